What follows belongs to an exercise in optimizing a design on an open flow for small area; a production flow would make more cautious choices.
RTL that was checked went through simulation tests only; none was proved equivalent to the original.
Order is by start time. A run may have started before the one above it ended, and the first run may already hold edits.
The series may have gaps, and a smaller design here may also do less where the tests do not look.
Only the layout flow was run in runs 1 and 3; the RTL was not checked for function there.
Power figures rest on the tool's default switching activity, not on a simulated workload.

==> design.v <==
module vga640x480(
    input wire i_clk,            
    input wire i_pix_stb,        
    input wire i_rst,            
    output wire o_hs,            
    output wire o_vs,            
    output wire o_blanking,      
    output wire o_active,        
    output wire o_screenend,     
    output wire o_animate,       
    output wire [9:0] o_x,       
    output wire [8:0] o_y        
    );
    localparam HS_STA = 16;               
    localparam HS_END = 16 + 96;          
    localparam HA_STA = 16 + 96 + 48;     
    localparam VS_STA = 480 + 10;         
    localparam VS_END = 480 + 10 + 2;     
    localparam VA_END = 480;              
    localparam LINE   = 800;              
    localparam SCREEN = 525;              
    reg [9:0] h_count;   
    reg [9:0] v_count;   
    assign o_hs = ~((h_count >= HS_STA) & (h_count < HS_END));
    assign o_vs = ~((v_count >= VS_STA) & (v_count < VS_END));
    assign o_x = (h_count < HA_STA) ? 0 : (h_count - HA_STA);
    assign o_y = (v_count >= VA_END) ? (VA_END - 1) : (v_count);
    assign o_blanking = ((h_count < HA_STA) | (v_count > VA_END - 1));
    assign o_active = ~((h_count < HA_STA) | (v_count > VA_END - 1)); 
    assign o_screenend = ((v_count == SCREEN - 1) & (h_count == LINE));
    assign o_animate = ((v_count == VA_END - 1) & (h_count == LINE));
    always @ (posedge i_clk)
    begin
        if (i_rst)   
        begin
            h_count <= 0;
            v_count <= 0;
        end
        if (i_pix_stb)   
        begin
            if (h_count == LINE)   
            begin
                h_count <= 0;
                v_count <= v_count + 1;
            end
            else 
                h_count <= h_count + 1;
            if (v_count == SCREEN)   
                v_count <= 0;
        end
    end
endmodule
module blockRunner(
    input wire CLK,              
    input wire RST_BTN,          
    output wire VGA_HS_O,        
    output wire VGA_VS_O,        
    output reg [3:0] VGA_R,      
    output reg [3:0] VGA_G,      
    output reg [3:0] VGA_B,      
    output wire a, ba, c, d, e, f, g,
    output wire a1, ba1, c1, d1, e1, f1, g1,
    output wire a2, ba2, c2, d2, e2, f2, g2,
    output wire a3, ba3, c3, d3, e3, f3, g3,
    input SW0,
    input KEY0,
    input KEY1,
    input KEY2,
    input KEY3
    );
    wire rst = ~RST_BTN;     
    reg [15:0] cnt;
    reg pix_stb;
    always @(posedge CLK)
        if (RST_BTN == 1'b0)
            {pix_stb, cnt} <= 17'd0;
        else
            {pix_stb, cnt} <= cnt + 16'h8000;   
    wire [9:0] x;   
    wire [8:0] y;   
    vga640x480 display (
        .i_clk(CLK),
        .i_pix_stb(pix_stb),
        .i_rst(rst),
        .o_hs(VGA_HS_O),
        .o_vs(VGA_VS_O),
        .o_x(x),
        .o_y(y)
    );
   	wire backDrop, sun, moon, cloud, cloud2, cloud3;
   	assign backDrop = ((x > 0) & (y > 300) & (x < 640) & (y < 477)) ? 1 : 0;
	assign sun = ((x > 475) & (y > 50) & (x < 550) & (y < 125)) ? 1 : 0;
	assign moon = ((x > 475) & (y > 50) & (x < 550) & (y < 125)) ? 1 : 0;
	assign cloud = ((x > cloud1X) & (x < cloud1Width + cloud1X) & (y > 75) & (y < 125)) ? 1 : 0;
	assign cloud2 = ((x > cloud2X) & (x < cloud2Width + cloud2X) & (y > 100) & (y < 150)) ? 1 : 0;
	assign cloud3 = ((x > cloud3X) & (x < cloud3Width + cloud3X) & (y > 85) & (y < 135)) ? 1 : 0;
	assign star = ((x > 20) & (x < 25) & (y > 50) & (y < 55)) ? 1 : 0;
	assign star1 = ((x > 70) & (x < 75) & (y > 125) & (y < 130)) ? 1 : 0;
	assign star2 = ((x > 100) & (x < 105) & (y > 30) & (y < 35)) ? 1 : 0;
	assign star3 = ((x > 150) & (x < 155) & (y > 65) & (y < 70)) ? 1 : 0;
	assign star4 = ((x > 200) & (x < 205) & (y > 20) & (y < 25)) ? 1 : 0;
	assign star5 = ((x > 240) & (x < 245) & (y > 80) & (y < 85)) ? 1 : 0;
	assign star6 = ((x > 300) & (x < 305) & (y > 90) & (y < 95)) ? 1 : 0;
	assign star7 = ((x > 340) & (x < 345) & (y > 40) & (y < 45)) ? 1 : 0;
	assign star8 = ((x > 410) & (x < 415) & (y > 75) & (y < 80)) ? 1 : 0;
	assign star9 = ((x > 450) & (x < 455) & (y > 90) & (y < 95)) ? 1 : 0;
	assign o1left = ((x > 90) & (y > 120) & (x < 120) & (y < 250)) ? 1 : 0;
	assign o1right = ((x > 190) & (y > 120) & (x < 220) & (y < 250)) ? 1 : 0;
	assign o1top = ((x > 90) & (y > 120) & (x < 220) & (y < 150)) ? 1 : 0;
	assign o1bottom = ((x > 90) & (y > 220) & (x < 220) & (y < 250)) ? 1 : 0;
	assign o2left = ((x > 285) & (y > 120) & (x < 315) & (y < 250)) ? 1 : 0;
	assign o2right = ((x > 385 ) & (y > 120) & (x < 415) & (y < 250 )) ? 1 : 0;
	assign o2top = ((x > 285) & (y > 120) & (x < 415) & (y < 150)) ? 1 : 0;
	assign o2bottom = ((x > 285) & (y > 220) & (x < 415) & (y < 250)) ? 1 : 0;
	assign fleft = ((x > 480) & (y > 120) & (x < 510) & (y <  250)) ? 1 : 0;
	assign ftop = ((x > 490) & (y > 120) & (x < 570) & (y < 150)) ? 1 : 0;
	assign fbottom = ((x > 490) & (y > 180) & (x < 550) & (y < 210)) ? 1 : 0;
	reg[9:0] cloud1X, cloud2X, cloud3X;
	reg[9:0] cloud1Width, cloud2Width, cloud3Width;
	reg nightToggle, dayToggle;
always@(posedge CLK)
	begin
		case(s)
			menu: begin
					cloud1X <= 10'd110;
					cloud2X <= 10'd300;
					cloud3X <= 10'd10;
					cloud1Width <= 10'd100;
					cloud2Width <= 10'd100;
					cloud3Width <= 10'd90;
					nightToggle <= 1'd0;
					dayToggle <= 1'd1;
					end
			playingDay: begin
						if(countTime >= 990)
							begin
								cloud1X <= cloud1X + 3'd2;
								cloud2X <= cloud2X + 1'd1;
								cloud3X <= cloud3X + 1'd1;
							end
						if(countDayNight >= 20)
							begin
								nightToggle <= !nightToggle;
								dayToggle <= !dayToggle;
							end
						end
			playingNight: begin
						if(countTime >= 990)
							begin
								cloud1X <= cloud1X + 3'd2;
								cloud2X <= cloud2X + 1'd1;
								cloud3X <= cloud3X + 1'd1;
							end
						if(countDayNight >= 20)
							begin
								nightToggle <= !nightToggle;
								dayToggle <= !dayToggle;
							end
						end		
		endcase
	end
	reg [1:0] s;
	reg [1:0] ns;
	parameter 
		menu = 2'd0,
		lose = 2'd1,
		playingDay = 2'd2,
		playingNight = 2'd3;
always@(posedge CLK or negedge RST_BTN)
begin
	if (RST_BTN == 1'b0)
		begin
			s <= menu;
		end
	else
		begin
			s <= ns;
		end
end
always@(*)
begin
	case(s)
		menu: 	begin
				if(KEY0 == 1'b0)
				begin
					ns = playingDay;
				end
				else
					ns = menu;
				end
		playingDay: begin
				if(hit == 1'b1)
					ns = lose;
				else if(nightToggle)
					ns = playingNight;
				else
					ns = playingDay;
				end
		playingNight: begin
				if(hit == 1'b1)
					ns = lose;
				else if(dayToggle)
					ns = playingDay;
				else
					ns = playingNight;
				end
		lose: begin
				if(KEY1 == 1'b0)
					ns = menu;
				else
					ns = lose;
				end
	endcase
end
sevenSeg ones(oneOut[3], oneOut[2], oneOut[1], oneOut[0], a, ba, c, d, e, f, g);
sevenSeg tens(tenOut[3], tenOut[2], tenOut[1], tenOut[0], a1, ba1, c1, d1, e1, f1, g1);
sevenSeg hunds(hunOut[3], hunOut[2], hunOut[1], hunOut[0], a2, ba2, c2, d2, e2, f2, g2);
sevenSeg thous(thoOut[3], thoOut[2], thoOut[1], thoOut[0], a3, ba3, c3, d3, e3, f3, g3);
reg[3:0] oneCount, oneHi, oneOut;
reg[3:0] tenCount, tenHi, tenOut;
reg[3:0] hunCount, hunHi, hunOut;
reg[3:0] thoCount, thoHi, thoOut;
always@(posedge CLK)
	begin
		if(RST_BTN == 1'b0)
			begin
				oneHi <= 4'd0;
				tenHi <= 4'd0;
				hunHi <= 4'd0;
				thoHi <= 4'd0;
			end
		if(SW0 == 1'b1)
			begin
				oneOut <= oneHi;
				tenOut <= tenHi;
				hunOut <= hunHi;
				thoOut <= thoHi;
			end
		else
			begin
				oneOut <= oneCount;
				tenOut <= tenCount;
				hunOut <= hunCount;
				thoOut <= thoCount;
			end
		case(s)
			menu: begin
					oneCount <= 4'd0;
					tenCount <= 4'd0;
					hunCount <= 4'd0;
					thoCount <= 4'd0;
					end
			playingDay: begin
						if(countTime >= 1_000)
							begin
								oneCount <= oneCount + 1'd1;
								if(oneCount >= 4'd9)
									begin
										tenCount <= tenCount + 1'd1;
										oneCount <= 1'd0;
									end
								if(tenCount > 4'd9)
									begin
										hunCount <= hunCount + 1'd1;
										tenCount <= 1'd0;
									end
								if(hunCount > 4'd9)
									begin
										thoCount <= thoCount + 1'd1;
										hunCount <= 1'd0;
									end
							end
						end
				playingNight: begin
						if(countTime >= 1_000)
							begin
								oneCount <= oneCount + 1'd1;
								if(oneCount >= 4'd9)
									begin
										tenCount <= tenCount + 1'd1;
										oneCount <= 1'd0;
									end
								if(tenCount >= 4'd9)
									begin
										hunCount <= hunCount + 1'd1;
										tenCount <= 1'd0;
									end
								if(hunCount >= 4'd9)
									begin
										thoCount <= thoCount + 1'd1;
										hunCount <= 1'd0;
									end
							end
						end
				lose: begin
						if(thoCount > thoHi)
							begin
								oneHi <= oneCount;
								tenHi <= tenCount;
								hunHi <= hunCount;
								thoHi <= thoCount;
							end
						else if(thoCount == thoHi)
							begin
								if(hunCount > hunHi)
									begin
										oneHi <= oneCount;
										tenHi <= tenCount;
										hunHi <= hunCount;
										thoHi <= thoCount;
									end
								else if(hunCount == hunHi)
									begin
										if(tenCount > tenHi)
											begin
												oneHi <= oneCount;
												tenHi <= tenCount;
												hunHi <= hunCount;
												thoHi <= thoCount;
											end
										else if(tenCount == tenHi)
											begin
												if(oneCount > oneHi)
													begin
														oneHi <= oneCount;
														tenHi <= tenCount;
														hunHi <= hunCount;
														thoHi <= thoCount;
													end
											end
									end
							end
						end				
			endcase
	end
wire bg = ~(backDrop || sun || blocks[0] || blocks[1] || blocks[2] || blocks[3] || dino || cloud || cloud2 || cloud3) && (x >= 1 && x <= 639 && y >= 1 && y <= 479);
always@(*)
	begin
		case(s)
			menu: begin
						VGA_R[3] = backDrop | sun;        
						VGA_G[3] = blocks[0] | blocks[1] | blocks[3] | blocks[2] | sun;  
						VGA_B[3] = dino | bg;         
						VGA_R[2] = backDrop | sun | cloud | cloud2 | cloud3 | bg;         
						VGA_G[2] = blocks[0] | blocks[1] | blocks[3] | blocks[2] | backDrop | sun | cloud | cloud2 | cloud3 | bg;  
						VGA_B[2] = cloud | cloud2 | cloud3 | dino;         
						VGA_R[1] = backDrop | sun | cloud | cloud2 | cloud3 | bg;         
						VGA_G[1] = backDrop | sun | cloud | cloud2 | cloud3 | bg;  
						VGA_B[1] = backDrop | cloud | cloud2 | cloud3 | dino;         
						VGA_R[0] = backDrop | cloud | cloud2 | cloud3;         
						VGA_G[0] = cloud | cloud2 | cloud3;  
						VGA_B[0] = cloud | cloud2 | cloud3 | dino | bg;         
					end
			playingDay: begin
						VGA_R[3] = backDrop | sun;         
						VGA_G[3] = blocks[0] | blocks[1] | blocks[3] | blocks[2] | sun;  
						VGA_B[3] = dino | bg;         
						VGA_R[2] = backDrop | sun | cloud | cloud2 | cloud3 | bg;         
						VGA_G[2] = backDrop | blocks[0] | blocks[1] | blocks[3] | blocks[2] | sun | cloud | cloud2 | cloud3 | bg;  
						VGA_B[2] = dino | cloud | cloud2 | cloud3;         
						VGA_R[1] = backDrop | sun | cloud | cloud2 | cloud3 | bg;         
						VGA_G[1] = backDrop | sun | cloud | cloud2 | cloud3 | bg; 
						VGA_B[1] = backDrop | dino | cloud | cloud2 | cloud3;         
						VGA_R[0] = backDrop | cloud | cloud2 | cloud3;         
						VGA_G[0] = cloud | cloud2 | cloud3;  
						VGA_B[0] = dino | cloud | cloud2 | cloud3 | bg;         
					end
			playingNight: begin
						VGA_R[3] = moon | star | star1 | star2 | star3 | star4 | star5 | star6 | star7 | star8 | star9;
						VGA_G[3] = moon | star | star1 | star2 | star3 | star4 | star5 | star6 | star7 | star8 | star9 | blocks[0] | blocks[1] | blocks[3] | blocks[2];  
						VGA_B[3] = dino | moon | star | star1 | star2 | star3 | star4 | star5 | star6 | star7 | star8 | star9;         
						VGA_R[2] = backDrop | moon | cloud | cloud2 | cloud3 |star | star1 | star2 | star3 | star4 | star5 | star6 | star7 | star8 | star9;         
						VGA_G[2] = backDrop | moon | cloud | cloud2 | cloud3 | star | star1 | star2 | star3 | star4 | star5 | star6 | star7 | star8 | star9 | blocks[0] | blocks[1] | blocks[3] | blocks[2];  
						VGA_B[2] = dino | cloud | cloud2 | cloud3 | moon | star | star1 | star2 | star3 | star4 | star5 | star6 | star7 | star8 | star9;         
						VGA_R[1] = backDrop | moon | cloud | cloud2 | cloud3 | star | star1 | star2 | star3 | star4 | star5 | star6 | star7 | star8 | star9;         
						VGA_G[1] = backDrop | moon | cloud | cloud2 | cloud3 | star | star1 | star2 | star3 | star4 | star5 | star6 | star7 | star8 | star9; 
						VGA_B[1] = backDrop | dino | cloud | cloud2 | cloud3 | moon | star | star1 | star2 | star3 | star4 | star5 | star6 | star7 | star8 | star9;         
						VGA_R[0] = backDrop | cloud | cloud2 | cloud3 | moon | star | star1 | star2 | star3 | star4 | star5 | star6 | star7 | star8 | star9;         
						VGA_G[0] = cloud | cloud2 | cloud3 | moon | star | star1 | star2 | star3 | star4 | star5 | star6 | star7 | star8 | star9;  
						VGA_B[0] = dino | cloud | cloud2 | cloud3 | moon | star | star1 | star2 | star3 | star4 | star5 | star6 | star7 | star8 | star9;         
						end
			lose: begin
						VGA_R[0] = backDrop;         
						VGA_G[0] = blocks[0] | blocks[1] | blocks[3] | blocks[2];  
						VGA_B[0] = 0;         
						VGA_R[1] = backDrop | o1left | o1right | o1bottom | o1top | o2left | o2right | o2top | o2bottom | fleft | ftop | fbottom;         
						VGA_G[1] = 0;  
						VGA_B[1] = 0;        
						VGA_R[2] = backDrop;         
						VGA_G[2] = 0; 
						VGA_B[2] = 0;         
						VGA_R[3] = backDrop | o1left | o1right | o1bottom | o1top | o2left | o2right | o2top | o2bottom | fleft | ftop | fbottom;         
						VGA_G[3] = 0;  
						VGA_B[3] = 0;         
					end
		endcase
end
wire dino;
reg[9:0] dinoX;
reg[8:0] dinoY;
reg[9:0] dinoWidth;
reg[8:0] dinoHeight;
reg[1:0] direction;
reg[7:0] speedD;
reg[19:0] count;
reg[7:0] count2;
reg st_count2;
always@(posedge CLK)
	begin
		case(s)
		menu: 		begin
					dinoX <= 75;
					dinoWidth <= 15;
					dinoHeight <= 40;			
				end
		playingDay: begin
			if(KEY2 == 1'b0)  
				begin
					dinoX <= 75;
					dinoWidth <= 15;
					dinoHeight <= 20;
					speedD <= 2;
				end
			else 
				begin
					dinoX <= 75;
					dinoWidth <= 15;
					dinoHeight <= 40;
					speedD <= 2;
				end
			end
		playingNight: begin
			if(KEY2 == 1'b0)  
				begin
					dinoX <= 75;
					dinoWidth <= 15;
					dinoHeight <= 20;
					speedD <= 2;
				end
			else 
				begin
					dinoX <= 75;
					dinoWidth <= 15;
					dinoHeight <= 40;
					speedD <= 2;
				end
			end
		endcase
	end
always@(posedge CLK)
	begin
		if(RST_BTN == 1'b0)
			begin
				count <= 20'd0;
				count2 <= 8'd0;
				st_count2 <= 1'b0;
			end
		else
		begin
		if(count == 20'd5000)
			begin
				count <= 20'd0;
			end
		else
			begin
				count <= count + 20'd1;
			end
		if (st_count2 == 1'b1)
			begin
				if (count2 <= 8'd90)
					begin
						if (count == 20'd5000)
							begin
								count2 <= count2 + 1'b1;
							end
					end
				else
					begin
						st_count2 <= 1'b0;
						count2 <= 8'd0;
					end
			end
		case(s)
			playingDay: begin
						if(KEY3 == 1'b0)
							begin
								st_count2 <= 1'b1;
							end
						else if(KEY2 == 1'b0 && st_count2 == 1'b1)
							begin
								count2 <= 8'd90;
							end
						end
			playingNight: begin
						if(KEY3 == 1'b0)
							begin
								st_count2 <= 1'b1;
							end
						else if(KEY2 == 1'b0 && st_count2 == 1'b1)
							begin
								count2 <= 8'd90;
							end
						end
		endcase
		end
end
assign dino = ((x > dinoX) & (x < dinoWidth + dinoX) & (y > dinoY) & (y < dinoHeight + dinoY)) ? 1 : 0;
always@(posedge CLK)
	begin
		case(s)
			menu: begin
					dinoY <= 260;
					direction <= 2'd3;
					end
			playingDay: begin
					if(count == 20'd5000)  
						begin
							if(direction == 2'b1)
								begin
									dinoY <= dinoY - speedD;
								end
							else if(direction == 2'd2)
								begin
									dinoY <= dinoY + speedD;
								end
							else if (direction == 2'd3)
								begin
									dinoY <= dinoY;
								end
							if(count2 > 8'd0 && count2 <= 8'd45)
								begin
									direction <= 2'b1;
								end
							else if(count2 >= 8'd45 && count2 <= 8'd90)
								begin
									direction <= 2'd2;
								end
							else if(count2 == 8'd0)
								begin
									direction <= 2'd3;
								end
							end
							else if(KEY2 == 1'b0  && (count2 >= 90 || count2 == 0))  
								begin
									dinoY <= 280;
								end
							else if(count2 >= 90 || count2 == 0)
								begin
									dinoY <= 260;
								end
						end
			playingNight: begin
					if(count == 20'd5000)  
						begin
							if(direction == 2'b1)
								begin
									dinoY <= dinoY - speedD;
								end
							else if(direction == 2'd2)
								begin
									dinoY <= dinoY + speedD;
								end
							else if (direction == 2'd3)
								begin
									dinoY <= dinoY;
								end
							if(count2 > 8'd0 && count2 <= 8'd45)
								begin
									direction <= 2'b1;
								end
							else if(count2 >= 8'd45 && count2 <= 8'd90)
								begin
									direction <= 2'd2;
								end
							else if(count2 == 8'd0)
								begin
									direction <= 2'd3;
								end
							end
							else if(KEY2 == 1'b0  && (count2 >= 90 || count2 == 0))
								begin
									dinoY <= 280;
								end
							else if(count2 >= 90 || count2 == 0)
								begin
									dinoY <= 260;
								end
					end
		endcase
end
	randomBlock randGen(CLK, rstRand, rstSeed, seed, ranHeight, ranWidth, ranY);
	reg rstRand;
	wire[3:0] blocks;
	reg[9:0] b1X, b2X, b3X, b4X;
	reg[8:0] b1Y, b2Y, b3Y, b4Y;
	wire[8:0] ranY;
	reg[9:0] b1Width, b2Width, b3Width, b4Width;
	wire[8:0] ranWidth;
	reg[8:0] b1Height, b2Height, b3Height, b4Height;
	wire[8:0] ranHeight;
	reg[7:0] speedB;
	reg[19:0] countB1, countB2;
	reg[25:0] countTime;
	reg[5:0] countTime2, countDayNight;
	assign blocks[0] = ((x > b1X) & (x < b1Width + b1X) & (y > b1Y) & (y < b1Height + b1Y)) ? 1 : 0;
	assign blocks[1] = ((x > b2X) & (x < b2Width + b2X) & (y > b2Y) & (y < b2Height + b2Y)) ? 1 : 0;
	assign blocks[2] = ((x > b3X) & (x < b3Width + b3X) & (y > b3Y) & (y < b3Height + b3Y)) ? 1 : 0;
	assign blocks[3] = ((x > b4X) & (x < b4Width + b4X) & (y > b4Y) & (y < b4Height + b4Y)) ? 1 : 0;
always@(posedge CLK) 
	begin
		if(RST_BTN == 1'b0)
			begin
				countTime <= 26'd0;
				countB1 <= 20'd0;
			end
		case(s)
			menu: begin
				b1Width <= 20;
				b2Width <= 20;
				b3Width <= 20;
				b4Width <= 25;
				b1Height <= 20;
				b2Height <= 40;
				b3Height <= 30;
				b4Height <= 10;
				b1Y <= 280;
				b2Y <= 260;
				b3Y <= 270;
				b4Y <= 260;
				b1X <= 10;
				b2X <= 690;
				b3X <= 460;
				b4X <= 230;
				speedB <= 1;
				countTime2 <= 1'd0;
				countDayNight <= 1'd0;
				rstRand <= 1'b0;
				end
			playingDay:	begin
					rstRand <= 1'b1;				
					if(blocks[0] == 1'b1 && (b1X < 1 || b1X > 679))
						begin
							b2Width <= ranWidth;
							b2Height <= ranHeight;
							b2Y <= ranY;
						end
					if(blocks[1] == 1'b1 && (b2X < 1 || b2X > 679))
						begin
							b3Width <= ranWidth;
							b3Height <= ranHeight;
							b3Y <= ranY;
						end
					if(blocks[2] == 1'b1 && (b3X < 1 || b3X > 679))
						begin
							b4Width <= ranWidth;
							b4Height <= ranHeight;
							b4Y <= ranY;
						end
					if(blocks[3] == 1'b1 && (b4X < 1 || b4X > 679))
						begin
							b1Width <= ranWidth;
							b1Height <= ranHeight;
							b1Y <= ranY;
						end
					countTime <= countTime + 1'd1;
					countB1 <= countB1 + 1'd1;
					if(countB1 == 20'd5000)
						begin
							b1X <= b1X - speedB;
							b2X <= b2X - speedB;
							b3X <= b3X - speedB;
							b4X <= b4X - speedB;
							countB1 <= 20'd0;
						end
					if(countTime >= 1_000)
						begin
							countTime <= 0;
							countTime2 <= countTime2 + 1'd1;
							countDayNight <= countDayNight + 1'd1;
						end
					if(countTime2 >= 5'd30 && speedB <= 5'd3)
						begin
							speedB <= speedB + 1'd1;
							countTime2 <= 1'd0;
						end
					if(countDayNight >= 5'd20)
						begin
							countDayNight <= 5'd0;
						end
				end
			playingNight:	begin
					rstRand <= 1'b1;
					if(blocks[0] == 1'b1 && (b1X < 1 || b1X > 679))
						begin
							b1Width <= ranWidth;
							b1Height <= ranHeight;
							b1Y <= ranY;
						end
					if(blocks[1] == 1'b1 && (b2X < 1 || b2X > 679))
						begin
							b2Width <= ranWidth;
							b2Height <= ranHeight;
							b2Y <= ranY;
						end
					if(blocks[2] == 1'b1 && (b3X < 1 || b3X > 679))
						begin
							b3Width <= ranWidth;
							b3Height <= ranHeight;
							b3Y <= ranY;
						end
					if(blocks[3] == 1'b1 && (b4X < 1 || b4X > 679))
						begin
							b4Width <= ranWidth;
							b4Height <= ranHeight;
							b4Y <= ranY;
						end
					countTime <= countTime + 1'd1;
					countB1 <= countB1 + 1'd1;
					if(countB1 == 20'd5000)
						begin
							b1X <= b1X - speedB;
							b2X <= b2X - speedB;
							b3X <= b3X - speedB;
							b4X <= b4X - speedB;
							countB1 <= 20'd0;
						end
					if(countTime >= 1_000)
						begin
							countTime <= 0;
							countTime2 <= countTime2 + 1'd1;
							countDayNight <= countDayNight + 1'd1;
						end
					if(countTime2 >= 5'd30 && speedB <= 5'd3)
						begin
							speedB <= speedB + 1'd1;
							countTime2 <= 1'd0;
						end
					if(countDayNight >= 5'd20)
						begin
							countDayNight <= 5'd0;
						end
				end
		endcase
	end
reg[2:0] seedCount, seed;
reg rstSeed;
always@(posedge CLK)
	begin
		case(s)
			menu: begin
					rstSeed <= 1'b1;
					seedCount <= 1'b0;
					end
			playingDay: begin
							rstSeed <= 1'b1;
							seedCount <= seedCount + 1'd1;
							if(seedCount >= 3'd8)
								begin
									seedCount <= 3'd0;
								end
							if(KEY3 == 1'b0 || KEY2 == 1'b0)
								begin
									rstSeed <= 1'b0;
									seed <= seedCount;
								end
							end
			playingNight: begin
							rstSeed <= 1'b1;
							seedCount <= seedCount + 1'd1;
							if(seedCount >= 3'd8)
								begin
									seedCount <= 3'd0;
								end
							if(KEY3 == 1'b0 || KEY2 == 1'b0)
								begin
									rstSeed <= 1'b0;
									seed <= seedCount;
								end
							end
		endcase
	end
wire hit;
assign hit = ((dino && blocks[0]) || (dino && blocks[1]) || (dino && blocks[3]) || (dino && blocks[2]));
endmodule
module sevenSeg(a, b, c, d, o1, o2, o3, o4, o5, o6, o7);
	input a, b, c, d; 
	output o1, o2, o3, o4, o5, o6, o7;
	assign o1 =~((~b&~d) | (~a&c) | (b&c) | (a&~d) | (~a&b&d) | (a&~b&~c));
	assign o2 =~((~a&~b) | (~b&~d) | (~a&~c&~d) | (~a&c&d) | (a&~c&d));
	assign o3 =~((~a&~c) | (~a&d) | (~c&d) | (~a&b) | (a&~b));
	assign o4 =~((~a&~b&~d) | (~b&c&d) | (b&~c&d) | (b&c&~d) | (a&~c&~d));
	assign o5 =~((~b&~d) | (c&~d) | (a&c) | (a&b));
	assign o6 =~((~c&~d) | (b&~d) | (a&~b) | (a&c) | (~a&b&~c));
	assign o7 =~((~b&c) | (c&~d) | (a&~b) | (a&d) | (~a&b&~c));
endmodule 
module linearFeedShiftReg(
input clk, rst, rstSeed,
input[2:0] seed,
output reg[2:0] out
);
always@(posedge clk)
	begin
		if(rst == 1'b0)
			out <= seed;
		else
			out <= {out[1]^out[2], out[2:0]};
	end
endmodule
module randomBlock(
input clk, rst, rstSeed,
input[2:0] seed,
output reg[5:0] height, width,
output reg[8:0] yVal
);
reg[2:0] S, NS;
wire[2:0] out;
linearFeedShiftReg regboi(clk, rstSeed, seed, out);
parameter
	blockT1 = 3'b000,
	blockT2 = 3'b001,
	blockT3 = 3'b010,
	blockT4 = 3'b011,
	blockT5 = 3'b100,
	blockT6 = 3'b101,
	blockT7 = 3'b110,
	blockT8 = 3'b111;
always@(posedge clk or negedge rst)
	begin
		if(rst == 1'b0)
			S <= blockT1;
		else
			S <= NS;
	end
always@(posedge clk)
	begin
		case(S)
			blockT1: begin
						height <= 6'd20;
						width <= 6'd20;
						yVal <= 9'd280;
						NS <= blockT2;
						end
			blockT2: begin
						height <= 6'd40;
						width <= 6'd15;
						yVal <= 9'd260;
						NS <= blockT3;
						end
			blockT3: begin
						height <= 6'd30;
						width <= 6'd10;
						yVal <= 9'd270;
						NS <= blockT4;
						end
			blockT4: begin
						height <= 6'd40;
						width <= 6'd20;
						yVal <= 9'd260;
						NS <= blockT5;
						end
			blockT5: begin
						height <= 6'd35;
						width <= 6'd20;
						yVal <= 9'd265;
						NS <= blockT6;
						end
			blockT6: begin
						height <= 6'd10;
						width <= 6'd25;
						yVal <= 9'd270;
						NS <= blockT7;
						end
			blockT7: begin
						height <= 6'd10;
						width <= 6'd25;
						yVal <= 9'd280;
						NS <= blockT8;
						end
			blockT8: begin
						height <= 6'd10;
						width <= 6'd25;
						yVal <= 9'd260;
						NS <= blockT1;
						end
			default: NS <= out;
		endcase
	end
endmodule
==> run.sh <==
#!/bin/bash
# synth_recipe.tcl (not shown) runs the flow's synth.tcl, then flattens the netlist and writes it again
# the make line also repeats each setting of config.mk as NAME=value (left out here)
make -C /OpenROAD-flow-scripts/flow DESIGN_CONFIG=/design/flow/config.mk WORK_HOME=/design/flow/orfs CLKGATE_MAP_FILE= SYNTH_SCRIPT=/design/flow/synth_recipe.tcl finish
==> config.mk <==
export PLATFORM = sky130hd
export DESIGN_NAME = blockRunner
export DESIGN_NICKNAME = blockRunner
export VERILOG_FILES = /design/flow/design.v
export SDC_FILE = /design/flow/constraint.sdc
export NUM_CORES = 4
export LEC_CHECK = 0
export CAP_MARGIN = 20
export CORE_MARGIN = 2
export CORE_UTILIZATION = 40
export SLEW_MARGIN = 20
==> constraint.sdc <==
create_clock -name core_clock -period 10.0 [get_ports {CLK}]
set_input_delay 2.0000 -clock core_clock [delete_from_list [all_inputs] [get_ports {CLK}]]
set_output_delay 2.0000 -clock core_clock [all_outputs]
set_load 0.01 [all_outputs]
==> qor.yml, run 1 <==
clock_tree:
  clock_path_buffers: 3
  htreeDepth: 2
  clock-sinks: 330
  numCtsBuffers: 39
  post_cts_buffers: 0
  cts_root_buffer: "clkbuf_16"
  cts_resized: 0
  clk_pin_slew_ps: 60
  clkLatencyLatePin_ps: 580
  hold_buffers: 0
  cts_tree: "yes"
sta:
  rsz0062_at_grt: "no"
  fin_crit_ps: 8950
  tns_ps: 0
  timing.hold.ws_ps: 58.09
  report.final.slew_viol_count: 0
  worstMarginPinSlew_ps: 1061
  finalCritPeriodShare_pct: 89.50
  slew_headroom_pct: 28.61
  finClkSkew_ps: 21.78
  fmax_mhz: 111.7
  final-hold-violation-count: 0
  setup_violations: 0
floorplan:
  die_area_um2: 65240
  coreArea_um2: 62740
  pin_count: 49
  start_util_pct: 40.31
  row_count: 92
  die_y_um: 255.4
  die_x_um: 255.4
critical_path:
  startpoint_type: "flop"
  arrival_ps: 6950
  cp_slowest_stage_delay_ps: 960
  slowest_stage: "edfxtp_1"
  cp_cell_sequence: "inv_1, ha_1, or2_2, o22ai_2, ha_1, and4_1, a221o_1, a311oi_1, nor3_1, o211ai_1, nand4_1, o31ai_1, or2_1, clkdlybuf4s50_1"
  crit_buf_inv: 2
  regToRegEndpoint: "b4Width[4]"
  reg2reg_slack_ps: 4490
  crit_top_cell: "ha_1"
  cp_top_family: "compound AO/OA/AOI/OAI gates"
  end_kind: "primary output"
  crit_fanout: 27
  rr_startpoint: "display.h_count[5]"
  crit_type: "reg -> out"
  reg2reg_depth: 14
  cp.required_ps: 8000
  cp-startpoint: "display.h_count[5]"
route:
  wirelength_mm: 71.23
  vias_per_cell: 5.626
  drcViolationCount: 0
  dr.first_iter.drc_count: 1672
  dr.pass1.iters: 5
  ant_nets: 0
  wl_per_cell_um: 19.19
  vias: 20880
yosys:
  synth_warnings: 30
  synthArstFlopShare_pct: 1.515
  synth_top_area_share_pct: 27.91
  ys_seq_area_share_pct: 35.53
  avgSynthCellArea_um2: 9.014
  yosys-top-cells-area: "edfxtp_1, ha_1, dfxtp_1"
  yosysTopAreaCell: "edfxtp_1"
  syn_inst: 2805
  synth_edf_count: 235
  synth_area_um2: 25290
  ys_ff_latch: 330
  synthFlopType: "edfxtp_1"
  ys_types: 85
pwr:
  ir_drop_mv: 0.1489
  p_per_area_nw_per_um2: 173.9
  leakagePower_nw: 11.69
layout:
  final_common_cell: "ha_1"
  final_core_util_pct: 44.67
  nets: 3167
  layout_common_cells: "ha_1, nor2_1, edfxtp_1"
  fin_cells: 3711
  areaGrowthSynthToFinish_pct: 10.84
  num-fill-cells: 6000
  layout-drive-gt1-share_pct: 4.330
place:
  portBuffers: 48
  place_congestion: 0.9303
  post-place-cells: 3636
  dp_hpwl_mm: 53.47
global_routing:
  grt_usage_pct: 21.53
  grt_pass1_wl_mm: 113.8
  grt_max_degree: 56
  antenna_found_initial: 0
  grt_overflow: 0
  first_global_vias: 20780
job:
  drv_cap: 0
min_path:
  worst_hold_path_type: "reg -> async"
run_status:
  status: "no timing/DRC/antenna violations"
## flip-flops by register name, summed over array words and instances (netlist names), 6 cells and up
register         flops
countTime           26
countB1             20
count               20
b1X                 10
b2X                 10
b3X                 10
b4X                 10
cloud2X             10
cloud3X             10
display.h_count     10
display.v_count     10
cloud1X              9
dinoY                9
count2               8
speedB               8
countDayNight        6
countTime2           6
## kinds of logic after synthesis
logic type,after synthesis,synth area share [%]
AO/OA/AOI/OAI,610,15.20
XOR/XNOR,196,6.789
adder cells (fa/ha/maj),337,16.99
buffers and inverters,342,5.156
flip-flops,330,35.53
multiplexers,31,1.252
other,1,0.01483
AND/OR/NAND/NOR,958,19.07
## cells in the mapped netlist, types with 9 or more instances
| cell | instances |
|---|---|
| nand2b_1 | 54 |
| nand4_1 | 47 |
| and2_1 | 36 |
| nand2_1 | 188 |
| or2_2 | 10 |
| a21oi_1 | 154 |
| and4_1 | 11 |
| a21o_1 | 53 |
| nand3_1 | 87 |
| mux2i_1 | 26 |
| xnor2_1 | 137 |
| or3_1 | 15 |
| clkbuf_1 | 82 |
| a211oi_1 | 29 |
| xor2_1 | 59 |
| ha_1 | 313 |
| o211ai_1 | 19 |
| nor2b_1 | 49 |
| dfxtp_1 | 90 |
| o22ai_1 | 9 |
| a31oi_1 | 20 |
| nor2_1 | 253 |
| and3_1 | 40 |
| a41oi_1 | 12 |
| inv_1 | 233 |
| nor3_1 | 75 |
| nor3b_1 | 18 |
| nor4_1 | 39 |
| o2111ai_1 | 10 |
| o31ai_1 | 10 |
| edfxtp_1 | 235 |
| o21ai_0 | 180 |
| o21bai_1 | 11 |
| o21a_1 | 12 |
| a22oi_1 | 9 |
| fa_1 | 14 |
| maj3_1 | 10 |
## report_power, final
group          internal (W)  switching [W]
clock              0.000855       0.000596
combinational      0.000675       0.000787
sequential          0.00170       0.000256
## layer usage
metal | track usage (%) | vias up | wire, um
li1 | - | 10150 | -
met1 | 28.72 | 10020 | 32280
met2 | 35.89 | 570 | 33130
met3 | 2.550 | 144 | 3350
met4 | 7.843 | 0 | 2470
met5 | 0 | - | 0
## cell type report
class | count | area, um^2 | area share (%)
diodes | 1 | 2.502 | 0.008929
clock buffers | 57 | 1104 | 3.938
clock inverters | 15 | 203.9 | 0.7277
inverters | 242 | 910.9 | 3.250
multi-input cells | 2149 | 15090 | 53.83
flip-flops and latches | 330 | 8987 | 32.07
well taps | 846 | 1059 | 3.777
repair buffers | 71 | 673.1 | 2.402
## worst max path at each step
| stage | endpoint | slack, ps | cells past startpoint |
|---|---|---|---|
| after floorplan | VGA_R[1] | 3340 | 16 |
| after global placement | VGA_R[1] | 1990 | 15 |
| after detailed placement | VGA_R[1] | 1790 | 15 |
| after CTS | VGA_R[1] | 1150 | 15 |
| after global routing | VGA_R[1] | 810 | 15 |
| final | VGA_R[1] | 1050 | 14 |
## stage by stage
stage               area, um^2  total power (W)  worst slack [ps]
finish                   28030         0.004873              1050
global route             28020         0.005199             810.4
CTS                      27980         0.004910              1154
detailed placement       26670         0.003433              1791
global placement         26670         0.003380              1989
floorplan                25350         0.002959              3337
==> run 2: changes to the inputs <==
==> design.v (replaced) <==
module vga640x480(
    input wire i_clk,            
    input wire i_pix_stb,        
    input wire i_rst,            
    output wire o_hs,            
    output wire o_vs,            
    output wire [9:0] o_hx,      
    output wire [9:0] o_v        
    );
    localparam HX_START = 10'd864;    
    localparam HX_LINE  = 10'd640;    
    reg [9:0] hx;
    reg [9:0] v_count;
    assign o_hs = ~((hx >= 10'd880) & (hx < 10'd976));
    assign o_vs = ~((v_count >= 10'd490) & (v_count < 10'd492));
    assign o_hx = hx;
    assign o_v  = v_count;
    always @(posedge i_clk)
    begin
        if (i_rst)
        begin
            hx <= HX_START;
            v_count <= 10'd0;
        end
        if (i_pix_stb)   
        begin
            if (hx == HX_LINE)
            begin
                hx <= HX_START;
                v_count <= v_count + 1'd1;
            end
            else
                hx <= hx + 1'd1;
            if (v_count == 10'd525)
                v_count <= 10'd0;
        end
    end
endmodule
module blockRunner(
    input wire CLK,              
    input wire RST_BTN,          
    output wire VGA_HS_O,        
    output wire VGA_VS_O,        
    output reg [3:0] VGA_R,      
    output reg [3:0] VGA_G,      
    output reg [3:0] VGA_B,      
    output wire a, ba, c, d, e, f, g,
    output wire a1, ba1, c1, d1, e1, f1, g1,
    output wire a2, ba2, c2, d2, e2, f2, g2,
    output wire a3, ba3, c3, d3, e3, f3, g3,
    input SW0,
    input KEY0,
    input KEY1,
    input KEY2,
    input KEY3
    );
    localparam menu = 2'd0, lose = 2'd1, playingDay = 2'd2, playingNight = 2'd3;
    reg [1:0] s;
    wire playing = s[1];
    wire inMenu  = (s == menu);
    wire inLose  = (s == lose);
    wire night   = (s == playingNight);
    reg pix_stb, ph;
    always @(posedge CLK)
        if (!RST_BTN) {pix_stb, ph} <= 2'b00;
        else          {pix_stb, ph} <= {ph, ~ph};
    wire [9:0] hx;
    wire [9:0] v;
    vga640x480 display (
        .i_clk(CLK), .i_pix_stb(pix_stb), .i_rst(~RST_BTN),
        .o_hs(VGA_HS_O), .o_vs(VGA_VS_O), .o_hx(hx), .o_v(v)
    );
    wire blank = hx[9] & hx[8];           
    reg [9:0]  cl;                  
    reg        nightToggle;         
    reg [3:0]  oneCount, tenCount, hunCount, thoCount;
    reg [3:0]  oneHi, tenHi, hunHi, thoHi;
    reg [3:0]  oneOut, tenOut, hunOut, thoOut;
    reg        crouch;              
    reg [12:0] count;
    reg [6:0]  count2;
    reg        st_count2;
    reg [7:0]  dinoYh;              
    reg [1:0]  direction;
    reg [9:0]  P;                   
    reg [2:0]  t1, t2, t4;          
    reg [3:0]  t3;                  
    reg [3:0]  rnd;                 
    reg [1:0]  spd;                 
    reg [12:0] countB1;
    reg [9:0]  countTime;
    reg [4:0]  countTime2;
    reg [4:0]  countDayNight;
    wire [8:0] dinoY = {dinoYh, 1'b0};
    wire tickT  = (count == 13'd5000);
    wire tickB  = (countB1 == 13'd5000);
    wire sec    = (countTime == 10'd1000);
    wire cstep  = (countTime >= 10'd990);
    wire backDrop = (hx > 0) & (hx < 640) & (v > 300) & (v < 477);
    wire sun      = (hx > 475) & (hx < 550) & (v > 50) & (v < 125);
    wire [9:0] ec3 = hx - cl;
    wire [9:0] ec2 = ec3 - 10'd290;
    wire [9:0] ec1 = hx - {cl[8:0], 1'b0} - 10'd90;
    wire wrap3 = (cl >= 10'd934);
    wire wrap2 = (cl >= 10'd634) & (cl <= 10'd733);
    wire wrap1 = (cl[8:0] >= 9'd417) & (cl[8:0] <= 9'd466);
    wire cloud  = ~blank & ~wrap1 & (ec1 != 0) & (ec1 < 10'd100) & (v > 75)  & (v < 125);
    wire cloud2 = ~blank & ~wrap2 & (ec2 != 0) & (ec2 < 10'd100) & (v > 100) & (v < 150);
    wire cloud3 = ~blank & ~wrap3 & (ec3 != 0) & (ec3 < 10'd90)  & (v > 85)  & (v < 135);
    wire clouds = cloud | cloud2 | cloud3;
    wire star = ((hx > 20)  & (hx < 25)  & (v > 50) & (v < 55))  |
                ((hx > 70)  & (hx < 75)  & (v > 125) & (v < 130)) |
                ((hx > 100) & (hx < 105) & (v > 30) & (v < 35))  |
                ((hx > 150) & (hx < 155) & (v > 65) & (v < 70))  |
                ((hx > 200) & (hx < 205) & (v > 20) & (v < 25))  |
                ((hx > 240) & (hx < 245) & (v > 80) & (v < 85))  |
                ((hx > 300) & (hx < 305) & (v > 90) & (v < 95))  |
                ((hx > 340) & (hx < 345) & (v > 40) & (v < 45))  |
                ((hx > 410) & (hx < 415) & (v > 75) & (v < 80))  |
                ((hx > 450) & (hx < 455) & (v > 90) & (v < 95));
    wire letters = ((hx > 90)  & (v > 120) & (hx < 120) & (v < 250)) |
                   ((hx > 190) & (v > 120) & (hx < 220) & (v < 250)) |
                   ((hx > 90)  & (v > 120) & (hx < 220) & (v < 150)) |
                   ((hx > 90)  & (v > 220) & (hx < 220) & (v < 250)) |
                   ((hx > 285) & (v > 120) & (hx < 315) & (v < 250)) |
                   ((hx > 385) & (v > 120) & (hx < 415) & (v < 250)) |
                   ((hx > 285) & (v > 120) & (hx < 415) & (v < 150)) |
                   ((hx > 285) & (v > 220) & (hx < 415) & (v < 250)) |
                   ((hx > 480) & (v > 120) & (hx < 510) & (v < 250)) |
                   ((hx > 490) & (v > 120) & (hx < 570) & (v < 150)) |
                   ((hx > 490) & (v > 180) & (hx < 550) & (v < 210));
    wire [8:0] dy = v[8:0] - dinoY;
    wire dino = (hx > 75) & (hx < 90) & (dy != 0) & (dy < (crouch ? 9'd20 : 9'd40));
    wire g260 = (v > 260), g265 = (v > 265), g270 = (v > 270), g280 = (v > 280);
    wire l270 = (v < 270), l280 = (v < 280), l290 = (v < 290), l300 = (v < 300);
    function yin;
        input [3:0] t;
        case (t)
            4'd0: yin = g280 & l300;
            4'd1: yin = g260 & l300;
            4'd2: yin = g270 & l300;
            4'd3: yin = g260 & l300;
            4'd4: yin = g265 & l300;
            4'd5: yin = g270 & l280;
            4'd6: yin = g280 & l290;
            4'd7: yin = g260 & l270;
            default: yin = g270 & l300;
        endcase
    endfunction
    function [4:0] wid;
        input [3:0] t;
        case (t)
            4'd1: wid = 5'd15;
            4'd2: wid = 5'd10;
            4'd5, 4'd6, 4'd7: wid = 5'd25;
            default: wid = 5'd20;
        endcase
    endfunction
    wire [9:0] D  = hx - P;
    wire [9:0] e1b = D;
    wire [9:0] e2b = D - 10'd680;
    wire [9:0] e3b = D - 10'd450;
    wire [9:0] e4b = D - 10'd220;
    wire x32 = (hx[9:5] != 0);
    wire [3:0] blocks;
    assign blocks[0] = ~blank & (e1b[9:5] == 0) & (e1b[4:0] != 0) & (e1b[4:0] < wid({1'b0, t1})) & (x32 | (e1b[4:0] <= hx[4:0])) & yin({1'b0, t1});
    assign blocks[1] = ~blank & (e2b[9:5] == 0) & (e2b[4:0] != 0) & (e2b[4:0] < wid({1'b0, t2})) & (x32 | (e2b[4:0] <= hx[4:0])) & yin({1'b0, t2});
    assign blocks[2] = ~blank & (e3b[9:5] == 0) & (e3b[4:0] != 0) & (e3b[4:0] < wid(t3))          & (x32 | (e3b[4:0] <= hx[4:0])) & yin(t3);
    assign blocks[3] = ~blank & (e4b[9:5] == 0) & (e4b[4:0] != 0) & (e4b[4:0] < wid({1'b0, t4})) & (x32 | (e4b[4:0] <= hx[4:0])) & yin({1'b0, t4});
    wire anyBlock = |blocks;
    wire rec0 = blocks[0] & (P == 10'd0);
    wire rec1 = blocks[1] & (P == 10'd344);
    wire rec2 = blocks[2] & (P == 10'd574);
    wire rec3 = blocks[3] & (P == 10'd804);
    wire hit = dino & anyBlock;
    wire inscreen = (hx >= 1) & (hx <= 639) & (v >= 1);
    wire bg = ~(backDrop | sun | anyBlock | dino | clouds) & inscreen;
    reg [1:0] ns;
    always @(*) begin
        case (s)
            menu:         ns = (KEY0 == 1'b0) ? playingDay : menu;
            playingDay:   ns = hit ? lose : (nightToggle ? playingNight : playingDay);
            playingNight: ns = hit ? lose : (!nightToggle ? playingDay : playingNight);
            default:      ns = (KEY1 == 1'b0) ? menu : lose;
        endcase
    end
    always @(posedge CLK or negedge RST_BTN)
        if (RST_BTN == 1'b0) s <= menu;
        else                 s <= ns;
    always @(posedge CLK) begin
        if (inMenu) begin
            cl <= 10'd10;
            nightToggle <= 1'b0;
        end else if (playing) begin
            if (cstep) cl <= cl + 1'd1;
            if (countDayNight >= 5'd20) nightToggle <= ~nightToggle;
        end
    end
    always @(posedge CLK) begin
        if (!RST_BTN) begin
            countTime <= 10'd0;
            countB1 <= 13'd0;
        end else if (playing) begin
            countTime <= sec ? 10'd0 : countTime + 1'd1;
            countB1 <= tickB ? 13'd0 : countB1 + 1'd1;
        end
    end
    always @(posedge CLK) begin
        if (inMenu) begin
            P <= 10'd10;
            t1 <= 3'd0;
            t2 <= 3'd3;
            t3 <= 4'd8;
            t4 <= 3'd7;
            spd <= 2'd0;
            countTime2 <= 5'd0;
            countDayNight <= 5'd0;
        end else if (playing) begin
            if (night) begin
                if (rec0) t1 <= rnd[3:1];
                if (rec1) t2 <= rnd[3:1];
                if (rec2) t3 <= {1'b0, rnd[3:1]};
                if (rec3) t4 <= rnd[3:1];
            end else begin
                if (rec0) t2 <= rnd[3:1];
                if (rec1) t3 <= {1'b0, rnd[3:1]};
                if (rec2) t4 <= rnd[3:1];
                if (rec3) t1 <= rnd[3:1];
            end
            if (tickB) P <= P - {8'd0, spd} - 1'd1;
            if (sec) begin
                countTime2 <= countTime2 + 1'd1;
                countDayNight <= countDayNight + 1'd1;
            end
            if (countTime2 >= 5'd30 && spd != 2'd3) begin
                spd <= spd + 1'd1;
                countTime2 <= 5'd0;
            end
            if (countDayNight >= 5'd20) countDayNight <= 5'd0;
        end
    end
    always @(posedge CLK)
        if (inMenu) rnd <= 4'd15;
        else        rnd <= rnd + 1'd1;
    always @(posedge CLK) begin
        if (RST_BTN == 1'b0) begin
            oneHi <= 4'd0; tenHi <= 4'd0; hunHi <= 4'd0; thoHi <= 4'd0;
        end
        if (SW0 == 1'b1) begin
            oneOut <= oneHi; tenOut <= tenHi; hunOut <= hunHi; thoOut <= thoHi;
        end else begin
            oneOut <= oneCount; tenOut <= tenCount; hunOut <= hunCount; thoOut <= thoCount;
        end
        case (s)
            menu: begin
                oneCount <= 4'd0; tenCount <= 4'd0; hunCount <= 4'd0; thoCount <= 4'd0;
            end
            playingDay, playingNight: begin
                if (sec) begin
                    oneCount <= oneCount + 1'd1;
                    if (oneCount >= 4'd9) begin
                        tenCount <= tenCount + 1'd1;
                        oneCount <= 4'd0;
                    end
                    if (night ? (tenCount >= 4'd9) : (tenCount > 4'd9)) begin
                        hunCount <= hunCount + 1'd1;
                        tenCount <= 4'd0;
                    end
                    if (night ? (hunCount >= 4'd9) : (hunCount > 4'd9)) begin
                        thoCount <= thoCount + 1'd1;
                        hunCount <= 4'd0;
                    end
                end
            end
            lose: begin
                if ({thoCount, hunCount, tenCount, oneCount} > {thoHi, hunHi, tenHi, oneHi}) begin
                    oneHi <= oneCount; tenHi <= tenCount; hunHi <= hunCount; thoHi <= thoCount;
                end
            end
        endcase
    end
    sevenSeg ones(oneOut[3], oneOut[2], oneOut[1], oneOut[0], a, ba, c, d, e, f, g);
    sevenSeg tens(tenOut[3], tenOut[2], tenOut[1], tenOut[0], a1, ba1, c1, d1, e1, f1, g1);
    sevenSeg hunds(hunOut[3], hunOut[2], hunOut[1], hunOut[0], a2, ba2, c2, d2, e2, f2, g2);
    sevenSeg thous(thoOut[3], thoOut[2], thoOut[1], thoOut[0], a3, ba3, c3, d3, e3, f3, g3);
    always @(posedge CLK) begin
        if (inMenu) crouch <= 1'b0;
        else if (playing) crouch <= ~KEY2;
    end
    always @(posedge CLK) begin
        if (RST_BTN == 1'b0) begin
            count <= 13'd0;
            count2 <= 7'd0;
            st_count2 <= 1'b0;
        end else begin
            count <= tickT ? 13'd0 : count + 1'd1;
            if (st_count2) begin
                if (count2 <= 7'd90) begin
                    if (tickT) count2 <= count2 + 1'd1;
                end else begin
                    st_count2 <= 1'b0;
                    count2 <= 7'd0;
                end
            end
            if (playing) begin
                if (KEY3 == 1'b0) st_count2 <= 1'b1;
                else if (KEY2 == 1'b0 && st_count2) count2 <= 7'd90;
            end
        end
    end
    wire c2rest = (count2 >= 7'd90) | (count2 == 7'd0);
    always @(posedge CLK) begin
        if (inMenu) begin
            dinoYh <= 8'd130;
            direction <= 2'd3;
        end else if (playing) begin
            if (tickT) begin
                if (direction == 2'd1) dinoYh <= dinoYh - 1'd1;
                else if (direction == 2'd2) dinoYh <= dinoYh + 1'd1;
                if (count2 != 0 && count2 <= 7'd45) direction <= 2'd1;
                else if (count2 >= 7'd45 && count2 <= 7'd90) direction <= 2'd2;
                else if (count2 == 7'd0) direction <= 2'd3;
            end else if (c2rest) begin
                dinoYh <= (KEY2 == 1'b0) ? 8'd140 : 8'd130;
            end
        end
    end
    always @(*) begin
        case (s)
            menu, playingDay: begin
                VGA_R[3] = backDrop | sun;
                VGA_G[3] = anyBlock | sun;
                VGA_B[3] = dino | bg;
                VGA_R[2] = backDrop | sun | clouds | bg;
                VGA_G[2] = anyBlock | backDrop | sun | clouds | bg;
                VGA_B[2] = clouds | dino;
                VGA_R[1] = backDrop | sun | clouds | bg;
                VGA_G[1] = backDrop | sun | clouds | bg;
                VGA_B[1] = backDrop | clouds | dino;
                VGA_R[0] = backDrop | clouds;
                VGA_G[0] = clouds;
                VGA_B[0] = clouds | dino | bg;
            end
            playingNight: begin
                VGA_R[3] = sun | star;
                VGA_G[3] = sun | star | anyBlock;
                VGA_B[3] = dino | sun | star;
                VGA_R[2] = backDrop | sun | clouds | star;
                VGA_G[2] = backDrop | sun | clouds | star | anyBlock;
                VGA_B[2] = dino | clouds | sun | star;
                VGA_R[1] = backDrop | sun | clouds | star;
                VGA_G[1] = backDrop | sun | clouds | star;
                VGA_B[1] = backDrop | dino | clouds | sun | star;
                VGA_R[0] = backDrop | clouds | sun | star;
                VGA_G[0] = clouds | sun | star;
                VGA_B[0] = dino | clouds | sun | star;
            end
            default: begin
                VGA_R[0] = backDrop;
                VGA_G[0] = anyBlock;
                VGA_B[0] = 1'b0;
                VGA_R[1] = backDrop | letters;
                VGA_G[1] = 1'b0;
                VGA_B[1] = 1'b0;
                VGA_R[2] = backDrop;
                VGA_G[2] = 1'b0;
                VGA_B[2] = 1'b0;
                VGA_R[3] = backDrop | letters;
                VGA_G[3] = 1'b0;
                VGA_B[3] = 1'b0;
            end
        endcase
    end
endmodule
module sevenSeg(a, b, c, d, o1, o2, o3, o4, o5, o6, o7);
	input a, b, c, d;
	output o1, o2, o3, o4, o5, o6, o7;
	assign o1 =~((~b&~d) | (~a&c) | (b&c) | (a&~d) | (~a&b&d) | (a&~b&~c));
	assign o2 =~((~a&~b) | (~b&~d) | (~a&~c&~d) | (~a&c&d) | (a&~c&d));
	assign o3 =~((~a&~c) | (~a&d) | (~c&d) | (~a&b) | (a&~b));
	assign o4 =~((~a&~b&~d) | (~b&c&d) | (b&~c&d) | (b&c&~d) | (a&~c&~d));
	assign o5 =~((~b&~d) | (c&~d) | (a&c) | (a&b));
	assign o6 =~((~c&~d) | (b&~d) | (a&~b) | (a&c) | (~a&b&~c));
	assign o7 =~((~b&c) | (c&~d) | (a&~b) | (a&d) | (~a&b&~c));
endmodule
==> run 2 against run 1 <==
  * Still clean on timing, DRC and antenna
  * Maximum frequency up 3.0%
  * Setup slack better by 260 ps
  * Power down 64%
  * Global-route usage up 0.41 points
  * Flip-flop and latch count down 153
  * Synthesized cell count down 29%
  * Wire length down 40%
  * Design area down 41%
==> qor.yml, run 2 <==
global_routing:
  antenna_found_initial: 0
  grt_overflow: 0
  grt_pass1_wl_mm: 69.29
  grt_max_degree: 42
  grt_usage_pct: 21.94
  first_global_vias: 13520
critical_path:
  crit_type: "reg -> out"
  cp.required_ps: 8000
  arrival_ps: 6690
  crit_buf_inv: 4
  rr_startpoint: "display.hx[0]"
  cp_slowest_stage_delay_ps: 640
  startpoint_type: "flop"
  end_kind: "primary output"
  crit_fanout: 13
  slowest_stage: "clkdlybuf4s50_1"
  cp_cell_sequence: "inv_1, ha_1, inv_1, fa_1, a21o_1, a21oi_1, xor2_1, inv_2, xnor2_1, ha_1, and3_1, a21boi_0, a211o_1, a31oi_1, o2111ai_1, nor4b_1, a311o_1, or3_1, o32ai_1, clkdlybuf4s50_1"
  reg2reg_slack_ps: 4150
  cp_top_family: "compound AO/OA/AOI/OAI gates"
  cp-startpoint: "display.hx[0]"
pwr:
  p_per_area_nw_per_um2: 104.6
  leakagePower_nw: 6.392
  ir_drop_mv: 0.1271
clock_tree:
  clk_pin_slew_ps: 80
  clkLatencyLatePin_ps: 460
  clock_path_buffers: 2
  post_cts_buffers: 0
  cts_tree: "yes"
  numCtsBuffers: 17
  clock-sinks: 177
  cts_resized: 0
  htreeDepth: 4
  hold_buffers: 0
  cts_root_buffer: "clkbuf_16"
floorplan:
  die_area_um2: 39340
  die_y_um: 198.4
  die_x_um: 198.4
  coreArea_um2: 37400
  pin_count: 49
  row_count: 71
  start_util_pct: 40.40
yosys:
  ys_seq_area_share_pct: 25.24
  yosys-top-cells-area: "dfxtp_1, ha_1, nor2_1"
  synth_common_cells: "nor2_1, nand2_1, dfxtp_1"
  syn_inst: 1986
  synth_top_area_share_pct: 19.74
  synth_area_um2: 15110
  yosysTopAreaCell: "dfxtp_1"
  ys_types: 92
  avgSynthCellArea_um2: 7.608
  yosysMostFrequentCell: "nor2_1"
  synthArstFlopShare_pct: 1.130
  synth_edf_count: 26
  synthFlopType: "dfxtp_1"
  ys_ff_latch: 177
  synth_warnings: 2
place:
  place_congestion: 0.9802
  dp_hpwl_mm: 32.00
  placed_area_um2: 15990
  pre_cts_slack_ps: 1810
  portBuffers: 48
layout:
  nets: 2131
  fin_area_um2: 16640
  layout_common_cells: "nor2_1, nand2_1, dfxtp_1"
  reg.largest.list: "countB1 (13), count (13)"
  areaGrowthSynthToFinish_pct: 10.10
  layout-drive-gt1-share_pct: 4.123
  antenna_cells: 0
  final_common_cell: "nor2_1"
sta:
  finClkSkew_ps: 19.71
  slew_headroom_pct: 23.15
  rsz0062_at_grt: "no"
  fmax_mhz: 115.1
  final-hold-violation-count: 0
  fin_crit_ps: 8687
  worstMarginPinSlew_ps: 1142
  finalCritPeriodShare_pct: 86.87
  worst_slack_ps: 1313
  setup_violations: 0
  report.final.slew_viol_count: 0
  tns_ps: 0
route:
  wl_per_cell_um: 17.17
  ant_nets: 0
  dr.first_iter.drc_count: 1074
  drcViolationCount: 0
  wirelength_mm: 42.93
  dr.pass1.iters: 8
  vias_per_cell: 5.780
  vias: 14450
min_path:
  min_from: "ph"
  worst_hold_path_type: "reg -> reg"
run_status:
  status: "no timing/DRC/antenna violations"
job:
  drv_cap: 0
-- run 2: changes by cell type in the layout (fill, tap and decap cells not counted), sizes merged, moves of 26 or more --
cell,change
a21o,-32
a21oi,-47
and2,-26
clkbuf,-39
dfxtp,+59
edfxtp,-209
ha,-171
inv,-92
nor2,-32
o21ai,-65
xnor2,-79
-- run 2: worst paths after layout --
path                       endpoint  depth (start not counted)
setup / recovery           VGA_R[2]                         20
hold / removal                   ph                          1
setup reg to reg              t4[0]                         17
hold reg to reg                  ph                          1
max in group asynchronous      s[0]                          2
min in group asynchronous      s[1]                          2
-- run 2: cell families after synthesis --
kind of cell | after synthesis | share of synthesized area (%)
AND/OR/NAND/NOR | 801 | 26.28
multiplexers | 32 | 2.153
XOR/XNOR | 108 | 6.351
buffers and inverters | 237 | 5.954
adder cells (fa/ha/maj) | 152 | 12.82
flip-flops | 177 | 25.24
AO/OA/AOI/OAI | 479 | 21.20
-- run 2: power breakdown --
part | internal, W | switching, W | total (W)
clock network | 0.000378 | 0.000343 | 0.000721
logic | 0.000108 | 0.000155 | 0.000263
registers | 0.000732 | 0.0000240 | 0.000756
total | 0.00122 | 0.000522 | 0.00174
-- run 2: metal layers --
layer	vias to the layer above	global-route usage, %	wire length [um]
met5	-	0	0
met1	6783	28.84	19720
met3	98	3.185	2352
li1	7134	-	-
met4	0	9.050	1501
met2	434	35.97	19350
-- run 2: worst reg2reg max path, stage by stage (launching register included) --
cell	delay (ps)
edfxtp_1	600
inv_1	200
ha_1	180
inv_1	50
fa_1	420
xor2_1	660
ha_1	320
xnor3_1	380
ha_1	320
nand2_1	70
or4b_2	600
o311ai_0	140
o2111ai_1	180
a211oi_1	470
nand3_1	230
nor4_2	370
nor3b_1	90
or3b_2	450
-- run 2: layout make-up --
type	count	area [um^2]
flip-flops and latches	177	3814
clock buffers	18	450.4
inverters	145	544.3
fillers	3781	20760
repair buffers	63	593.1
well taps	511	639.4
clock inverters	14	185.2
multi-input cells	1572	10410
-- run 2: stage by stage --
step	cells	power [W]	hold WS, ps	utilization [%]
floorplan	1986	0.0009552	375.5	-
detailed placement	2468	0.001029	388.8	42.77
global placement	2468	0.001022	389.1	42.77
finish	2500	0.001740	409.1	44.48
CTS	2500	0.001748	406.6	44.46
global route	2500	0.001814	426.0	44.48
==> run 3: changes to the inputs <==
--- a/design.v
+++ b/design.v
@@ -74,7 +74,9 @@
     reg [9:0]  cl;                  
     reg        nightToggle;         
-    reg [3:0]  oneCount, tenCount, hunCount, thoCount;
-    reg [3:0]  oneHi, tenHi, hunHi, thoHi;
-    reg [3:0]  oneOut, tenOut, hunOut, thoOut;
+    reg [3:0]  oneC, tenC, hunC, thoC;      
+    reg [3:0]  oneH, tenH, hunH, thoH;      
+    reg [2:0]  m6;                          
+    reg [1:0]  s_d;                         
+    reg        SW0_d;
     reg        crouch;              
     reg [12:0] count;
@@ -90,6 +92,4 @@
     reg [12:0] countB1;
     reg [9:0]  countTime;
-    reg [4:0]  countTime2;
-    reg [4:0]  countDayNight;
     wire [8:0] dinoY = {dinoYh, 1'b0};
     wire tickT  = (count == 13'd5000);
@@ -99,12 +99,11 @@
     wire backDrop = (hx > 0) & (hx < 640) & (v > 300) & (v < 477);
     wire sun      = (hx > 475) & (hx < 550) & (v > 50) & (v < 125);
-    wire [9:0] ec3 = hx - cl;
-    wire [9:0] ec2 = ec3 - 10'd290;
-    wire [9:0] ec1 = hx - {cl[8:0], 1'b0} - 10'd90;
+    wire [9:0] ec3 = hx - cl;                  
+    wire [9:0] fc1 = hx - {cl[8:0], 1'b0};     
     wire wrap3 = (cl >= 10'd934);
     wire wrap2 = (cl >= 10'd634) & (cl <= 10'd733);
     wire wrap1 = (cl[8:0] >= 9'd417) & (cl[8:0] <= 9'd466);
-    wire cloud  = ~blank & ~wrap1 & (ec1 != 0) & (ec1 < 10'd100) & (v > 75)  & (v < 125);
-    wire cloud2 = ~blank & ~wrap2 & (ec2 != 0) & (ec2 < 10'd100) & (v > 100) & (v < 150);
+    wire cloud  = ~blank & ~wrap1 & (fc1 > 10'd90) & (fc1 < 10'd190) & (v > 75)  & (v < 125);
+    wire cloud2 = ~blank & ~wrap2 & (ec3 > 10'd290) & (ec3 < 10'd390) & (v > 100) & (v < 150);
     wire cloud3 = ~blank & ~wrap3 & (ec3 != 0) & (ec3 < 10'd90)  & (v > 85)  & (v < 135);
     wire clouds = cloud | cloud2 | cloud3;
@@ -158,19 +157,17 @@
     endfunction
     wire [9:0] D  = hx - P;
-    wire [9:0] e1b = D;
-    wire [9:0] e2b = D - 10'd680;
-    wire [9:0] e3b = D - 10'd450;
-    wire [9:0] e4b = D - 10'd220;
+    wire [4:0] eA = D[4:0];               
+    wire [4:0] eB = D[4:0] - 5'd8;        
+    wire [4:0] eC = D[4:0] - 5'd2;        
+    wire [4:0] eD = D[4:0] + 5'd4;        
+    wire RA = (D[9:5] == 5'd0);
+    wire RB = (D[9:5] == ((D[4:0] < 5'd8)  ? 5'd22 : 5'd21));
+    wire RC = (D[9:5] == ((D[4:0] < 5'd2)  ? 5'd15 : 5'd14));
+    wire RD = (D[9:5] == ((D[4:0] < 5'd28) ? 5'd7  : 5'd6));
+    wire [4:0] eb = ({5{RA}} & eA) | ({5{RB}} & eB) | ({5{RC}} & eC) | ({5{RD}} & eD);
+    wire [3:0] tb = ({4{RA}} & {1'b0, t1}) | ({4{RB}} & {1'b0, t2}) | ({4{RC}} & t3) | ({4{RD}} & {1'b0, t4});
     wire x32 = (hx[9:5] != 0);
-    wire [3:0] blocks;
-    assign blocks[0] = ~blank & (e1b[9:5] == 0) & (e1b[4:0] != 0) & (e1b[4:0] < wid({1'b0, t1})) & (x32 | (e1b[4:0] <= hx[4:0])) & yin({1'b0, t1});
-    assign blocks[1] = ~blank & (e2b[9:5] == 0) & (e2b[4:0] != 0) & (e2b[4:0] < wid({1'b0, t2})) & (x32 | (e2b[4:0] <= hx[4:0])) & yin({1'b0, t2});
-    assign blocks[2] = ~blank & (e3b[9:5] == 0) & (e3b[4:0] != 0) & (e3b[4:0] < wid(t3))          & (x32 | (e3b[4:0] <= hx[4:0])) & yin(t3);
-    assign blocks[3] = ~blank & (e4b[9:5] == 0) & (e4b[4:0] != 0) & (e4b[4:0] < wid({1'b0, t4})) & (x32 | (e4b[4:0] <= hx[4:0])) & yin({1'b0, t4});
-    wire anyBlock = |blocks;
-    wire rec0 = blocks[0] & (P == 10'd0);
-    wire rec1 = blocks[1] & (P == 10'd344);
-    wire rec2 = blocks[2] & (P == 10'd574);
-    wire rec3 = blocks[3] & (P == 10'd804);
+    wire anyBlock = ~blank & (eb != 0) & (eb < wid(tb)) & (x32 | (eb <= hx[4:0])) & yin(tb);
+    wire recAny = anyBlock & ~x32 & (eb == hx[4:0]);
     wire hit = dino & anyBlock;
     wire inscreen = (hx >= 1) & (hx <= 639) & (v >= 1);
@@ -189,4 +186,14 @@
         else                 s <= ns;
     always @(posedge CLK) begin
+        s_d <= s;
+        SW0_d <= SW0;
+    end
+    wire inc_d   = s_d[1] & (countTime == 10'd0);    
+    wire night_d = (s_d == playingNight);
+    wire rst_d   = ~pix_stb & ~ph;                   
+    wire wrap_d  = inc_d & (oneC == 4'd9);           
+    wire dn_ev   = playing & wrap_d & m6[0];                                  
+    wire spd_ev  = playing & wrap_d & ((m6 == 3'd2) | (m6 == 3'd5)) & (spd != 2'd3);  
+    always @(posedge CLK) begin
         if (inMenu) begin
             cl <= 10'd10;
@@ -194,5 +201,5 @@
         end else if (playing) begin
             if (cstep) cl <= cl + 1'd1;
-            if (countDayNight >= 5'd20) nightToggle <= ~nightToggle;
+            if (dn_ev) nightToggle <= ~nightToggle;
         end
     end
@@ -206,4 +213,5 @@
         end
     end
+    wire rec = recAny & playing;
     always @(posedge CLK) begin
         if (inMenu) begin
@@ -214,28 +222,11 @@
             t4 <= 3'd7;
             spd <= 2'd0;
-            countTime2 <= 5'd0;
-            countDayNight <= 5'd0;
         end else if (playing) begin
-            if (night) begin
-                if (rec0) t1 <= rnd[3:1];
-                if (rec1) t2 <= rnd[3:1];
-                if (rec2) t3 <= {1'b0, rnd[3:1]};
-                if (rec3) t4 <= rnd[3:1];
-            end else begin
-                if (rec0) t2 <= rnd[3:1];
-                if (rec1) t3 <= {1'b0, rnd[3:1]};
-                if (rec2) t4 <= rnd[3:1];
-                if (rec3) t1 <= rnd[3:1];
-            end
+            if (rec & (night ? RA : RD)) t1 <= rnd[3:1];
+            if (rec & (night ? RB : RA)) t2 <= rnd[3:1];
+            if (rec & (night ? RC : RB)) t3 <= {1'b0, rnd[3:1]};
+            if (rec & (night ? RD : RC)) t4 <= rnd[3:1];
             if (tickB) P <= P - {8'd0, spd} - 1'd1;
-            if (sec) begin
-                countTime2 <= countTime2 + 1'd1;
-                countDayNight <= countDayNight + 1'd1;
-            end
-            if (countTime2 >= 5'd30 && spd != 2'd3) begin
-                spd <= spd + 1'd1;
-                countTime2 <= 5'd0;
-            end
-            if (countDayNight >= 5'd20) countDayNight <= 5'd0;
+            if (spd_ev) spd <= spd + 1'd1;
         end
     end
@@ -244,40 +235,33 @@
         else        rnd <= rnd + 1'd1;
     always @(posedge CLK) begin
-        if (RST_BTN == 1'b0) begin
-            oneHi <= 4'd0; tenHi <= 4'd0; hunHi <= 4'd0; thoHi <= 4'd0;
+        if (s_d == menu) begin
+            oneC <= 4'd0; tenC <= 4'd0; hunC <= 4'd0; thoC <= 4'd0;
+            m6 <= 3'd0;
+        end else if (inc_d) begin
+            oneC <= oneC + 1'd1;
+            if (oneC >= 4'd9) begin
+                tenC <= tenC + 1'd1;
+                oneC <= 4'd0;
+                m6 <= (m6 == 3'd5) ? 3'd0 : m6 + 1'd1;
+            end
+            if (night_d ? (tenC >= 4'd9) : (tenC > 4'd9)) begin
+                hunC <= hunC + 1'd1;
+                tenC <= 4'd0;
+            end
+            if (night_d ? (hunC >= 4'd9) : (hunC > 4'd9)) begin
+                thoC <= thoC + 1'd1;
+                hunC <= 4'd0;
+            end
         end
-        if (SW0 == 1'b1) begin
-            oneOut <= oneHi; tenOut <= tenHi; hunOut <= hunHi; thoOut <= thoHi;
-        end else begin
-            oneOut <= oneCount; tenOut <= tenCount; hunOut <= hunCount; thoOut <= thoCount;
+        if (rst_d) begin
+            oneH <= 4'd0; tenH <= 4'd0; hunH <= 4'd0; thoH <= 4'd0;
+        end else if (s_d == lose && {thoC, hunC, tenC, oneC} > {thoH, hunH, tenH, oneH}) begin
+            oneH <= oneC; tenH <= tenC; hunH <= hunC; thoH <= thoC;
         end
-        case (s)
-            menu: begin
-                oneCount <= 4'd0; tenCount <= 4'd0; hunCount <= 4'd0; thoCount <= 4'd0;
-            end
-            playingDay, playingNight: begin
-                if (sec) begin
-                    oneCount <= oneCount + 1'd1;
-                    if (oneCount >= 4'd9) begin
-                        tenCount <= tenCount + 1'd1;
-                        oneCount <= 4'd0;
-                    end
-                    if (night ? (tenCount >= 4'd9) : (tenCount > 4'd9)) begin
-                        hunCount <= hunCount + 1'd1;
-                        tenCount <= 4'd0;
-                    end
-                    if (night ? (hunCount >= 4'd9) : (hunCount > 4'd9)) begin
-                        thoCount <= thoCount + 1'd1;
-                        hunCount <= 4'd0;
-                    end
-                end
-            end
-            lose: begin
-                if ({thoCount, hunCount, tenCount, oneCount} > {thoHi, hunHi, tenHi, oneHi}) begin
-                    oneHi <= oneCount; tenHi <= tenCount; hunHi <= hunCount; thoHi <= thoCount;
-                end
-            end
-        endcase
     end
+    wire [3:0] oneOut = SW0_d ? oneH : oneC;
+    wire [3:0] tenOut = SW0_d ? tenH : tenC;
+    wire [3:0] hunOut = SW0_d ? hunH : hunC;
+    wire [3:0] thoOut = SW0_d ? thoH : thoC;
     sevenSeg ones(oneOut[3], oneOut[2], oneOut[1], oneOut[0], a, ba, c, d, e, f, g);
     sevenSeg tens(tenOut[3], tenOut[2], tenOut[1], tenOut[0], a1, ba1, c1, d1, e1, f1, g1);
--- a/config.mk
+++ b/config.mk
@@ -8,4 +8,5 @@
 export CAP_MARGIN = 20
 export CORE_MARGIN = 2
-export CORE_UTILIZATION = 40
+export CORE_UTILIZATION = 70
+export PLACE_DENSITY = 0.8
 export SLEW_MARGIN = 20
==> run 3 against run 2 <==
  * Clock-buffer cell count decreased by 1
  * Synthesized cell count decreased by 13%
  * Largest cell class unchanged
  * Non-clock buffer count increased by 3
  * Critical path type unchanged
  * Design area decreased by 14%
  * First-iteration DRC count decreased by 1.2%
  * Die area decreased by 49%
  * Setup slack got worse by 660 ps
  * Global-route usage increased by 14 points
  * Worst hold slack improved by 4.8 ps
  * Sequential share of layout area decreased by 0.31 points
  * Cell count decreased by 20%
  * Still clean on timing, DRC and antenna
==> qor.yml, run 3 <==
run_status:
  status: "no timing/DRC/antenna violations"
layout:
  final_common_cell: "nor2_1"
  fin_area_um2: 14390
  layout_common_cells: "nor2_1, nand2_1, dfxtp_1"
  areaGrowthSynthToFinish_pct: 9.224
  layout-drive-gt1-share_pct: 5.511
  reg.largest.list: "countB1 (13), count (13)"
  num-fill-cells: 1382
  antenna_cells: 0
  fin_cells: 1994
  nets: 1868
pwr:
  power_w: 0.002166
  pwr-share-clk_pct: 30.1
  ir_drop_mv: 0.1143
  p_per_area_nw_per_um2: 150.6
  swShare_pct: 38.24
  seq_power_share_pct: 35.9
  comb_power_share_pct: 34.0
  leakagePower_nw: 5.594
  power.switching_w: 0.0008284
  p_int_w: 0.001338
critical_path:
  crit_fanout: 11
  cp_top_family: "compound AO/OA/AOI/OAI gates"
  crit_buf_inv: 4
  cp-startpoint: "display.hx[0]"
  startpoint_type: "flop"
  arrival_ps: 7350
  end_kind: "primary output"
  rr_startpoint: "display.hx[0]"
  slowest_stage: "edfxtp_1"
  cp_slowest_stage_delay_ps: 620
  crit_type: "reg -> out"
  cp.required_ps: 8000
yosys:
  synth_area_um2: 13170
  yosys-top-cells-area: "dfxtp_1, ha_1, nor2_1"
  avgSynthCellArea_um2: 7.587
  synth_warnings: 2
  synth_edf_count: 10
  synthMuxAreaShare_pct: 3.619
  ys_types: 98
  yosysMostFrequentCell: "nor2_1"
  synth-adder-area-share_pct: 11.17
  syn_inst: 1736
  synth-simple-area-share_pct: 25.56
  synth_top_area_share_pct: 22.04
  synth-compound-area-share_pct: 22.42
  synth_common_cells: "nor2_1, nand2_1, dfxtp_1"
  yosysTopAreaCell: "dfxtp_1"
  synth_xor_area_share_pct: 7.324
  ys_ff_latch: 157
  ys_seq_area_share_pct: 24.70
  synth_top_family_by_area: "simple AND/OR/NAND/NOR gates"
  synthFlopType: "dfxtp_1"
  synthArstFlopShare_pct: 1.274
route:
  vias_per_cell: 6.591
  dr.pass1.iters: 8
  ant_nets: 0
  wl_per_cell_um: 17.90
  wirelength_mm: 35.68
  dr.first_iter.drc_count: 1061
  drcViolationCount: 0
  vias: 13140
clock_tree:
  clock-sinks: 157
  cts_tree: "yes"
  clkLatencyLatePin_ps: 440
  hold_buffers: 0
  post_cts_buffers: 0
  cts_resized: 0
  numCtsBuffers: 17
  clock_path_buffers: 2
  htreeDepth: 4
  cts_root_buffer: "clkbuf_16"
  clk_pin_slew_ps: 70
floorplan:
  row_count: 50
  die_area_um2: 19930
  coreArea_um2: 18580
  die_x_um: 141.2
  start_util_pct: 70.89
  pin_count: 49
  die_y_um: 141.2
sta:
  tns_ps: 0
  fin_crit_ps: 9348
  finClkSkew_ps: 17.79
  setup_violations: 0
  slew_headroom_pct: 23.91
  rsz0062_at_grt: "no"
  report.final.slew_viol_count: 0
  fmax_mhz: 107.0
  final-hold-violation-count: 0
  finalCritPeriodShare_pct: 93.48
  worstMarginPinSlew_ps: 1141
place:
  place_congestion: 0.9741
  post-place-cells: 1962
  portBuffers: 48
  placed_area_um2: 13790
  dp_hpwl_mm: 26.20
global_routing:
  antenna_found_initial: 0
  grt_pass1_wl_mm: 58.57
  grt_max_degree: 36
  first_global_vias: 12230
  grt_usage_pct: 35.60
  grt_overflow: 0
job:
  drv_cap: 0
min_path:
  worst_hold_path_type: "reg -> reg"
  min_from: "rnd[0]"
[run 3: worst reg2reg max path, delay by kind of cell (launching register included)]
family,cells,cell delay [ps]
AO/OA/AOI/OAI,8,1930
AND/OR/NAND/NOR,6,1530
adder cells (fa/ha/maj),4,1200
XOR/XNOR,3,680
flip-flops,1,620
buffers and inverters,3,410
[run 3: power groups by stage]
| stage | Clock (W) | Sequential (W) | Combinational (W) |
|---|---|---|---|
| floorplan | 0 | 0.000752 | 0.000545 |
| global placement | 0 | 0.000784 | 0.000698 |
| detailed placement | 0 | 0.000787 | 0.000720 |
| CTS | 0.000654 | 0.000775 | 0.000730 |
| global route | 0.000683 | 0.000786 | 0.000819 |
| finish | 0.000652 | 0.000777 | 0.000737 |
[run 3: final cells by class]
type	count	area, um^2	share of cell area [%]
Tap cell	234	292.8	2.035
Inverter	104	390.4	2.714
Clock inverter	15	167.7	1.165
Clock buffer	17	425.4	2.957
Multi-Input combinational cell	1401	9241	64.24
Sequential cell	157	3253	22.61
Timing Repair Buffer	66	615.6	4.279
[run 3: logic make-up after synthesis]
| kind of cell | count (synthesis) |
|---|---|
| AND/OR/NAND/NOR | 697 |
| AO/OA/AOI/OAI | 442 |
| buffers and inverters | 178 |
| flip-flops | 157 |
| adder cells (fa/ha/maj) | 114 |
| XOR/XNOR | 102 |
| multiplexers | 46 |
[run 3: per-layer routing]
layer	GRT usage, %	vias up	routed length, um
li1	-	6277	-
met1	42.62	6128	14520
met2	62.16	598	17190
met3	5.605	139	2364
met4	17.53	0	1606
met5	0	-	0
[run 3: final timing paths]
path                            end  slack (ps)  cells past startpoint
setup reg to reg               s[1]        3510                     24
hold reg to reg              rnd[0]         410                      1
min in group asynchronous      s[1]        2070                      1
max in group asynchronous      s[0]        7380                      1
hold / removal               rnd[0]         410                      1
setup / recovery           VGA_G[0]         650                     25
[run 3: per-stage QoR]
step | hold WS (ps) | utilization [%] | setup WS (ps)
final | 413.9 | 77.43 | 651.9
after global routing | 454.7 | 77.43 | 134.8
after floorplan | 375.5 | - | 2401
after global placement | 387.1 | 74.24 | 1548
after detailed placement | 397.8 | 74.24 | 1235
after CTS | 415.5 | 77.43 | 730.2
==> run 4: changes to the inputs <==
--- a/design.v
+++ b/design.v
@@ -93,8 +93,19 @@
     reg [9:0]  countTime;
     wire [8:0] dinoY = {dinoYh, 1'b0};
-    wire tickT  = (count == 13'd5000);
-    wire tickB  = (countB1 == 13'd5000);
-    wire sec    = (countTime == 10'd1000);
-    wire cstep  = (countTime >= 10'd990);
+    function [12:0] step13;
+        input [12:0] q;
+        step13 = {q[11:0], ~(q[12] ^ q[3] ^ q[2] ^ q[0])};
+    endfunction
+    function [9:0] step10;
+        input [9:0] q;
+        step10 = {q[8:0], ~(q[9] ^ q[6])};
+    endfunction
+    localparam [12:0] S5000 = 13'b0110110000010;    
+    localparam [9:0]  S989  = 10'b0100001000;       
+    localparam [9:0]  S1000 = 10'b0101100100;       
+    reg cstep;                                      
+    wire tickT  = (count == S5000);
+    wire tickB  = (countB1 == S5000);
+    wire sec    = (countTime == S1000);
     wire backDrop = (hx > 0) & (hx < 640) & (v > 300) & (v < 477);
     wire sun      = (hx > 475) & (hx < 550) & (v > 50) & (v < 125);
@@ -207,8 +218,10 @@
         if (!RST_BTN) begin
             countTime <= 10'd0;
+            cstep <= 1'b0;
             countB1 <= 13'd0;
         end else if (playing) begin
-            countTime <= sec ? 10'd0 : countTime + 1'd1;
-            countB1 <= tickB ? 13'd0 : countB1 + 1'd1;
+            countTime <= sec ? 10'd0 : step10(countTime);
+            cstep <= (countTime == S989) | (cstep & ~sec);
+            countB1 <= tickB ? 13'd0 : step13(countB1);
         end
     end
@@ -264,7 +277,7 @@
     wire [3:0] hunOut = SW0_d ? hunH : hunC;
     wire [3:0] thoOut = SW0_d ? thoH : thoC;
-    sevenSeg ones(oneOut[3], oneOut[2], oneOut[1], oneOut[0], a, ba, c, d, e, f, g);
-    sevenSeg tens(tenOut[3], tenOut[2], tenOut[1], tenOut[0], a1, ba1, c1, d1, e1, f1, g1);
-    sevenSeg hunds(hunOut[3], hunOut[2], hunOut[1], hunOut[0], a2, ba2, c2, d2, e2, f2, g2);
+    sevenSeg9  ones(oneOut[3], oneOut[2], oneOut[1], oneOut[0], a, ba, c, d, e, f, g);
+    sevenSeg10 tens(tenOut[3], tenOut[2], tenOut[1], tenOut[0], a1, ba1, c1, d1, e1, f1, g1);
+    sevenSeg10 hunds(hunOut[3], hunOut[2], hunOut[1], hunOut[0], a2, ba2, c2, d2, e2, f2, g2);
     sevenSeg thous(thoOut[3], thoOut[2], thoOut[1], thoOut[0], a3, ba3, c3, d3, e3, f3, g3);
     always @(posedge CLK) begin
@@ -278,5 +291,5 @@
             st_count2 <= 1'b0;
         end else begin
-            count <= tickT ? 13'd0 : count + 1'd1;
+            count <= tickT ? 13'd0 : step13(count);
             if (st_count2) begin
                 if (count2 <= 7'd90) begin
@@ -368,2 +381,24 @@
 	assign o7 =~((~b&c) | (c&~d) | (a&~b) | (a&d) | (~a&b&~c));
 endmodule
+module sevenSeg9(a, b, c, d, o1, o2, o3, o4, o5, o6, o7);
+	input a, b, c, d;
+	output o1, o2, o3, o4, o5, o6, o7;
+	assign o1 = (~a&~b&~c&d) | (b&~c&~d);
+	assign o2 = (b&~c&d) | (b&c&~d);
+	assign o3 = (~b&c&~d);
+	assign o4 = (~b&~c&d) | (b&~c&~d) | (b&c&d);
+	assign o5 = (b&~c) | d;
+	assign o6 = (~a&~b&d) | (~b&c) | (c&d);
+	assign o7 = (~a&~b&~c) | (b&c&d);
+endmodule
+module sevenSeg10(a, b, c, d, o1, o2, o3, o4, o5, o6, o7);
+	input a, b, c, d;
+	output o1, o2, o3, o4, o5, o6, o7;
+	assign o1 = (~a&~b&~c&d) | (b&~c&~d);
+	assign o2 = (b&~c&d) | (b&c&~d);
+	assign o3 = (~a&~b&c&~d);
+	assign o4 = (a&c) | (~b&~c&d) | (b&~c&~d) | (b&c&d);
+	assign o5 = (b&~c) | d;
+	assign o6 = (~a&~b&c) | (~a&~b&d) | (c&d);
+	assign o7 = (~a&~b&~c) | (b&c&d);
+endmodule
==> flow/run.sh (new file) <==
#!/bin/bash
# Own layout flow: the standard synthesis, then an area re-mapping of the logic between the
# registers (reabc.sh), then the standard layout from floorplan to finish.
# Each tool writes its full output to a log of its own in the work folder.
set -euo pipefail
HERE=$(cd "$(dirname "${BASH_SOURCE[0]}")" && pwd)
WORK=$(cd "$HERE/.." && pwd)
cd "$WORK"
YOSYS=$FLOW_HOME/../tools/install/yosys/bin/yosys
[[ -x $YOSYS ]] || YOSYS=yosys
LIB=$FLOW_HOME/platforms/$FLOW_PLATFORM/lib/sky130_fd_sc_hd__tt_025C_1v80.lib
R=$WORK/orfs/results/$FLOW_PLATFORM/blockRunner/base

bash standard.sh synth > "$WORK/flow_1_synth.log" 2>&1
cp "$R/1_2_yosys.v" "$WORK/1_2_yosys.standard.v"
YOSYS=$YOSYS bash "$HERE/reabc.sh" "$WORK/1_2_yosys.standard.v" "$WORK/1_2_yosys.reabc.v" "$LIB" "$FLOW_TOP" "$WORK/flow_2_reabc.log"
cp "$WORK/1_2_yosys.reabc.v" "$R/1_2_yosys.v"
rm -f "$R/1_synth.odb"
bash standard.sh finish > "$WORK/flow_3_layout.log" 2>&1
==> flow/reabc.sh (new file) <==
#!/bin/bash
# usage: reabc.sh IN.v OUT.v LIB TOP LOG
# Re-maps the combinational logic of a mapped netlist for area with yosys/abc.
# Registers and tie cells are kept as black boxes, so their instances, names and cell types stay.
set -euo pipefail
IN=$1; OUT=$2; LIB=$3; TOP=$4; LOG=$5
YOSYS=${YOSYS:-yosys}
KEEP=$(grep -oE 'sky130_fd_sc_hd__(df|edf|sdf|dl|conb)[a-z0-9_]*' "$IN" | sort -u | tr '\n' ' ')
SCRIPT=${REABC_SCRIPT:-"+strash;dc2;dch,-f;map,-a;mfs2;strash;dc2;dch,-f;map,-a;mfs2;strash;dch,-f;map,-a;topo"}
YS=$(dirname "$LOG")/reabc.ys
cat > "$YS" <<EOS
read_liberty -ignore_miss_func $LIB
read_verilog $IN
hierarchy -top $TOP
blackbox $KEEP
flatten
opt_clean
stat -liberty $LIB
abc -liberty $LIB -dont_use *lpflow* -dont_use *probe* -script "$SCRIPT"
opt_clean -purge
hilomap -singleton -hicell sky130_fd_sc_hd__conb_1 HI -locell sky130_fd_sc_hd__conb_1 LO
insbuf -buf sky130_fd_sc_hd__buf_4 A X
opt_clean -purge
stat -liberty $LIB
select -module $TOP
write_verilog -noattr -nohex -nodec -selected $OUT
EOS
$YOSYS -s "$YS" > $LOG 2>&1
==> standard.sh (new file) <==
#!/bin/bash
# synth_recipe.tcl (not shown) runs the flow's synth.tcl, then flattens the netlist and writes it again
# the make line also repeats each setting of config.mk as NAME=value (left out here)
make -C /OpenROAD-flow-scripts/flow DESIGN_CONFIG=/design/flow/config.mk WORK_HOME=/design/flow/orfs CLKGATE_MAP_FILE= SYNTH_SCRIPT=/design/flow/synth_recipe.tcl "${@:-finish}"
--- a/config.mk
+++ b/config.mk
@@ -8,5 +8,4 @@
 export CAP_MARGIN = 20
 export CORE_MARGIN = 2
-export CORE_UTILIZATION = 70
-export PLACE_DENSITY = 0.8
+export CORE_UTILIZATION = 40
 export SLEW_MARGIN = 20
removed: run.sh
==> run 4 against run 3 <==
  * Utilization fell by 31 points
  * Area after synthesis fell by 23%
  * Sequential power fell by 2.7%
  * Clock power rose by 4.9%
  * Flip-flop and latch count rose by 1
  * Power fell by 16%
  * Global-route usage fell by 11 points
  * Critical path depth rose by 8
  * Register-to-register slack improved by 610 ps
  * Design area fell by 19%
  * Non-clock buffer count fell by 11
  * Wire length fell by 11%
  * Critical path type unchanged
  * Critical endpoint is now VGA_G[2]
  * Largest cell class unchanged
  * Largest power group unchanged
  * Highest routed layer unchanged
==> qor.yml, run 4 <==
route:
  dr.pass1.iters: 9
  ant_nets: 0
  wl_per_cell_um: 15.46
  vias_per_cell: 5.472
  drcViolationCount: 0
  dr.first_iter.drc_count: 829
  vias: 11300
  wirelength_mm: 31.92
critical_path:
  end_kind: "primary output"
  arrival_ps: 6730
  crit_type: "reg -> out"
  slowest_stage: "clkdlybuf4s50_1"
  crit_top_cell: "clkinv_1"
  startpoint_type: "flop"
  cp_slowest_stage_delay_ps: 530
  crit_fanout: 9
  reg2reg_depth: 31
  rr_startpoint: "display.hx[1]"
  reg2reg_slack_ps: 4120
  regToRegEndpoint: "t4[0]"
  cp.required_ps: 8000
floorplan:
  die_area_um2: 26670
  start_util_pct: 40.54
  coreArea_um2: 25040
  pin_count: 49
  die_y_um: 163.3
  row_count: 58
  die_x_um: 163.3
layout:
  fin_area_um2: 11720
  layout_common_cells: "nor2_1, nand2_1, clkinv_1"
  final_core_util_pct: 46.80
  antenna_cells: 0
  num-fill-cells: 2624
  reg.largest.list: "countB1 (13), count (13)"
  seq_area_um2: 3273
  areaGrowthSynthToFinish_pct: 15.42
  nets: 1729
  layout-drive-gt1-share_pct: 3.055
  multiInputGateArea_um2: 5916
  final_common_cell: "nor2_1"
place:
  placed_area_um2: 11100
  dp_hpwl_mm: 24.59
  portBuffers: 48
  place_congestion: 0.9615
global_routing:
  grt_usage_pct: 24.44
  first_global_vias: 10450
  grt_overflow: 0
  antenna_found_initial: 0
  grt_pass1_wl_mm: 52.38
  grt_max_degree: 36
sta:
  slew_headroom_pct: 24.90
  rsz0062_at_grt: "no"
  fmax_mhz: 114.5
  fin_crit_ps: 8730
  tns_ps: 0
  worstMarginPinSlew_ps: 1098
  final-hold-violation-count: 0
  setup_violations: 0
  finalCritPeriodShare_pct: 87.30
  finClkSkew_ps: 20.65
  report.final.slew_viol_count: 0
clock_tree:
  cts_root_buffer: "clkbuf_16"
  clk_pin_slew_ps: 80
  clock_path_buffers: 2
  cts_resized: 0
  numCtsBuffers: 17
  cts_tree: "yes"
  clkLatencyLatePin_ps: 440
  htreeDepth: 4
  clock-sinks: 158
  hold_buffers: 0
  post_cts_buffers: 0
run_status:
  status: "no timing/DRC/antenna violations"
job:
  drv_cap: 0
min_path:
  worst_hold_path_type: "reg -> reg"
  min_from: "count[4]"
  min_path_cells: 2
  min_to: "count[5]"
yosys:
  synth_warnings: 2
  syn_inst: 1648
  synth_area_um2: 10150
  avgSynthCellArea_um2: 6.160
pwr:
  ir_drop_mv: 0.09997
  p_per_area_nw_per_um2: 155.6
  leakagePower_nw: 4.293
  power_w: 0.001823
==> run 4: worst max-delay path, delay by kind of cell, from the launching register on <==
family | cells | cell delay, ps
AO/OA/AOI/OAI | 10 | 1790
buffers and inverters | 8 | 1510
flip-flops | 1 | 470
AND/OR/NAND/NOR | 15 | 2500
==> run 4: worst max path at each step <==
| stage | start | endpoint | slack [ps] |
|---|---|---|---|
| final | display.hx[1] | VGA_G[2] | 1270 |
| after global routing | display.hx[1] | VGA_G[2] | 590 |
| after CTS | display.hx[2] | VGA_G[2] | 1230 |
| after detailed placement | display.hx[2] | VGA_G[2] | 1730 |
| after global placement | display.hx[2] | VGA_G[2] | 1940 |
| after floorplan | display.hx[2] | VGA_G[2] | 3420 |
==> run 4: per-layer routing <==
metal / wire length, um / vias up / track usage [%]
li1: - / 5712 / -
met1: 14710 / 5146 / 32.38
met2: 14100 / 362 / 39.14
met3: 2031 / 80 / 4.444
met4: 1087 / 0 / 10.10
met5: 0 / - / 0
==> run 4: per-stage QoR <==
step / setup WS (ps) / hold slack (ps) / instances
floorplan: 3421 / 400.7 / 1648
global placement: 1944 / 417.5 / 2033
detailed placement: 1727 / 423.4 / 2033
CTS: 1234 / 422.2 / 2065
global route: 588.8 / 443.8 / 2065
finish: 1270 / 426.1 / 2065
==> run 4: area by class of cell <==
type	count	share of cell area, %
Clock buffer	17	3.631
Inverter	257	8.234
Multi-Input combinational cell	1233	50.49
Sequential cell	158	27.94
Clock inverter	15	1.634
Tap cell	330	3.524
Timing Repair Buffer	55	4.549
==> run 4: where the power goes <==
part / switching, W / internal (W)
clock network: 0.000322 / 0.000361
registers: 0.0000673 / 0.000689
logic: 0.000226 / 0.000157
total: 0.000616 / 0.00121
==> run 5: changes to the inputs <==
--- a/flow/run.sh
+++ b/flow/run.sh
@@ -17,3 +17,8 @@
 cp "$WORK/1_2_yosys.reabc.v" "$R/1_2_yosys.v"
 rm -f "$R/1_synth.odb"
-bash standard.sh finish > "$WORK/flow_3_layout.log" 2>&1
+# Port buffers as the standard flow places them, but of the smallest buffer cell; a clock tree of
+# small buffers without dummy loads.
+bash standard.sh finish \
+  "BUFFER_PORTS_ARGS=-buffer_cell sky130_fd_sc_hd__buf_1" \
+  "CTS_ARGS=-sink_clustering_enable -repair_clock_nets -dont_use_dummy_load -buf_list sky130_fd_sc_hd__clkbuf_8 -root_buf sky130_fd_sc_hd__clkbuf_16 -sink_clustering_size 20 -sink_clustering_max_diameter 60" \
+  > "$WORK/flow_3_layout.log" 2>&1
--- a/flow/reabc.sh
+++ b/flow/reabc.sh
@@ -7,5 +7,5 @@
 YOSYS=${YOSYS:-yosys}
 KEEP=$(grep -oE 'sky130_fd_sc_hd__(df|edf|sdf|dl|conb)[a-z0-9_]*' "$IN" | sort -u | tr '\n' ' ')
-SCRIPT=${REABC_SCRIPT:-"+strash;dc2;dch,-f;map,-a;mfs2;strash;dc2;dch,-f;map,-a;mfs2;strash;dch,-f;map,-a;topo"}
+SCRIPT=${REABC_SCRIPT:-"+strash;dc2;dch,-f;map,-a;mfs2;strash;dc2;dch,-f;amap;mfs2;strash;dch,-f;amap;mfs2;strash;dch,-f;amap;topo"}
 YS=$(dirname "$LOG")/reabc.ys
 cat > "$YS" <<EOS
==> run 5 against run 4 <==
  * Still clean on timing, DRC and antenna
  * Utilization down 1.8 points
  * Worst hold slack better by 11 ps
  * Critical path depth increased by 3
  * Die area decreased by 4.5%
  * Register-to-register slack got worse by 2000 ps
  * Setup slack got worse by 270 ps
  * Clock-buffer cell count is the same
  * Wire length fell by 8.6%
  * Synthesized cell count down 12%
  * Non-clock buffer count up 5
  * Critical path type unchanged
  * Critical endpoint unchanged
  * Largest power group unchanged
  * Highest routed layer unchanged
==> qor.yml, run 5 <==
route:
  wirelength_mm: 29.19
  vias: 10620
  vias_per_cell: 5.774
  dr.pass1.iters: 6
  wl_per_cell_um: 15.87
  ant_nets: 0
  drcViolationCount: 0
  dr.first_iter.drc_count: 772
clock_tree:
  numCtsBuffers: 17
  hold_buffers: 0
  clkLatencyLatePin_ps: 390
  clock-sinks: 158
  cts_root_buffer: "clkbuf_16"
  clk_pin_slew_ps: 90
  htreeDepth: 4
  cts_tree: "yes"
  clock_path_buffers: 2
floorplan:
  die_x_um: 159.6
  pin_count: 49
  row_count: 56
  die_y_um: 159.6
  start_util_pct: 40.99
  coreArea_um2: 23610
  die_area_um2: 25460
sta:
  setup_violations: 0
  fmax_mhz: 111.1
  final-hold-violation-count: 0
  slew_headroom_pct: 44.44
  rsz0062_at_grt: "no"
  tns_ps: 0
  report.final.slew_viol_count: 0
  fin_crit_ps: 9002
  worstMarginPinSlew_ps: 822.9
  timing.hold.ws_ps: 437.3
  finalCritPeriodShare_pct: 90.02
  finClkSkew_ps: 33.13
job:
  drv_cap: 0
layout:
  areaGrowthSynthToFinish_pct: 9.656
  layout-drive-gt1-share_pct: 2.171
  fin_cells: 1839
  multiInputGateArea_um2: 5698
  nets: 1529
  final_common_cell: "nor2_1"
  seq_area_um2: 3273
  reg.largest.list: "countB1 (13), count (13)"
  final_core_util_pct: 44.95
  num-fill-cells: 2441
  antenna_cells: 0
  layout_common_cells: "nor2_1, clkinv_1, dfxtp_1"
critical_path:
  crit_end: "VGA_G[2]"
  worstSetupPathDepth: 36
  cp-startpoint: "display.hx[0]"
  regToRegEndpoint: "t4[2]"
  crit_type: "reg -> out"
  slowest_stage: "edfxtp_1"
  crit_top_cell: "o21ai_0"
  crit_buf_inv: 4
  startpoint_type: "flop"
  reg2reg_slack_ps: 2170
  rr_startpoint: "display.hx[0]"
  crit_fanout: 7
  end_kind: "primary output"
  reg2reg_depth: 37
  cp.required_ps: 8000
  cp_top_family: "compound AO/OA/AOI/OAI gates"
  arrival_ps: 7000
  cp_slowest_stage_delay_ps: 470
place:
  place_congestion: 0.9665
  dp_hpwl_mm: 21.78
  portBuffers: 48
  post-place-cells: 1819
global_routing:
  grt_max_degree: 32
  grt_overflow: 0
  grt_usage_pct: 22.33
  grt_pass1_wl_mm: 47.14
  antenna_found_initial: 0
  first_global_vias: 9464
pwr:
  ir_drop_mv: 0.07736
  p_per_area_nw_per_um2: 150.7
  pwr-share-clk_pct: 23.2
  power.switching_w: 0.0005721
  p_int_w: 0.001028
  comb_power_share_pct: 27.7
  swShare_pct: 35.75
  seq_power_share_pct: 49.1
  leakagePower_nw: 3.539
run_status:
  status: "no timing/DRC/antenna violations"
min_path:
  worst_hold_path_type: "reg -> reg"
  min_path_cells: 2
  min_from: "count[2]"
yosys:
  avgSynthCellArea_um2: 6.708
  synth_area_um2: 9679
  synth_warnings: 2
  syn_inst: 1443
[run 5: cell count changes in the layout (fill, tap and decap cells not counted), sizes merged, moves of 17 or more]
cell,delta
a21oi,-46
buf,+53
clkdlybuf4s50,-48
clkinv,-69
nand2,-143
nand4,-29
nor2,-33
o22ai,+36
xnor2,-17
xor2,-24
[run 5: power by group through the flow]
stage / sequential, W / combinational (W) / clock, W
2_1_floorplan: 0.000774 / 0.000342 / 0
4_1_cts: 0.000784 / 0.000437 / 0.000382
3_5_place_dp: 0.000798 / 0.000435 / 0
6_report: 0.000786 / 0.000443 / 0.000371
5_1_grt: 0.000795 / 0.000504 / 0.000407
3_3_place_gp: 0.000798 / 0.000430 / 0
[run 5: metal layers]
layer | global-route usage, % | wire (um)
met5 | 0 | 0
met2 | 35.28 | 12600
met1 | 30.66 | 13720
met4 | 7.769 | 837
met3 | 3.959 | 2034
[run 5: worst min path at each step]
stage                     to  slack [ps]
floorplan           count[6]         410
global placement    count[6]         420
detailed placement  count[6]         430
CTS                 count[6]         440
global route        count[6]         470
finish              count[3]         440
[run 5: layout make-up]
type,count,share of cell area [%]
Inverter,194,6.861
Multi-Input combinational cell,1091,53.68
Sequential cell,158,30.84
Timing Repair Buffer,60,2.546
Clock buffer,17,2.311
Tap cell,319,3.760
[run 5: repair_timing]
item / 4_1_cts / 5_1_grt
resized for setup: 0 / 5
buffers inserted: 0 / 3
endpoints found under the setup margin: 0 / 8
[run 5: worst min-delay path: cells and delay by family, from the launching register on]
kind          cells  cell delay, ps
flops             1             310
buf+inv           1              60
simple gates      1              40
[run 5: through the flow]
stage               setup slack, ps  instance area (um^2)  power [W]
floorplan                      1340                  9679   0.001115
global placement              996.1                 10330   0.001228
detailed placement            726.9                 10330   0.001233
CTS                           274.6                 10580   0.001604
global route                  95.22                 10610   0.001706
finish                        997.6                 10610   0.001600
==> run 6: changes to the inputs <==
--- a/flow/reabc.sh
+++ b/flow/reabc.sh
@@ -20,5 +20,5 @@
 opt_clean -purge
 hilomap -singleton -hicell sky130_fd_sc_hd__conb_1 HI -locell sky130_fd_sc_hd__conb_1 LO
-insbuf -buf sky130_fd_sc_hd__buf_4 A X
+insbuf -buf sky130_fd_sc_hd__buf_1 A X
 opt_clean -purge
 stat -liberty $LIB
--- a/config.mk
+++ b/config.mk
@@ -9,3 +9,4 @@
 export CORE_MARGIN = 2
 export CORE_UTILIZATION = 40
+export GPL_TIMING_DRIVEN = 0
 export SLEW_MARGIN = 20
==> run 6 against run 5 <==
  * Power rose by 0.32%
  * Wire length fell by 2.0%
  * Die area did not move
  * Setup slack got worse by 220 ps
  * Combinational power barely moved
  * Synthesized cell count did not move
  * Critical path depth rose by 1
  * Area after synthesis did not move
==> qor.yml, run 6 <==
critical_path:
  rr_startpoint: "display.hx[0]"
  slowest_stage: "edfxtp_1"
  cp_slowest_stage_delay_ps: 510
  arrival_ps: 7220
  crit_fanout: 6
  crit_top_cell: "o21ai_0"
  cp-startpoint: "display.hx[0]"
  crit_type: "reg -> out"
  end_kind: "primary output"
  startpoint_type: "flop"
  cp.required_ps: 8000
global_routing:
  grt_pass1_wl_mm: 47.69
  grt_max_degree: 33
  first_global_vias: 9459
  grt_overflow: 0
  grt_usage_pct: 22.49
  antenna_found_initial: 0
route:
  dr.first_iter.drc_count: 859
  vias_per_cell: 5.730
  wirelength_mm: 28.62
  ant_nets: 0
  drcViolationCount: 0
  vias: 10500
  dr.pass1.iters: 5
  wl_per_cell_um: 15.62
sta:
  fmax_mhz: 108.5
  report.final.slew_viol_count: 0
  tns_ps: 0
  slew_headroom_pct: 36.32
  finalCritPeriodShare_pct: 92.21
  finClkSkew_ps: 32.28
  setup_violations: 0
  timing.hold.ws_ps: 435.3
  worst_slack_ps: 779.2
  worstMarginPinSlew_ps: 952.8
  final-hold-violation-count: 0
  fin_crit_ps: 9221
place:
  post-place-cells: 1811
  place_congestion: 0.9814
  dp_hpwl_mm: 21.45
  pre_cts_slack_ps: 132.7
  portBuffers: 48
clock_tree:
  clock_path_buffers: 2
  numCtsBuffers: 17
  htreeDepth: 4
  clk_pin_slew_ps: 90
  cts_root_buffer: "clkbuf_16"
  cts_tree: "yes"
  clkLatencyLatePin_ps: 390
  hold_buffers: 0
  clock-sinks: 158
floorplan:
  row_count: 56
  coreArea_um2: 23610
  die_area_um2: 25460
  die_x_um: 159.6
  pin_count: 49
  die_y_um: 159.6
  start_util_pct: 40.99
layout:
  seq_area_um2: 3274
  layout_common_cells: "nor2_1, clkinv_1, dfxtp_1"
  reg.largest.list: "countB1 (13), count (13)"
  antenna_cells: 0
  layout-drive-gt1-share_pct: 2.247
  multiInputGateArea_um2: 5753
  final_common_cell: "nor2_1"
  areaGrowthSynthToFinish_pct: 9.759
  num-fill-cells: 2492
  fin_cells: 1832
  nets: 1522
pwr:
  ir_drop_mv: 0.07340
  p_per_area_nw_per_um2: 151.1
  pwr-share-clk_pct: 23.5
  leakagePower_nw: 3.514
  p_int_w: 0.001028
  seq_power_share_pct: 48.8
  swShare_pct: 35.94
  comb_power_share_pct: 27.7
  power.switching_w: 0.0005768
  power_w: 0.001605
job:
  drv_cap: 0
yosys:
  avgSynthCellArea_um2: 6.708
  synth_area_um2: 9679
  syn_inst: 1443
  synth_warnings: 2
min_path:
  min_from: "count[5]"
  worst_hold_path_type: "reg -> reg"
run_status:
  status: "no timing/DRC/antenna violations"
==> run 6: path summary, 6_finish.rpt <==
kind	to	depth (start not counted)	slack, ps
worst max-delay path	VGA_G[2]	37	780
worst min-delay path	count[6]	2	440
worst max register to register	t4[2]	38	2050
worst min register to register	count[6]	2	440
max in group asynchronous	s[1]	1	8010
min in group asynchronous	s[1]	1	1600
==> run 6: worst max-delay path, delay by kind of cell, from the launching register on <==
kind	cells	cell delay (ps)
DFF	1	510
buffers and inverters	3	580
AOI/OAI and AO/OA	19	3240
and+or+nand+nor	15	2530
==> run 6: final cells by class <==
type                       instances  share of cell area, %
inverter                         194                  6.866
timing repair buffer              53                  2.096
multi-input combinational       1091                  54.15
sequential                       158                  30.82
clock buffer                      17                  2.308
tap                              319                  3.757
==> run 6: per-stage QoR <==
| step | instance area (um^2) | util (%) |
|---|---|---|
| after floorplan | 9679 | - |
| after global placement | 10260 | 43.45 |
| after detailed placement | 10290 | 43.58 |
| after CTS | 10560 | 44.71 |
| after global routing | 10620 | 44.99 |
| final | 10620 | 44.99 |
==> run 6: per-layer routing <==
layer  wire, um  part of all wire (%)  track usage, %  up-vias
met5          0                     0               0        -
li1           -                     -               -     5363
met2      12230                    43           34.49      335
met4        598                   2.1           6.612        0
met1      14170                    50           32.27     4745
met3       1622                   5.7           3.855       55
==> run 6: power groups by stage <==
stage                     Clock (W)  Combinational (W)  Sequential, W
after floorplan                   0           0.000342       0.000774
after global placement            0           0.000424       0.000795
after detailed placement          0           0.000432       0.000795
after CTS                  0.000390           0.000437       0.000782
after global routing       0.000414           0.000512       0.000795
final                      0.000377           0.000445       0.000783
==> run 6: repair_timing <==
| action | CTS | global route |
|---|---|---|
| setup buffers | 0 | 4 |
| endpoints found under the setup margin | 8 | 8 |
| gates cloned | 0 | 0 |
| pin swaps | 0 | 1 |
| gates resized for setup | 4 | 7 |
==> run 7: changes to the inputs <==
--- a/design.v
+++ b/design.v
@@ -110,5 +110,6 @@
     wire backDrop = (hx > 0) & (hx < 640) & (v > 300) & (v < 477);
     wire sun      = (hx > 475) & (hx < 550) & (v > 50) & (v < 125);
-    wire [9:0] ec3 = hx - cl;                  
+    wire [9:0] D  = hx - (v[8] ? P : cl);
+    wire [9:0] ec3 = D;                        
     wire [9:0] fc1 = hx - {cl[8:0], 1'b0};     
     wire wrap3 = (cl >= 10'd934);
@@ -167,5 +168,4 @@
         endcase
     endfunction
-    wire [9:0] D  = hx - P;
     wire [4:0] eA = D[4:0];               
     wire [4:0] eB = D[4:0] - 5'd8;        
--- a/flow/reabc.sh
+++ b/flow/reabc.sh
@@ -20,5 +20,5 @@
 opt_clean -purge
 hilomap -singleton -hicell sky130_fd_sc_hd__conb_1 HI -locell sky130_fd_sc_hd__conb_1 LO
-insbuf -buf sky130_fd_sc_hd__buf_1 A X
+insbuf -buf sky130_fd_sc_hd__buf_4 A X
 opt_clean -purge
 stat -liberty $LIB
--- a/config.mk
+++ b/config.mk
@@ -9,4 +9,3 @@
 export CORE_MARGIN = 2
 export CORE_UTILIZATION = 40
-export GPL_TIMING_DRIVEN = 0
 export SLEW_MARGIN = 20
==> run 7 against run 6 <==
  * Critical endpoint unchanged
  * Clock power increased by 2%
  * Largest power group unchanged
  * Highest routed layer unchanged
  * Global-route usage increased by 0.98 points
  * Via count decreased by 0.58%
  * Critical path type unchanged
==> qor.yml, run 7 <==
critical_path:
  slowest_stage: "dfxtp_2"
  cp.required_ps: 8000
  end_kind: "primary output"
  cp_slowest_stage_delay_ps: 500
  crit_type: "reg -> out"
  crit_fanout: 15
  startpoint_type: "flop"
  crit_top_cell: "clkinv_1"
  arrival_ps: 7220
pwr:
  ir_drop_mv: 0.09163
  pwr-share-clk_pct: 26.3
  leakagePower_nw: 3.480
  comb_power_share_pct: 22.7
  swShare_pct: 33.90
  seq_power_share_pct: 50.9
  p_int_w: 0.0009606
  power.switching_w: 0.0004927
  p_per_area_nw_per_um2: 139.0
route:
  dr.first_iter.drc_count: 983
  wirelength_mm: 29.35
  vias: 10440
  drcViolationCount: 0
  dr.pass1.iters: 5
  wl_per_cell_um: 16.35
  vias_per_cell: 5.814
  ant_nets: 0
sta:
  setup_violations: 0
  fin_crit_ps: 9215
  worstMarginPinSlew_ps: 993.8
  finClkSkew_ps: 44.03
  worst_slack_ps: 784.7
  tns_ps: 0
  slew_headroom_pct: 33.75
  final-hold-violation-count: 0
  finalCritPeriodShare_pct: 92.15
  fmax_mhz: 108.5
  report.final.slew_viol_count: 0
  rsz0062_at_grt: "no"
job:
  drv_cap: 0
floorplan:
  die_area_um2: 25020
  pin_count: 49
  die_x_um: 158.2
  start_util_pct: 40.63
  coreArea_um2: 23400
  row_count: 56
  die_y_um: 158.2
layout:
  layout-drive-gt1-share_pct: 2.439
  num-fill-cells: 2509
  reg.largest.list: "countB1 (13), count (13)"
  multiInputGateArea_um2: 5484
  final_common_cell: "nor2_1"
  layout_common_cells: "nor2_1, clkinv_1, dfxtp_1"
  final_core_util_pct: 44.69
  nets: 1485
  areaGrowthSynthToFinish_pct: 9.973
  seq_area_um2: 3274
  antenna_cells: 0
place:
  portBuffers: 48
  dp_hpwl_mm: 21.98
  place_congestion: 0.9933
  pre_cts_slack_ps: 529.6
clock_tree:
  clock-sinks: 158
  cts_tree: "yes"
  clock_path_buffers: 2
  clkLatencyLatePin_ps: 400
  cts_root_buffer: "clkbuf_16"
  numCtsBuffers: 17
  htreeDepth: 4
  clk_pin_slew_ps: 100
yosys:
  syn_inst: 1399
  synth_warnings: 2
  avgSynthCellArea_um2: 6.797
  synth_area_um2: 9509
global_routing:
  first_global_vias: 9185
  grt_usage_pct: 23.46
  grt_max_degree: 39
  grt_pass1_wl_mm: 46.79
  antenna_found_initial: 0
  grt_overflow: 0
run_status:
  status: "no timing/DRC/antenna violations"
min_path:
  worst_hold_path_type: "reg -> reg"
==> run 7: metal layers <==
layer	routed length, um	vias to the layer above	global-route usage, %
li1	-	5233	-
met1	13990	4780	32.53
met5	0	-	0
met3	1725	59	3.504
met4	748	0	8.108
met2	12880	365	37.23
==> run 7: layout make-up <==
| type | count | share of cell area, % |
|---|---|---|
| tap | 319 | 3.817 |
| timing repair buffer | 60 | 2.584 |
| sequential | 158 | 31.31 |
| inverter | 208 | 7.502 |
| multi-input combinational | 1033 | 52.44 |
| clock buffer | 17 | 2.345 |
==> run 7: worst paths after layout <==
kind,from,end,slack [ps],depth (start not counted)
max,display.v_count[8],VGA_G[2],780,38
max in group asynchronous,RST_BTN,s[0],8190,2
max reg2reg,display.v_count[8],t3[0],2730,30
min reg2reg,count[4],count[5],430,2
min in group asynchronous,RST_BTN,s[1],1600,2
min,count[4],count[5],430,2
==> run 7: metrics by stage <==
step	std cells	total power, W	area (um^2)	hold slack, ps
3_5_place_dp	1776	0.001078	10170	406.4
5_1_grt	1795	0.001537	10460	442.5
3_3_place_gp	1776	0.001074	10170	417.4
6_report	1795	0.001453	10460	425.7
4_1_cts	1793	0.001457	10410	426.0
2_1_floorplan	1399	0.0009901	9509	398.1
==> run 7: power groups by stage <==
stage	registers (W)	logic [W]	clock network, W
2_1_floorplan	0.000737	0.000253	0
3_5_place_dp	0.000753	0.000326	0
6_report	0.000740	0.000330	0.000383
3_3_place_gp	0.000752	0.000322	0
4_1_cts	0.000738	0.000328	0.000391
5_1_grt	0.000746	0.000376	0.000415
==> run 7: worst max-delay path, delay by kind of cell (launching register included) <==
kind            cells  cell delay (ps)
flops               1              500
compound gates     19             3480
simple gates       11             1640
buf+inv             8             1200
==> run 7: repair_timing <==
item	CTS	global route
setup endpoints to repair	0	8
hold buffers	0	0
setup buffers	0	2
resized for setup	0	6
hold endpoints to repair	0	0
==> run 8: changes to the inputs <==
--- a/flow/run.sh
+++ b/flow/run.sh
@@ -21,4 +21,4 @@
 bash standard.sh finish \
   "BUFFER_PORTS_ARGS=-buffer_cell sky130_fd_sc_hd__buf_1" \
-  "CTS_ARGS=-sink_clustering_enable -repair_clock_nets -dont_use_dummy_load -buf_list sky130_fd_sc_hd__clkbuf_8 -root_buf sky130_fd_sc_hd__clkbuf_16 -sink_clustering_size 20 -sink_clustering_max_diameter 60" \
+  "CTS_ARGS=-sink_clustering_enable -repair_clock_nets -dont_use_dummy_load -buf_list sky130_fd_sc_hd__clkbuf_8 -root_buf sky130_fd_sc_hd__clkbuf_16 -sink_clustering_size 40 -sink_clustering_max_diameter 150 -sink_clustering_levels 1" \
   > "$WORK/flow_3_layout.log" 2>&1
==> run 8 against run 7 <==
  * Critical path depth stayed put
  * Sequential share of layout area unchanged
  * Clock power barely moved
  * Via count did not move
  * Design area unchanged
  * Area after synthesis is the same
  * Largest cell class unchanged
  * Cell count unchanged
  * Utilization is the same
  * Maximum frequency unchanged
==> qor.yml, run 8 <==
floorplan:
  die_area_um2: 25020
  coreArea_um2: 23400
  die_x_um: 158.2
  row_count: 56
  die_y_um: 158.2
  start_util_pct: 40.63
  pin_count: 49
pwr:
  leakagePower_nw: 3.480
  p_per_area_nw_per_um2: 139.0
  ir_drop_mv: 0.09163
global_routing:
  grt_max_degree: 39
  grt_pass1_wl_mm: 46.79
  grt_overflow: 0
  grt_usage_pct: 23.46
  antenna_found_initial: 0
  first_global_vias: 9185
sta:
  report.final.slew_viol_count: 0
  finalCritPeriodShare_pct: 92.15
  slew_headroom_pct: 33.75
  finClkSkew_ps: 44.03
  fin_crit_ps: 9215
  rsz0062_at_grt: "no"
  tns_ps: 0
  final-hold-violation-count: 0
  fmax_mhz: 108.5
  worstMarginPinSlew_ps: 993.8
  setup_violations: 0
  timing.hold.ws_ps: 425.7
clock_tree:
  clock-sinks: 158
  numCtsBuffers: 17
  clkLatencyLatePin_ps: 400
  clk_pin_slew_ps: 100
  htreeDepth: 4
  clock_path_buffers: 2
  cts_tree: "yes"
  cts_root_buffer: "clkbuf_16"
  hold_buffers: 0
job:
  drv_cap: 0
critical_path:
  cp_slowest_stage_delay_ps: 500
  crit_top_cell: "clkinv_1"
  startpoint_type: "flop"
  reg2reg_slack_ps: 2730
  cp.required_ps: 8000
  crit_fanout: 15
  arrival_ps: 7220
  slowest_stage: "dfxtp_2"
  end_kind: "primary output"
  crit_type: "reg -> out"
route:
  wl_per_cell_um: 16.35
  ant_nets: 0
  wirelength_mm: 29.35
  dr.pass1.iters: 5
  dr.first_iter.drc_count: 983
  vias_per_cell: 5.814
  drcViolationCount: 0
  vias: 10440
run_status:
  status: "no timing/DRC/antenna violations"
place:
  portBuffers: 48
  post-place-cells: 1776
  placed_area_um2: 10170
  place_congestion: 0.9933
  dp_hpwl_mm: 21.98
layout:
  layout_common_cells: "nor2_1, clkinv_1, dfxtp_1"
  fin_cells: 1795
  reg.largest.list: "countB1 (13), count (13)"
  final_core_util_pct: 44.69
  nets: 1485
  final_common_cell: "nor2_1"
  areaGrowthSynthToFinish_pct: 9.973
  fin_area_um2: 10460
  antenna_cells: 0
  layout-drive-gt1-share_pct: 2.439
yosys:
  syn_inst: 1399
  synth_warnings: 2
  avgSynthCellArea_um2: 6.797
  synth_area_um2: 9509
min_path:
  worst_hold_path_type: "reg -> reg"
-- run 8: worst paths after layout --
| check | to | start | cells after the start |
|---|---|---|---|
| max in group asynchronous | s[0] | RST_BTN | 2 |
| min | count[5] | count[4] | 2 |
| min in group asynchronous | s[1] | RST_BTN | 2 |
| max | VGA_G[2] | display.v_count[8] | 38 |
| max reg2reg | t3[0] | display.v_count[8] | 30 |
| min reg2reg | count[5] | count[4] | 2 |
-- run 8: timing repair --
action	CTS	global route
buffers inserted	0	2
resized for setup	0	6
endpoints found under the setup margin	0	8
-- run 8: final cells by class --
class | instances | area (um^2)
fill | 2509 | 12940
multi-input combinational | 1033 | 5484
sequential | 158 | 3274
inverter | 208 | 784.5
tap | 319 | 399.1
timing repair buffer | 60 | 270.3
clock buffer | 17 | 245.2
-- run 8: report_power, final --
| part | internal [W] | switching, W | total [W] | leakage, nW |
|---|---|---|---|---|
| Combinational | 0.000114 | 0.000216 | 0.000330 | 2.05 |
| Clock | 0.000161 | 0.000222 | 0.000383 | 0.127 |
| Sequential | 0.000685 | 0.0000549 | 0.000740 | 1.30 |
| Total | 0.000961 | 0.000493 | 0.00145 | 3.48 |
-- run 8: metrics by stage --
| stage | total power, W | worst slack (ps) |
|---|---|---|
| finish | 0.001453 | 784.7 |
| global route | 0.001537 | 23.75 |
| CTS | 0.001457 | 71.51 |
| detailed placement | 0.001078 | 529.6 |
| global placement | 0.001074 | 764.1 |
| floorplan | 0.0009901 | 993.7 |
-- run 8: per-layer routing --
layer	vias up	global-route usage, %	wire (um)
met5	-	0	0
met4	0	8.108	748
met3	59	3.504	1725
met2	365	37.23	12880
met1	4780	32.53	13990
li1	5233	-	-
-- run 8: critical path: cells and delay by family (launching register included) --
family          cells  cell delay [ps]
compound gates     19             3480
simple gates       11             1640
flops               1              500
buf+inv             8             1200
==> run 9: changes to the inputs <==
--- a/flow/run.sh
+++ b/flow/run.sh
@@ -21,4 +21,4 @@
 bash standard.sh finish \
   "BUFFER_PORTS_ARGS=-buffer_cell sky130_fd_sc_hd__buf_1" \
-  "CTS_ARGS=-sink_clustering_enable -repair_clock_nets -dont_use_dummy_load -buf_list sky130_fd_sc_hd__clkbuf_8 -root_buf sky130_fd_sc_hd__clkbuf_16 -sink_clustering_size 40 -sink_clustering_max_diameter 150 -sink_clustering_levels 1" \
+  "CTS_ARGS=-sink_clustering_enable -repair_clock_nets -dont_use_dummy_load -buf_list sky130_fd_sc_hd__clkbuf_8 -root_buf sky130_fd_sc_hd__clkbuf_16 -sink_clustering_size 20 -sink_clustering_max_diameter 60" \
   > "$WORK/flow_3_layout.log" 2>&1
--- a/flow/reabc.sh
+++ b/flow/reabc.sh
@@ -2,4 +2,5 @@
 # usage: reabc.sh IN.v OUT.v LIB TOP LOG
 # Re-maps the combinational logic of a mapped netlist for area with yosys/abc.
+# The AIG is first restructured for size with ABC's &deepsyn (time-limited), then mapped for area.
 # Registers and tie cells are kept as black boxes, so their instances, names and cell types stay.
 set -euo pipefail
@@ -7,5 +8,6 @@
 YOSYS=${YOSYS:-yosys}
 KEEP=$(grep -oE 'sky130_fd_sc_hd__(df|edf|sdf|dl|conb)[a-z0-9_]*' "$IN" | sort -u | tr '\n' ' ')
-SCRIPT=${REABC_SCRIPT:-"+strash;dc2;dch,-f;map,-a;mfs2;strash;dc2;dch,-f;amap;mfs2;strash;dch,-f;amap;mfs2;strash;dch,-f;amap;topo"}
+B="strash;dc2;dch,-f;amap;mfs2"
+SCRIPT=${REABC_SCRIPT:-"+strash;&get,-n;&deepsyn,-T,240,-S,1;&put;dch,-f;map,-a;mfs2;$B;$B;strash;dch,-f;amap;topo"}
 YS=$(dirname "$LOG")/reabc.ys
 cat > "$YS" <<EOS
@@ -20,5 +22,5 @@
 opt_clean -purge
 hilomap -singleton -hicell sky130_fd_sc_hd__conb_1 HI -locell sky130_fd_sc_hd__conb_1 LO
-insbuf -buf sky130_fd_sc_hd__buf_4 A X
+insbuf -buf sky130_fd_sc_hd__buf_1 A X
 opt_clean -purge
 stat -liberty $LIB
==> run 9 against run 8 <==
  * Still clean on timing, DRC and antenna
  * Clock skew about the same
  * Clock power is 3% lower
  * Sequential power is 2% higher
  * Critical path type unchanged
  * Largest cell class unchanged
  * Highest routed layer unchanged
==> qor.yml, run 9 <==
run_status:
  status: "no timing/DRC/antenna violations"
clock_tree:
  cts_root_buffer: "clkbuf_16"
  numCtsBuffers: 17
  clkLatencyLatePin_ps: 390
  htreeDepth: 4
  clk_pin_slew_ps: 80
  hold_buffers: 0
  clock_path_buffers: 2
  cts_tree: "yes"
  clock-sinks: 158
critical_path:
  slowest_stage: "dfxtp_4"
  reg2reg_slack_ps: 3070
  end_kind: "primary output"
  cp.required_ps: 8000
  arrival_ps: 7200
  reg2reg_depth: 41
  crit_type: "reg -> out"
  crit_end: "VGA_R[1]"
  startpoint_type: "flop"
  cp-startpoint: "display.v_count[8]"
  crit_fanout: 14
  rr_startpoint: "display.v_count[8]"
  cp_slowest_stage_delay_ps: 450
  regToRegEndpoint: "t1[0]"
layout:
  final_common_cell: "nor2_1"
  nets: 1365
  layout_common_cells: "nor2_1, clkinv_1, dfxtp_1"
  antenna_cells: 0
  layout-drive-gt1-share_pct: 2.655
  reg.largest.list: "countB1 (13), count (13)"
  areaGrowthSynthToFinish_pct: 9.821
  fin_area_um2: 9766
global_routing:
  grtUsageMet2_pct: 35.29
  top_usage_layer: "met2"
  grt_overflow: 0
  antenna_found_initial: 0
  grt_pass1_wl_mm: 42.59
  grt_max_degree: 22
  grtUsageMet1_pct: 30.34
  grt_usage_pct: 22.19
  first_global_vias: 8321
  grt_util_met3_pct: 3.771
route:
  dr.first_iter.drc_count: 848
  vias: 9375
  dr.pass1.iters: 6
  drcViolationCount: 0
  vias_per_cell: 5.730
  wirelength_mm: 26.36
  wl_per_cell_um: 16.11
  ant_nets: 0
place:
  pre_cts_slack_ps: 487.3
  dp_hpwl_mm: 20.10
  placed_area_um2: 9457
  portBuffers: 48
  place_congestion: 0.9726
sta:
  final-hold-violation-count: 0
  finClkSkew_ps: 44.52
  timing.hold.ws_ps: 406.7
  fmax_mhz: 108.7
  fin_crit_ps: 9201
  worstMarginPinSlew_ps: 982.8
  setup_violations: 0
  finalCritPeriodShare_pct: 92.01
  slew_headroom_pct: 34.48
  report.final.slew_viol_count: 0
  worst_slack_ps: 799.2
pwr:
  leakagePower_nw: 3.294
  p_per_area_nw_per_um2: 155.9
  power_w: 0.001522
  ir_drop_mv: 0.1394
floorplan:
  die_area_um2: 23440
  die_y_um: 153.1
  pin_count: 49
  start_util_pct: 40.75
  row_count: 54
  coreArea_um2: 21820
  die_x_um: 153.1
yosys:
  syn_inst: 1284
  avgSynthCellArea_um2: 6.925
  synth_warnings: 2
  synth_area_um2: 8892
min_path:
  min_path_cells: 1
  worst_hold_path_type: "reg -> reg"
job:
  drv_cap: 0
## run 9: worst max-delay path: cells and delay by family, from the launching register on
family,cells,cell delay (ps)
AND/OR/NAND/NOR,22,2800
AO/OA/AOI/OAI,19,2710
buffers and inverters,6,870
flip-flops,1,450
## run 9: how the worst min path moves through the flow
stage                  end  startpoint  slack, ps
floorplan           rnd[0]      rnd[0]        370
global placement    rnd[0]      rnd[0]        380
detailed placement  rnd[0]      rnd[0]        380
CTS                 rnd[0]      rnd[0]        400
global route        rnd[0]      rnd[0]        440
finish              rnd[0]      rnd[0]        410
## run 9: area by class of cell
cell class,count,area [um^2]
flip-flops and latches,158,3277
fillers,2279,12060
multi-input cells,919,4880
inverters,207,780.7
clock buffers,17,245.2
repair buffers,55,232.7
well taps,280,350.3
## run 9: per-layer routing
| layer | vias to the layer above | wire length [um] |
|---|---|---|
| met1 | 4256 | 12310 |
| met5 | - | 0 |
| met2 | 328 | 11700 |
| met3 | 55 | 1673 |
| li1 | 4736 | - |
| met4 | 0 | 680 |
## run 9: power by group
group	leakage (nW)	total [W]	switching (W)	internal (W)
logic	1.86	0.000397	0.000261	0.000135
registers	1.30	0.000755	0.0000646	0.000691
clock network	0.127	0.000370	0.000209	0.000161
## run 9: repair_timing
| item | 4_1_cts | 5_1_grt |
|---|---|---|
| endpoints found under the setup margin | 0 | 11 |
| buffers inserted | 0 | 3 |
| gates resized for setup | 0 | 13 |
| hold endpoints to repair | 0 | 0 |
## run 9: through the flow
stage | cells | TNS [ps] | util (%)
final | 1636 | 0 | 44.75
after global routing | 1636 | -85.89 | 44.75
after floorplan | 1284 | 0 | -
after CTS | 1633 | 0 | 44.46
after detailed placement | 1616 | 0 | 43.33
after global placement | 1616 | 0 | 43.32
==> run 10: changes to the inputs <==
==> flow/reabc.sh (replaced) <==
#!/bin/bash
# usage: reabc.sh IN.v OUT.v LIB TOP LOG
# Re-maps the combinational logic of a mapped netlist for area with yosys/abc. The AIG is first
# restructured for size with ABC's &deepsyn (time-limited) from several random seeds in parallel,
# each then mapped for area; the smallest result is kept.
# Registers and tie cells are kept as black boxes, so their instances, names and cell types stay.
set -euo pipefail
IN=$1; OUT=$2; LIB=$3; TOP=$4; LOG=$5
YOSYS=${YOSYS:-yosys}
DIR=$(dirname "$LOG")/reabc_runs
mkdir -p "$DIR"
KEEP=$(grep -oE 'sky130_fd_sc_hd__(df|edf|sdf|dl|conb)[a-z0-9_]*' "$IN" | sort -u | tr '\n' ' ')
B="strash;dc2;dch,-f;amap;mfs2"
SEEDS=${REABC_SEEDS:-"1 2 3 4"}
for S in $SEEDS; do
  SCRIPT="+strash;&get,-n;&deepsyn,-T,240,-S,$S;&put;dch,-f;map,-a;mfs2;$B;$B;strash;dch,-f;amap;topo"
  cat > "$DIR/reabc_$S.ys" <<EOS
read_liberty -ignore_miss_func $LIB
read_verilog $IN
hierarchy -top $TOP
blackbox $KEEP
flatten
opt_clean
stat -liberty $LIB
abc -liberty $LIB -dont_use *lpflow* -dont_use *probe* -script "$SCRIPT"
opt_clean -purge
hilomap -singleton -hicell sky130_fd_sc_hd__conb_1 HI -locell sky130_fd_sc_hd__conb_1 LO
insbuf -buf sky130_fd_sc_hd__buf_1 A X
opt_clean -purge
stat -liberty $LIB
select -module $TOP
write_verilog -noattr -nohex -nodec -selected $DIR/out_$S.v
EOS
  $YOSYS -s "$DIR/reabc_$S.ys" > "$DIR/reabc_$S.log" 2>&1 &
done
wait
BEST=""; BESTA=""
for S in $SEEDS; do
  A=$(grep "Chip area" "$DIR/reabc_$S.log" | tail -1 | awk '{print $NF}')
  echo "seed $S: area $A" >> "$LOG"
  if [[ -s "$DIR/out_$S.v" && -n "$A" ]] && { [[ -z "$BESTA" ]] || awk -v a="$A" -v b="$BESTA" 'BEGIN{exit !(a<b)}'; }; then
    BEST=$S; BESTA=$A
  fi
done
[[ -n "$BEST" ]] || { echo "no result" >> "$LOG"; exit 1; }
echo "kept seed $BEST: area $BESTA" >> "$LOG"
cp "$DIR/out_$BEST.v" "$OUT"
==> run 10 against run 9 <==
  * Still clean on timing, DRC and antenna
  * Maximum frequency up 0.14%
  * Setup slack improved by 13 ps
  * Combinational power fell by 27%
  * Critical endpoint is now VGA_G[2]
  * Largest power group unchanged
==> qor.yml, run 10 <==
critical_path:
  slowest_stage: "or4_1"
  crit_type: "reg -> out"
  cp.required_ps: 8000
  crit_buf_inv: 4
  crit_top_cell: "nor2_1"
  end_kind: "primary output"
  arrival_ps: 7190
  startpoint_type: "flop"
  crit_fanout: 13
  cp_slowest_stage_delay_ps: 500
  cp_top_family: "simple AND/OR/NAND/NOR gates"
route:
  dr.first_iter.drc_count: 974
  drcViolationCount: 0
  vias_per_cell: 5.749
  wl_per_cell_um: 15.75
  ant_nets: 0
  dr.pass1.iters: 6
  vias: 9429
  wirelength_mm: 25.82
sta:
  finClkSkew_ps: 39.51
  fmax_mhz: 108.8
  rsz0062_at_grt: "no"
  setup_violations: 0
  fin_crit_ps: 9188
  slew_headroom_pct: 42.41
  report.final.slew_viol_count: 0
  tns_ps: 0
  finalCritPeriodShare_pct: 91.88
  final-hold-violation-count: 0
  worst_slack_ps: 811.7
  worstMarginPinSlew_ps: 852.6
pwr:
  ir_drop_mv: 0.08970
  leakagePower_nw: 3.234
  p_per_area_nw_per_um2: 143.2
yosys:
  syn_inst: 1289
  synth_warnings: 2
  avgSynthCellArea_um2: 6.861
  synth_area_um2: 8843
clock_tree:
  clk_pin_slew_ps: 100
  post_cts_buffers: 0
  clock_path_buffers: 2
  numCtsBuffers: 17
  clock-sinks: 158
  htreeDepth: 4
  clkLatencyLatePin_ps: 390
  cts_root_buffer: "clkbuf_16"
  cts_tree: "yes"
global_routing:
  antenna_found_initial: 0
  grt_overflow: 0
  grt_max_degree: 25
  first_global_vias: 8587
  grt_usage_pct: 21.99
  grt_pass1_wl_mm: 42.66
place:
  portBuffers: 48
  dp_hpwl_mm: 19.59
  pre_cts_slack_ps: 392.8
  placed_area_um2: 9419
  place_congestion: 0.9614
  post-place-cells: 1623
run_status:
  status: "no timing/DRC/antenna violations"
min_path:
  worst_hold_path_type: "reg -> reg"
layout:
  antenna_cells: 0
  reg.largest.list: "countB1 (13), count (13)"
  final_common_cell: "nor2_1"
  layout_common_cells: "nor2_1, clkinv_1, dfxtp_1"
  fin_cells: 1640
  areaGrowthSynthToFinish_pct: 9.649
  nets: 1369
  layout-drive-gt1-share_pct: 2.206
  final_core_util_pct: 44.57
  num-fill-cells: 2280
  fin_area_um2: 9697
floorplan:
  start_util_pct: 40.65
  row_count: 54
  die_y_um: 152.7
  die_x_um: 152.7
  coreArea_um2: 21760
  pin_count: 49
  die_area_um2: 23310
job:
  drv_cap: 0
[run 10: cell count changes in the layout (fill, tap and decap cells not counted), sizes merged, moves of 4 or more]
cell	change
nor2	+14
nor4	-7
o32ai	+4
nor2b	-4
a21oi	+29
or3	-9
o21ai	-10
a211oi	-4
nand3	-10
nor3	+9
clkinv	+4
o31ai	+5
[run 10: routing by layer]
layer  vias up  share of wire, %  GRT usage [%]
met5         -                 0              0
met4         0               2.4          8.113
met3        51               6.6          3.441
met2       390                44          33.95
met1      4238                47          31.07
li1       4750                 -              -
[run 10: power by group]
part           switching [W]  total [W]  internal [W]
Clock               0.000206   0.000367      0.000161
Combinational       0.000190   0.000288     0.0000977
Sequential         0.0000518   0.000734      0.000682
[run 10: worst paths after layout]
kind / cells past startpoint / slack, ps / endpoint / startpoint
max: 35 / 810 / VGA_G[2] / display.hx[2]
min: 2 / 400 / count[6] / count[5]
max reg2reg: 38 / 2590 / t3[1] / display.hx[2]
min reg2reg: 2 / 400 / count[6] / count[5]
max in group asynchronous: 2 / 8220 / s[0] / RST_BTN
min in group asynchronous: 2 / 1570 / s[1] / RST_BTN
[run 10: worst reg2reg max path: cells and delay by family, from the launching register on]
family	cells	cell delay, ps
simple gates	19	2970
compound gates	15	2880
buf+inv	4	990
flops	1	460
[run 10: metrics by stage]
| stage | total power (W) | hold slack (ps) |
|---|---|---|
| after global placement | 0.001029 | 382.1 |
| after floorplan | 0.0009469 | 371.0 |
| after detailed placement | 0.001031 | 386.9 |
| after global routing | 0.001473 | 422.2 |
| after CTS | 0.001397 | 406.0 |
| final | 0.001389 | 404.3 |
[run 10: area by class of cell]
class / count / area [um^2] / share of cell area (%)
Tap cell: 280 / 350.3 / 3.613
Multi-Input combinational cell: 922 / 4812 / 49.63
Sequential cell: 158 / 3277 / 33.79
Inverter: 209 / 787.0 / 8.116
Clock buffer: 17 / 245.2 / 2.529
Timing Repair Buffer: 54 / 225.2 / 2.323
[run 10: what timing repair did]
action | CTS | global route
setup endpoints to repair | 3 | 8
hold buffers | 0 | 0
gates resized for setup | 1 | 10
==> run 11: changes to the inputs <==
--- a/design.v
+++ b/design.v
@@ -16,23 +16,17 @@
     assign o_hx = hx;
     assign o_v  = v_count;
+    wire wrap_h = i_pix_stb & (hx == HX_LINE);
     always @(posedge i_clk)
     begin
-        if (i_rst)
-        begin
+        if ((i_rst & ~i_pix_stb) | wrap_h)
             hx <= HX_START;
+        else
+            hx <= hx + {9'd0, i_pix_stb};
+        if (i_pix_stb & (v_count == 10'd525))
+            v_count <= 10'd0;
+        else if (wrap_h)
+            v_count <= v_count + 1'd1;
+        else if (i_rst)
             v_count <= 10'd0;
-        end
-        if (i_pix_stb)   
-        begin
-            if (hx == HX_LINE)
-            begin
-                hx <= HX_START;
-                v_count <= v_count + 1'd1;
-            end
-            else
-                hx <= hx + 1'd1;
-            if (v_count == 10'd525)
-                v_count <= 10'd0;
-        end
     end
 endmodule
==> run 11 against run 10 <==
  * Power rose by 9.6%
  * Worst hold slack got worse by 7.7 ps
  * Utilization fell by 0.17 points
  * Sequential share of layout area fell by 0.83 points
  * Synthesized cell count rose by 0.47%
  * Setup slack improved by 200 ps
  * Via count fell by 0.67%
  * Critical endpoint unchanged
  * Largest power group unchanged
==> qor.yml, run 11 <==
run_status:
  status: "no timing/DRC/antenna violations"
layout:
  num-fill-cells: 2251
  reg.largest.list: "countB1 (13), count (13)"
  layout_common_cells: "nor2_1, clkinv_1, dfxtp_1"
  nets: 1374
  antenna_cells: 0
  areaGrowthSynthToFinish_pct: 9.426
  fin_cells: 1645
  layout-drive-gt1-share_pct: 1.905
  final_common_cell: "nor2_1"
sta:
  tns_ps: 0
  final-hold-violation-count: 0
  fmax_mhz: 111.2
  setup_violations: 0
  report.final.slew_viol_count: 0
  worstMarginPinSlew_ps: 872.7
  slew_headroom_pct: 40.32
  finClkSkew_ps: 31.99
  rsz0062_at_grt: "no"
  finalCritPeriodShare_pct: 89.91
  fin_crit_ps: 8991
clock_tree:
  clock_path_buffers: 2
  hold_buffers: 0
  numCtsBuffers: 17
  post_cts_buffers: 0
  cts_tree: "yes"
  clkLatencyLatePin_ps: 390
  clk_pin_slew_ps: 80
  clock-sinks: 158
  cts_root_buffer: "clkbuf_16"
  htreeDepth: 4
route:
  wirelength_mm: 25.49
  vias: 9366
  dr.pass1.iters: 6
  drcViolationCount: 0
  vias_per_cell: 5.694
  wl_per_cell_um: 15.50
  ant_nets: 0
  dr.first_iter.drc_count: 916
critical_path:
  crit_type: "reg -> out"
  cp.required_ps: 8000
  rr_startpoint: "display.v_count[8]"
  end_kind: "primary output"
  cp_slowest_stage_delay_ps: 550
  cp-startpoint: "display.v_count[8]"
  crit_top_cell: "nand2_1"
  slowest_stage: "dfxtp_2"
  arrival_ps: 6990
  crit_fanout: 18
  startpoint_type: "flop"
pwr:
  leakagePower_nw: 3.308
  p_per_area_nw_per_um2: 158.0
  power_w: 0.001522
  ir_drop_mv: 0.09835
global_routing:
  grt_max_degree: 28
  grt_pass1_wl_mm: 42.37
  grt_usage_pct: 21.98
  first_global_vias: 8575
  antenna_found_initial: 0
  grt_overflow: 0
job:
  drv_cap: 0
min_path:
  worst_hold_path_type: "reg -> reg"
  min_from: "rnd[0]"
yosys:
  synth_warnings: 2
  avgSynthCellArea_um2: 6.796
  synth_area_um2: 8801
  syn_inst: 1295
floorplan:
  pin_count: 49
  die_x_um: 152.3
  die_area_um2: 23200
  start_util_pct: 40.58
  row_count: 54
  coreArea_um2: 21690
  die_y_um: 152.3
place:
  post-place-cells: 1628
  portBuffers: 48
  dp_hpwl_mm: 19.50
  place_congestion: 0.9908
-- run 11: per-stage QoR --
| stage | instance area (um^2) | worst slack, ps | utilization, % | hold WS (ps) |
|---|---|---|---|---|
| floorplan | 8801 | 2258 | - | 371.0 |
| global placement | 9369 | 1249 | 43.20 | 379.2 |
| detailed placement | 9373 | 919.0 | 43.22 | 383.4 |
| CTS | 9618 | 515.3 | 44.35 | 402.0 |
| global route | 9630 | 179.3 | 44.40 | 429.6 |
| finish | 9630 | 1009 | 44.40 | 396.6 |
-- run 11: critical path: cells and delay by family, from the launching register on --
family / cells / cell delay (ps)
compound gates: 16 / 2640
buf+inv: 5 / 1060
flops: 1 / 550
simple gates: 16 / 2380
-- run 11: repair_timing --
action	in CTS	in global routing
setup endpoints to repair	0	10
hold endpoints to repair	0	0
gates resized for setup	0	3
-- run 11: power by group --
| part | leakage (nW) | internal, W | switching (W) |
|---|---|---|---|
| clock | 0.127 | 0.000161 | 0.000212 |
| combinational | 1.89 | 0.000144 | 0.000270 |
| sequential | 1.29 | 0.000681 | 0.0000538 |
-- run 11: cell type report --
cell class                      instances  area, um^2  area share (%)
Clock buffer                           17       245.2           2.546
Inverter                              210       792.0           8.224
Multi-Input combinational cell        927        4851           50.37
Sequential cell                       158        3174           32.96
Tap cell                              280       350.3           3.638
Timing Repair Buffer                   53       217.7           2.261
-- run 11: final timing paths --
check                                end  slack, ps  cells past startpoint
worst max-delay path            VGA_G[2]       1010                     37
worst min-delay path              rnd[0]        400                      1
worst max register to register     t4[1]       2650                     37
worst min register to register    rnd[0]        400                      1
max in group asynchronous           s[0]       8240                      2
min in group asynchronous           s[1]       1550                      2
-- run 11: layer usage --
metal  vias to the layer above  track usage [%]  wire length, um
li1                       4746                -                -
met1                      4240            30.97            12080
met2                       330            34.58            11190
met3                        50            3.356             1667
met4                         0            7.165              559
met5                         -                0                0
==> run 12: changes to the inputs <==
--- a/design.v
+++ b/design.v
@@ -16,17 +16,23 @@
     assign o_hx = hx;
     assign o_v  = v_count;
-    wire wrap_h = i_pix_stb & (hx == HX_LINE);
     always @(posedge i_clk)
     begin
-        if ((i_rst & ~i_pix_stb) | wrap_h)
+        if (i_rst)
+        begin
             hx <= HX_START;
-        else
-            hx <= hx + {9'd0, i_pix_stb};
-        if (i_pix_stb & (v_count == 10'd525))
-            v_count <= 10'd0;
-        else if (wrap_h)
-            v_count <= v_count + 1'd1;
-        else if (i_rst)
             v_count <= 10'd0;
+        end
+        if (i_pix_stb)   
+        begin
+            if (hx == HX_LINE)
+            begin
+                hx <= HX_START;
+                v_count <= v_count + 1'd1;
+            end
+            else
+                hx <= hx + 1'd1;
+            if (v_count == 10'd525)
+                v_count <= 10'd0;
+        end
     end
 endmodule
--- a/flow/run.sh
+++ b/flow/run.sh
@@ -21,4 +21,4 @@
 bash standard.sh finish \
   "BUFFER_PORTS_ARGS=-buffer_cell sky130_fd_sc_hd__buf_1" \
-  "CTS_ARGS=-sink_clustering_enable -repair_clock_nets -dont_use_dummy_load -buf_list sky130_fd_sc_hd__clkbuf_8 -root_buf sky130_fd_sc_hd__clkbuf_16 -sink_clustering_size 20 -sink_clustering_max_diameter 60" \
+  "CTS_ARGS=-repair_clock_nets -dont_use_dummy_load -buf_list sky130_fd_sc_hd__clkbuf_8 -root_buf sky130_fd_sc_hd__clkbuf_16" \
   > "$WORK/flow_3_layout.log" 2>&1
==> flow/reabc.sh (replaced) <==
#!/bin/bash
# usage: reabc.sh IN.v OUT.v LIB TOP LOG
# Re-maps the combinational logic of a mapped netlist for area with yosys/abc.
# Registers and tie cells are kept as black boxes, so their instances, names and cell types stay.
set -euo pipefail
IN=$1; OUT=$2; LIB=$3; TOP=$4; LOG=$5
YOSYS=${YOSYS:-yosys}
KEEP=$(grep -oE 'sky130_fd_sc_hd__(df|edf|sdf|dl|conb)[a-z0-9_]*' "$IN" | sort -u | tr '\n' ' ')
SCRIPT=${REABC_SCRIPT:-"+strash;dc2;dch,-f;map,-a;mfs2;strash;dc2;dch,-f;amap;mfs2;strash;dch,-f;amap;mfs2;strash;dch,-f;amap;topo"}
YS=$(dirname "$LOG")/reabc.ys
cat > "$YS" <<EOS
read_liberty -ignore_miss_func $LIB
read_verilog $IN
hierarchy -top $TOP
blackbox $KEEP
flatten
opt_clean
stat -liberty $LIB
abc -liberty $LIB -dont_use *lpflow* -dont_use *probe* -script "$SCRIPT"
opt_clean -purge
hilomap -singleton -hicell sky130_fd_sc_hd__conb_1 HI -locell sky130_fd_sc_hd__conb_1 LO
insbuf -buf sky130_fd_sc_hd__buf_4 A X
opt_clean -purge
stat -liberty $LIB
select -module $TOP
write_verilog -noattr -nohex -nodec -selected $OUT
EOS
$YOSYS -s "$YS" > $LOG 2>&1
==> run 12 against run 11 <==
  * Still clean on timing, DRC and antenna
  * Synthesized cell count grew 8.0%
  * First-iteration DRC count grew 7.3%
  * Critical path depth grew 1
  * Combinational power shrank about 20%
  * Clock-buffer cell count is the same
  * Maximum frequency shrank 2.4%
  * Flip-flop and latch count is the same
  * Wire length grew 15%
  * Critical path type unchanged
  * Critical endpoint unchanged
  * Largest cell class unchanged
==> qor.yml, run 12 <==
run_status:
  status: "no timing/DRC/antenna violations"
route:
  dr.first_iter.drc_count: 983
  vias_per_cell: 5.814
  wl_per_cell_um: 16.35
  wl_met1_mm: 13.99
  wl_met3_mm: 1.725
  wirelength_mm: 29.35
  vias: 10440
  wl_met2_mm: 12.88
  dr.pass1.iters: 5
  top_layer_used: "met4"
  drcViolationCount: 0
  ant_nets: 0
place:
  portBuffers: 48
  place_congestion: 0.9933
  dp_hpwl_mm: 21.98
  post-place-cells: 1776
layout:
  fin_cells: 1795
  reg.largest.list: "countB1 (13), count (13)"
  antenna_cells: 0
  seq_area_um2: 3274
  nets: 1485
  layout_common_cells: "nor2_1, clkinv_1, dfxtp_1"
  areaGrowthSynthToFinish_pct: 9.973
  layout-drive-gt1-share_pct: 2.439
  final_common_cell: "nor2_1"
  multiInputGateArea_um2: 5484
  final_core_util_pct: 44.69
  num-fill-cells: 2509
floorplan:
  die_y_um: 158.2
  coreArea_um2: 23400
  start_util_pct: 40.63
  die_x_um: 158.2
  pin_count: 49
  die_area_um2: 25020
  row_count: 56
critical_path:
  regToRegEndpoint: "t3[0]"
  end_kind: "primary output"
  startpoint_type: "flop"
  reg2reg_depth: 30
  crit_fanout: 15
  crit_type: "reg -> out"
  arrival_ps: 7220
  rr_startpoint: "display.v_count[8]"
  crit_end: "VGA_G[2]"
  cp_slowest_stage_delay_ps: 500
  cp-startpoint: "display.v_count[8]"
  crit_top_cell: "clkinv_1"
  reg2reg_slack_ps: 2730
  slowest_stage: "dfxtp_2"
  cp.required_ps: 8000
sta:
  rsz0062_at_grt: "no"
  fmax_mhz: 108.5
  finClkSkew_ps: 44.03
  worstMarginPinSlew_ps: 993.8
  tns_ps: 0
  report.final.slew_viol_count: 0
  fin_crit_ps: 9215
  final-hold-violation-count: 0
  setup_violations: 0
  finalCritPeriodShare_pct: 92.15
  slew_headroom_pct: 33.75
pwr:
  power_w: 0.001453
  p_per_area_nw_per_um2: 139.0
  ir_drop_mv: 0.09163
  leakagePower_nw: 3.480
clock_tree:
  htreeDepth: 4
  clock_path_buffers: 2
  hold_buffers: 0
  clock-sinks: 158
  cts_tree: "yes"
  clkLatencyLatePin_ps: 400
  clk_pin_slew_ps: 100
  cts_root_buffer: "clkbuf_16"
  numCtsBuffers: 17
global_routing:
  grt_pass1_wl_mm: 46.79
  antenna_found_initial: 0
  first_global_vias: 9185
  grt_usage_pct: 23.46
  grt_max_degree: 39
  grt_overflow: 0
yosys:
  synth_warnings: 2
  syn_inst: 1399
  avgSynthCellArea_um2: 6.797
  synth_area_um2: 9509
job:
  drv_cap: 0
min_path:
  worst_hold_path_type: "reg -> reg"
-- run 12: report_power, final --
part           internal [W]  switching (W)  total, W
logic              0.000114       0.000216  0.000330
clock network      0.000161       0.000222  0.000383
registers          0.000685      0.0000549  0.000740
total              0.000961       0.000493   0.00145
-- run 12: cell type report --
cell class / count / share of cell area [%]
multi-input cells: 1033 / 52.44
flip-flops and latches: 158 / 31.31
inverters: 208 / 7.502
well taps: 319 / 3.817
repair buffers: 60 / 2.584
clock buffers: 17 / 2.345
-- run 12: layer usage --
| metal | up-vias | GRT usage, % |
|---|---|---|
| met5 | - | 0 |
| met4 | 0 | 8.108 |
| met3 | 59 | 3.504 |
| met2 | 365 | 37.23 |
| met1 | 4780 | 32.53 |
| li1 | 5233 | - |
-- run 12: worst min path at each step --
stage               startpoint       end  slack, ps  depth (start not counted)
CTS                   count[4]  count[5]        430                          2
finish                count[4]  count[5]        430                          2
global placement      count[4]  count[5]        420                          2
detailed placement    count[4]  count[5]        410                          2
floorplan             count[4]  count[5]        400                          2
global route          count[4]  count[5]        440                          2
-- run 12: stage by stage --
step                hold slack (ps)  instance area [um^2]  setup slack (ps)
CTS                           426.0                 10410             71.51
finish                        425.7                 10460             784.7
global placement              417.4                 10170             764.1
global route                  442.5                 10460             23.75
floorplan                     398.1                  9509             993.7
detailed placement            406.4                 10170             529.6
-- run 12: what timing repair did --
action	4_1_cts	5_1_grt
setup buffers	0	2
resized for setup	0	6
setup endpoints to repair	0	8
-- run 12: critical path: cells and delay by family (launching register included) --
family / cells / cell delay [ps]
AO/OA/AOI/OAI: 19 / 3480
flip-flops: 1 / 500
AND/OR/NAND/NOR: 11 / 1640
buffers and inverters: 8 / 1200
==> run 13: changes to the inputs <==
--- a/design.v
+++ b/design.v
@@ -16,23 +16,17 @@
     assign o_hx = hx;
     assign o_v  = v_count;
+    wire wrap_h = i_pix_stb & (hx == HX_LINE);
     always @(posedge i_clk)
     begin
-        if (i_rst)
-        begin
+        if ((i_rst & ~i_pix_stb) | wrap_h)
             hx <= HX_START;
+        else
+            hx <= hx + {9'd0, i_pix_stb};
+        if (i_pix_stb & (v_count == 10'd525))
+            v_count <= 10'd0;
+        else if (wrap_h)
+            v_count <= v_count + 1'd1;
+        else if (i_rst)
             v_count <= 10'd0;
-        end
-        if (i_pix_stb)   
-        begin
-            if (hx == HX_LINE)
-            begin
-                hx <= HX_START;
-                v_count <= v_count + 1'd1;
-            end
-            else
-                hx <= hx + 1'd1;
-            if (v_count == 10'd525)
-                v_count <= 10'd0;
-        end
     end
 endmodule
--- a/flow/run.sh
+++ b/flow/run.sh
@@ -21,4 +21,4 @@
 bash standard.sh finish \
   "BUFFER_PORTS_ARGS=-buffer_cell sky130_fd_sc_hd__buf_1" \
-  "CTS_ARGS=-repair_clock_nets -dont_use_dummy_load -buf_list sky130_fd_sc_hd__clkbuf_8 -root_buf sky130_fd_sc_hd__clkbuf_16" \
+  "CTS_ARGS=-sink_clustering_enable -repair_clock_nets -dont_use_dummy_load -buf_list sky130_fd_sc_hd__clkbuf_8 -root_buf sky130_fd_sc_hd__clkbuf_16 -sink_clustering_size 20 -sink_clustering_max_diameter 60" \
   > "$WORK/flow_3_layout.log" 2>&1
==> flow/reabc.sh (replaced) <==
#!/bin/bash
# usage: reabc.sh IN.v OUT.v LIB TOP LOG
# Re-maps the combinational logic of a mapped netlist for area with yosys/abc. The AIG is first
# restructured for size with ABC's &deepsyn (time-limited) from several starts (seeds, and with or
# without a first mapping pass), each then mapped for area; the smallest result is kept.
# Registers and tie cells are kept as black boxes, so their instances, names and cell types stay.
set -euo pipefail
IN=$1; OUT=$2; LIB=$3; TOP=$4; LOG=$5
YOSYS=${YOSYS:-yosys}
DIR=$(dirname "$LOG")/reabc_runs
mkdir -p "$DIR"
KEEP=$(grep -oE 'sky130_fd_sc_hd__(df|edf|sdf|dl|conb)[a-z0-9_]*' "$IN" | sort -u | tr '\n' ' ')
B="strash;dc2;dch,-f;amap;mfs2"
# Eight starts: four seeds of &deepsyn on the netlist as given, four on it after a first area mapping;
# run four at a time.
PRE_0="+strash"
PRE_1="+strash;dc2;dch,-f;map,-a;mfs2;strash"
run_one() {  # tag prefix seed
  local T=$1 PRE=$2 S=$3
  local SCRIPT="$PRE;&get,-n;&deepsyn,-T,240,-S,$S;&put;dch,-f;map,-a;mfs2;$B;$B;strash;dch,-f;amap;topo"
  cat > "$DIR/reabc_$T.ys" <<EOS
read_liberty -ignore_miss_func $LIB
read_verilog $IN
hierarchy -top $TOP
blackbox $KEEP
flatten
opt_clean
stat -liberty $LIB
abc -liberty $LIB -dont_use *lpflow* -dont_use *probe* -script "$SCRIPT"
opt_clean -purge
hilomap -singleton -hicell sky130_fd_sc_hd__conb_1 HI -locell sky130_fd_sc_hd__conb_1 LO
insbuf -buf sky130_fd_sc_hd__buf_1 A X
opt_clean -purge
stat -liberty $LIB
select -module $TOP
write_verilog -noattr -nohex -nodec -selected $DIR/out_$T.v
EOS
  $YOSYS -s "$DIR/reabc_$T.ys" > "$DIR/reabc_$T.log" 2>&1 || true
}
TAGS=""
for P in 0 1; do
  for S in 1 2 3 4; do
    PREV=PRE_$P
    run_one "p${P}s$S" "${!PREV}" $S &
    TAGS="$TAGS p${P}s$S"
  done
  wait
done
BEST=""; BESTA=""
for S in $TAGS; do
  A=""
  if [[ $(grep -c "Chip area" "$DIR/reabc_$S.log" || true) -ge 2 ]]; then
    A=$(grep "Chip area" "$DIR/reabc_$S.log" | tail -1 | awk '{print $NF}')
  fi
  echo "start $S: area $A" >> "$LOG"
  if [[ -s "$DIR/out_$S.v" && -n "$A" ]] && { [[ -z "$BESTA" ]] || awk -v a="$A" -v b="$BESTA" 'BEGIN{exit !(a<b)}'; }; then
    BEST=$S; BESTA=$A
  fi
done
[[ -n "$BEST" ]] || { echo "no result" >> "$LOG"; exit 1; }
echo "kept start $BEST: area $BESTA" >> "$LOG"
cp "$DIR/out_$BEST.v" "$OUT"
==> run 13 against run 12 <==
  * Cell count decreased by 8.5%
  * Still clean on timing, DRC and antenna
  * Setup slack lost 120 ps
  * Critical path depth grew 4
  * Worst hold slack got worse by 24 ps
  * Largest cell class unchanged
  * First-iteration DRC count is 8.3% lower
  * Sequential power about the same
  * Highest routed layer unchanged
  * Combinational power rose by 7.3%
  * Design area fell by 7.1%
  * Critical endpoint is now VGA_R[1]
==> qor.yml, run 13 <==
pwr:
  seq_power_share_pct: 50.5
  p_int_w: 0.0009649
  comb_power_share_pct: 24.2
  pwr-share-clk_pct: 25.3
  p_per_area_nw_per_um2: 150.3
  ir_drop_mv: 0.1185
  leakagePower_nw: 3.283
  power_w: 0.001461
  power.switching_w: 0.0004956
  swShare_pct: 33.93
critical_path:
  rr_startpoint: "display.v_count[8]"
  startpoint_type: "flop"
  slowest_stage: "dfxtp_4"
  end_kind: "primary output"
  arrival_ps: 7340
  crit_type: "reg -> out"
  cp_slowest_stage_delay_ps: 430
  cp-startpoint: "display.v_count[8]"
  cp.required_ps: 8000
  crit_fanout: 11
sta:
  fin_crit_ps: 9336
  tns_ps: 0
  rsz0062_at_grt: "no"
  fmax_mhz: 107.1
  final-hold-violation-count: 0
  report.final.slew_viol_count: 0
  slew_headroom_pct: 34.39
  setup_violations: 0
  worstMarginPinSlew_ps: 984.1
  finalCritPeriodShare_pct: 93.36
  finClkSkew_ps: 33.38
min_path:
  min_from: "rnd[0]"
  worst_hold_path_type: "reg -> reg"
global_routing:
  first_global_vias: 8292
  antenna_found_initial: 0
  grt_overflow: 0
  grt_usage_pct: 21.18
  grt_pass1_wl_mm: 40.94
  grt_max_degree: 23
yosys:
  synth_warnings: 2
  syn_inst: 1289
  synth_area_um2: 8792
  avgSynthCellArea_um2: 6.821
place:
  portBuffers: 48
  dp_hpwl_mm: 19.07
  place_congestion: 0.9362
floorplan:
  die_area_um2: 23180
  row_count: 54
  coreArea_um2: 21690
  pin_count: 49
  start_util_pct: 40.54
  die_y_um: 152.3
  die_x_um: 152.3
route:
  dr.pass1.iters: 6
  wl_per_cell_um: 15.18
  dr.first_iter.drc_count: 901
  vias_per_cell: 5.721
  vias: 9399
  wirelength_mm: 24.94
  drcViolationCount: 0
  ant_nets: 0
layout:
  reg.largest.list: "countB1 (13), count (13)"
  final_common_cell: "nor2_1"
  num-fill-cells: 2261
  nets: 1372
  areaGrowthSynthToFinish_pct: 10.52
  final_core_util_pct: 44.80
  layout_common_cells: "nor2_1, clkinv_1, dfxtp_1"
  layout-drive-gt1-share_pct: 3.081
  multiInputGateArea_um2: 4930
  seq_area_um2: 3178
  antenna_cells: 0
run_status:
  status: "no timing/DRC/antenna violations"
clock_tree:
  clock-sinks: 158
  clock_path_buffers: 2
  htreeDepth: 4
  cts_tree: "yes"
  cts_root_buffer: "clkbuf_16"
  numCtsBuffers: 17
  clk_pin_slew_ps: 80
  clkLatencyLatePin_ps: 390
job:
  drv_cap: 0
run 13: area by class of cell:
class / instances / area share [%]
clock buffers: 17 / 2.524
well taps: 280 / 3.605
inverters: 203 / 7.880
multi-input cells: 928 / 50.73
flip-flops and latches: 158 / 32.71
repair buffers: 57 / 2.550
run 13: what timing repair did:
action | CTS | global route
endpoints found under the setup margin | 3 | 8
pin swaps | 0 | 1
buffers inserted | 0 | 1
hold buffers | 0 | 0
gates resized for setup | 2 | 20
run 13: final timing paths:
check | slack, ps | end | cells past startpoint
min in group asynchronous | 1600 | s[1] | 2
max in group asynchronous | 8200 | s[0] | 2
setup / recovery | 660 | VGA_R[1] | 42
hold reg to reg | 400 | rnd[0] | 1
setup reg to reg | 2770 | t3[1] | 45
hold / removal | 400 | rnd[0] | 1
run 13: power groups by stage:
| stage | registers, W | logic (W) | clock network (W) |
|---|---|---|---|
| 5_1_grt | 0.000748 | 0.000402 | 0.000408 |
| 3_3_place_gp | 0.000752 | 0.000345 | 0 |
| 6_report | 0.000737 | 0.000354 | 0.000370 |
| 2_1_floorplan | 0.000735 | 0.000268 | 0 |
| 3_5_place_dp | 0.000752 | 0.000347 | 0 |
| 4_1_cts | 0.000737 | 0.000349 | 0.000382 |
run 13: worst max-delay path, delay by kind of cell (launching register included):
family          cells  cell delay [ps]
simple gates       16             2530
buf+inv             8             1140
compound gates     18             2860
flops               1              430
run 13: stage by stage:
step / cells / worst slack [ps] / hold WS (ps) / instance area (um^2)
after global placement: 1625 / 652.0 / 382.0 / 9383
after floorplan: 1289 / 991.6 / 371.0 / 8792
after detailed placement: 1625 / 255.3 / 383.2 / 9383
final: 1643 / 664.3 / 402.1 / 9717
after CTS: 1642 / 55.08 / 404.1 / 9635
after global routing: 1643 / 21.38 / 430.7 / 9717
run 13: layer usage:
layer	GRT usage [%]	up-vias	share of wire (%)
li1	-	4769	-
met1	30.46	4210	48
met2	32.52	361	43
met3	3.413	59	6.9
met4	6.453	0	2.1
met5	1.035	-	0
==> run 14: changes to the inputs <==
--- a/design.v
+++ b/design.v
@@ -16,17 +16,23 @@
     assign o_hx = hx;
     assign o_v  = v_count;
-    wire wrap_h = i_pix_stb & (hx == HX_LINE);
     always @(posedge i_clk)
     begin
-        if ((i_rst & ~i_pix_stb) | wrap_h)
+        if (i_rst)
+        begin
             hx <= HX_START;
-        else
-            hx <= hx + {9'd0, i_pix_stb};
-        if (i_pix_stb & (v_count == 10'd525))
-            v_count <= 10'd0;
-        else if (wrap_h)
-            v_count <= v_count + 1'd1;
-        else if (i_rst)
             v_count <= 10'd0;
+        end
+        if (i_pix_stb)   
+        begin
+            if (hx == HX_LINE)
+            begin
+                hx <= HX_START;
+                v_count <= v_count + 1'd1;
+            end
+            else
+                hx <= hx + 1'd1;
+            if (v_count == 10'd525)
+                v_count <= 10'd0;
+        end
     end
 endmodule
--- a/flow/run.sh
+++ b/flow/run.sh
@@ -21,4 +21,4 @@
 bash standard.sh finish \
   "BUFFER_PORTS_ARGS=-buffer_cell sky130_fd_sc_hd__buf_1" \
-  "CTS_ARGS=-sink_clustering_enable -repair_clock_nets -dont_use_dummy_load -buf_list sky130_fd_sc_hd__clkbuf_8 -root_buf sky130_fd_sc_hd__clkbuf_16 -sink_clustering_size 20 -sink_clustering_max_diameter 60" \
+  "CTS_ARGS=-sink_clustering_enable -repair_clock_nets -dont_use_dummy_load -buf_list {sky130_fd_sc_hd__clkbuf_4 sky130_fd_sc_hd__clkbuf_8} -root_buf sky130_fd_sc_hd__clkbuf_16 -sink_clustering_size 20 -sink_clustering_max_diameter 60" \
   > "$WORK/flow_3_layout.log" 2>&1
==> flow/reabc.sh (replaced) <==
#!/bin/bash
# usage: reabc.sh IN.v OUT.v LIB TOP LOG
# Re-maps the combinational logic of a mapped netlist for area with yosys/abc.
# Registers and tie cells are kept as black boxes, so their instances, names and cell types stay.
set -euo pipefail
IN=$1; OUT=$2; LIB=$3; TOP=$4; LOG=$5
YOSYS=${YOSYS:-yosys}
KEEP=$(grep -oE 'sky130_fd_sc_hd__(df|edf|sdf|dl|conb)[a-z0-9_]*' "$IN" | sort -u | tr '\n' ' ')
SCRIPT=${REABC_SCRIPT:-"+strash;dc2;dch,-f;map,-a;mfs2;strash;dc2;dch,-f;amap;mfs2;strash;dch,-f;amap;mfs2;strash;dch,-f;amap;topo"}
YS=$(dirname "$LOG")/reabc.ys
cat > "$YS" <<EOS
read_liberty -ignore_miss_func $LIB
read_verilog $IN
hierarchy -top $TOP
blackbox $KEEP
flatten
opt_clean
stat -liberty $LIB
abc -liberty $LIB -dont_use *lpflow* -dont_use *probe* -script "$SCRIPT"
opt_clean -purge
hilomap -singleton -hicell sky130_fd_sc_hd__conb_1 HI -locell sky130_fd_sc_hd__conb_1 LO
insbuf -buf sky130_fd_sc_hd__buf_4 A X
opt_clean -purge
stat -liberty $LIB
select -module $TOP
write_verilog -noattr -nohex -nodec -selected $OUT
EOS
$YOSYS -s "$YS" > $LOG 2>&1
==> run 14 against run 13 <==
  * Register-to-register slack worse by 40 ps
  * Power is 0.50% lower
  * Largest cell class unchanged
  * Clock power is 4% higher
  * Maximum frequency is 1.3% higher
  * Clock skew is 11 ps higher
  * First-iteration DRC count is 9.1% higher
==> qor.yml, run 14 <==
critical_path:
  crit_type: "reg -> out"
  crit_fanout: 15
  cp.required_ps: 8000
  rr_startpoint: "display.v_count[8]"
  arrival_ps: 7220
  reg2reg_depth: 30
  slowest_stage: "dfxtp_2"
  regToRegEndpoint: "t3[0]"
  end_kind: "primary output"
  reg2reg_slack_ps: 2730
  startpoint_type: "flop"
  crit_top_cell: "clkinv_1"
  cp-startpoint: "display.v_count[8]"
  cp_slowest_stage_delay_ps: 500
  crit_end: "VGA_G[2]"
pwr:
  ir_drop_mv: 0.09163
  comb_power_share_pct: 22.7
  leakagePower_nw: 3.480
  swShare_pct: 33.90
  p_per_area_nw_per_um2: 139.0
  p_int_w: 0.0009606
  seq_power_share_pct: 50.9
  power.switching_w: 0.0004927
  pwr-share-clk_pct: 26.3
clock_tree:
  htreeDepth: 4
  cts_root_buffer: "clkbuf_16"
  cts_tree: "yes"
  clkLatencyLatePin_ps: 400
  clk_pin_slew_ps: 100
  clock_path_buffers: 2
  numCtsBuffers: 17
  clock-sinks: 158
  hold_buffers: 0
layout:
  final_common_cell: "nor2_1"
  layout_common_cells: "nor2_1, clkinv_1, dfxtp_1"
  areaGrowthSynthToFinish_pct: 9.973
  antenna_cells: 0
  reg.largest.list: "countB1 (13), count (13)"
  layout-drive-gt1-share_pct: 2.439
  nets: 1485
floorplan:
  die_y_um: 158.2
  pin_count: 49
  die_area_um2: 25020
  start_util_pct: 40.63
  die_x_um: 158.2
  row_count: 56
  coreArea_um2: 23400
sta:
  fin_crit_ps: 9215
  tns_ps: 0
  finalCritPeriodShare_pct: 92.15
  fmax_mhz: 108.5
  worst_slack_ps: 784.7
  timing.hold.ws_ps: 425.7
  slew_headroom_pct: 33.75
  worstMarginPinSlew_ps: 993.8
  final-hold-violation-count: 0
  rsz0062_at_grt: "no"
  setup_violations: 0
  report.final.slew_viol_count: 0
  finClkSkew_ps: 44.03
route:
  dr.pass1.iters: 5
  vias: 10440
  wl_per_cell_um: 16.35
  vias_per_cell: 5.814
  ant_nets: 0
  dr.first_iter.drc_count: 983
  drcViolationCount: 0
  wirelength_mm: 29.35
job:
  drv_cap: 0
yosys:
  synth_area_um2: 9509
  syn_inst: 1399
  avgSynthCellArea_um2: 6.797
  synth_warnings: 2
global_routing:
  antenna_found_initial: 0
  grt_pass1_wl_mm: 46.79
  grt_usage_pct: 23.46
  grt_overflow: 0
  grt_max_degree: 39
  first_global_vias: 9185
place:
  portBuffers: 48
  pre_cts_slack_ps: 529.6
  place_congestion: 0.9933
  dp_hpwl_mm: 21.98
run_status:
  status: "no timing/DRC/antenna violations"
min_path:
  min_path_cells: 2
  worst_hold_path_type: "reg -> reg"
[run 14: worst min-delay path by stage]
stage                     startpoint  endpoint  slack [ps]
after floorplan             count[4]  count[5]         400
after global placement      count[4]  count[5]         420
after detailed placement    count[4]  count[5]         410
after CTS                   count[4]  count[5]         430
after global routing        count[4]  count[5]         440
final                       count[4]  count[5]         430
[run 14: final cells by class]
cell class | instances | area [um^2]
clock buffer | 17 | 245.2
fill | 2509 | 12940
inverter | 208 | 784.5
multi-input combinational | 1033 | 5484
sequential | 158 | 3274
tap | 319 | 399.1
timing repair buffer | 60 | 270.3
[run 14: timing repair]
item                       4_1_cts  5_1_grt
gates resized for setup          0        6
hold endpoints to repair         0        0
setup buffers                    0        2
setup endpoints to repair        0        8
[run 14: power groups by stage]
stage               sequential, W  clock, W  combinational (W)
floorplan                0.000737         0           0.000253
global placement         0.000752         0           0.000322
detailed placement       0.000753         0           0.000326
CTS                      0.000738  0.000391           0.000328
global route             0.000746  0.000415           0.000376
finish                   0.000740  0.000383           0.000330
[run 14: routing by layer]
metal  vias to the layer above  part of all wire, %  GRT usage [%]
met1                      4780                   48          32.53
met2                       365                   44          37.23
met4                         0                  2.5          8.108
li1                       5233                    -              -
met5                         -                    0              0
met3                        59                  5.9          3.504
[run 14: through the flow]
step / instance area (um^2) / power [W] / utilization [%] / instances
2_1_floorplan: 9509 / 0.0009901 / - / 1399
3_3_place_gp: 10170 / 0.001074 / 43.45 / 1776
3_5_place_dp: 10170 / 0.001078 / 43.45 / 1776
4_1_cts: 10410 / 0.001457 / 44.49 / 1793
5_1_grt: 10460 / 0.001537 / 44.69 / 1795
6_report: 10460 / 0.001453 / 44.69 / 1795
[run 14: critical path: cells and delay by family (launching register included)]
family / cells / cell delay, ps
buffers and inverters: 8 / 1200
and+or+nand+nor: 11 / 1640
AOI/OAI and AO/OA: 19 / 3480
DFF: 1 / 500

==> re-timing with driven ports <==
Ports are ideal in the flow. The routed layouts listed here were re-timed in OpenROAD.
Step 1 assumes that a clkbuf_16 drives the clock port and a buf_2 every other input.
Step 2 moves the port delays by t, midway between the first and last clock arrival at a register: inputs arrive t later, outputs are due t later. That takes back most of the time a late clock gives input paths.
Three values: ideal ports, drivers, drivers and shift; two values: the first two.
run | shift t [ns] | setup slack, ns | worst setup path at the end
run 1 | 0.636 | 1.050 / 0.987 / 1.623 | register to output
run 2 | 0.506 | 1.313 / 1.261 / 1.767 | register to output
run 3 | 0.484 | 0.652 / 0.604 / 1.088 | register to output
run 4 | 0.472 | 1.270 / 1.225 / 1.697 | register to output
run 5 | 0.418 | 0.998 / 0.950 / 1.368 | register to output
run 6 | 0.427 | 0.779 / 0.728 / 1.156 | register to output
run 7 | 0.420 | 0.785 / 0.738 / 1.158 | register to output
run 8 | 0.420 | 0.785 / 0.738 / 1.158 | register to output
run 9 | 0.416 | 0.799 / 0.752 / 1.168 | register to output
run 10 | 0.417 | 0.812 / 0.766 / 1.183 | register to output
run 11 | 0.423 | 1.009 / 0.961 / 1.385 | register to output
run 12 | 0.420 | 0.785 / 0.738 / 1.158 | register to output
run 13 | 0.415 | 0.664 / 0.621 / 1.036 | register to output
run 14 | 0.420 | 0.785 / 0.738 / 1.158 | register to output
After both steps every run listed still meets setup and hold.
